Source: an optimization exercise on an open RTL-to-GDS flow (aim: a short achievable clock period and few clock cycles). Production flows keep margins and buffers that such runs may drop. In this exercise RTL edits were held to simulation tests only and were not proved equivalent to the original. The runs stand in the order in which they began. Some may have run side by side, so a run need not build on the results above it, and the first need not be the original design. Not every run is shown, and edits may drop behaviour that the tests do not exercise. No driver is modelled on the clock port, so clocking that relies on it looks cheaper here than on a real chip. Power is estimated from default activity; no workload was simulated.

$ cat flow/design.v
module microprocessor(clk, rst, imem_addr, imem_data, dmem_addr, dmem_data, dbg_sel, dbg_data, done, data_out);
	input clk;
	input rst;
	output [7:0] imem_addr;
	input [31:0] imem_data;
	output [7:0] dmem_addr;
	input [7:0] dmem_data;
	input [4:0] dbg_sel;
	output [7:0] dbg_data;
	output done;
	output [7:0] data_out;
	reg [7:0] data_out;
	reg [7:0] register_file [31:0];
	reg [7:0] pc;
	reg [31:0] instruction;
	reg [5:0] opcode;
	reg [4:0] rs;
	reg [4:0] rt;
	reg [4:0] rd;
	reg [4:0] shift;
	reg [5:0] function_field;
	reg [7:0] immediate;
	reg [7:0] register_operand_1;
	reg [7:0] register_operand_2;
	reg [7:0] address;
	reg [7:0] lw_read_data;
	reg [2:0] state;
	integer i;
	assign imem_addr = pc;
	assign dmem_addr = address;
	assign dbg_data = register_file[dbg_sel];
	assign done = (state == 3'd7);
	always @(posedge clk) begin
		if (rst) begin
			state <= 0;
			pc <= 8'b00000000;
			address <= 8'b00000000;
			for (i = 0; i < 32; i = i + 1)
				register_file[i] <= 8'b00000000;
		end
		else begin
		case(state) 
			0 :
			begin
				instruction <= imem_data;
				state <= state + 1;
			end
			1 : 
			begin
				opcode <= instruction[31:26];
				case(instruction[31:26])
					0 : 
					begin
						rs <= instruction[25:21];
						rt <= instruction[20:16];
						rd <= instruction[15:11];
						shift <= instruction[10:6];
						function_field <= instruction[5:0];
					end
					default : 
					begin
						rs <= instruction[25:21];
						rt <= instruction[20:16];
						immediate <= instruction[7:0];
					end
				endcase
				state <= state + 1;
			end
			2 : 
			begin
				register_operand_1 <= register_file[rs];
				register_operand_2 <= register_file[rt];
				state <= state + 1;
			end
			3 :
			begin
				case(opcode)
					0 : begin
							case(function_field)
								6'h2a : begin
									register_file[rd] <= $signed(register_operand_1) < $signed(register_operand_2) ? 8'b00000001 : 8'b00000000;
								end
								6'h21 : begin
									register_file[rd] <= register_operand_1 + register_operand_2;
								end
							endcase
							pc <= pc + 1;
						end
					6'h09 : begin
						register_file[rt] <= register_operand_1 + immediate;
						pc <= pc + 1;
					end
					6'h05 : begin
						if(register_operand_1 != register_operand_2) begin
							pc <= pc + immediate;
						end
						else begin
							pc <= pc + 1;
						end
					end
					6'h04 : begin
						if(register_operand_1 == register_operand_2) begin
							pc <= pc + immediate;
						end
						else begin
							pc <= pc + 1;
						end
					end
					6'h23 : begin
						address <= register_operand_1 + immediate;
						pc <= pc + 1;
					end
				endcase
				state <= state + 1;
			end
			4 : 
			begin
				case(opcode) 
					6'h23 : begin
						lw_read_data <= dmem_data;
					end
				endcase
				state <= state + 1;
			end
			5 : 
			begin
				case(opcode)
					6'h23 : begin
						register_file[rt] <= lw_read_data;
					end
				endcase
				if(pc >= 8'h80) begin
					state <= 6;
				end
				else begin
					state <= 0;
				end
			end
			6 :
			begin
				state <= state + 1;
			end
		endcase
		end
	end
	always @(posedge clk)begin
		data_out <= register_file[8'h04];
	end
endmodule
$ cat flow/run.sh
#!/bin/bash
# synth_recipe.tcl (not shown) runs the flow's synth.tcl, then flattens the netlist and writes it again
# the make line also repeats each setting of config.mk as NAME=value (left out here)
make -C /OpenROAD-flow-scripts/flow DESIGN_CONFIG=/design/flow/config.mk WORK_HOME=/design/flow/orfs CLKGATE_MAP_FILE= SYNTH_SCRIPT=/design/flow/synth_recipe.tcl finish
$ cat flow/config.mk
export PLATFORM = sky130hd
export DESIGN_NAME = microprocessor
export DESIGN_NICKNAME = microprocessor
export VERILOG_FILES = /design/flow/design.v
export SDC_FILE = /design/flow/constraint.sdc
export NUM_CORES = 4
export LEC_CHECK = 0
export CAP_MARGIN = 20
export CORE_MARGIN = 2
export CORE_UTILIZATION = 40
export PLACE_DENSITY = 0.6
export SLEW_MARGIN = 20
$ cat flow/constraint.sdc
create_clock -name core_clock -period 10.0 [get_ports {clk}]
set_input_delay 2.0000 -clock core_clock [delete_from_list [all_inputs] [get_ports {clk}]]
set_output_delay 2.0000 -clock core_clock [all_outputs]
set_load 0.01 [all_outputs]
==> results.toml, run 1 <==
[finish]
layout.area.seq_mm2 = 0.01087
stdcell_area_mm2 = 0.02456
regMostFlops = "register_file"
final_cell_mix = "344 x edfxtp_1, 240 x mux4_2, 164 x a21oi_1, 160 x nor2_1, 91 x nand2_1"
largest_register_ffs = 256
layout_commonest_cell = "edfxtp_1"
fill_cells = 4789
drive_above_1_share = 0.2587
multiInputGateArea_mm2 = 0.01016
fin_nets = 1663
reg_top3 = "register_file (256), instruction (29)"
area_growth_pct = 13.88

[global_route]
grt_max_degree = 65
track_usage = 0.2548
grt_pass1_vias = 15030
grt_pass1_wl_um = 102400
antenna_found_initial = 0
grt_overflow = 0

[sta]
max_slew_margin = 0.2175
slew_viol_final = 0
fmax_mhz = 138.6
hold_viol_final = 0
fin_skew_ns = 0.02669
fin_crit_ns = 7.215
period_share = 0.7215
hold_slack_ns = 0.4133
tightestPinTransition_ns = 1.174
rsz0062_at_grt = "false"
fin_ws_ns = 2.785
finalSetupViolations = 0
setup_tns_ns = 0

[worst_setup_path]
setup.worst_path.start_class = "primary input"
crit_buf_inv = 3
crit_chain = "buf_4, buf_4, mux4_2, mux4_2, mux2_2, clkdlybuf4s50_1"
cpPeakStageDelay_ns = 0.65
crit_arrival_ns = 5.22
required_ns = 8.00
slowest_stage = "buf_4"
cp_top_family = "buffers and inverters"
critPathKind = "in2out"
end_kind = "output pin"
crit_fanout = 37

[power]
leakage_nw = 8.024
power_density_mw_per_mm2 = 160.9
peakVddDrop_v = 0.0001144

[clock_tree]
cts_tree = "built"
cts-resized-gates = 0
clockBufferDepth = 3
root_buffer = "clkbuf_16"
holdBufCountCts = 0
numCtsBuffers = 44
htree_levels = 2
clk_latency_ns = 0.60
path_clk_slew_ns = 0.06
cts_setup_buffers = 0
clock-sinks = 371

[synthesis]
synth-simple-area-share = 0.09220
synth_compound_gate_area_share = 0.07799
syn-cell-area_mm2 = 0.02156
yosysWarnings = 1
synthAdderAreaFrac = 0.02425
syn_inst = 1531
synthMuxAreaShare = 0.2686
ys_ff_latch = 371
synth-seq-area-share = 0.5041
ys.flop_type = "edfxtp_1"
async_reset_ff_frac = 0
synth_edf_count = 344
ys_types = 77
avgSynthCellArea_um2 = 14.08
synth_xor_area_frac = 0.006093
synth_top_family_by_area = "multiplexers"

[floorplanning]
design.core.area_mm2 = 0.05360
rows = 85
die_x_um = 236.2
dieArea_mm2 = 0.05578
io_pins = 80
initial_core_util = 0.4023
die_h_um = 236.2

[min_path]
hp-class = "reg2reg"

[detailed_routing]
first_pass_iters = 6
initialDrtViolationCount = 2120
vias = 15260
ant_nets = 0
routed_wirelength_um = 70650
drcViolationCount = 0
routed_via_density = 6.608
wl_per_cell_um = 30.60

[placed_design]
hpwl_um = 48190
placed_cell_area_mm2 = 0.02304
place_ws_ns = 2.669
place_congestion = 0.9502
portBuffers = 76

[status]
status = "timing/DRC/antenna clean"

[run]
cap_violations = 0
==> final cells by class <==
type / count / area share
antenna: 1 / 0.0001019
inverter: 27 / 0.004127
clock inverter: 35 / 0.01610
multi-input combinational: 1018 / 0.4139
tap: 696 / 0.03546
timing repair buffer: 114 / 0.04229
clock buffer: 47 / 0.04530
sequential: 371 / 0.4427
==> worst reg2reg max path: stages, from the launching register on <==
cell and delay (ns):
edfxtp_1 0.32, buf_4 0.61, buf_4 0.80, o31ai_2 0.42, a32oi_1 0.82, nand2_1 0.71
==> cell families after synthesis <==
| group | after synthesis |
|---|---|
| adders and majority gates | 40 |
| and+or+nand+nor | 409 |
| DFF | 371 |
| muxes | 275 |
| AOI/OAI and AO/OA | 279 |
| xor gates and xnor gates | 15 |
| buffers and inverters | 142 |
==> metal layers <==
layer,up-vias,GRT usage,part of all wire
met5,-,0,0
met4,0,0.1166,0.048
met3,171,0.05711,0.11
met2,1033,0.3909,0.46
met1,7805,0.3477,0.38
li1,6248,-,-
==> worst paths after layout <==
kind | depth (start not counted) | end | slack (ns) | startpoint
worst min register to register | 0 | immediate[6] | 0.41 | instruction[6]
worst min-delay path | 0 | immediate[6] | 0.41 | instruction[6]
worst max register to register | 5 | register_file[12][5] | 5.85 | rt[0]
worst max-delay path | 6 | dbg_data[5] | 2.78 | dbg_sel[0]
==> where the power goes <==
| group | leakage, nW | switching (mW) | internal, mW |
|---|---|---|---|
| Sequential | 3.67 | 0.0446 | 1.76 |
| Combinational | 3.62 | 0.243 | 0.213 |
| Clock | 0.727 | 0.693 | 0.996 |
==> synth_stat cells, drive strengths merged, types with 3 or more instances <==
cell type | n | share of area
a211oi | 13 | 0.0048
or2 | 7 | 0.0020
nand2b | 16 | 0.0046
o31ai | 4 | 0.0016
a21oi | 164 | 0.038
and2 | 8 | 0.0023
mux4 | 240 | 0.25
and4 | 4 | 0.0016
mux2i | 6 | 0.0028
mux2 | 29 | 0.015
edfxtp | 344 | 0.48
buf | 45 | 0.0099
nand3 | 15 | 0.0035
a32oi | 6 | 0.0024
nor2 | 164 | 0.029
and3 | 6 | 0.0017
clkbuf | 70 | 0.012
a21boi | 3 | 0.0010
or3 | 5 | 0.0015
fa | 3 | 0.0028
o211ai | 4 | 0.0014
inv | 26 | 0.0045
nor3b | 6 | 0.0021
nor4b | 3 | 0.0012
xor2 | 4 | 0.0016
a2111oi | 3 | 0.0012
nand4 | 8 | 0.0023
a31oi | 10 | 0.0029
nand2 | 96 | 0.018
xnor2 | 11 | 0.0045
o21bai | 4 | 0.0014
dfxtp | 27 | 0.025
nor4 | 7 | 0.0030
o21ai | 31 | 0.0072
a21o | 7 | 0.0024
a22oi | 9 | 0.0031
nor3 | 42 | 0.011
nand3b | 4 | 0.0020
nor2b | 12 | 0.0035
or4 | 3 | 0.0014
ha | 37 | 0.021
==> metrics by stage <==
stage,power (mW),std cells,utilization
2_1_floorplan,2.115,1531,-
3_3_place_gp,2.276,2226,0.4299
3_5_place_dp,2.288,2226,0.4299
4_1_cts,3.955,2308,0.4580
5_1_grt,4.056,2308,0.4581
6_report,3.951,2309,0.4581
Testbench counts, summed over its fixed seeds: cycles 311,328.
==> inputs of run 2 (changes only) <==
==> flow/design.v (replaced) <==
module microprocessor(clk, rst, imem_addr, imem_data, dmem_addr, dmem_data, dbg_sel, dbg_data, done, data_out);
	input clk;
	input rst;
	output [7:0] imem_addr;
	input [31:0] imem_data;
	output [7:0] dmem_addr;
	input [7:0] dmem_data;
	input [4:0] dbg_sel;
	output [7:0] dbg_data;
	output done;
	output [7:0] data_out;
	reg [7:0] register_file [31:0];
	reg [7:0] pc;
	reg [7:0] address;
	reg [31:0] lw_pending;	 
	reg halted;
	reg done_r;
	integer i;
	wire [5:0] opcode = imem_data[31:26];
	wire [4:0] rs = imem_data[25:21];
	wire [4:0] rt = imem_data[20:16];
	wire [4:0] rd = imem_data[15:11];
	wire [5:0] function_field = imem_data[5:0];
	wire [7:0] immediate = imem_data[7:0];
	reg [7:0] operand_file [31:0];
	always @(*)
		for (i = 0; i < 32; i = i + 1)
			operand_file[i] = lw_pending[i] ? dmem_data : register_file[i];
	wire [7:0] register_operand_1 = operand_file[rs];
	wire [7:0] register_operand_2 = operand_file[rt];
	wire is_r = (opcode == 6'h00);
	wire is_addu = is_r && (function_field == 6'h21);
	wire is_slt = is_r && (function_field == 6'h2a);
	wire is_addiu = (opcode == 6'h09);
	wire is_lw = (opcode == 6'h23);
	wire is_beq = (opcode == 6'h04);
	wire is_bne = (opcode == 6'h05);
	wire [7:0] sum_rr = register_operand_1 + register_operand_2;
	wire [7:0] sum_ri = register_operand_1 + immediate;
	wire less = $signed(register_operand_1) < $signed(register_operand_2);
	wire equal = (register_operand_1 == register_operand_2);
	wire taken = (is_beq && equal) || (is_bne && !equal);
	wire [7:0] next_pc = taken ? pc + immediate : pc + 8'd1;
	wire write_en = is_addu || is_slt || is_addiu;
	wire [4:0] write_reg = is_r ? rd : rt;
	wire [7:0] write_data = is_addu ? sum_rr : is_slt ? {7'd0, less} : sum_ri;
	wire run = !halted;
	wire halt_now = run && (next_pc >= 8'h80);
	assign imem_addr = pc;
	assign dmem_addr = address;
	assign dbg_data = register_file[dbg_sel];
	assign data_out = register_file[8'h04];
	assign done = done_r;
	always @(posedge clk) begin
		if (rst) begin
			pc <= 8'd0;
			halted <= 1'b0;
			done_r <= 1'b0;
			lw_pending <= 32'd0;
			for (i = 0; i < 32; i = i + 1)
				register_file[i] <= 8'd0;
		end
		else begin
			for (i = 0; i < 32; i = i + 1) begin
				if (run && write_en && write_reg == i)
					register_file[i] <= write_data;
				else if (lw_pending[i])
					register_file[i] <= dmem_data;
			end
			for (i = 0; i < 32; i = i + 1)
				lw_pending[i] <= run && is_lw && rt == i;
			if (run)
				pc <= next_pc;
			if (halt_now)
				halted <= 1'b1;
			done_r <= halted || (halt_now && !is_lw);
		end
	end
	always @(posedge clk)
		address <= sum_ri;
endmodule
==> run 2 against run 1 <==
Net effect: register-to-register slack got worse by 3.0 ns; combinational power decreased by 38%; clock power decreased by 14%; global-route usage increased by 28 points; sequential share of layout area decreased by 16 points; sequential cell count decreased by 65; final cell count increased by 29%; die area decreased by 12%; critical endpoint is now pc[7]; largest cell class is now multi-input gates.
==> results.toml, run 2 <==
[floorplanning]
io_pins = 80
die_h_um = 221.6
rows = 79
die_x_um = 221.6
dieArea_mm2 = 0.04912
design.core.area_mm2 = 0.04665
initial_core_util = 0.4061

[detailed_routing]
first_pass_iters = 22
routed_wirelength_um = 137300
ant_nets = 0
initialDrtViolationCount = 4856
drcViolationCount = 0
vias = 23070
wl_per_cell_um = 46.05
routed_via_density = 7.735

[clock_tree]
cts-resized-gates = 0
path_clk_slew_ns = 0.06
numCtsBuffers = 38
clk_latency_ns = 0.60
clockBufferDepth = 3
htree_levels = 2
cts_setup_buffers = 0
clock-sinks = 306
holdBufCountCts = 0
root_buffer = "clkbuf_16"
cts_tree = "built"

[worst_setup_path]
crit_arrival_ns = 9.24
end_kind = "flip-flop"
required_ns = 10.49
crit_fanout = 22
setup.worst_path.start_class = "primary input"
critPathKind = "in2reg"
reg2reg_depth = 21

[global_route]
grt_overflow = 0
grt_max_degree = 109
grt_pass1_vias = 20700
antenna_found_initial = 8
track_usage = 0.5369
grt_pass1_wl_um = 179900

[synthesis]
yosys.area.top_type = "dfxtp_1"
synth_common_cells = "383 x nor2_1, 306 x dfxtp_1, 228 x mux2i_1, 222 x a211oi_1, 208 x o22ai_1"
ys_types = 70
avgSynthCellArea_um2 = 8.287
ys_ff_latch = 306
syn-cell-area_mm2 = 0.01894
synth_top_area_frac = 0.3234
synthTopCellsByArea = "dfxtp_1 32%, mux2i_1 12%, a211oi_1 8.8%"
yosysWarnings = 3
syn_inst = 2286
ys.flop_type = "dfxtp_1"
synth_edf_count = 0
async_reset_ff_frac = 0
synth_most_common_cell = "nor2_1"
synth-seq-area-share = 0.3234

[finish]
final_cell_mix = "361 x nor2_1, 304 x dfxtp_1, 228 x mux2i_1, 222 x a211oi_1, 208 x o22ai_1"
area_growth_pct = 16.06
utilization = 0.4713
largest_register_ffs = 256
fill_cells = 4587
fin_nets = 2423
layout_commonest_cell = "nor2_1"
reg_top3 = "register_file (256), lw_pending (32)"
stdcell_area_mm2 = 0.02199
drive_above_1_share = 0.1215
regMostFlops = "register_file"
finalNonFillerCells = 2982

[sta]
hold_slack_ns = 0.4910
setup_tns_ns = 0
fmax_mhz = 114.2
fin_crit_ns = 8.754
hold_viol_final = 0
finalSetupViolations = 0
slew_viol_final = 0
fin_ws_ns = 1.246
max_slew_margin = 0.07414
period_share = 0.8754
rsz0062_at_grt = "false"
tightestPinTransition_ns = 1.387
fin_skew_ns = 0.01457

[min_path]
hp-class = "reg2reg"
holdPathStages = 2

[placed_design]
portBuffers = 76
placedCellCount = 2909
place_congestion = 1.178
hpwl_um = 89300
place_ws_ns = 0.8961
placed_cell_area_mm2 = 0.02069

[run]
cap_violations = 0

[power]
leakage_nw = 6.946
peakVddDrop_v = 0.0001230
power.total_mw = 2.959
power_density_mw_per_mm2 = 134.6

[status]
status = "timing/DRC/antenna clean"
run 2: cell count changes after synthesis, moves of 208 or more:
cell      change
a211oi_1    +210
dfxtp_1     +279
mux2i_1     +222
nor2_1      +222
o22ai_1     +208
mux4_2      -240
edfxtp_1    -344
run 2: worst paths after layout:
path                  startpoint     to  slack [ns]
hold / removal             pc[3]  pc[3]        0.49
hold reg to reg            pc[3]  pc[3]        0.49
setup reg to reg  lw_pending[30]  pc[7]        2.84
setup / recovery    dmem_data[6]  pc[7]        1.25
run 2: cell families after synthesis:
family,share of synthesized area
fa+ha+maj,0.02232
compound gates,0.2750
buf+inv,0.05257
xor+xnor,0.009048
mux,0.1407
simple gates,0.1770
flops,0.3234
run 2: metal layers:
| layer | up-vias | global-route usage | share of wire |
|---|---|---|---|
| met5 | - | 0.07625 | 0.0053 |
| met4 | 29 | 0.4189 | 0.10 |
| met3 | 792 | 0.3452 | 0.18 |
| met2 | 2439 | 0.6901 | 0.36 |
| met1 | 10940 | 0.6148 | 0.35 |
| li1 | 8864 | - | - |
run 2: power by group:
group,internal [mW],switching (mW),total (mW)
registers,1.22,0.00322,1.23
logic,0.0701,0.211,0.281
clock network,0.832,0.619,1.45
run 2: cell type report:
type,count,area [um^2],share of cell area
clock buffers,61,1181,0.05372
flip-flops and latches,306,6128,0.2787
diodes,4,10.01,0.0004552
repair buffers,208,1770,0.08052
well taps,607,759.5,0.03454
clock inverters,6,57.56,0.002618
multi-input cells,1767,11990,0.5455
inverters,23,86.33,0.003926
run 2: critical path, cell delays in order:
cell and delay [ns]:
clkdlybuf4s50_1 0.95, mux2i_1 0.94, o22ai_1 0.14, or4_1 0.50, nor4_1 0.67, a22oi_1 0.31
ha_1 0.45, nor4_1 0.29, nand4_1 0.18, xor2_1 0.19, nor3_1 0.49, nand2_1 0.22
inv_1 0.10, ha_1 0.23, a21o_1 0.18, a21oi_1 0.22, nor2b_1 0.08, o21a_1 0.19
o41ai_1 0.36, xor2_1 0.25, a21oi_1 0.14, o21a_1 0.16
Testbench counts for the RTL of run 2, summed over its fixed seeds: cycles 51,952.
==> inputs of run 3 (changes only) <==
==> flow/design.v (replaced) <==
module microprocessor(clk, rst, imem_addr, imem_data, dmem_addr, dmem_data, dbg_sel, dbg_data, done, data_out);
	input clk;
	input rst;
	output [7:0] imem_addr;
	input [31:0] imem_data;
	output [7:0] dmem_addr;
	input [7:0] dmem_data;
	input [4:0] dbg_sel;
	output [7:0] dbg_data;
	output done;
	output [7:0] data_out;
	function [7:0] prefix_carry;
		input [7:0] a;
		input [7:0] b;
		input cin;
		reg [7:0] g, p, g1, p1, g2, p2, g3;
		begin
			g = a & b;
			p = a ^ b;
			g[0] = g[0] | (p[0] & cin);
			g1 = g | ((p & {g[6:0], 1'b0}));
			p1 = p & {p[6:0], 1'b1};
			g2 = g1 | ((p1 & {g1[5:0], 2'b0}));
			p2 = p1 & {p1[5:0], 2'b11};
			g3 = g2 | ((p2 & {g2[3:0], 4'b0}));
			prefix_carry = g3;
		end
	endfunction
	function [7:0] add8;
		input [7:0] a;
		input [7:0] b;
		reg [7:0] c;
		begin
			c = prefix_carry(a, b, 1'b0);
			add8 = (a ^ b) ^ {c[6:0], 1'b0};
		end
	endfunction
	reg [7:0] register_file [31:0];
	reg [7:0] pc;
	reg [7:0] alu_out;	 
	reg load_pending;	 
	reg [31:0] write_pending;	 
	reg halted;
	reg done_r;
	integer i;
	wire [5:0] opcode = imem_data[31:26];
	wire [4:0] rs = imem_data[25:21];
	wire [4:0] rt = imem_data[20:16];
	wire [4:0] rd = imem_data[15:11];
	wire [5:0] function_field = imem_data[5:0];
	wire [7:0] immediate = imem_data[7:0];
	wire [7:0] write_back = load_pending ? dmem_data : alu_out;
	reg [7:0] operand_file [31:0];
	always @(*)
		for (i = 0; i < 32; i = i + 1)
			operand_file[i] = write_pending[i] ? write_back : register_file[i];
	wire is_r = (opcode == 6'h00);
	wire is_addu = is_r && (function_field == 6'h21);
	wire is_slt = is_r && (function_field == 6'h2a);
	wire is_addiu = (opcode == 6'h09);
	wire is_lw = (opcode == 6'h23);
	wire is_beq = (opcode == 6'h04);
	wire is_bne = (opcode == 6'h05);
	wire use_imm = is_addiu || is_lw;
	wire [7:0] register_operand_1 = operand_file[rs];
	wire [7:0] register_operand_2 = use_imm ? immediate : operand_file[rt];
	wire [7:0] sum = add8(register_operand_1, register_operand_2);
	wire [7:0] cmp_carry = prefix_carry({1'b0, register_operand_1[6:0]}, {1'b0, ~register_operand_2[6:0]}, 1'b1);
	wire low_ge = cmp_carry[6];
	wire less = (register_operand_1[7] != register_operand_2[7]) ? register_operand_1[7] : !low_ge;
	wire equal = (register_operand_1 == register_operand_2);
	wire taken = (is_beq && equal) || (is_bne && !equal);
	wire [7:0] pc_target = add8(pc, immediate);
	wire [7:0] pc_inc = pc + 8'd1;
	wire [7:0] next_pc = ({8{taken}} & pc_target) | ({8{!taken}} & pc_inc);
	wire write_en = is_addu || is_slt || is_addiu || is_lw;
	wire [4:0] write_reg = is_r ? rd : rt;
	wire run = !halted;
	wire halt_now = run && next_pc[7];
	assign imem_addr = pc;
	assign dmem_addr = alu_out;
	assign dbg_data = register_file[dbg_sel];
	assign data_out = register_file[8'h04];
	assign done = done_r;
	always @(posedge clk) begin
		if (rst) begin
			pc <= 8'd0;
			halted <= 1'b0;
			done_r <= 1'b0;
			write_pending <= 32'd0;
			for (i = 0; i < 32; i = i + 1)
				register_file[i] <= 8'd0;
		end
		else begin
			for (i = 0; i < 32; i = i + 1)
				if (write_pending[i])
					register_file[i] <= write_back;
			for (i = 0; i < 32; i = i + 1)
				write_pending[i] <= run && write_en && write_reg == i;
			if (run)
				pc <= next_pc;
			if (halt_now)
				halted <= 1'b1;
			done_r <= halted || (halt_now && !write_en);
		end
	end
	always @(posedge clk) begin
		alu_out <= is_slt ? {7'd0, less} : sum;
		load_pending <= is_lw;
	end
endmodule
--- a/flow/config.mk
+++ b/flow/config.mk
@@ -11,2 +11,3 @@
 export PLACE_DENSITY = 0.6
+export SETUP_SLACK_MARGIN = 5
 export SLEW_MARGIN = 20
==> run 3 against run 2 <==
Net effect: count of clock-buffer cells in the layout decreased by 15; non-clock buffer count increased by 195; clock skew increased by 0.0057 ns; register-to-register slack improved by 2.2 ns; clock power increased by 17%; total power increased by 14%; first-iteration DRC count decreased by 15%; combinational power increased by 48%; synthesized cell count decreased by 1.5%; critical endpoint is now dbg_data[3].
==> results.toml, run 3 <==
[synthesis]
synth_common_cells = "448 x nor2_1, 325 x nand2_1, 307 x dfxtp_1, 254 x o21ai_0, 188 x o22ai_1"
synth_edf_count = 0
async_reset_ff_frac = 0
yosysWarnings = 3
ys.flop_type = "dfxtp_1"
ys_types = 62
synth_top_area_frac = 0.3730
syn_inst = 2252
yosys.area.top_type = "dfxtp_1"
syn-cell-area_mm2 = 0.01648
synth-seq-area-share = 0.3730
synth_most_common_cell = "nor2_1"
synthTopCellsByArea = "dfxtp_1 37%, nor2_1 10%, o21ai_0 7.7%"
avgSynthCellArea_um2 = 7.317
ys_ff_latch = 307

[finish]
utilization = 0.6294
final_cell_mix = "398 x nor2_1, 305 x dfxtp_1, 241 x nand2_1, 202 x buf_4, 164 x o22ai_1"
drive_above_1_share = 0.3435
fill_cells = 3412
layout_commonest_cell = "nor2_1"
reg_top3 = "register_file (256), write_pending (32)"
largest_register_ffs = 256
area_growth_pct = 55.61
stdcell_area_mm2 = 0.02564
regMostFlops = "register_file"
finalNonFillerCells = 3122
fin_nets = 2625

[sta]
period_share = 0.5950
tightestPinTransition_ns = 1.220
finalSetupViolations = 0
max_slew_margin = 0.1859
fin_crit_ns = 5.950
fin_skew_ns = 0.02024
hold_viol_final = 0
slew_viol_final = 0
setup_tns_ns = 0
hold_slack_ns = 0.5307
rsz0062_at_grt = "true"
fmax_mhz = 168.1

[worst_setup_path]
crit_arrival_ns = 3.95
crit_fanout = 8
required_ns = 8.00
critPathKind = "in2out"
setup.worst_path.start_class = "primary input"
end_kind = "output pin"

[detailed_routing]
vias = 23060
wl_per_cell_um = 39.08
routed_wirelength_um = 122000
first_pass_iters = 12
drcViolationCount = 0
ant_nets = 0
initialDrtViolationCount = 4139
routed_via_density = 7.386

[placed_design]
placedCellCount = 2767
place_congestion = 1.059
hpwl_um = 67910
portBuffers = 76
placed_cell_area_mm2 = 0.01795

[global_route]
grt_pass1_wl_um = 159800
antenna_found_initial = 8
track_usage = 0.5442
grt_pass1_vias = 20870
grt_max_degree = 102
grt_overflow = 0

[floorplanning]
die_h_um = 207.0
die_x_um = 207.0
io_pins = 80
initial_core_util = 0.4045
rows = 74
dieArea_mm2 = 0.04283
design.core.area_mm2 = 0.04074

[clock_tree]
clock-sinks = 307
clk_latency_ns = 0.61
holdBufCountCts = 0
cts_tree = "built"
path_clk_slew_ns = 0.06
numCtsBuffers = 38
root_buffer = "clkbuf_16"
clockBufferDepth = 3
htree_levels = 2

[power]
pwr-share-comb = 0.124
seqPwrFrac = 0.370
swShare = 0.2667
power_density_mw_per_mm2 = 131.0
peakVddDrop_v = 0.0001123
p_sw_uw = 896.2
clkPwrFrac = 0.506
power.internal_mw = 2.464
leakage_nw = 9.143

[run]
cap_violations = 0

[min_path]
hp-class = "reg2reg"

[status]
status = "timing/DRC/antenna clean"
==> run 3: changes by cell type after synthesis, moves of 20 or more <==
| cell | change |
|---|---|
| nand3_1 | -41 |
| a211oi_1 | -191 |
| clkbuf_1 | +21 |
| mux2i_1 | -220 |
| nor2_1 | +65 |
| a21oi_1 | -20 |
| a311oi_1 | -32 |
| buf_2 | -60 |
| a2111oi_0 | +46 |
| a22oi_1 | +25 |
| o22ai_1 | -20 |
| nand2_1 | +209 |
| mux2_2 | -33 |
| o21ai_0 | +232 |
==> run 3: layout make-up <==
| class | instances | area, um^2 | share of cell area |
|---|---|---|---|
| clock inverter | 22 | 416.7 | 0.01625 |
| tap | 532 | 665.6 | 0.02596 |
| inverter | 25 | 100.1 | 0.003904 |
| antenna | 8 | 20.02 | 0.0007807 |
| multi-input combinational | 1779 | 12610 | 0.4916 |
| clock buffer | 46 | 1095 | 0.04270 |
| sequential | 307 | 6148 | 0.2398 |
| timing repair buffer | 403 | 4591 | 0.1790 |
==> run 3: metrics by stage <==
| step | total power, mW | setup WS, ns |
|---|---|---|
| 3_5_place_dp | 1.497 | 2.735 |
| 5_1_grt | 3.393 | 4.078 |
| 3_3_place_gp | 1.496 | 2.771 |
| 6_report | 3.360 | 4.050 |
| 2_1_floorplan | 1.397 | 4.786 |
| 4_1_cts | 3.269 | 4.155 |
==> run 3: path summary, 6_finish.rpt <==
| path | end | startpoint | cells past startpoint | slack (ns) |
|---|---|---|---|---|
| worst max-delay path | dbg_data[3] | dbg_sel[4] | 9 | 4.05 |
| worst min-delay path | register_file[26][6] | register_file[26][6] | 2 | 0.53 |
| worst max register to register | pc[0] | load_pending | 18 | 5.03 |
| worst min register to register | register_file[26][6] | register_file[26][6] | 2 | 0.53 |
==> run 3: metal layers <==
metal	GRT usage	vias up	share of wire
li1	-	8958	-
met1	0.6124	10880	0.34
met2	0.7226	2369	0.38
met3	0.3339	842	0.17
met4	0.4230	14	0.099
met5	0.1025	-	0.0033
==> run 3: cells by family (layout without fill, tap and decap cells) <==
family                   Yosys count  after routing  synth area share
other                              0              8                 0
XOR/XNOR                          14             14          0.007441
adder cells (fa/ha/maj)           25             25           0.01974
flip-flops                       307            307            0.3730
multiplexers                      10             10          0.006910
AND/OR/NAND/NOR                  983            987            0.2574
AO/OA/AOI/OAI                    743            743            0.2929
buffers and inverters            170            496           0.04267
==> run 3: timing repair <==
| action | CTS | global route |
|---|---|---|
| resized for setup | 753 | 219 |
| pin swaps | 163 | 112 |
| cloned | 17 | 6 |
| setup buffers | 194 | 62 |
| endpoints found under the setup margin | 26 | 21 |
| endpoints found under the hold margin | 0 | 0 |
==> run 3: worst max-delay path, cell delays in order <==
cell	delay (ns)
buf_12	0.12
nor2_1	0.18
nand2_2	0.19
nor2_4	0.70
a221oi_2	0.14
nand4_1	0.24
nor3_2	0.08
nor2_1	0.13
buf_2	0.15
==> run 3: power by group through the flow <==
stage | Sequential [mW] | Combinational [mW] | Clock (mW)
after CTS | 1.24 | 0.352 | 1.67
after floorplan | 1.27 | 0.131 | 0
final | 1.24 | 0.417 | 1.70
after global placement | 1.27 | 0.226 | 0
after detailed placement | 1.27 | 0.228 | 0
after global routing | 1.24 | 0.418 | 1.73
Testbench counts for the RTL of run 3, summed over its fixed seeds: cycles 51,952.
==> inputs of run 4 (changes only) <==
--- a/flow/design.v
+++ b/flow/design.v
@@ -38,2 +38,3 @@
 	reg [7:0] register_file [31:0];
+	reg [7:0] debug_file [31:0];	 
 	reg [7:0] pc;
@@ -81,4 +82,4 @@
 	assign dmem_addr = alu_out;
-	assign dbg_data = register_file[dbg_sel];
-	assign data_out = register_file[8'h04];
+	assign dbg_data = debug_file[dbg_sel];
+	assign data_out = debug_file[8'h04];
 	assign done = done_r;
@@ -90,4 +91,6 @@
 			write_pending <= 32'd0;
-			for (i = 0; i < 32; i = i + 1)
+			for (i = 0; i < 32; i = i + 1) begin
 				register_file[i] <= 8'd0;
+				debug_file[i] <= 8'd0;
+			end
 		end
@@ -95,8 +98,9 @@
 			for (i = 0; i < 32; i = i + 1)
-				if (write_pending[i])
+				if (write_pending[i]) begin
 					register_file[i] <= write_back;
+					debug_file[i] <= write_back;
+				end
 			for (i = 0; i < 32; i = i + 1)
 				write_pending[i] <= run && write_en && write_reg == i;
-			if (run)
-				pc <= next_pc;
+			pc <= next_pc;
 			if (halt_now)
==> run 4 against run 3 <==
Net effect: total power rose by 48%; routed wire length hardly changed; combinational power fell by 6.2%; register-to-register slack improved by 0.19 ns; clock skew grew 0.0035 ns; count of clock-buffer cells in the layout up 47; die area is 49% higher; area after synthesis increased by 50%; sequential power is 81% higher; clock power up 37%; synthesized cell count increased by 37%; critical endpoint is now dbg_data[0]; largest cell class unchanged.
==> results.toml, run 4 <==
[worst_setup_path]
crit_arrival_ns = 3.92
crit_fanout = 8
critPathKind = "in2out"
required_ns = 8.00
end_kind = "output pin"
setup.worst_path.start_class = "primary input"

[placed_design]
hpwl_um = 69500
placedCellCount = 3758
place_ws_ns = 2.589
portBuffers = 76
place_congestion = 1.021
placed_cell_area_mm2 = 0.02633

[synthesis]
ys.flop_type = "dfxtp_1"
synth-seq-area-share = 0.4564
synthTopCellsByArea = "dfxtp_1 46%, nor2_1 11%, a211oi_1 8.8%"
synth_most_common_cell = "nor2_1"
avgSynthCellArea_um2 = 8.028
synth_common_cells = "700 x nor2_1, 563 x dfxtp_1, 322 x nand2_1, 288 x a211oi_1, 251 x o21ai_0"
async_reset_ff_frac = 0
ys_ff_latch = 563
synth_top_area_frac = 0.4564
ys_types = 56
syn-cell-area_mm2 = 0.02469
yosysWarnings = 4
yosys.area.top_type = "dfxtp_1"
syn_inst = 3076
synth_edf_count = 0

[floorplanning]
io_pins = 80
die_x_um = 252.5
initial_core_util = 0.4024
rows = 91
dieArea_mm2 = 0.06374
die_h_um = 252.5
design.core.area_mm2 = 0.06137

[sta]
fin_ws_ns = 4.085
tightestPinTransition_ns = 1.105
setup_tns_ns = 0
rsz0062_at_grt = "true"
period_share = 0.5915
fin_skew_ns = 0.02374
hold_viol_final = 0
fmax_mhz = 169.1
fin_crit_ns = 5.915
hold_slack_ns = 0.4843
slew_viol_final = 0
max_slew_margin = 0.2631
finalSetupViolations = 0

[finish]
final_cell_mix = "655 x nor2_1, 562 x dfxtp_1, 285 x a211oi_1, 240 x nand2_1, 203 x buf_4"
fill_cells = 5575
multiInputGateArea_mm2 = 0.01512
num_antenna_cells = 0
layout.area.seq_mm2 = 0.01127
finalNonFillerCells = 4097
layout_commonest_cell = "nor2_1"
area_growth_pct = 34.69
stdcell_area_mm2 = 0.03326
reg_top3 = "debug_file (256), register_file (256), write_pending (32)"
fin_nets = 3329
drive_above_1_share = 0.2543

[detailed_routing]
routed_wirelength_um = 122000
routed_via_density = 6.533
wl_per_cell_um = 29.79
vias = 26770
drcViolationCount = 0
first_pass_iters = 7
initialDrtViolationCount = 3449
ant_nets = 0

[clock_tree]
root_buffer = "clkbuf_16"
clock-sinks = 563
path_clk_slew_ns = 0.06
cts_tree = "built"
holdBufCountCts = 0
numCtsBuffers = 60
clk_latency_ns = 0.66
clockBufferDepth = 3
htree_levels = 2

[global_route]
grt_pass1_vias = 25340
antenna_found_initial = 0
track_usage = 0.3736
grt_overflow = 0
grt_pass1_wl_um = 174400
grt_max_degree = 215

[run]
cap_violations = 0

[status]
status = "timing/DRC/antenna clean"

[power]
power.internal_mw = 3.736
seqPwrFrac = 0.453
peakVddDrop_v = 0.0001305
p_sw_mw = 1.239
swShare = 0.2491
leakage_nw = 11.31
pwr-share-comb = 0.079
power_density_mw_per_mm2 = 149.6
clkPwrFrac = 0.468

[min_path]
hp-class = "reg2reg"
-- run 4: cell count changes after synthesis, sizes merged, moves of 7 or more --
| cell | previous run | this run |
|---|---|---|
| a2111oi | 51 | 62 |
| a211oi | 31 | 291 |
| a221oi | 40 | 50 |
| a22o | 40 | 48 |
| a22oi | 41 | 24 |
| a31oi | 17 | 4 |
| buf | 23 | 47 |
| clkbuf | 122 | 192 |
| dfxtp | 307 | 563 |
| nor2 | 448 | 700 |
| nor4 | 46 | 39 |
| or2 | 11 | 4 |
-- run 4: power groups by stage --
stage          Clock, mW  Combinational (mW)  Sequential, mW
4_1_cts             2.34               0.359            2.25
3_3_place_gp           0               0.237            2.30
2_1_floorplan          0               0.147            2.30
5_1_grt             2.43               0.398            2.25
6_report            2.33               0.391            2.25
3_5_place_dp           0               0.238            2.30
-- run 4: area by class of cell --
cell class	count	area share
well taps	790	0.02972
multi-input cells	2258	0.4546
repair buffers	355	0.1125
flip-flops and latches	563	0.3389
clock buffers	93	0.05428
clock inverters	18	0.007335
inverters	20	0.002708
-- run 4: worst max-delay path, cell delays in order --
cell      delay [ns]
buf_12          0.12
or3b_4          0.32
nor2_4          0.12
a22o_1          0.21
a221oi_1        0.31
nand4_1         0.30
o32a_1          0.38
buf_2           0.14
-- run 4: metrics by stage --
stage,power [mW],utilization
floorplan,2.450,-
global placement,2.539,0.4291
detailed placement,2.541,0.4291
CTS,4.949,0.5303
global route,5.082,0.5420
finish,4.975,0.5420
-- run 4: cells by family after synthesis --
| kind of cell | synth area share |
|---|---|
| and+or+nand+nor | 0.2037 |
| buffers and inverters | 0.04129 |
| muxes | 0.004560 |
| adders and majority gates | 0.01317 |
| DFF | 0.4564 |
| xor gates and xnor gates | 0.006739 |
| AOI/OAI and AO/OA | 0.2741 |
-- run 4: repair_timing --
item / CTS / global route
pin swaps: 135 / 95
gates cloned: 21 / 0
gates resized for setup: 765 / 112
endpoints found under the setup margin: 26 / 22
buffers inserted: 170 / 37
-- run 4: path summary, 6_finish.rpt --
check,startpoint,end,cells past startpoint,slack [ns]
worst max-delay path,dbg_sel[0],dbg_data[0],8,4.08
worst min-delay path,debug_file[13][2],debug_file[13][2],2,0.48
worst max register to register,load_pending,pc[0],19,5.22
worst min register to register,debug_file[13][2],debug_file[13][2],2,0.48
-- run 4: per-layer routing --
metal	wire length, um	GRT usage
met1	46040	0.4598
met4	8835	0.2335
met5	0	0
met3	13690	0.09691
met2	53470	0.5830
Testbench counts for the RTL of run 4, summed over its fixed seeds: cycles 51,952.
==> inputs of run 5 (changes only) <==
--- a/flow/config.mk
+++ b/flow/config.mk
@@ -9,4 +9,4 @@
 export CORE_MARGIN = 2
-export CORE_UTILIZATION = 40
-export PLACE_DENSITY = 0.6
+export CORE_UTILIZATION = 60
+export PLACE_DENSITY = 0.75
 export SETUP_SLACK_MARGIN = 5
==> run 5 against run 4 <==
Net effect: still clean on timing, DRC and antenna; combinational power down 5%; first-iteration DRC count rose by 75%; synthesized cell count unchanged; total power down 0.61%; design area is 4.0% lower; hold slack gained 0.0018 ns; via count rose by 8.7%; non-clock buffer count decreased by 47; sequential power is essentially flat; critical endpoint is now dbg_data[3].
==> results.toml, run 5 <==
[worst_setup_path]
crit_fanout = 7
reg2reg_depth = 22
cpPeakStageDelay_ns = 0.56
r2r_end = "alu_out[0]"
crit_buf_inv = 3
slowest_stage = "o32a_1"
critPathKind = "in2out"
crit_arrival_ns = 4.31
cp_top_family = "compound AO/OA/AOI/OAI gates"
end_kind = "output pin"
r2r_start = "load_pending"
crit_chain = "buf_12, nand3b_1, nor2_2, buf_6, a22o_1, a221oi_2, nand4_1, o32a_1, buf_2"
required_ns = 8.00
setup.worst_path.start_class = "primary input"
reg2reg_slack_ns = 4.88

[clock_tree]
cts_tree = "built"
clock-sinks = 563
numCtsBuffers = 57
htree_levels = 2
holdBufCountCts = 0
clk_latency_ns = 0.67
clockBufferDepth = 3
root_buffer = "clkbuf_16"
path_clk_slew_ns = 0.07

[placed_design]
placed_cell_area_mm2 = 0.02600
place_congestion = 1.060
hpwl_um = 65050
placedCellCount = 3499
portBuffers = 76

[synthesis]
synth_common_cells = "700 x nor2_1, 563 x dfxtp_1, 322 x nand2_1, 288 x a211oi_1, 251 x o21ai_0"
synth_xor_area_frac = 0.006739
yosys.area.top_type = "dfxtp_1"
syn-cell-area_mm2 = 0.02469
synthMuxAreaShare = 0.004560
syn_inst = 3076
synthTopCellsByArea = "dfxtp_1 46%, nor2_1 11%, a211oi_1 8.8%"
ys.flop_type = "dfxtp_1"
synth_most_common_cell = "nor2_1"
ys_ff_latch = 563
avgSynthCellArea_um2 = 8.028
yosysWarnings = 4
synth-simple-area-share = 0.2037
ys_types = 56
synth_top_family_by_area = "compound AO/OA/AOI/OAI gates"
synth_top_area_frac = 0.4564
synth_compound_gate_area_share = 0.2741
async_reset_ff_frac = 0
synthAdderAreaFrac = 0.01317
synth-seq-area-share = 0.4564
synth_edf_count = 0

[sta]
fin_crit_ns = 6.305
fin_skew_ns = 0.03071
rsz0062_at_grt = "true"
fmax_mhz = 158.6
setup_tns_ns = 0
max_slew_margin = 0.2346
slew_viol_final = 0
hold_viol_final = 0
tightestPinTransition_ns = 1.148
period_share = 0.6305
finalSetupViolations = 0

[floorplanning]
die_x_um = 206.9
rows = 74
dieArea_mm2 = 0.04280
die_h_um = 206.9
design.core.area_mm2 = 0.04074
initial_core_util = 0.6062
io_pins = 80

[min_path]
holdPathEnd = "debug_file[24][4]"
hp-start = "debug_file[24][4]"
holdPathStages = 2
hp-class = "reg2reg"

[power]
peakVddDrop_v = 0.0001328
leakage_nw = 10.74
power_density_mw_per_mm2 = 154.9

[detailed_routing]
initialDrtViolationCount = 6038
vias = 29110
top_layer = "met5"
met3WireLength_um = 20760
routed_wirelength_um = 125400
drt-met1-wl_um = 40800
first_pass_iters = 14
drcViolationCount = 0
ant_nets = 0
wl_per_cell_um = 33.03
routed_via_density = 7.666
dr_wl_met2_um = 49330

[finish]
fin_nets = 3278
layout.area.seq_mm2 = 0.01128
final_cell_mix = "650 x nor2_1, 558 x dfxtp_1, 282 x a211oi_1, 250 x nand2_1, 179 x o22ai_1"
drive_above_1_share = 0.2299
finalNonFillerCells = 3797
stdcell_area_mm2 = 0.03193
utilization = 0.7838
area_growth_pct = 29.30
reg_top3 = "debug_file (256), register_file (256), write_pending (32)"
fill_cells = 2573
layout_commonest_cell = "nor2_1"
multiInputGateArea_mm2 = 0.01460

[global_route]
track_usage = 0.5575
grt_pass1_vias = 26490
grt_overflow = 0
antenna_found_initial = 12
grt_max_degree = 148
grt_pass1_wl_um = 172800

[status]
status = "timing/DRC/antenna clean"

[run]
cap_violations = 0
run 5: cells by family (layout without fill, tap and decap cells):
| logic type | Yosys count | count (layout) |
|---|---|---|
| other | 0 | 11 |
| flip-flops | 563 | 563 |
| adder cells (fa/ha/maj) | 25 | 25 |
| XOR/XNOR | 19 | 19 |
| buffers and inverters | 259 | 434 |
| AND/OR/NAND/NOR | 1209 | 1209 |
| AO/OA/AOI/OAI | 991 | 992 |
| multiplexers | 10 | 12 |
run 5: worst max path at each step:
stage                 startpoint           to  slack (ns)  cells after the start
floorplan             dbg_sel[3]  dbg_data[0]        4.75                      7
global placement    dmem_data[3]       done_r        2.55                     17
detailed placement  dmem_data[3]       done_r        2.44                     17
CTS                   dbg_sel[1]  dbg_data[3]        4.22                      9
global route          dbg_sel[4]  dbg_data[3]        3.60                      9
finish                dbg_sel[4]  dbg_data[3]        3.69                      9
run 5: worst reg2reg max path, stage by stage (launching register included):
cell and delay (ns):
dfxtp_2 0.87, mux2i_4 0.40, buf_12 0.16, buf_12 0.15
buf_6 0.13, nand2_4 0.05, o21ai_4 0.11, o22ai_1 0.11
or4_4 0.58, nor4_4 0.37, a221oi_2 0.14, a21o_1 0.23
ha_4 0.30, buf_6 0.11, inv_4 0.04, a21oi_2 0.12
nor2_1 0.06, nor2_1 0.16, o21bai_1 0.11, a21oi_1 0.17
o21bai_1 0.12, maj3_2 0.33, mux2i_2 0.21
run 5: repair_timing:
| item | 4_1_cts | 5_1_grt |
|---|---|---|
| setup endpoints to repair | 26 | 23 |
| resized for setup | 596 | 129 |
| endpoints found under the hold margin | 0 | 0 |
| gates cloned | 19 | 1 |
| pin swaps | 136 | 97 |
| buffers inserted | 115 | 46 |
run 5: cell type report:
| cell class | instances | share of cell area |
|---|---|---|
| flip-flops and latches | 563 | 0.3532 |
| multi-input cells | 2257 | 0.4574 |
| inverters | 20 | 0.002508 |
| repair buffers | 308 | 0.1029 |
| clock inverters | 30 | 0.01293 |
| clock buffers | 76 | 0.04941 |
| diodes | 11 | 0.0008621 |
| well taps | 532 | 0.02085 |
run 5: metrics by stage:
step | hold WS (ns) | power, mW | worst slack, ns
floorplan | 0.4593 | 2.450 | 4.746
global placement | 0.4712 | 2.529 | 2.552
detailed placement | 0.4768 | 2.535 | 2.444
CTS | 0.4847 | 4.838 | 4.224
global route | 0.5061 | 5.001 | 3.601
finish | 0.4861 | 4.945 | 3.695
run 5: metal layers:
layer / global-route usage / up-vias
li1: - / 11550
met4: 0.4620 / 20
met3: 0.2812 / 1151
met2: 0.7826 / 3012
met5: 0.04378 / -
met1: 0.6265 / 13370
run 5: report_power, final:
group / internal, mW / leakage [nW] / switching (mW)
combinational: 0.125 / 5.22 / 0.247
clock: 1.33 / 0.982 / 0.993
sequential: 2.25 / 4.54 / 0.00803
==> inputs of run 6 (changes only) <==
--- a/flow/design.v
+++ b/flow/design.v
@@ -39,9 +39,14 @@
 	reg [7:0] debug_file [31:0];	 
-	reg [7:0] pc;
+	reg [7:0] pc_inc;	 
+	reg [7:0] pc_target;	 
+	reg branch_taken;	 
+	reg halted;	 
 	reg [7:0] alu_out;	 
 	reg load_pending;	 
+	reg write_any;	 
 	reg [31:0] write_pending;	 
-	reg halted;
-	reg done_r;
 	integer i;
+	wire [7:0] pc = branch_taken ? pc_target : pc_inc;
+	wire stopped = halted || (pc >= 8'h80);
+	wire run = !stopped;
 	wire [5:0] opcode = imem_data[31:26];
@@ -73,9 +78,4 @@
 	wire taken = (is_beq && equal) || (is_bne && !equal);
-	wire [7:0] pc_target = add8(pc, immediate);
-	wire [7:0] pc_inc = pc + 8'd1;
-	wire [7:0] next_pc = ({8{taken}} & pc_target) | ({8{!taken}} & pc_inc);
 	wire write_en = is_addu || is_slt || is_addiu || is_lw;
 	wire [4:0] write_reg = is_r ? rd : rt;
-	wire run = !halted;
-	wire halt_now = run && next_pc[7];
 	assign imem_addr = pc;
@@ -84,8 +84,10 @@
 	assign data_out = debug_file[8'h04];
-	assign done = done_r;
+	assign done = stopped && !write_any;
 	always @(posedge clk) begin
 		if (rst) begin
-			pc <= 8'd0;
+			pc_inc <= 8'd0;
+			pc_target <= 8'd0;
+			branch_taken <= 1'b0;
 			halted <= 1'b0;
-			done_r <= 1'b0;
+			write_any <= 1'b0;
 			write_pending <= 32'd0;
@@ -104,6 +106,7 @@
 				write_pending[i] <= run && write_en && write_reg == i;
-			pc <= next_pc;
-			if (halt_now)
-				halted <= 1'b1;
-			done_r <= halted || (halt_now && !write_en);
+			write_any <= run && write_en;
+			pc_inc <= pc + 8'd1;
+			pc_target <= add8(pc, immediate);
+			branch_taken <= taken;
+			halted <= stopped;
 		end
--- a/flow/config.mk
+++ b/flow/config.mk
@@ -9,4 +9,4 @@
 export CORE_MARGIN = 2
-export CORE_UTILIZATION = 60
-export PLACE_DENSITY = 0.75
+export CORE_UTILIZATION = 40
+export PLACE_DENSITY = 0.6
 export SETUP_SLACK_MARGIN = 5
==> run 6 against run 5 <==
Net effect: maximum frequency rose by 7.4%; still clean; die area is 51% higher; register-to-register slack improved by 0.77 ns; combinational power decreased by 7.5%; setup slack better by 0.44 ns; first-iteration DRC count decreased by 43%; sequential power up 2%; synthesized cell count increased by 3.2%; sequential cell count grew 9; critical path depth grew 2; routed wire length down 2.7%; critical path type unchanged; via count is 8.8% lower.
==> results.toml, run 6 <==
[placed_design]
portBuffers = 76
hpwl_um = 71790
place_congestion = 1.024

[detailed_routing]
initialDrtViolationCount = 3443
drcViolationCount = 0
routed_via_density = 6.392
first_pass_iters = 8
ant_nets = 0
routed_wirelength_um = 122000
wl_per_cell_um = 29.37
vias = 26550

[power]
p_sw_mw = 1.236
leakage_nw = 10.71
pwr-share-comb = 0.069
swShare = 0.2462
peakVddDrop_v = 0.0001410
clkPwrFrac = 0.475
power.internal_mw = 3.783
power_density_mw_per_mm2 = 156.4
seqPwrFrac = 0.456

[synthesis]
ys_ff_latch = 572
ys_types = 58
syn_inst = 3173
synth-seq-area-share = 0.4569
synth_most_common_cell = "nor2_1"
synthTopCellsByArea = "dfxtp_1 46%, nor2_1 12%, a211oi_1 8.5%"
synth_common_cells = "818 x nor2_1, 572 x dfxtp_1, 321 x nand2_1, 283 x a211oi_1, 253 x o21ai_0"
syn-cell-area_mm2 = 0.02506
synth_edf_count = 0
async_reset_ff_frac = 0
ys.flop_type = "dfxtp_1"
yosys.area.top_type = "dfxtp_1"
avgSynthCellArea_um2 = 7.898
yosysWarnings = 4
synth_top_area_frac = 0.4569

[worst_setup_path]
crit_arrival_ns = 3.87
required_ns = 8.00
slowest_stage = "o32a_1"
crit_top_cell = "buf_12"
crit_fanout = 8
cpPeakStageDelay_ns = 0.33
end_kind = "output pin"
critPathKind = "in2out"
setup.worst_path.start_class = "primary input"
crit_chain = "buf_8, or3b_4, buf_12, nor2_4, buf_12, buf_6, a22o_1, a221oi_2, nand4_1, o32a_1, buf_2"

[finish]
layout_commonest_cell = "nor2_1"
fin_nets = 3337
final_cell_mix = "778 x nor2_1, 570 x dfxtp_1, 283 x a211oi_1, 258 x nand2_1, 148 x o21ai_0"
area_growth_pct = 28.02
utilization = 0.5189
reg_top3 = "debug_file (256), register_file (256), write_pending (32)"
drive_above_1_share = 0.1942

[clock_tree]
clockBufferDepth = 3
path_clk_slew_ns = 0.06
cts_tree = "built"
numCtsBuffers = 61
clk_latency_ns = 0.67
holdBufCountCts = 0
clock-sinks = 572
htree_levels = 2
root_buffer = "clkbuf_16"

[floorplanning]
io_pins = 80
initial_core_util = 0.4053
die_x_um = 254.3
die_h_um = 254.3
rows = 91
design.core.area_mm2 = 0.06183
dieArea_mm2 = 0.06467

[sta]
setup_tns_ns = 0
rsz0062_at_grt = "true"
tightestPinTransition_ns = 1.220
fmax_mhz = 170.4
period_share = 0.5869
fin_crit_ns = 5.869
hold_viol_final = 0
fin_skew_ns = 0.04233
finalSetupViolations = 0
slew_viol_final = 0
max_slew_margin = 0.1853

[status]
status = "timing/DRC/antenna clean"

[global_route]
grt_pass1_vias = 23950
grt_overflow = 0
grt_pass1_wl_um = 168800
track_usage = 0.3605
antenna_found_initial = 3
grt_max_degree = 218

[min_path]
hp-class = "reg2reg"

[run]
cap_violations = 0
run 6: area by class of cell:
| class | instances | area [um^2] |
|---|---|---|
| fill | 5742 | 29740 |
| sequential | 572 | 11450 |
| inverter | 17 | 67.56 |
| timing repair buffer | 270 | 2879 |
| tap | 837 | 1047 |
| clock buffer | 91 | 1780 |
| clock inverter | 22 | 312.8 |
| multi-input combinational | 2344 | 14540 |
| antenna | 1 | 2.502 |
run 6: per-layer routing:
layer	GRT usage	vias up	wire length, um
li1	-	11660	-
met5	0	-	21
met2	0.5415	1719	52130
met3	0.09369	499	13240
met4	0.2247	4	9023
met1	0.4616	12680	47610
run 6: cells by family after synthesis:
logic type / Yosys count / synth area share
simple gates: 1368 / 0.2281
compound gates: 916 / 0.2478
flops: 572 / 0.4569
buf+inv: 260 / 0.04029
fa+ha+maj: 24 / 0.01258
mux: 18 / 0.008537
xor+xnor: 15 / 0.005792
run 6: worst max-delay path, delay by kind of cell:
kind,cells,cell delay (ns)
AO/OA/AOI/OAI,3,0.74
buffers and inverters,5,0.62
AND/OR/NAND/NOR,3,0.50
run 6: what timing repair did:
action / 4_1_cts / 5_1_grt
setup buffers: 76 / 45
pin swaps: 57 / 74
resized for setup: 370 / 249
setup endpoints to repair: 17 / 14
cloned: 9 / 8
run 6: metrics by stage:
stage          setup slack (ns)  total power [mW]  hold slack [ns]  cells  instance area (um^2)
5_1_grt                   4.092             5.128           0.4958   4153                 32080
6_report                  4.131             5.019           0.4857   4154                 32080
2_1_floorplan             4.787             2.476           0.4333   3173                 25360
4_1_cts                   4.192             4.989           0.4842   4100                 30780
3_3_place_gp              2.712             2.577           0.4625   3902                 26710
3_5_place_dp              2.745             2.579           0.4765   3902                 26710
run 6: path summary, 6_finish.rpt:
check                         start               end  slack [ns]  cells past startpoint
setup / recovery         dbg_sel[1]       dbg_data[5]        4.13                     11
setup reg to reg  write_pending[24]        alu_out[7]        5.65                     17
hold / removal     debug_file[5][5]  debug_file[5][5]        0.49                      2
hold reg to reg    debug_file[5][5]  debug_file[5][5]        0.49                      2
run 6: power by group through the flow:
stage | Sequential (mW) | Combinational [mW] | Clock [mW]
2_1_floorplan | 2.34 | 0.137 | 0
3_3_place_gp | 2.34 | 0.237 | 0
3_5_place_dp | 2.34 | 0.238 | 0
4_1_cts | 2.29 | 0.296 | 2.40
5_1_grt | 2.29 | 0.351 | 2.49
6_report | 2.29 | 0.344 | 2.38
Testbench counts for the RTL of run 6, summed over its fixed seeds: cycles 51,952.
==> inputs of run 7 (changes only) <==
--- a/flow/design.v
+++ b/flow/design.v
@@ -82,3 +82,10 @@
 	assign dmem_addr = alu_out;
-	assign dbg_data = debug_file[dbg_sel];
+	wire [255:0] debug_bits;
+	genvar g;
+	generate
+		for (g = 0; g < 32; g = g + 1) begin : debug_flat
+			assign debug_bits[8*g+7:8*g] = debug_file[g];
+		end
+	endgenerate
+	register_select debug_read(.sel(dbg_sel), .regs(debug_bits), .value(dbg_data));
 	assign data_out = debug_file[8'h04];
@@ -118 +125,14 @@
 endmodule
+module register_select(sel, regs, value);
+	input [4:0] sel;
+	input [255:0] regs;
+	output [7:0] value;
+	reg [7:0] acc;
+	integer i;
+	always @(*) begin
+		acc = 8'd0;
+		for (i = 0; i < 32; i = i + 1)
+			acc = acc | (regs[8*i +: 8] & {8{sel == i}});
+	end
+	assign value = acc;
+endmodule
--- a/flow/config.mk
+++ b/flow/config.mk
@@ -13 +13,2 @@
 export SLEW_MARGIN = 20
+export SYNTH_HIERARCHICAL = 1
==> run 7 against run 6 <==
Net effect: still clean; combinational power up 17%; global-route usage is 1.4 points lower; sequential cell count unchanged; hold slack lost 0.0039 ns; area after synthesis up 3.6%; design area grew 2.7%; sequential power is essentially flat; non-clock buffer count rose by 4; critical path depth is 3 lower; synthesized cell count grew 3.9%; via count increased by 1.2%.
==> results.toml, run 7 <==
[clock_tree]
numCtsBuffers = 60
root_buffer = "clkbuf_16"
clockBufferDepth = 3
holdBufCountCts = 0
path_clk_slew_ns = 0.06
clock-sinks = 572
clk_latency_ns = 0.64
cts_tree = "built"
htree_levels = 2

[sta]
fmax_mhz = 177.5
slew_viol_final = 0
rsz0062_at_grt = "true"
max_slew_margin = 0.2206
fin_skew_ns = 0.01608
hold_slack_ns = 0.4818
finalSetupViolations = 0
setup_tns_ns = 0
period_share = 0.5634
hold_viol_final = 0
tightestPinTransition_ns = 1.168
fin_ws_ns = 4.366
fin_crit_ns = 5.634

[worst_setup_path]
setup.worst_path.start_class = "primary input"
slowest_stage = "nor4_4"
r2r_start = "load_pending"
crit_fanout = 5
cpPeakStageDelay_ns = 0.38
end_kind = "output pin"
r2r_end = "alu_out[7]"
reg2reg_depth = 17
path_depth = 8
reg2reg_slack_ns = 5.13
required_ns = 8.00
critPathKind = "in2out"
crit_buf_inv = 3
cp_top_family = "simple AND/OR/NAND/NOR gates"
crit_arrival_ns = 3.63
crit_chain = "buf_16, buf_12, and2_4, nor3b_4, a32o_2, nor4_4, nand4_1, buf_2"

[synthesis]
synth_most_common_cell = "nor2_1"
yosysWarnings = 11
ys.flop_type = "dfxtp_1"
synth_top_area_frac = 0.4410
synth_common_cells = "775 x nor2_1, 572 x dfxtp_1, 330 x nand2_1, 283 x a211oi_1, 263 x o21ai_0"
syn_inst = 3297
yosys.area.top_type = "dfxtp_1"
synth_edf_count = 0
avgSynthCellArea_um2 = 7.875
synthMuxAreaShare = 0.02573
synth_xor_area_frac = 0.004723
ys_ff_latch = 572
synthTopCellsByArea = "dfxtp_1 44%, nor2_1 11%, a211oi_1 8.2%"
synthAdderAreaFrac = 0.01214
synth_compound_gate_area_share = 0.2285
synth-simple-area-share = 0.2367
ys_types = 71
synth_top_family_by_area = "simple AND/OR/NAND/NOR gates"
synth-seq-area-share = 0.4410
async_reset_ff_frac = 0
syn-cell-area_mm2 = 0.02596

[floorplanning]
initial_core_util = 0.4035
die_x_um = 258.8
die_h_um = 258.8
design.core.area_mm2 = 0.06435
dieArea_mm2 = 0.06696
io_pins = 80
rows = 93

[finish]
area_growth_pct = 26.96
num_antenna_cells = 0
fill_cells = 6036
drive_above_1_share = 0.2015
final_cell_mix = "757 x nor2_1, 571 x dfxtp_1, 283 x a211oi_1, 259 x nand2_1, 139 x o22ai_1"
multiInputGateArea_mm2 = 0.01502
reg_top3 = "debug_file (256), register_file (256), write_pending (32)"
layout_commonest_cell = "nor2_1"
fin_nets = 3419
finalNonFillerCells = 4250
stdcell_area_mm2 = 0.03296
layout.area.seq_mm2 = 0.01145
utilization = 0.5123

[global_route]
busiest_layer = "met2"
grt_pass1_wl_um = 171300
grt_pass1_vias = 25000
grt.met1_usage = 0.4342
track_usage = 0.3467
antenna_found_initial = 1
grt_max_degree = 193
use_met3 = 0.07473
gr-usage-met2 = 0.5444
grt_overflow = 0

[detailed_routing]
wl_per_cell_um = 28.35
initialDrtViolationCount = 3416
first_pass_iters = 8
routed_via_density = 6.324
drcViolationCount = 0
ant_nets = 0
routed_wirelength_um = 120500
vias = 26880

[placed_design]
portBuffers = 76
place_ws_ns = 2.533
placed_cell_area_mm2 = 0.02715
hpwl_um = 71180
placedCellCount = 4003
place_congestion = 1.018

[min_path]
holdPathStages = 2
holdPathEnd = "debug_file[1][7]"
hp-class = "reg2reg"
hp-start = "debug_file[1][7]"

[run]
cap_violations = 0

[power]
power.total_mw = 5.088
leakage_nw = 11.18
peakVddDrop_v = 0.0001337
power_density_mw_per_mm2 = 154.3

[status]
status = "timing/DRC/antenna clean"
run 7: changes by cell type after synthesis, moves of 10 or more:
cell,change
nor2_1,-43
a22o_1,-37
a22oi_1,-17
o22ai_1,+31
o21ai_0,+10
buf_4,+12
buf_2,+19
buf_1,+11
mux2_2,+10
nor4_1,-12
mux2i_1,+36
nand3_1,+56
a221oi_1,-31
run 7: timing repair:
| action | in CTS | in global routing |
|---|---|---|
| hold endpoints to repair | 0 | 0 |
| buffers inserted | 70 | 39 |
| gates cloned | 24 | 5 |
| pin swaps | 76 | 62 |
| gates resized for setup | 509 | 230 |
| setup endpoints to repair | 17 | 14 |
run 7: cell families after synthesis:
group / Yosys count
DFF: 572
AOI/OAI and AO/OA: 900
buffers and inverters: 305
xor gates and xnor gates: 14
and+or+nand+nor: 1420
adders and majority gates: 24
muxes: 62
run 7: worst max path at each step:
stage / start / endpoint / slack (ns)
2_1_floorplan: dbg_sel[0] / dbg_data[4] / 4.78
3_3_place_gp: dbg_sel[1] / dbg_data[3] / 2.54
3_5_place_dp: dbg_sel[1] / dbg_data[3] / 2.53
4_1_cts: dbg_sel[0] / dbg_data[5] / 4.37
5_1_grt: dbg_sel[0] / dbg_data[3] / 4.35
6_report: dbg_sel[0] / dbg_data[2] / 4.37
run 7: layout make-up:
| type | instances | area share |
|---|---|---|
| clock buffers | 82 | 0.04988 |
| clock inverters | 27 | 0.01279 |
| multi-input cells | 2422 | 0.4557 |
| flip-flops and latches | 572 | 0.3474 |
| repair buffers | 274 | 0.09960 |
| well taps | 855 | 0.03245 |
| inverters | 18 | 0.002164 |
run 7: where the power goes:
part,internal (mW),switching [mW]
Combinational,0.145,0.258
Sequential,2.29,0.00408
Clock,1.41,0.988
run 7: metal layers:
layer / part of all wire / vias up
li1: - / 11970
met5: 0 / -
met2: 0.44 / 1582
met1: 0.39 / 12890
met3: 0.094 / 436
met4: 0.075 / 0
run 7: worst min-delay path, stage by stage, from the launching register on:
cell      delay, ns
dfxtp_1        0.31
nor2_1         0.08
a211oi_1       0.05
run 7: per-module statistics from Yosys (local to each module, per instance):
| module | cells | cell area (um^2) | flops+latches |
|---|---|---|---|
| microprocessor | 2953 | 23560 | 572 |
| register_select | 344 | 2406 | 0 |
Testbench counts for the RTL of run 7, summed over its fixed seeds: cycles 51,952.
==> inputs of run 8 (changes only) <==
--- a/flow/design.v
+++ b/flow/design.v
@@ -129,8 +129,16 @@
 	output [7:0] value;
+	wire [3:0] lo = 4'b1 << sel[1:0];
+	wire [7:0] hi = 8'b1 << sel[4:2];
+	reg [7:0] grp [7:0];
 	reg [7:0] acc;
-	integer i;
+	integer i, j;
 	always @(*) begin
+		for (j = 0; j < 8; j = j + 1) begin
+			grp[j] = 8'd0;
+			for (i = 0; i < 4; i = i + 1)
+				grp[j] = grp[j] | (regs[8*(4*j+i) +: 8] & {8{lo[i]}});
+		end
 		acc = 8'd0;
-		for (i = 0; i < 32; i = i + 1)
-			acc = acc | (regs[8*i +: 8] & {8{sel == i}});
+		for (j = 0; j < 8; j = j + 1)
+			acc = acc | (grp[j] & {8{hi[j]}});
 	end
==> run 8 against run 7 <==
Net effect: still clean; sequential power is essentially flat; count of clock-buffer cells in the layout up 9; die area is 0.20% lower; first-iteration DRC count decreased by 9.7%; global-route usage is 1.0 points lower; hold slack got worse by 0.0061 ns; synthesized cell count down 1.7%; core utilization hardly changed; final cell count down 1.3%; critical path type unchanged; largest cell class unchanged; largest power group unchanged; highest routed layer is now met5.
==> results.toml, run 8 <==
[status]
status = "timing/DRC/antenna clean"

[finish]
layout.area.seq_mm2 = 0.01146
drive_above_1_share = 0.1887
fill_cells = 6051
final_cell_mix = "794 x nor2_1, 566 x dfxtp_1, 283 x a211oi_1, 259 x nand2_1, 163 x o22ai_1"
area_growth_pct = 27.02
multiInputGateArea_mm2 = 0.01511
layout_commonest_cell = "nor2_1"
fin_nets = 3359
finalNonFillerCells = 4194
reg_top3 = "debug_file (256), register_file (256), write_pending (32)"

[synthesis]
synth_most_common_cell = "nor2_1"
ys_types = 61
synth_common_cells = "803 x nor2_1, 572 x dfxtp_1, 321 x nand2_1, 283 x a211oi_1, 252 x o21ai_0"
ys.flop_type = "dfxtp_1"
syn_inst = 3241
yosysWarnings = 12
synthTopCellsByArea = "dfxtp_1 44%, nor2_1 12%, a211oi_1 8.2%"
avgSynthCellArea_um2 = 7.994
synth_edf_count = 0
ys_ff_latch = 572
synth_top_area_frac = 0.4420
syn-cell-area_mm2 = 0.02591
synth-seq-area-share = 0.4420
async_reset_ff_frac = 0
yosys.area.top_type = "dfxtp_1"

[global_route]
grt_pass1_wl_um = 165900
grt_pass1_vias = 24060
grt_overflow = 0
track_usage = 0.3364
grt_max_degree = 231
antenna_found_initial = 3

[sta]
finalSetupViolations = 0
setup_tns_ns = 0
fin_crit_ns = 5.476
hold_viol_final = 0
tightestPinTransition_ns = 1.340
period_share = 0.5476
slew_viol_final = 0
fmax_mhz = 182.6
max_slew_margin = 0.1066
fin_ws_ns = 4.524
rsz0062_at_grt = "true"
fin_skew_ns = 0.02836
hold_slack_ns = 0.4757

[power]
power_density_mw_per_mm2 = 151.9
leakage_nw = 11.11
power.total_mw = 5.000
peakVddDrop_v = 0.0001484

[min_path]
holdPathStages = 1
hp-class = "reg2reg"
hp-start = "halted"
holdPathEnd = "write_any"

[worst_setup_path]
crit_arrival_ns = 3.48
crit_fanout = 6
r2r_end = "alu_out[7]"
critPathKind = "in2out"
reg2reg_depth = 18
setup.worst_path.start_class = "primary input"
end_kind = "output pin"
reg2reg_slack_ns = 5.78
required_ns = 8.00
r2r_start = "load_pending"

[clock_tree]
clockBufferDepth = 3
root_buffer = "clkbuf_16"
cts_tree = "built"
holdBufCountCts = 0
htree_levels = 2
clock-sinks = 572
path_clk_slew_ns = 0.06
numCtsBuffers = 61
clk_latency_ns = 0.65

[detailed_routing]
initialDrtViolationCount = 3086
first_pass_iters = 8
routed_wirelength_um = 117500
ant_nets = 0
wl_per_cell_um = 28.02
routed_via_density = 6.191
vias = 25970
drcViolationCount = 0

[placed_design]
place_congestion = 0.9839
hpwl_um = 68170
place_ws_ns = 2.945
placedCellCount = 3962
portBuffers = 76

[floorplanning]
rows = 93
design.core.area_mm2 = 0.06423
die_h_um = 258.5
die_x_um = 258.5
io_pins = 80
dieArea_mm2 = 0.06683
initial_core_util = 0.4034

[run]
cap_violations = 0
## run 8: cell types whose count changed in the layout (fill, tap and decap cells not counted), sizes merged, moves of 11 or more
| cell | delta |
|---|---|
| nand3 | -61 |
| a21oi | -11 |
| buf | -23 |
| nand4 | -15 |
| o21ai | -11 |
| o22ai | +40 |
| nor2 | +27 |
| clkbuf | +12 |
| mux2i | +97 |
| a22oi | -25 |
## run 8: repair_timing
| action | in CTS | in global routing |
|---|---|---|
| setup endpoints to repair | 17 | 14 |
| pin swaps | 62 | 42 |
| gates resized for setup | 489 | 193 |
| buffers inserted | 63 | 27 |
| cloned | 21 | 7 |
## run 8: critical path, stage by stage
cell and delay [ns]:
buf_16 0.11, buf_6 0.11, buf_16 0.12, buf_8 0.11, mux2i_4 0.23, o22ai_2 0.14
nor4_4 0.34, nand2_1 0.16, buf_6 0.15
## run 8: metal layers
layer,wire length [um],part of all wire,track usage
met1,47720,0.41,0.4275
met2,52240,0.44,0.5355
met3,11190,0.095,0.08187
met4,6315,0.054,0.1628
met5,40,0.00034,0
## run 8: modules after synthesis, one instance, submodules excluded
module	cell area, um^2	cells
register_select	2242	261
microprocessor	23670	2980
## run 8: power by group
part	leakage, nW	switching [mW]	internal [mW]
logic	5.48	0.237	0.139
clock network	1.02	0.984	1.35
registers	4.61	0.00469	2.29
total	11.1	1.23	3.77
## run 8: worst max-delay path by stage
| stage | slack [ns] | end | depth (start not counted) | start |
|---|---|---|---|---|
| 4_1_cts | 4.54 | dbg_data[5] | 9 | dbg_sel[0] |
| 3_3_place_gp | 2.95 | dbg_data[5] | 7 | dbg_sel[0] |
| 3_5_place_dp | 2.94 | dbg_data[5] | 7 | dbg_sel[0] |
| 2_1_floorplan | 4.93 | dbg_data[0] | 6 | dbg_sel[3] |
| 5_1_grt | 4.51 | dbg_data[1] | 8 | dbg_sel[0] |
| 6_report | 4.52 | dbg_data[5] | 9 | dbg_sel[0] |
## run 8: cells by family after synthesis
logic type	after synthesis	share of synthesized area
xor+xnor	15	0.005602
compound gates	850	0.2133
simple gates	1345	0.2196
fa+ha+maj	24	0.01217
mux	146	0.05785
flops	572	0.4420
buf+inv	289	0.04959
## run 8: final cells by class
type	count	area share
Antenna cell	1	0.00007603
Clock buffer	91	0.05592
Clock inverter	22	0.007451
Inverter	18	0.002243
Multi-Input combinational cell	2382	0.4591
Sequential cell	572	0.3482
Tap cell	855	0.03250
Timing Repair Buffer	253	0.09455
## run 8: metrics by stage
step	cell area [um^2]	utilization
2_1_floorplan	25950	-
3_3_place_gp	27080	0.4216
3_5_place_dp	27080	0.4216
4_1_cts	31940	0.4973
5_1_grt	32910	0.5124
6_report	32910	0.5124
Testbench counts for the RTL of run 8, summed over its fixed seeds: cycles 51,952.
==> inputs of run 9 (changes only) <==
--- a/flow/design.v
+++ b/flow/design.v
@@ -89,3 +89,12 @@
 	endgenerate
-	register_select debug_read(.sel(dbg_sel), .regs(debug_bits), .value(dbg_data));
+	genvar b;
+	generate
+		for (b = 0; b < 8; b = b + 1) begin : debug_read
+			wire [31:0] column;
+			for (g = 0; g < 32; g = g + 1) begin : col
+				assign column[g] = debug_file[g][b];
+			end
+			bit_select sel_bit(.sel(dbg_sel), .bits(column), .value(dbg_data[b]));
+		end
+	endgenerate
 	assign data_out = debug_file[8'h04];
@@ -125,10 +134,10 @@
 endmodule
-module register_select(sel, regs, value);
+module bit_select(sel, bits, value);
 	input [4:0] sel;
-	input [255:0] regs;
-	output [7:0] value;
+	input [31:0] bits;
+	output value;
 	wire [3:0] lo = 4'b1 << sel[1:0];
 	wire [7:0] hi = 8'b1 << sel[4:2];
-	reg [7:0] grp [7:0];
-	reg [7:0] acc;
+	reg [7:0] grp;
+	reg acc;
 	integer i, j;
@@ -136,9 +145,9 @@
 		for (j = 0; j < 8; j = j + 1) begin
-			grp[j] = 8'd0;
+			grp[j] = 1'b0;
 			for (i = 0; i < 4; i = i + 1)
-				grp[j] = grp[j] | (regs[8*(4*j+i) +: 8] & {8{lo[i]}});
+				grp[j] = grp[j] | (bits[4*j+i] & lo[i]);
 		end
-		acc = 8'd0;
+		acc = 1'b0;
 		for (j = 0; j < 8; j = j + 1)
-			acc = acc | (grp[j] & {8{hi[j]}});
+			acc = acc | (grp[j] & hi[j]);
 	end
==> run 9 against run 8 <==
Net effect: area after synthesis increased by 1.3%; design area decreased by 1.8%; core utilization decreased by 1.3 points; die area is 1.3% higher; still clean; largest cell class unchanged; sequential cell count unchanged; sequential power hardly changed; critical path type unchanged; count of clock-buffer cells in the layout decreased by 8.
==> results.toml, run 9 <==
[finish]
final_cell_mix = "782 x nor2_1, 568 x dfxtp_1, 311 x nand2_1, 292 x a211oi_1, 150 x o21ai_0"
stdcell_area_mm2 = 0.03233
area_growth_pct = 23.18
layout_commonest_cell = "nor2_1"
multiInputGateArea_mm2 = 0.01479
drive_above_1_share = 0.1685
fill_cells = 6309
num_antenna_cells = 0
layout.area.seq_mm2 = 0.01146
reg_top3 = "debug_file (256), register_file (256), write_pending (32)"
fin_nets = 3413

[sta]
fin_skew_ns = 0.02093
setup_tns_ns = 0
slew_viol_final = 0
hold_slack_ns = 0.4828
fmax_mhz = 183.5
fin_crit_ns = 5.450
max_slew_margin = 0.2766
period_share = 0.5450
tightestPinTransition_ns = 1.085
rsz0062_at_grt = "true"
finalSetupViolations = 0
hold_viol_final = 0

[power]
peakVddDrop_v = 0.0001516
leakage_nw = 10.93
power.total_mw = 4.975
power_density_mw_per_mm2 = 153.9

[synthesis]
syn_inst = 3302
synthAdderAreaFrac = 0.01201
ys_ff_latch = 572
synth_top_family_by_area = "simple AND/OR/NAND/NOR gates"
ys_types = 60
synth_common_cells = "803 x nor2_1, 572 x dfxtp_1, 372 x nand2_1, 292 x a211oi_1, 254 x o21ai_0"
synth_compound_gate_area_share = 0.2140
synthMuxAreaShare = 0.05725
yosysWarnings = 11
synth-seq-area-share = 0.4363
synth_xor_area_frac = 0.005530
synth_edf_count = 0
synth-simple-area-share = 0.2259
syn-cell-area_mm2 = 0.02625
async_reset_ff_frac = 0
yosys.area.top_type = "dfxtp_1"
synth_most_common_cell = "nor2_1"
avgSynthCellArea_um2 = 7.949
synth_top_area_frac = 0.4363
synthTopCellsByArea = "dfxtp_1 44%, nor2_1 11%, a211oi_1 8.4%"
ys.flop_type = "dfxtp_1"

[detailed_routing]
met3WireLength_um = 9578
vias = 25570
drt-met1-wl_um = 46300
first_pass_iters = 7
initialDrtViolationCount = 3270
top_layer = "met5"
routed_via_density = 6.024
routed_wirelength_um = 109500
drcViolationCount = 0
wl_per_cell_um = 25.80
dr_wl_met2_um = 47180
ant_nets = 0

[worst_setup_path]
setup.worst_path.start_class = "primary input"
critPathKind = "in2out"
crit_arrival_ns = 3.45
end_kind = "output pin"
crit_fanout = 7
required_ns = 8.00

[placed_design]
hpwl_um = 64960
place_congestion = 1.016
placed_cell_area_mm2 = 0.02737
portBuffers = 76

[floorplanning]
initial_core_util = 0.4057
die_x_um = 260.2
rows = 93
design.core.area_mm2 = 0.06470
io_pins = 80
die_h_um = 260.2
dieArea_mm2 = 0.06768

[clock_tree]
holdBufCountCts = 0
htree_levels = 2
clk_latency_ns = 0.65
clock-sinks = 572
numCtsBuffers = 59
path_clk_slew_ns = 0.06
cts_tree = "built"
root_buffer = "clkbuf_16"
clockBufferDepth = 3

[global_route]
grt_max_degree = 134
grt_pass1_wl_um = 154900
grt_overflow = 0
track_usage = 0.3078
grt_pass1_vias = 22640
antenna_found_initial = 1

[status]
status = "timing/DRC/antenna clean"

[min_path]
hp-class = "reg2reg"

[run]
cap_violations = 0
run 9: logic make-up (layout without fill, tap and decap cells):
group	count (synthesis)	after routing
AO/OA/AOI/OAI	855	855
XOR/XNOR	15	15
AND/OR/NAND/NOR	1414	1414
adder cells (fa/ha/maj)	24	24
buffers and inverters	276	363
flip-flops	572	572
multiplexers	146	146
run 9: per-stage QoR:
step | instances | util | worst slack [ns]
floorplan | 3302 | - | 5.003
global placement | 4032 | 0.4232 | 3.055
detailed placement | 4032 | 0.4231 | 3.057
CTS | 4205 | 0.4844 | 4.559
global route | 4244 | 0.4997 | 4.505
finish | 4244 | 0.4997 | 4.550
run 9: layout make-up:
type / instances / share of cell area
multi-input combinational: 2454 / 0.4575
sequential: 572 / 0.3543
timing repair buffer: 238 / 0.09133
clock buffer: 83 / 0.05186
tap: 855 / 0.03309
clock inverter: 25 / 0.009830
inverter: 17 / 0.002090
run 9: modules after synthesis (local to each module, per instance):
module          cells inside  area, um^2
microprocessor          2974       23640
bit_select                41       325.3
run 9: timing repair:
item	4_1_cts	5_1_grt
resized for setup	353	220
pin swaps	45	62
setup buffers	41	30
setup endpoints to repair	17	14
cloned	24	9
run 9: path summary, 6_finish.rpt:
kind                           from                end  slack (ns)  depth (start not counted)
setup / recovery         dbg_sel[4]        dbg_data[6]        4.55                          9
hold / removal    debug_file[24][3]  debug_file[24][3]        0.48                          2
setup reg to reg       load_pending         alu_out[0]        5.33                         19
hold reg to reg   debug_file[24][3]  debug_file[24][3]        0.48                          2
run 9: critical path: stages:
cell	delay (ns)
buf_12	0.08
buf_12	0.11
buf_12	0.12
and2b_2	0.25
a22oi_2	0.21
nand4b_1	0.14
a21oi_2	0.15
a311o_1	0.22
buf_2	0.17
run 9: metal layers:
layer  global-route usage  vias to the layer above
met5                    0                        -
met4               0.1514                        2
met3              0.05604                      357
met2               0.4731                     1339
met1               0.4149                    12010
li1                     -                    11860
run 9: power breakdown:
group	internal [mW]	switching (mW)
registers	2.29	0.00400
logic	0.155	0.250
clock network	1.30	0.978
Testbench counts for the RTL of run 9, summed over its fixed seeds: cycles 51,952.
==> inputs of run 10 (changes only) <==
--- a/flow/design.v
+++ b/flow/design.v
@@ -82,9 +82,5 @@
 	assign dmem_addr = alu_out;
-	wire [255:0] debug_bits;
 	genvar g;
-	generate
-		for (g = 0; g < 32; g = g + 1) begin : debug_flat
-			assign debug_bits[8*g+7:8*g] = debug_file[g];
-		end
-	endgenerate
+	wire [31:0] debug_select;
+	decode5 debug_decode(.sel(dbg_sel), .one_hot(debug_select));
 	genvar b;
@@ -96,3 +92,3 @@
 			end
-			bit_select sel_bit(.sel(dbg_sel), .bits(column), .value(dbg_data[b]));
+			select_or32 sel_bit(.one_hot(debug_select), .bits(column), .value(dbg_data[b]));
 		end
@@ -134,22 +130,74 @@
 endmodule
-module bit_select(sel, bits, value);
+module decode5(sel, one_hot);
 	input [4:0] sel;
+	output [31:0] one_hot;
+	wire [3:0] low_n;	 
+	wire [7:0] high_n;	 
+	genvar i, j;
+	generate
+		for (i = 0; i < 4; i = i + 1) begin : low
+			match2_n #(.VALUE(i)) m(.sel(sel[1:0]), .y_n(low_n[i]));
+		end
+		for (j = 0; j < 8; j = j + 1) begin : high
+			match3_n #(.VALUE(j)) m(.sel(sel[4:2]), .y_n(high_n[j]));
+		end
+		for (j = 0; j < 8; j = j + 1) begin : line_high
+			for (i = 0; i < 4; i = i + 1) begin : line_low
+				gate_nor2 n(.a(low_n[i]), .b(high_n[j]), .y(one_hot[4*j+i]));
+			end
+		end
+	endgenerate
+endmodule
+module match2_n(sel, y_n);
+	parameter VALUE = 0;
+	input [1:0] sel;
+	output y_n;
+	assign y_n = !(sel == VALUE);
+endmodule
+module match3_n(sel, y_n);
+	parameter VALUE = 0;
+	input [2:0] sel;
+	output y_n;
+	assign y_n = !(sel == VALUE);
+endmodule
+module gate_nor2(a, b, y);
+	input a, b;
+	output y;
+	assign y = !(a || b);
+endmodule
+module gate_nand2(a, b, y);
+	input a, b;
+	output y;
+	assign y = !(a && b);
+endmodule
+module gate_nand4(a, b, c, d, y);
+	input a, b, c, d;
+	output y;
+	assign y = !(a && b && c && d);
+endmodule
+module gate_a22oi(a1, a2, b1, b2, y);
+	input a1, a2, b1, b2;
+	output y;
+	assign y = !((a1 && a2) || (b1 && b2));
+endmodule
+module select_or32(one_hot, bits, value);
+	input [31:0] one_hot;
 	input [31:0] bits;
 	output value;
-	wire [3:0] lo = 4'b1 << sel[1:0];
-	wire [7:0] hi = 8'b1 << sel[4:2];
-	reg [7:0] grp;
-	reg acc;
-	integer i, j;
-	always @(*) begin
-		for (j = 0; j < 8; j = j + 1) begin
-			grp[j] = 1'b0;
-			for (i = 0; i < 4; i = i + 1)
-				grp[j] = grp[j] | (bits[4*j+i] & lo[i]);
-		end
-		acc = 1'b0;
-		for (j = 0; j < 8; j = j + 1)
-			acc = acc | (grp[j] & hi[j]);
-	end
-	assign value = acc;
-endmodule
+	wire [15:0] pair_n;	 
+	wire [3:0] oct;	 
+	wire [1:0] half_n;	 
+	genvar k;
+	generate
+		for (k = 0; k < 16; k = k + 1) begin : pair
+			gate_a22oi g(.a1(one_hot[2*k]), .a2(bits[2*k]), .b1(one_hot[2*k+1]), .b2(bits[2*k+1]), .y(pair_n[k]));
+		end
+		for (k = 0; k < 4; k = k + 1) begin : octet
+			gate_nand4 g(.a(pair_n[4*k]), .b(pair_n[4*k+1]), .c(pair_n[4*k+2]), .d(pair_n[4*k+3]), .y(oct[k]));
+		end
+		for (k = 0; k < 2; k = k + 1) begin : half
+			gate_nor2 g(.a(oct[2*k]), .b(oct[2*k+1]), .y(half_n[k]));
+		end
+	endgenerate
+	gate_nand2 top(.a(half_n[0]), .b(half_n[1]), .y(value));
+endmodule
==> run 10 against run 9 <==
Net effect: still clean; sequential share of layout area shrank 1.2 points; die area is 2.2% lower; count of clock-buffer cells in the layout grew 4; final cell count is 0.78% lower; critical path depth stayed put; design area up 3.5%; clock skew down 0.010 ns; sequential cell count did not move; sequential power about the same; setup slack worse by 0.14 ns.
==> results.toml, run 10 <==
[floorplanning]
dieArea_mm2 = 0.06620
design.core.area_mm2 = 0.06331
initial_core_util = 0.4054
rows = 92
die_h_um = 257.3
io_pins = 80
die_x_um = 257.3

[synthesis]
synth-seq-area-share = 0.4462
synth_edf_count = 0
synthTopCellsByArea = "dfxtp_1 45%, nor2_1 12%, a211oi_1 8.2%"
avgSynthCellArea_um2 = 8.078
synth_top_area_frac = 0.4462
async_reset_ff_frac = 0
syn_inst = 3177
ys_ff_latch = 572
yosysWarnings = 10
yosys.area.top_type = "dfxtp_1"
ys_types = 55
ys.flop_type = "dfxtp_1"
syn-cell-area_mm2 = 0.02566
synth_most_common_cell = "nor2_1"
synth_common_cells = "820 x nor2_1, 572 x dfxtp_1, 326 x nand2_1, 281 x a211oi_1, 253 x o21ai_0"

[sta]
hold_viol_final = 0
max_slew_margin = 0.2332
fmax_mhz = 178.8
tightestPinTransition_ns = 1.150
fin_ws_ns = 4.408
period_share = 0.5592
rsz0062_at_grt = "true"
slew_viol_final = 0
fin_crit_ns = 5.592
hold_slack_ns = 0.4924
fin_skew_ns = 0.01092
setup_tns_ns = 0
finalSetupViolations = 0

[worst_setup_path]
crit_fanout = 7
crit_arrival_ns = 3.59
critPathKind = "in2out"
reg2reg_depth = 19
cp-endpoint = "dbg_data[2]"
setup.worst_path.start_class = "primary input"
slowest_stage = "or3b_4"
end_kind = "output pin"
crit_chain = "buf_12, or3b_4, nor2_4, buf_12, a22oi_2, nand4_1, nor2_4, nand2_1, buf_2"
required_ns = 8.00
cp-startpoint = "dbg_sel[2]"
reg2reg_slack_ns = 5.32
cpPeakStageDelay_ns = 0.32
r2r_start = "load_pending"
r2r_end = "alu_out[7]"

[min_path]
hp-class = "reg2reg"

[global_route]
grt_max_degree = 246
grt_overflow = 0
grt_pass1_vias = 24600
track_usage = 0.3482
antenna_found_initial = 1
grt_pass1_wl_um = 169500

[finish]
multiInputGateArea_mm2 = 0.01520
layout.area.seq_mm2 = 0.01146
drive_above_1_share = 0.2536
layout_commonest_cell = "nor2_1"
fin_nets = 3382
stdcell_area_mm2 = 0.03347
final_cell_mix = "770 x nor2_1, 566 x dfxtp_1, 281 x a211oi_1, 255 x nand2_1, 156 x buf_4"
reg_top3 = "debug_file (256), register_file (256), write_pending (32)"
fill_cells = 5899
utilization = 0.5287
area_growth_pct = 30.43

[power]
peakVddDrop_v = 0.0001349
leakage_nw = 11.02
power_density_mw_per_mm2 = 152.2

[clock_tree]
root_buffer = "clkbuf_16"
path_clk_slew_ns = 0.07
clk_latency_ns = 0.66
numCtsBuffers = 61
htree_levels = 2
cts_tree = "built"
clock-sinks = 572
clockBufferDepth = 3

[detailed_routing]
wl_per_cell_um = 28.23
initialDrtViolationCount = 2681
drcViolationCount = 0
routed_wirelength_um = 118900
ant_nets = 0
routed_via_density = 6.186
vias = 26050
first_pass_iters = 6

[status]
status = "timing/DRC/antenna clean"

[placed_design]
placed_cell_area_mm2 = 0.02729
place_congestion = 0.9992
hpwl_um = 72750
portBuffers = 76
place_ws_ns = 2.854

[run]
cap_violations = 0
run 10: worst max-delay path, delay by kind of cell:
kind	cells	cell delay [ns]
buf+inv	3	0.39
compound gates	1	0.15
simple gates	5	1.03
run 10: per-module statistics from Yosys, one instance, submodules excluded, a selection:
module,cells,times used
gate_a22oi,1,128
gate_nor2,1,48
gate_nand2,1,8
microprocessor,2949,1
gate_nand4,1,32
run 10: worst min path at each step:
stage / from / to / cells after the start
2_1_floorplan: halted / write_any / 1
3_3_place_gp: halted / write_any / 1
3_5_place_dp: halted / write_any / 1
4_1_cts: halted / write_any / 1
5_1_grt: debug_file[3][4] / debug_file[3][4] / 2
6_report: register_file[8][2] / register_file[8][2] / 2
run 10: power by group:
| part | switching (mW) | leakage, nW | internal (mW) |
|---|---|---|---|
| Combinational | 0.234 | 5.36 | 0.131 |
| Sequential | 0.00425 | 4.61 | 2.29 |
| Clock | 1.02 | 1.05 | 1.42 |
| Total | 1.26 | 11.0 | 3.84 |
run 10: what timing repair did:
action,in CTS,in global routing
gates cloned,17,3
gates resized for setup,557,167
pin swaps,121,70
hold buffers,0,0
setup buffers,113,48
endpoints found under the hold margin,0,0
setup endpoints to repair,17,14
run 10: per-stage QoR:
| stage | cells | total power [mW] |
|---|---|---|
| floorplan | 3177 | 2.478 |
| global placement | 3913 | 2.577 |
| detailed placement | 3913 | 2.580 |
| CTS | 4159 | 5.089 |
| global route | 4210 | 5.223 |
| finish | 4211 | 5.094 |
run 10: cells by family after synthesis:
family                   synth area share
AO/OA/AOI/OAI                      0.2639
multiplexers                     0.008824
AND/OR/NAND/NOR                    0.2253
XOR/XNOR                         0.005655
adder cells (fa/ha/maj)           0.01229
flip-flops                         0.4462
buffers and inverters             0.03783
run 10: layout make-up:
class,instances,share of cell area
inverter,18,0.002355
sequential,572,0.3423
clock inverter,29,0.01219
timing repair buffer,304,0.1047
tap,846,0.03162
antenna,1,0.00007476
clock buffer,87,0.05270
multi-input combinational,2354,0.4541
run 10: layer usage:
metal  vias to the layer above  wire length, um  GRT usage
li1                      11730                -          -
met1                     12620            47110     0.4338
met2                      1324            53620     0.5603
met3                       383             9763    0.05861
met4                         0             8378     0.2197
met5                         -                0          0
Testbench counts for the RTL of run 10, summed over its fixed seeds: cycles 51,952.
==> inputs of run 11 (changes only) <==
--- a/flow/design.v
+++ b/flow/design.v
@@ -46,2 +46,3 @@
 	reg write_any;	 
+	reg [4:0] last_write_reg;	 
 	reg [31:0] write_pending;	 
@@ -58,6 +59,2 @@
 	wire [7:0] write_back = load_pending ? dmem_data : alu_out;
-	reg [7:0] operand_file [31:0];
-	always @(*)
-		for (i = 0; i < 32; i = i + 1)
-			operand_file[i] = write_pending[i] ? write_back : register_file[i];
 	wire is_r = (opcode == 6'h00);
@@ -70,4 +67,21 @@
 	wire use_imm = is_addiu || is_lw;
-	wire [7:0] register_operand_1 = operand_file[rs];
-	wire [7:0] register_operand_2 = use_imm ? immediate : operand_file[rt];
+	wire forward_1 = write_any && (rs == last_write_reg);
+	wire forward_2 = write_any && (rt == last_write_reg) && !use_imm;
+	wire [31:0] select_1;
+	wire [31:0] select_2;
+	decode5 decode_rs(.sel(rs), .off(1'b0), .one_hot(select_1));
+	decode5 decode_rt(.sel(rt), .off(use_imm), .one_hot(select_2));
+	wire [7:0] register_operand_1;
+	wire [7:0] register_operand_2;
+	genvar g, b;
+	generate
+		for (b = 0; b < 8; b = b + 1) begin : operand_read
+			wire [31:0] column;
+			for (g = 0; g < 32; g = g + 1) begin : col
+				assign column[g] = register_file[g][b] && !write_pending[g];
+			end
+			select_or34 read_1(.one_hot(select_1), .bits(column), .sel_a(forward_1), .a(write_back[b]), .sel_b(1'b0), .b(1'b0), .value(register_operand_1[b]));
+			select_or34 read_2(.one_hot(select_2), .bits(column), .sel_a(forward_2), .a(write_back[b]), .sel_b(use_imm), .b(immediate[b]), .value(register_operand_2[b]));
+		end
+	endgenerate
 	wire [7:0] sum = add8(register_operand_1, register_operand_2);
@@ -82,6 +96,4 @@
 	assign dmem_addr = alu_out;
-	genvar g;
 	wire [31:0] debug_select;
-	decode5 debug_decode(.sel(dbg_sel), .one_hot(debug_select));
-	genvar b;
+	decode5 debug_decode(.sel(dbg_sel), .off(1'b0), .one_hot(debug_select));
 	generate
@@ -104,2 +116,3 @@
 			write_any <= 1'b0;
+			last_write_reg <= 5'd0;
 			write_pending <= 32'd0;
@@ -119,2 +132,3 @@
 			write_any <= run && write_en;
+			last_write_reg <= write_reg;
 			pc_inc <= pc + 8'd1;
@@ -130,4 +144,5 @@
 endmodule
-module decode5(sel, one_hot);
+module decode5(sel, off, one_hot);
 	input [4:0] sel;
+	input off;	 
 	output [31:0] one_hot;
@@ -145,3 +160,3 @@
 			for (i = 0; i < 4; i = i + 1) begin : line_low
-				gate_nor2 n(.a(low_n[i]), .b(high_n[j]), .y(one_hot[4*j+i]));
+				gate_nor3 n(.a(low_n[i]), .b(high_n[j]), .c(off), .y(one_hot[4*j+i]));
 			end
@@ -166,2 +181,12 @@
 	assign y = !(a || b);
+endmodule
+module gate_nor3(a, b, c, y);
+	input a, b, c;
+	output y;
+	assign y = !(a || b || c);
+endmodule
+module gate_and2(a, b, y);
+	input a, b;
+	output y;
+	assign y = a && b;
 endmodule
@@ -203 +228,24 @@
 endmodule
+module select_or34(one_hot, bits, sel_a, a, sel_b, b, value);
+	input [31:0] one_hot;
+	input [31:0] bits;
+	input sel_a, a, sel_b, b;
+	output value;
+	wire [15:0] pair_n;	 
+	wire [3:0] oct;	 
+	wire extra_n;	 
+	wire [1:0] half_n;	 
+	genvar k;
+	generate
+		for (k = 0; k < 16; k = k + 1) begin : pair
+			gate_a22oi g(.a1(one_hot[2*k]), .a2(bits[2*k]), .b1(one_hot[2*k+1]), .b2(bits[2*k+1]), .y(pair_n[k]));
+		end
+		for (k = 0; k < 4; k = k + 1) begin : octet
+			gate_nand4 g(.a(pair_n[4*k]), .b(pair_n[4*k+1]), .c(pair_n[4*k+2]), .d(pair_n[4*k+3]), .y(oct[k]));
+		end
+	endgenerate
+	gate_a22oi extra(.a1(sel_a), .a2(a), .b1(sel_b), .b2(b), .y(extra_n));
+	gate_nor2 half0(.a(oct[0]), .b(oct[1]), .y(half_n[0]));
+	gate_nor3 half1(.a(oct[2]), .b(oct[3]), .c(!extra_n), .y(half_n[1]));
+	gate_nand2 top(.a(half_n[0]), .b(half_n[1]), .y(value));
+endmodule
==> run 11 against run 10 <==
Net effect: combinational power fell by 16%; design area fell by 20%; maximum frequency down 1.1%; area after synthesis down 19%; critical path type unchanged; critical endpoint is now dbg_data[6]; largest cell class unchanged; highest routed layer unchanged.
==> results.toml, run 11 <==
[sta]
max_slew_margin = 0.2648
period_share = 0.5656
fin_skew_ns = 0.02829
setup_tns_ns = 0
rsz0062_at_grt = "true"
finalSetupViolations = 0
slew_viol_final = 0
tightestPinTransition_ns = 1.103
hold_slack_ns = 0.5048
fin_crit_ns = 5.656
fin_ws_ns = 4.344
fmax_mhz = 176.8
hold_viol_final = 0

[synthesis]
avgSynthCellArea_um2 = 9.242
syn_inst = 2255
ys_types = 65
ys.flop_type = "dfxtp_1"
synth_edf_count = 0
synth_common_cells = "400 x a22oi_2, 345 x nor2_1, 321 x dfxtp_1, 267 x nor2b_1, 263 x a211oi_1"
yosys.area.top_type = "dfxtp_1"
yosysWarnings = 9
synth_top_area_frac = 0.3084
synthTopCellsByArea = "dfxtp_1 31%, a22oi_2 24%, a211oi_1 9.5%"
ys_ff_latch = 321
synth-seq-area-share = 0.3084
syn-cell-area_mm2 = 0.02084
async_reset_ff_frac = 0
synth_most_common_cell = "a22oi_2"

[floorplanning]
die_x_um = 232.3
dieArea_mm2 = 0.05394
initial_core_util = 0.4054
io_pins = 80
design.core.area_mm2 = 0.05141
rows = 83
die_h_um = 232.3

[power]
power_density_mw_per_mm2 = 115.1
peakVddDrop_v = 0.00009205
leakage_nw = 8.830

[finish]
finalNonFillerCells = 3207
final_cell_mix = "400 x a22oi_2, 334 x nor2_1, 321 x dfxtp_1, 267 x nor2b_1, 263 x a211oi_1"
layout_commonest_cell = "a22oi_2"
regMostFlops = "register_file"
fin_nets = 2566
largest_register_ffs = 248
area_growth_pct = 27.93
drive_above_1_share = 0.3476
reg_top3 = "register_file (248), write_pending (32)"

[detailed_routing]
ant_nets = 0
initialDrtViolationCount = 1827
routed_via_density = 6.051
drcViolationCount = 0
first_pass_iters = 6
routed_wirelength_um = 79480
vias = 19410
wl_per_cell_um = 24.78

[worst_setup_path]
slowest_stage = "nand3b_1"
cpPeakStageDelay_ns = 0.38
crit_arrival_ns = 3.66
end_kind = "output pin"
crit_buf_inv = 3
critPathKind = "in2out"
required_ns = 8.00
setup.worst_path.start_class = "primary input"
crit_fanout = 8
crit_top_cell = "buf_12"
cp_top_family = "simple AND/OR/NAND/NOR gates"
crit_chain = "buf_12, nand3b_1, nor3_4, buf_12, a22oi_2, nand4_1, nor2_1, nand2_1, buf_2"

[placed_design]
place_ws_ns = 2.793
hpwl_um = 55020
placedCellCount = 2991
portBuffers = 76
place_congestion = 0.9110

[clock_tree]
numCtsBuffers = 39
htree_levels = 2
root_buffer = "clkbuf_16"
clk_latency_ns = 0.59
clockBufferDepth = 3
cts_tree = "built"
path_clk_slew_ns = 0.06
holdBufCountCts = 0
clock-sinks = 321

[global_route]
grt_pass1_vias = 18230
antenna_found_initial = 1
track_usage = 0.2890
grt_pass1_wl_um = 116900
grt_max_degree = 120
grt_overflow = 0

[status]
status = "timing/DRC/antenna clean"

[run]
cap_violations = 0

[min_path]
hp-class = "reg2reg"
run 11: path summary, 6_finish.rpt:
check | from | cells past startpoint | slack, ns | end
max reg2reg | load_pending | 15 | 6.09 | alu_out[6]
min reg2reg | register_file[7][2] | 2 | 0.50 | register_file[7][2]
min | register_file[7][2] | 2 | 0.50 | register_file[7][2]
max | dbg_sel[4] | 9 | 4.34 | dbg_data[6]
run 11: modules after synthesis, one instance, submodules excluded, excerpt:
module / flip-flops and latches / copies in the design
gate_a22oi: 0 / 400
gate_nor3: 0 / 112
select_or34: 0 / 16
microprocessor: 321 / 1
gate_nor2: 0 / 32
gate_nand4: 0 / 96
gate_nand2: 0 / 24
run 11: layout make-up:
type | instances | area [um^2]
Antenna cell | 1 | 2.502
Clock buffer | 49 | 1055
Clock inverter | 23 | 249.0
Fill cell | 4662 | 24750
Inverter | 49 | 183.9
Multi-Input combinational cell | 1833 | 15070
Sequential cell | 321 | 6426
Tap cell | 680 | 850.8
Timing Repair Buffer | 251 | 2823
run 11: cells by family after synthesis:
logic type,Yosys count,share of synthesized area
adder cells (fa/ha/maj),24,0.01513
other,1,0.0001799
multiplexers,23,0.01147
AO/OA/AOI/OAI,719,0.3557
AND/OR/NAND/NOR,966,0.2672
flip-flops,321,0.3084
buffers and inverters,181,0.03362
XOR/XNOR,20,0.008405
run 11: tightest hold or removal path, cell delays in order, from the launching register on:
cell      delay (ns)
dfxtp_1         0.32
nor2_1          0.08
a211oi_1        0.05
run 11: metal layers:
metal  track usage  wire (um)  vias to the layer above
met4        0.1222       3007                        0
met3       0.05317       6004                      124
met2        0.4232      34000                      766
met1        0.4124      36460                     9526
met5             0          0                        -
li1              -          -                     8989
run 11: repair_timing:
item,in CTS,in global routing
setup buffers,93,47
endpoints found under the setup margin,17,13
resized for setup,254,37
gates cloned,3,0
pin swaps,120,87
run 11: through the flow:
step | instance area, um^2 | power (mW) | util
6_report | 26660 | 3.070 | 0.5186
5_1_grt | 26660 | 3.159 | 0.5186
3_5_place_dp | 22930 | 1.571 | 0.4460
4_1_cts | 26080 | 3.079 | 0.5073
2_1_floorplan | 21480 | 1.463 | -
3_3_place_gp | 22930 | 1.568 | 0.4460
run 11: power by group:
part	switching, mW	leakage [nW]	internal, mW
Sequential	0.00650	2.59	1.29
Clock	0.609	0.640	0.858
Combinational	0.210	5.60	0.0974
Testbench counts for the RTL of run 11, summed over its fixed seeds: cycles 51,952.
==> inputs of run 12 (changes only) <==
==> flow/design.v (replaced) <==
module microprocessor(clk, rst, imem_addr, imem_data, dmem_addr, dmem_data, dbg_sel, dbg_data, done, data_out);
	input clk;
	input rst;
	output [7:0] imem_addr;
	input [31:0] imem_data;
	output [7:0] dmem_addr;
	input [7:0] dmem_data;
	input [4:0] dbg_sel;
	output [7:0] dbg_data;
	output done;
	output [7:0] data_out;
	function [7:0] prefix_carry;
		input [7:0] a;
		input [7:0] b;
		input cin;
		reg [7:0] g, p, g1, p1, g2, p2, g3;
		begin
			g = a & b;
			p = a ^ b;
			g[0] = g[0] | (p[0] & cin);
			g1 = g | ((p & {g[6:0], 1'b0}));
			p1 = p & {p[6:0], 1'b1};
			g2 = g1 | ((p1 & {g1[5:0], 2'b0}));
			p2 = p1 & {p1[5:0], 2'b11};
			g3 = g2 | ((p2 & {g2[3:0], 4'b0}));
			prefix_carry = g3;
		end
	endfunction
	function [7:0] add8;
		input [7:0] a;
		input [7:0] b;
		reg [7:0] c;
		begin
			c = prefix_carry(a, b, 1'b0);
			add8 = (a ^ b) ^ {c[6:0], 1'b0};
		end
	endfunction
	reg [7:0] register_file [31:0];
	reg [7:0] debug_file [31:0];	 
	reg [7:0] pc_inc;	 
	reg [7:0] pc_target;	 
	reg branch_taken;	 
	reg halted;	 
	reg [7:0] alu_out;	 
	reg load_pending;	 
	reg write_any;	 
	reg [31:0] debug_pending;	 
	reg [7:0] debug_write_back;	 
	reg debug_any;	 
	reg [31:0] write_pending;	 
	integer i;
	wire [7:0] pc = branch_taken ? pc_target : pc_inc;
	wire stopped = halted || (pc >= 8'h80);
	wire run = !stopped;
	wire [5:0] opcode = imem_data[31:26];
	wire [4:0] rs = imem_data[25:21];
	wire [4:0] rt = imem_data[20:16];
	wire [4:0] rd = imem_data[15:11];
	wire [5:0] function_field = imem_data[5:0];
	wire [7:0] immediate = imem_data[7:0];
	wire [7:0] write_back = load_pending ? dmem_data : alu_out;
	reg [7:0] operand_file [31:0];
	always @(*)
		for (i = 0; i < 32; i = i + 1)
			operand_file[i] = write_pending[i] ? write_back : register_file[i];
	wire is_r = (opcode == 6'h00);
	wire is_addu = is_r && (function_field == 6'h21);
	wire is_slt = is_r && (function_field == 6'h2a);
	wire is_addiu = (opcode == 6'h09);
	wire is_lw = (opcode == 6'h23);
	wire is_beq = (opcode == 6'h04);
	wire is_bne = (opcode == 6'h05);
	wire use_imm = is_addiu || is_lw;
	wire [7:0] register_operand_1 = operand_file[rs];
	wire [7:0] register_operand_2 = use_imm ? immediate : operand_file[rt];
	wire [7:0] sum = add8(register_operand_1, register_operand_2);
	wire [7:0] cmp_carry = prefix_carry({1'b0, register_operand_1[6:0]}, {1'b0, ~register_operand_2[6:0]}, 1'b1);
	wire low_ge = cmp_carry[6];
	wire less = (register_operand_1[7] != register_operand_2[7]) ? register_operand_1[7] : !low_ge;
	wire equal = (register_operand_1 == register_operand_2);
	wire taken = (is_beq && equal) || (is_bne && !equal);
	wire write_en = is_addu || is_slt || is_addiu || is_lw;
	wire [4:0] write_reg = is_r ? rd : rt;
	assign imem_addr = pc;
	assign dmem_addr = alu_out;
	wire [255:0] debug_bits;
	genvar g;
	generate
		for (g = 0; g < 32; g = g + 1) begin : debug_flat
			assign debug_bits[8*g+7:8*g] = debug_file[g];
		end
	endgenerate
	register_select debug_read(.sel(dbg_sel), .regs(debug_bits), .value(dbg_data));
	assign data_out = debug_file[8'h04];
	assign done = stopped && !write_any && !debug_any;
	always @(posedge clk) begin
		if (rst) begin
			pc_inc <= 8'd0;
			pc_target <= 8'd0;
			branch_taken <= 1'b0;
			halted <= 1'b0;
			write_any <= 1'b0;
			debug_pending <= 32'd0;
			debug_any <= 1'b0;
			write_pending <= 32'd0;
			for (i = 0; i < 32; i = i + 1) begin
				register_file[i] <= 8'd0;
				debug_file[i] <= 8'd0;
			end
		end
		else begin
			for (i = 0; i < 32; i = i + 1)
				if (write_pending[i])
					register_file[i] <= write_back;
			for (i = 0; i < 32; i = i + 1)
				if (debug_pending[i])
					debug_file[i] <= debug_write_back;
			debug_pending <= write_pending;
			debug_any <= write_any;
			for (i = 0; i < 32; i = i + 1)
				write_pending[i] <= run && write_en && write_reg == i;
			write_any <= run && write_en;
			pc_inc <= pc + 8'd1;
			pc_target <= add8(pc, immediate);
			branch_taken <= taken;
			halted <= stopped;
		end
	end
	always @(posedge clk) begin
		debug_write_back <= write_back;
		alu_out <= is_slt ? {7'd0, less} : sum;
		load_pending <= is_lw;
	end
endmodule
module register_select(sel, regs, value);
	input [4:0] sel;
	input [255:0] regs;
	output [7:0] value;
	wire [3:0] lo = 4'b1 << sel[1:0];
	wire [7:0] hi = 8'b1 << sel[4:2];
	reg [7:0] grp [7:0];
	reg [7:0] acc;
	integer i, j;
	always @(*) begin
		for (j = 0; j < 8; j = j + 1) begin
			grp[j] = 8'd0;
			for (i = 0; i < 4; i = i + 1)
				grp[j] = grp[j] | (regs[8*(4*j+i) +: 8] & {8{lo[i]}});
		end
		acc = 8'd0;
		for (j = 0; j < 8; j = j + 1)
			acc = acc | (grp[j] & {8{hi[j]}});
	end
	assign value = acc;
endmodule
==> run 12 against run 11 <==
Net effect: still clean on timing, DRC and antenna; final cell count is 34% higher; design area is 31% higher; setup slack better by 0.026 ns; total power is 78% higher; combinational power is 16% higher; count of clock-buffer cells in the layout is 44 higher; via count is 32% higher; critical endpoint is now dbg_data[3].
==> results.toml, run 12 <==
[floorplanning]
design.core.area_mm2 = 0.06835
die_h_um = 266.2
die_x_um = 266.2
io_pins = 80
rows = 96
initial_core_util = 0.4023
dieArea_mm2 = 0.07085

[sta]
period_share = 0.5630
max_slew_margin = 0.1274
setup_tns_ns = 0
hold_viol_final = 0
rsz0062_at_grt = "true"
hold_slack_ns = 0.4716
slew_viol_final = 0
tightestPinTransition_ns = 1.307
fmax_mhz = 177.6
fin_skew_ns = 0.02777
finalSetupViolations = 0
fin_crit_ns = 5.630

[detailed_routing]
vias = 25530
routed_via_density = 5.959
initialDrtViolationCount = 3113
wl_per_cell_um = 26.70
routed_wirelength_um = 114400
drcViolationCount = 0
first_pass_iters = 5
ant_nets = 0

[placed_design]
place_congestion = 1.048
hpwl_um = 70800
portBuffers = 76

[global_route]
grt_pass1_wl_um = 160600
grt_pass1_vias = 23020
grt_overflow = 0
antenna_found_initial = 6
track_usage = 0.3072
grt_max_degree = 219

[clock_tree]
holdBufCountCts = 0
clk_latency_ns = 0.63
htree_levels = 3
clockBufferDepth = 3
clock-sinks = 613
numCtsBuffers = 68
cts_tree = "built"
path_clk_slew_ns = 0.06
root_buffer = "clkbuf_16"

[synthesis]
synth_common_cells = "747 x nor2_1, 613 x dfxtp_1, 397 x mux2i_1, 336 x nand2_1, 257 x o21ai_0"
async_reset_ff_frac = 0
avgSynthCellArea_um2 = 8.370
synth_top_area_frac = 0.4463
ys.flop_type = "dfxtp_1"
synth_edf_count = 0
synthTopCellsByArea = "dfxtp_1 45%, mux2i_1 14%, nor2_1 10%"
ys_types = 64
synth-seq-area-share = 0.4463
syn_inst = 3285
ys_ff_latch = 613
yosys.area.top_type = "dfxtp_1"
yosysWarnings = 12
synth_most_common_cell = "nor2_1"
syn-cell-area_mm2 = 0.02750

[worst_setup_path]
crit_fanout = 8
critPathKind = "in2out"
required_ns = 8.00
setup.worst_path.start_class = "primary input"
crit_arrival_ns = 3.63
end_kind = "output pin"

[min_path]
hp-class = "reg2reg"

[finish]
num_antenna_cells = 0
layout.area.seq_mm2 = 0.01227
multiInputGateArea_mm2 = 0.01615
fin_nets = 3424
fill_cells = 6419
layout_commonest_cell = "nor2_1"
final_cell_mix = "725 x nor2_1, 611 x dfxtp_1, 384 x mux2i_1, 261 x nand2_1, 166 x o22ai_1"
drive_above_1_share = 0.2105
area_growth_pct = 26.86
reg_top3 = "debug_file (256), register_file (256)"

[power]
power_density_mw_per_mm2 = 156.8
peakVddDrop_v = 0.0001301
leakage_nw = 12.22

[run]
cap_violations = 0

[status]
status = "timing/DRC/antenna clean"
[run 12: path summary, 6_finish.rpt]
path,from,endpoint,slack (ns),depth (start not counted)
max,dbg_sel[1],dbg_data[3],4.37,8
min,write_any,debug_any,0.47,1
max reg2reg,load_pending,alu_out[7],5.53,22
min reg2reg,write_any,debug_any,0.47,1
[run 12: modules after synthesis, one instance, submodules excluded]
module,copies in the design,flip-flops and latches,cell area (um^2),cells
microprocessor,1,613,25250,3024
register_select,1,0,2242,261
[run 12: layout make-up]
cell class	count	area share
flip-flops and latches	613	0.3519
multi-input cells	2377	0.4629
clock buffers	93	0.05610
inverters	24	0.002583
clock inverters	26	0.01159
repair buffers	269	0.08326
well taps	882	0.03164
[run 12: through the flow]
stage | setup WS (ns) | std cells | area, um^2 | total power, mW | util
final | 4.370 | 4284 | 34880 | 5.469 | 0.5104
after detailed placement | 2.799 | 4033 | 28700 | 2.759 | 0.4199
after global routing | 4.373 | 4284 | 34880 | 5.610 | 0.5104
after floorplan | 4.931 | 3285 | 27530 | 2.664 | -
after global placement | 2.740 | 4033 | 28700 | 2.761 | 0.4199
after CTS | 4.359 | 4225 | 33340 | 5.463 | 0.4878
[run 12: cell families (layout without fill, tap and decap cells)]
family	after synthesis	after routing	share of synthesized area
AO/OA/AOI/OAI	617	617	0.1361
buffers and inverters	295	412	0.04837
multiplexers	403	403	0.1474
XOR/XNOR	15	15	0.005279
adder cells (fa/ha/maj)	24	24	0.01147
AND/OR/NAND/NOR	1318	1318	0.2051
flip-flops	613	613	0.4463
[run 12: critical path, cell delays in order]
cell and delay (ns):
buf_12 0.12, buf_8 0.13, or4b_4 0.65, buf_6 0.17
o22ai_4 0.18, nor4_4 0.08, nand2_1 0.14, buf_2 0.15
[run 12: layer usage]
layer / share of wire / track usage
met1: 0.43 / 0.4205
met2: 0.43 / 0.4739
met3: 0.091 / 0.05989
met4: 0.050 / 0.1244
met5: 0.00040 / 0
[run 12: power by group]
part           total (mW)  switching (mW)  internal, mW
clock                2.66            1.09          1.57
combinational       0.356           0.230         0.126
sequential           2.46         0.00593          2.45
total                5.47            1.32          4.14
[run 12: timing repair]
| action | CTS | global route |
|---|---|---|
| pin swaps | 70 | 92 |
| cloned | 11 | 8 |
| setup buffers | 62 | 51 |
| setup endpoints to repair | 17 | 13 |
| gates resized for setup | 490 | 321 |
Testbench counts for the RTL of run 12, summed over its fixed seeds: cycles 52,014.
==> inputs of run 13 (changes only) <==
--- a/flow/design.v
+++ b/flow/design.v
@@ -46,5 +46,2 @@
 	reg write_any;	 
-	reg [31:0] debug_pending;	 
-	reg [7:0] debug_write_back;	 
-	reg debug_any;	 
 	reg [31:0] write_pending;	 
@@ -94,3 +91,3 @@
 	assign data_out = debug_file[8'h04];
-	assign done = stopped && !write_any && !debug_any;
+	assign done = stopped && !write_any;
 	always @(posedge clk) begin
@@ -102,4 +99,2 @@
 			write_any <= 1'b0;
-			debug_pending <= 32'd0;
-			debug_any <= 1'b0;
 			write_pending <= 32'd0;
@@ -112,9 +107,6 @@
 			for (i = 0; i < 32; i = i + 1)
-				if (write_pending[i])
+				if (write_pending[i]) begin
 					register_file[i] <= write_back;
-			for (i = 0; i < 32; i = i + 1)
-				if (debug_pending[i])
-					debug_file[i] <= debug_write_back;
-			debug_pending <= write_pending;
-			debug_any <= write_any;
+					debug_file[i] <= write_back;
+				end
 			for (i = 0; i < 32; i = i + 1)
@@ -129,3 +121,2 @@
 	always @(posedge clk) begin
-		debug_write_back <= write_back;
 		alu_out <= is_slt ? {7'd0, less} : sum;
==> flow/flow/run.sh (new file) <==
#!/bin/bash
# The standard layout (standard.sh) with one addition: after clock tree
# synthesis and after global routing, the cells on the worst setup paths are
# resized greedily (sizing.tcl); placement is legalized and global routing
# updated afterwards. Synthesis, floorplan, power grid, placement, clock tree,
# routing and finishing are the standard flow's.
set -euo pipefail
cd "$(dirname "$0")/.."
W=$(pwd)
export POST_CTS_TCL=$W/flow/post_cts.tcl
export POST_GLOBAL_ROUTE_TCL=$W/flow/post_grt.tcl
export GREEDY_SIZING_TCL=$W/flow/sizing.tcl
bash standard.sh finish > "$W/standard_flow.log" 2>&1
==> flow/flow/post_cts.tcl (new file) <==
# After clock tree synthesis: greedy sizing with placement parasitics, then legalize.
source $::env(GREEDY_SIZING_TCL)
estimate_parasitics -placement
greedy_sizing 6 40
detailed_placement
check_placement -verbose
estimate_parasitics -placement
report_worst_slack
==> flow/flow/post_grt.tcl (new file) <==
# After global routing: greedy sizing with global-route parasitics, then fix
# slew and capacitance, legalize, update the global routes and the guides.
source $::env(GREEDY_SIZING_TCL)
global_route -start_incremental
estimate_parasitics -global_routing
greedy_sizing 6 40
repair_design_helper
detailed_placement
global_route -end_incremental -congestion_report_file $::env(REPORTS_DIR)/congestion_post_greedy.rpt
check_placement -verbose
estimate_parasitics -global_routing
report_worst_slack
write_guides $::env(RESULTS_DIR)/route.guide
==> flow/flow/sizing.tcl (new file) <==
# Greedy gate sizing: for each cell on the worst setup paths, try every
# equivalent cell (same function, other drive strength) and keep the one that
# gives the best worst setup slack, without making hold or the worst hold
# slack negative. Registers and clock cells are left alone.
proc gs_wslack {} { return [sta::worst_slack_cmd max] }
proc gs_hslack {} { return [sta::worst_slack_cmd min] }

set gs_dont_use {}
if { [info exists ::env(DONT_USE_CELLS)] } { set gs_dont_use $::env(DONT_USE_CELLS) }
proc gs_allowed { name } {
  foreach pat $::gs_dont_use {
    if { [string match $pat $name] } { return 0 }
  }
  return 1
}

proc gs_path_insts { n } {
  set res {}
  foreach pe [find_timing_paths -path_delay max -group_path_count $n -endpoint_path_count 1 -sort_by_slack] {
    foreach pt [get_property $pe points] {
      set pin [get_property $pt pin]
      if { [get_property $pin is_port] } { continue }
      set pn [get_full_name $pin]
      set name [string range $pn 0 [expr { [string last "/" $pn] - 1 }]]
      if { [lsearch -exact $res $name] < 0 } { lappend res $name }
    }
  }
  return $res
}

proc gs_pass { n } {
  set changed 0
  foreach name [gs_path_insts $n] {
    set inst [get_cells $name]
    set cur [get_property $inst ref_name]
    if { [string match "*df*" $cur] || [string match "*clk*" $cur] } { continue }
    set lc [lindex [get_lib_cells */$cur] 0]
    set eqs [sta::find_equiv_cells $lc]
    if { [llength $eqs] < 2 } { continue }
    set best [gs_wslack]
    set bestc $cur
    foreach e $eqs {
      set en [get_name $e]
      if { $en eq $cur || ![gs_allowed $en] } { continue }
      replace_cell $inst $en
      set s [gs_wslack]
      if { $s > $best + 1e-12 && [gs_hslack] > 0.05e-9 } {
        set best $s
        set bestc $en
      }
    }
    replace_cell $inst $bestc
    if { $bestc ne $cur } { incr changed }
  }
  return $changed
}

proc greedy_sizing { passes n } {
  sta::make_equiv_cells [get_libs *]
  puts "greedy sizing: worst setup slack [gs_wslack] before"
  for { set k 0 } { $k < $passes } { incr k } {
    set c [gs_pass $n]
    puts "greedy sizing: pass $k resized $c, worst setup slack [gs_wslack]"
    if { $c == 0 } { break }
  }
}
==> flow/standard.sh (new file) <==
#!/bin/bash
# synth_recipe.tcl (not shown) runs the flow's synth.tcl, then flattens the netlist and writes it again
# the make line also repeats each setting of config.mk as NAME=value (left out here)
make -C /OpenROAD-flow-scripts/flow DESIGN_CONFIG=/design/flow/config.mk WORK_HOME=/design/flow/orfs CLKGATE_MAP_FILE= SYNTH_SCRIPT=/design/flow/synth_recipe.tcl "${@:-finish}"
removed: flow/run.sh
==> run 13 against run 12 <==
Net effect: the run now fails in clock tree synthesis (4_1_cts); area after synthesis shrank 5.8%; synthesized cell count shrank 1.3%.
==> results.toml, run 13 <==
[floorplanning]
io_pins = 80
initial_core_util = 0.4034
die_h_um = 258.5
die_x_um = 258.5
rows = 93

[synthesis]
synth_top_area_frac = 0.4420
synthTopCellsByArea = "dfxtp_1 44%, nor2_1 12%, a211oi_1 8.2%"
synth_common_cells = "803 x nor2_1, 572 x dfxtp_1, 321 x nand2_1, 283 x a211oi_1, 252 x o21ai_0"
syn_inst = 3241
synth_most_common_cell = "nor2_1"
yosys.area.top_type = "dfxtp_1"
yosysWarnings = 12
synth_edf_count = 0
avgSynthCellArea_um2 = 7.994
synth-seq-area-share = 0.4420
syn-cell-area_mm2 = 0.02591
ys_ff_latch = 572
ys.flop_type = "dfxtp_1"
async_reset_ff_frac = 0
ys_types = 61

[status]
stop_error = "Error: cts.tcl, 90 can't read \"::gs_dont_use\": no such variable"
lastStage = "clock tree synthesis (4_1_cts)"
status = "stopped before the end"

[placed_design]
hpwl_um = 68170
place_congestion = 0.9839
portBuffers = 76

[clock_tree]
clock-sinks = 572
run 13: changes by cell type after synthesis, moves of 7 or more:
cell / change
a211oi_1: +261
buf_1: +13
a2111oi_0: +7
nand2_1: -15
nor2b_1: -36
nor3_1: +9
clkbuf_1: -8
mux2i_1: -262
dfxtp_1: -41
nor2_1: +56
nand4_1: +8
o22ai_1: -18
run 13: cells by family after synthesis:
kind of cell | share of synthesized area
adder cells (fa/ha/maj) | 0.01217
XOR/XNOR | 0.005602
flip-flops | 0.4420
multiplexers | 0.05785
buffers and inverters | 0.04959
AO/OA/AOI/OAI | 0.2133
AND/OR/NAND/NOR | 0.2196
run 13: per-stage QoR:
step	utilization	hold WS [ns]	area (um^2)	setup WS [ns]	instances
global placement	0.4216	0.4509	27080	2.947	3962
detailed placement	0.4216	0.4465	27080	2.945	3962
floorplan	-	0.4219	25950	4.931	3241
run 13: power groups by stage:
stage / registers (mW) / clock network (mW) / logic [mW]
after floorplan: 2.34 / 0 / 0.155
after global placement: 2.34 / 0 / 0.244
after detailed placement: 2.34 / 0 / 0.245
run 13: Yosys stat by module (local to each module, per instance):
module | cells | cell area [um^2]
register_select | 261 | 2242
microprocessor | 2980 | 23670
run 13: worst max-delay path by stage:
stage	startpoint	to	slack, ns	cells after the start
after floorplan	dbg_sel[3]	dbg_data[0]	4.93	6
after detailed placement	dbg_sel[0]	dbg_data[5]	2.94	7
after global placement	dbg_sel[0]	dbg_data[5]	2.95	7
Testbench counts for the RTL of run 13, summed over its fixed seeds: cycles 51,952.
==> inputs of run 14 (changes only) <==
--- a/flow/flow/sizing.tcl
+++ b/flow/flow/sizing.tcl
@@ -7,4 +7,4 @@
 
-set gs_dont_use {}
-if { [info exists ::env(DONT_USE_CELLS)] } { set gs_dont_use $::env(DONT_USE_CELLS) }
+set ::gs_dont_use {}
+if { [info exists ::env(DONT_USE_CELLS)] } { set ::gs_dont_use $::env(DONT_USE_CELLS) }
 proc gs_allowed { name } {
==> run 14 against run 13 <==
Net effect: synthesized cell count unchanged; the run fails in global routing (5_1_grt); area after synthesis unchanged.
==> results.toml, run 14 <==
[status]
status = "stopped before the end"
lastStage = "global routing (5_1_grt)"
stop_error = "[ERROR EST-0104] inconsistent parasitics state"

[synthesis]
yosysWarnings = 12
ys_ff_latch = 572
synthTopCellsByArea = "dfxtp_1 44%, nor2_1 12%, a211oi_1 8.2%"
syn_inst = 3241
synth-seq-area-share = 0.4420
synth_common_cells = "803 x nor2_1, 572 x dfxtp_1, 321 x nand2_1, 283 x a211oi_1, 252 x o21ai_0"
ys.flop_type = "dfxtp_1"
synth_most_common_cell = "nor2_1"
avgSynthCellArea_um2 = 7.994
ys_types = 61
synth_top_area_frac = 0.4420
synth_edf_count = 0
async_reset_ff_frac = 0
syn-cell-area_mm2 = 0.02591
yosys.area.top_type = "dfxtp_1"

[floorplanning]
io_pins = 80
die_h_um = 258.5
rows = 93
initial_core_util = 0.4034
die_x_um = 258.5

[clock_tree]
clock-sinks = 572

[placed_design]
placedCellCount = 3962
place_congestion = 0.9839
portBuffers = 76
placed_cell_area_mm2 = 0.02708
hpwl_um = 68170

[sta]
worst-ep-kind = "primary output"
worst_endpoint = "dbg_data[0]"

[global_route]
grt_max_degree = 231
antenna_found_initial = 3
run 14: cell counts after synthesis:
Identical to the previous run, type by type.
run 14: kinds of logic after synthesis:
group | count (synthesis) | synth area share
AOI/OAI and AO/OA | 850 | 0.2133
muxes | 146 | 0.05785
DFF | 572 | 0.4420
and+or+nand+nor | 1345 | 0.2196
xor gates and xnor gates | 15 | 0.005602
adders and majority gates | 24 | 0.01217
buffers and inverters | 289 | 0.04959
run 14: power by group through the flow:
stage          clock (mW)  combinational, mW  sequential [mW]
3_3_place_gp            0              0.244             2.34
2_1_floorplan           0              0.155             2.34
3_5_place_dp            0              0.245             2.34
run 14: worst min-delay path by stage:
stage | from | endpoint | cells after the start
2_1_floorplan | halted | write_any | 1
3_3_place_gp | halted | write_any | 1
3_5_place_dp | halted | write_any | 1
run 14: Yosys stat by module (local to each module, per instance):
| module | cells inside | area [um^2] |
|---|---|---|
| register_select | 261 | 2242 |
| microprocessor | 2980 | 23670 |
run 14: metrics by stage:
step | util | total power, mW | hold WS, ns | setup slack (ns)
2_1_floorplan | - | 2.494 | 0.4219 | 4.931
3_5_place_dp | 0.4216 | 2.586 | 0.4465 | 2.945
3_3_place_gp | 0.4216 | 2.584 | 0.4509 | 2.947
==> inputs of run 15 (changes only) <==
==> flow/flow/post_grt.tcl (replaced) <==
# After global routing: greedy sizing with global-route parasitics, fix slew
# and capacitance, then legalize, update the global routes and the guides, as
# global_route.tcl does after its own repairs.
source $::env(GREEDY_SIZING_TCL)
estimate_parasitics -global_routing
greedy_sizing 6 40
repair_design_helper
global_route -start_incremental
detailed_placement
global_route -end_incremental -congestion_report_file $::env(REPORTS_DIR)/congestion_post_greedy.rpt
check_placement -verbose
estimate_parasitics -global_routing
report_worst_slack
write_guides $::env(RESULTS_DIR)/route.guide
==> run 15 against run 14 <==
Net effect: synthesized cell count is the same; area after synthesis unchanged; the run again fails in global routing (5_1_grt).
==> results.toml, run 15 <==
[synthesis]
synthTopCellsByArea = "dfxtp_1 44%, nor2_1 12%, a211oi_1 8.2%"
synth_edf_count = 0
yosys.area.top_type = "dfxtp_1"
ys.flop_type = "dfxtp_1"
synth-seq-area-share = 0.4420
syn_inst = 3241
synth_most_common_cell = "nor2_1"
yosysWarnings = 12
ys_types = 61
synth_common_cells = "803 x nor2_1, 572 x dfxtp_1, 321 x nand2_1, 283 x a211oi_1, 252 x o21ai_0"
syn-cell-area_mm2 = 0.02591
ys_ff_latch = 572
async_reset_ff_frac = 0
synth_top_area_frac = 0.4420
avgSynthCellArea_um2 = 7.994

[status]
status = "stopped before the end"
stop_error = "[ERROR EST-0104] inconsistent parasitics state"
lastStage = "global routing (5_1_grt)"

[placed_design]
portBuffers = 76
hpwl_um = 68170
placed_cell_area_mm2 = 0.02708
place_ws_ns = 2.945
place_congestion = 0.9839
placedCellCount = 3962

[sta]
worst_endpoint = "dbg_data[0]"
worst-ep-kind = "primary output"

[global_route]
grt_max_degree = 231
antenna_found_initial = 3

[floorplanning]
die_x_um = 258.5
io_pins = 80
initial_core_util = 0.4034
rows = 93
die_h_um = 258.5

[clock_tree]
clock-sinks = 572
==> run 15: metrics by stage <==
| step | hold WS [ns] | utilization | power [mW] |
|---|---|---|---|
| 2_1_floorplan | 0.4219 | - | 2.494 |
| 3_3_place_gp | 0.4509 | 0.4216 | 2.584 |
| 3_5_place_dp | 0.4465 | 0.4216 | 2.586 |
==> run 15: kinds of logic after synthesis <==
| logic type | share of synthesized area |
|---|---|
| AO/OA/AOI/OAI | 0.2133 |
| buffers and inverters | 0.04959 |
| AND/OR/NAND/NOR | 0.2196 |
| flip-flops | 0.4420 |
| adder cells (fa/ha/maj) | 0.01217 |
| multiplexers | 0.05785 |
| XOR/XNOR | 0.005602 |
==> run 15: worst min-delay path by stage <==
stage	cells after the start	start	to	slack [ns]
3_5_place_dp	1	halted	write_any	0.45
3_3_place_gp	1	halted	write_any	0.45
2_1_floorplan	1	halted	write_any	0.42
==> run 15: power groups by stage <==
stage          sequential, mW  clock [mW]  combinational [mW]
2_1_floorplan            2.34           0               0.155
3_3_place_gp             2.34           0               0.244
3_5_place_dp             2.34           0               0.245
==> run 15: Yosys stat by module, one instance, submodules excluded <==
| module | area, um^2 | times used | cells inside | flip-flops and latches |
|---|---|---|---|---|
| register_select | 2242 | 1 | 261 | 0 |
| microprocessor | 23670 | 1 | 2980 | 572 |
==> inputs of run 16 (changes only) <==
--- a/flow/flow/post_grt.tcl
+++ b/flow/flow/post_grt.tcl
@@ -6,2 +6,3 @@
 greedy_sizing 6 40
+estimate_parasitics -global_routing
 repair_design_helper
==> run 16 against run 15 <==
Net effect: the flow again stops in global routing (5_1_grt); synthesized cell count unchanged; area after synthesis unchanged.
==> results.toml, run 16 <==
[synthesis]
avgSynthCellArea_um2 = 7.994
synth_top_area_frac = 0.4420
synth-seq-area-share = 0.4420
synth_common_cells = "803 x nor2_1, 572 x dfxtp_1, 321 x nand2_1, 283 x a211oi_1, 252 x o21ai_0"
syn_inst = 3241
ys_ff_latch = 572
synth_edf_count = 0
yosys.area.top_type = "dfxtp_1"
synth_most_common_cell = "nor2_1"
ys.flop_type = "dfxtp_1"
synthTopCellsByArea = "dfxtp_1 44%, nor2_1 12%, a211oi_1 8.2%"
yosysWarnings = 12
async_reset_ff_frac = 0
syn-cell-area_mm2 = 0.02591
ys_types = 61

[floorplanning]
initial_core_util = 0.4034
rows = 93
io_pins = 80
die_h_um = 258.5
die_x_um = 258.5

[sta]
worst-ep-kind = "primary output"
worst_endpoint = "dbg_data[0]"

[global_route]
antenna_found_initial = 3
grt_max_degree = 231

[clock_tree]
clock-sinks = 572

[placed_design]
place_congestion = 0.9839
hpwl_um = 68170
portBuffers = 76

[status]
status = "stopped before the end"
lastStage = "global routing (5_1_grt)"
stop_error = "[ERROR EST-0104] inconsistent parasitics state"
-- run 16: how the worst min path moves through the flow --
stage                       from         to  slack, ns  cells after the start
after global placement    halted  write_any       0.45                      1
after floorplan           halted  write_any       0.42                      1
after detailed placement  halted  write_any       0.45                      1
-- run 16: power groups by stage --
| stage | logic (mW) | registers (mW) | clock network, mW |
|---|---|---|---|
| floorplan | 0.155 | 2.34 | 0 |
| global placement | 0.244 | 2.34 | 0 |
| detailed placement | 0.245 | 2.34 | 0 |
-- run 16: logic make-up after synthesis --
family | after synthesis | synth area share
simple gates | 1345 | 0.2196
xor+xnor | 15 | 0.005602
compound gates | 850 | 0.2133
mux | 146 | 0.05785
fa+ha+maj | 24 | 0.01217
buf+inv | 289 | 0.04959
flops | 572 | 0.4420
-- run 16: metrics by stage --
stage | power, mW | worst slack (ns) | cell area (um^2) | hold WS (ns) | cells
after detailed placement | 2.586 | 2.945 | 27080 | 0.4465 | 3962
after global placement | 2.584 | 2.947 | 27080 | 0.4509 | 3962
after floorplan | 2.494 | 4.931 | 25950 | 0.4219 | 3241
-- run 16: modules after synthesis, one instance, submodules excluded --
| module | cells | copies in the design | area [um^2] |
|---|---|---|---|
| microprocessor | 2980 | 1 | 23670 |
| register_select | 261 | 1 | 2242 |
==> inputs of run 17 (changes only) <==
==> flow/flow/post_grt.tcl (replaced) <==
# After global routing: greedy sizing with global-route parasitics, then
# legalize, update the global routes and the guides, as global_route.tcl does
# after its own repairs.
source $::env(GREEDY_SIZING_TCL)
estimate_parasitics -global_routing
greedy_sizing 6 40
global_route -start_incremental
detailed_placement
global_route -end_incremental -congestion_report_file $::env(REPORTS_DIR)/congestion_post_greedy.rpt
check_placement -verbose
estimate_parasitics -global_routing
report_worst_slack
write_guides $::env(RESULTS_DIR)/route.guide
--- a/flow/flow/sizing.tcl
+++ b/flow/flow/sizing.tcl
@@ -3,5 +3,7 @@
 # gives the best worst setup slack, without making hold or the worst hold
-# slack negative. Registers and clock cells are left alone.
+# slack negative, and without adding max-slew or max-capacitance violations.
+# Registers and clock cells are left alone.
 proc gs_wslack {} { return [sta::worst_slack_cmd max] }
 proc gs_hslack {} { return [sta::worst_slack_cmd min] }
+proc gs_drv {} { return [expr { [sta::max_slew_violation_count] + [sta::max_capacitance_violation_count] }] }
 
@@ -41,2 +43,3 @@
     set bestc $cur
+    set drv [gs_drv]
     foreach e $eqs {
@@ -46,3 +49,3 @@
       set s [gs_wslack]
-      if { $s > $best + 1e-12 && [gs_hslack] > 0.05e-9 } {
+      if { $s > $best + 1e-12 && [gs_hslack] > 0.05e-9 && [gs_drv] <= $drv } {
         set best $s
==> run 17 against run 16 <==
Net effect: now clean on timing, DRC and antenna; synthesized cell count stayed put; area after synthesis is the same.
==> results.toml, run 17 <==
[status]
status = "timing/DRC/antenna clean"

[floorplanning]
dieArea_mm2 = 0.06683
initial_core_util = 0.4034
io_pins = 80
die_x_um = 258.5
rows = 93
design.core.area_mm2 = 0.06423
die_h_um = 258.5

[detailed_routing]
drcViolationCount = 0
vias = 26080
ant_nets = 0
routed_wirelength_um = 117900
initialDrtViolationCount = 3312
wl_per_cell_um = 28.08
first_pass_iters = 6
routed_via_density = 6.211

[worst_setup_path]
cp-startpoint = "dbg_sel[0]"
end_kind = "output pin"
required_ns = 8.00
crit_arrival_ns = 3.89
reg2reg_depth = 18
setup.worst_path.start_class = "primary input"
reg2reg_slack_ns = 5.79
r2r_end = "alu_out[7]"
critPathKind = "in2out"
crit_fanout = 6
r2r_start = "load_pending"

[finish]
finalNonFillerCells = 4199
utilization = 0.5129
fin_nets = 3365
final_cell_mix = "794 x nor2_1, 566 x dfxtp_1, 283 x a211oi_1, 255 x nand2_1, 161 x o22ai_1"
layout.area.seq_mm2 = 0.01146
reg_top3 = "debug_file (256), register_file (256), write_pending (32)"
fill_cells = 6059
layout_commonest_cell = "nor2_1"
num_antenna_cells = 0
drive_above_1_share = 0.1920
stdcell_area_mm2 = 0.03295
area_growth_pct = 27.16
multiInputGateArea_mm2 = 0.01511

[global_route]
antenna_found_initial = 3
track_usage = 0.3364
grt_pass1_vias = 24080
grt_overflow = 0
grt_max_degree = 231
grt_pass1_wl_um = 166000

[min_path]
hp-class = "reg2reg"
holdPathEnd = "write_any"
hp-start = "halted"
holdPathStages = 1

[synthesis]
synth_most_common_cell = "nor2_1"
syn-cell-area_mm2 = 0.02591
ys_ff_latch = 572
yosys.area.top_type = "dfxtp_1"
ys.flop_type = "dfxtp_1"
synth_edf_count = 0
synth_top_area_frac = 0.4420
synthTopCellsByArea = "dfxtp_1 44%, nor2_1 12%, a211oi_1 8.2%"
syn_inst = 3241
avgSynthCellArea_um2 = 7.994
ys_types = 61
async_reset_ff_frac = 0
yosysWarnings = 12
synth-seq-area-share = 0.4420
synth_common_cells = "803 x nor2_1, 572 x dfxtp_1, 321 x nand2_1, 283 x a211oi_1, 252 x o21ai_0"

[clock_tree]
clock-sinks = 572
path_clk_slew_ns = 0.06
cts_tree = "built"
clk_latency_ns = 0.65

[sta]
finalSetupViolations = 0
fmax_mhz = 169.6
max_slew_margin = 0.1371
hold_viol_final = 0
period_share = 0.5895
setup_tns_ns = 0
fin_skew_ns = 0.02333
hold_slack_ns = 0.4738
tightestPinTransition_ns = 1.294
slew_viol_final = 0
fin_ws_ns = 4.105
fin_crit_ns = 5.895

[placed_design]
place_congestion = 0.9839
place_ws_ns = 2.945
hpwl_um = 68170
placed_cell_area_mm2 = 0.02708
placedCellCount = 3962
portBuffers = 76

[power]
leakage_nw = 11.07
peakVddDrop_v = 0.0001479
power_density_mw_per_mm2 = 152.0
power.total_mw = 5.008

[run]
cap_violations = 0
run 17: worst max-delay path, stage by stage:
cell	delay, ns
buf_12	0.12
buf_8	0.12
buf_16	0.13
mux2i_2	0.18
o22ai_2	0.11
nor4_1	0.82
nand2_1	0.20
buf_2	0.20
run 17: worst max-delay path by stage:
stage	end	slack (ns)	cells after the start
3_3_place_gp	dbg_data[5]	2.95	7
2_1_floorplan	dbg_data[0]	4.93	6
3_5_place_dp	dbg_data[5]	2.94	7
6_report	dbg_data[0]	4.11	8
run 17: cell families (layout without fill, tap and decap cells):
group | count (synthesis) | after routing | share of synthesized area
adder cells (fa/ha/maj) | 24 | 24 | 0.01217
buffers and inverters | 289 | 390 | 0.04959
XOR/XNOR | 15 | 15 | 0.005602
flip-flops | 572 | 572 | 0.4420
multiplexers | 146 | 148 | 0.05785
AND/OR/NAND/NOR | 1345 | 1345 | 0.2196
AO/OA/AOI/OAI | 850 | 850 | 0.2133
run 17: per-layer routing:
layer | wire length, um | vias to the layer above | track usage
li1 | - | 11690 | -
met1 | 47530 | 12700 | 0.4270
met2 | 52300 | 1318 | 0.5362
met3 | 11440 | 375 | 0.08187
met4 | 6586 | 6 | 0.1627
met5 | 40 | - | 0
run 17: power by group:
| part | leakage [nW] | internal (mW) | switching [mW] |
|---|---|---|---|
| Clock | 1.02 | 1.35 | 0.989 |
| Combinational | 5.44 | 0.140 | 0.238 |
| Sequential | 4.61 | 2.29 | 0.00469 |
run 17: per-module statistics from Yosys, one instance, submodules excluded:
module	cells	times used	cell area, um^2	flip-flops and latches
microprocessor	2980	1	23670	572
register_select	261	1	2242	0
run 17: area by class of cell:
| class | instances | share of cell area |
|---|---|---|
| Multi-Input combinational cell | 2382 | 0.4588 |
| Timing Repair Buffer | 259 | 0.09544 |
| Clock inverter | 22 | 0.007443 |
| Tap cell | 855 | 0.03247 |
| Sequential cell | 572 | 0.3478 |
| Clock buffer | 91 | 0.05586 |
| Inverter | 18 | 0.002241 |
==> inputs of run 18 (changes only) <==
==> flow/flow/post_grt.tcl (replaced) <==
# After global routing: rounds of greedy sizing with global-route parasitics,
# each followed by legalization and an update of the global routes, as
# global_route.tcl does after its own repairs; then the guides are rewritten.
source $::env(GREEDY_SIZING_TCL)
for { set round 0 } { $round < 3 } { incr round } {
  estimate_parasitics -global_routing
  greedy_sizing 4 40
  global_route -start_incremental
  detailed_placement
  global_route -end_incremental -congestion_report_file $::env(REPORTS_DIR)/congestion_post_greedy.rpt
  estimate_parasitics -global_routing
  puts "greedy sizing: round $round after legalization, worst setup slack [gs_wslack]"
}
check_placement -verbose
report_worst_slack
write_guides $::env(RESULTS_DIR)/route.guide
--- a/flow/flow/sizing.tcl
+++ b/flow/flow/sizing.tcl
@@ -1,3 +1,3 @@
 # Greedy gate sizing: for each cell on the worst setup paths, try every
-# equivalent cell (same function, other drive strength) and keep the one that
+# equivalent cell (same function, same or larger drive strength) and keep the one that
 # gives the best worst setup slack, without making hold or the worst hold
@@ -16,2 +16,7 @@
   return 1
+}
+
+proc gs_drive { name } {
+  if { [regexp {_([0-9]+)$} $name m d] } { return $d }
+  return 0
 }
@@ -47,2 +52,3 @@
       if { $en eq $cur || ![gs_allowed $en] } { continue }
+      if { [gs_drive $en] < [gs_drive $cur] } { continue }
       replace_cell $inst $en
==> run 18 against run 17 <==
Net effect: maximum frequency grew 6.4%; first-iteration DRC count shrank 6.3%; global-route usage is essentially flat; sequential power is essentially flat; largest cell class unchanged.
==> results.toml, run 18 <==
[detailed_routing]
initialDrtViolationCount = 3104
wl_per_cell_um = 28.13
drcViolationCount = 0
vias = 26120
routed_via_density = 6.217
dr_wl_met2_um = 52280
met3WireLength_um = 11460
top_layer = "met5"
ant_nets = 0
drt-met1-wl_um = 47700
first_pass_iters = 7
routed_wirelength_um = 118200

[worst_setup_path]
crit_fanout = 7
crit_arrival_ns = 3.54
critPathKind = "in2out"
setup.worst_path.start_class = "primary input"
required_ns = 8.00
end_kind = "output pin"

[sta]
period_share = 0.5538
max_slew_margin = 0.1562
hold_slack_ns = 0.4740
setup_tns_ns = 0
tightestPinTransition_ns = 1.266
fin_crit_ns = 5.538
finalSetupViolations = 0
fin_skew_ns = 0.02034
hold_viol_final = 0
slew_viol_final = 0
fmax_mhz = 180.6

[synthesis]
yosys.area.top_type = "dfxtp_1"
synth_top_area_frac = 0.4420
synth_common_cells = "803 x nor2_1, 572 x dfxtp_1, 321 x nand2_1, 283 x a211oi_1, 252 x o21ai_0"
synthTopCellsByArea = "dfxtp_1 44%, nor2_1 12%, a211oi_1 8.2%"
avgSynthCellArea_um2 = 7.994
synth_most_common_cell = "nor2_1"
synth_edf_count = 0
ys_types = 61
async_reset_ff_frac = 0
synth-seq-area-share = 0.4420
ys.flop_type = "dfxtp_1"
syn-cell-area_mm2 = 0.02591
yosysWarnings = 12
ys_ff_latch = 572
syn_inst = 3241

[power]
power_density_mw_per_mm2 = 150.6
seqPwrFrac = 0.457
pwr-share-comb = 0.076
power.internal_mw = 3.778
swShare = 0.2458
p_sw_mw = 1.231
leakage_nw = 11.20
clkPwrFrac = 0.466
peakVddDrop_v = 0.0001453
power.total_mw = 5.009

[floorplanning]
die_x_um = 258.5
io_pins = 80
die_h_um = 258.5
initial_core_util = 0.4034
design.core.area_mm2 = 0.06423
dieArea_mm2 = 0.06683
rows = 93

[finish]
fill_cells = 5989
layout.area.seq_mm2 = 0.01146
stdcell_area_mm2 = 0.03326
fin_nets = 3368
area_growth_pct = 28.38
num_antenna_cells = 0
final_cell_mix = "794 x nor2_1, 566 x dfxtp_1, 283 x a211oi_1, 252 x nand2_1, 160 x o22ai_1"
drive_above_1_share = 0.1960
reg_top3 = "debug_file (256), register_file (256), write_pending (32)"
multiInputGateArea_mm2 = 0.01531
layout_commonest_cell = "nor2_1"

[clock_tree]
clock-sinks = 572
clk_latency_ns = 0.65
path_clk_slew_ns = 0.06
cts_tree = "built"

[global_route]
grt_max_degree = 231
grt_overflow = 0
track_usage = 0.3365
grt_pass1_wl_um = 166000
grt_pass1_vias = 24070
antenna_found_initial = 4

[placed_design]
hpwl_um = 68170
placed_cell_area_mm2 = 0.02708
portBuffers = 76
place_congestion = 0.9839

[status]
status = "timing/DRC/antenna clean"

[run]
cap_violations = 0

[min_path]
hp-class = "reg2reg"
run 18: changes by cell type in the layout (fill, tap and decap cells not counted), sizes merged:
cell and delta:
clkbuf +7, buf -4
run 18: path summary, 6_finish.rpt:
kind / start / end / slack, ns / depth (start not counted)
setup / recovery: dbg_sel[0] / dbg_data[1] / 4.46 / 9
hold reg to reg: halted / write_any / 0.47 / 1
setup reg to reg: load_pending / alu_out[7] / 5.78 / 18
hold / removal: halted / write_any / 0.47 / 1
run 18: kinds of logic after synthesis:
logic type / share of synthesized area
buf+inv: 0.04959
compound gates: 0.2133
simple gates: 0.2196
mux: 0.05785
fa+ha+maj: 0.01217
xor+xnor: 0.005602
flops: 0.4420
run 18: layout make-up:
type,count,area share
clock buffer,91,0.05533
clock inverter,22,0.007373
inverter,18,0.002219
multi-input combinational,2382,0.4603
sequential,572,0.3445
tap,855,0.03216
timing repair buffer,262,0.09818
run 18: per-module statistics from Yosys, one instance, submodules excluded:
module | cell area, um^2 | cells inside
microprocessor | 23670 | 2980
register_select | 2242 | 261
run 18: through the flow:
| step | setup WS, ns | util | instances |
|---|---|---|---|
| finish | 4.462 | 0.5179 | 4202 |
| detailed placement | 2.945 | 0.4216 | 3962 |
| global placement | 2.947 | 0.4216 | 3962 |
| floorplan | 4.931 | - | 3241 |
run 18: metal layers:
metal / GRT usage / vias up
li1: - / 11700
met1: 0.4269 / 12580
met2: 0.5370 / 1443
met3: 0.08196 / 396
met4: 0.1612 / 6
met5: 0 / -
run 18: critical path, cell delays in order:
cell       delay (ns)
buf_16           0.11
clkbuf_16        0.16
clkbuf_16        0.16
buf_16           0.11
mux2i_4          0.23
o22ai_4          0.09
nor4_4           0.36
nand2_1          0.14
buf_2            0.17
run 18: power groups by stage:
| stage | Sequential (mW) | Combinational [mW] | Clock (mW) |
|---|---|---|---|
| 2_1_floorplan | 2.34 | 0.155 | 0 |
| 3_3_place_gp | 2.34 | 0.244 | 0 |
| 3_5_place_dp | 2.34 | 0.245 | 0 |
| 6_report | 2.29 | 0.382 | 2.34 |
==> inputs of run 19 (changes only) <==
==> flow/run.sh (new file) <==
#!/bin/bash
# synth_recipe.tcl (not shown) runs the flow's synth.tcl, then flattens the netlist and writes it again
# the make line also repeats each setting of config.mk as NAME=value (left out here)
make -C /OpenROAD-flow-scripts/flow DESIGN_CONFIG=/design/flow/config.mk WORK_HOME=/design/flow/orfs CLKGATE_MAP_FILE= SYNTH_SCRIPT=/design/flow/synth_recipe.tcl finish
--- a/flow/config.mk
+++ b/flow/config.mk
@@ -9,4 +9,4 @@
 export CORE_MARGIN = 2
-export CORE_UTILIZATION = 40
-export PLACE_DENSITY = 0.6
+export CORE_UTILIZATION = 60
+export PLACE_DENSITY = 0.75
 export SETUP_SLACK_MARGIN = 5
removed: flow/flow/run.sh
removed: flow/flow/post_cts.tcl
removed: flow/flow/post_grt.tcl
removed: flow/flow/sizing.tcl
removed: flow/standard.sh
==> run 19 against run 18 <==
Net effect: first-iteration DRC count rose by 110%; still clean; combinational power rose by 5.5%; largest power group is now registers; sequential power barely moved; via count rose by 15%; global-route usage rose by 18 points; sequential cell count did not move; maximum frequency fell by 15%; die area fell by 33%; final cell count fell by 5.5%; register-to-register slack got worse by 0.32 ns; clock skew rose by 0.017 ns; sequential share of layout area rose by 0.40 points.
==> results.toml, run 19 <==
[status]
status = "timing/DRC/antenna clean"

[sta]
setup_tns_ns = 0
fmax_mhz = 153.7
fin_crit_ns = 6.504
fin_skew_ns = 0.03693
tightestPinTransition_ns = 1.450
hold_viol_final = 0
hold_slack_ns = 0.4674
period_share = 0.6504
slew_viol_final = 0
max_slew_margin = 0.03358
finalSetupViolations = 0
rsz0062_at_grt = "true"

[worst_setup_path]
reg2reg_slack_ns = 5.46
cp_top_family = "multiplexers"
crit_arrival_ns = 4.50
crit_buf_inv = 2
crit_fanout = 31
r2r_end = "alu_out[6]"
critPathKind = "in2out"
slowest_stage = "mux2i_1"
r2r_start = "load_pending"
cpPeakStageDelay_ns = 1.10
end_kind = "output pin"
cp-startpoint = "dbg_sel[0]"
crit_chain = "buf_16, mux2i_1, o22ai_4, nor4_4, nand2_1, buf_2"
required_ns = 8.00
setup.worst_path.start_class = "primary input"
reg2reg_depth = 19

[global_route]
track_usage = 0.5185
grt.met1_usage = 0.5995
grt_overflow = 0
use_met3 = 0.2069
gr-usage-met2 = 0.7642
busiest_layer = "met2"
grt_pass1_vias = 26500
grt_pass1_wl_um = 170300
grt_max_degree = 235
antenna_found_initial = 13

[power]
leakage_nw = 11.27
power_density_mw_per_mm2 = 151.1
peakVddDrop_v = 0.0001831
power.total_mw = 4.969

[min_path]
holdPathStages = 1
hp-start = "halted"
hp-class = "reg2reg"
holdPathEnd = "write_any"

[floorplanning]
dieArea_mm2 = 0.04486
die_h_um = 211.8
initial_core_util = 0.6042
die_x_um = 211.8
rows = 76
design.core.area_mm2 = 0.04289
io_pins = 80

[finish]
reg_top3 = "debug_file (256), register_file (256), write_pending (32)"
layout_commonest_cell = "nor2_1"
layout.area.seq_mm2 = 0.01146
drive_above_1_share = 0.2084
utilization = 0.7670
multiInputGateArea_mm2 = 0.01530
fin_nets = 3392
final_cell_mix = "783 x nor2_1, 563 x dfxtp_1, 282 x a211oi_1, 252 x nand2_1, 160 x o22ai_1"
fill_cells = 2681
area_growth_pct = 26.96

[clock_tree]
root_buffer = "clkbuf_16"
clockBufferDepth = 3
numCtsBuffers = 58
clk_latency_ns = 0.68
htree_levels = 2
cts_tree = "built"
holdBufCountCts = 0
clock-sinks = 572
path_clk_slew_ns = 0.06

[synthesis]
syn-cell-area_mm2 = 0.02591
ys_ff_latch = 572
synth-seq-area-share = 0.4420
synth_edf_count = 0
ys_types = 61
synth_top_area_frac = 0.4420
avgSynthCellArea_um2 = 7.994
synth_common_cells = "803 x nor2_1, 572 x dfxtp_1, 321 x nand2_1, 283 x a211oi_1, 252 x o21ai_0"
yosysWarnings = 12
yosys.area.top_type = "dfxtp_1"
ys.flop_type = "dfxtp_1"
syn_inst = 3241
synthTopCellsByArea = "dfxtp_1 44%, nor2_1 12%, a211oi_1 8.2%"
synth_most_common_cell = "nor2_1"
async_reset_ff_frac = 0

[detailed_routing]
drcViolationCount = 0
ant_nets = 0
initialDrtViolationCount = 6417
routed_via_density = 7.541
wl_per_cell_um = 33.46
first_pass_iters = 20
vias = 29940
routed_wirelength_um = 132800

[placed_design]
hpwl_um = 62090
portBuffers = 76
place_congestion = 1.061

[run]
cap_violations = 0
## run 19: metal layers
metal	up-vias	part of all wire
met4	24	0.11
met3	1196	0.16
li1	11770	-
met1	13860	0.33
met5	-	0.0045
met2	3098	0.40
## run 19: cell type report
| cell class | count | share of cell area |
|---|---|---|
| Multi-Input combinational cell | 2381 | 0.4650 |
| Clock buffer | 89 | 0.05283 |
| Timing Repair Buffer | 290 | 0.1010 |
| Tap cell | 585 | 0.02225 |
| Clock inverter | 19 | 0.006733 |
| Inverter | 18 | 0.002510 |
| Antenna cell | 16 | 0.001217 |
| Sequential cell | 572 | 0.3485 |
## run 19: cell families (layout without fill, tap and decap cells)
logic type                 count (synthesis)  in the layout  share of synthesized area
AOI/OAI and AO/OA                        850            850                     0.2133
buffers and inverters                    289            416                    0.04959
muxes                                    146            147                    0.05785
adders and majority gates                 24             24                    0.01217
xor gates and xnor gates                  15             15                   0.005602
DFF                                      572            572                     0.4420
and+or+nand+nor                         1345           1345                     0.2196
other                                      0             16                          0
## run 19: timing repair
item | in CTS | in global routing
gates resized for setup | 482 | 302
setup endpoints to repair | 17 | 13
pin swaps | 60 | 79
setup buffers | 67 | 79
cloned | 16 | 6
## run 19: how the worst max path moves through the flow
stage                        endpoint  slack (ns)  cells after the start
after floorplan           dbg_data[0]        4.93                      6
after global routing      dbg_data[6]        3.22                      6
after CTS                 dbg_data[3]        4.57                      7
after detailed placement  dbg_data[6]        2.97                      7
after global placement    dbg_data[5]        3.02                      7
final                     dbg_data[6]        3.50                      6
## run 19: modules after synthesis (local to each module, per instance)
module           cells inside  flops+latches  cell area (um^2)
register_select           261              0              2242
microprocessor           2980            572             23670
## run 19: where the power goes
group | leakage [nW] | internal [mW] | switching [mW]
Sequential | 4.61 | 2.29 | 0.00519
Combinational | 5.70 | 0.146 | 0.257
Clock | 0.961 | 1.28 | 0.997
Total | 11.3 | 3.71 | 1.26
## run 19: stage by stage
step,std cells,cell area (um^2),setup slack [ns]
after CTS,3869,31220,4.574
after global placement,3678,26640,3.016
final,3970,32890,3.496
after detailed placement,3678,26640,2.968
after global routing,3959,32870,3.218
after floorplan,3241,25950,4.931
==> inputs of run 20 (changes only) <==
--- a/flow/config.mk
+++ b/flow/config.mk
@@ -9,4 +9,4 @@
 export CORE_MARGIN = 2
-export CORE_UTILIZATION = 60
-export PLACE_DENSITY = 0.75
+export CORE_UTILIZATION = 50
+export PLACE_DENSITY = 0.68
 export SETUP_SLACK_MARGIN = 5
==> run 20 against run 19 <==
Net effect: still clean on timing, DRC and antenna; first-iteration DRC count down 48%; clock power is 3% higher; via count decreased by 14%; count of clock-buffer cells in the layout fell by 3; area after synthesis is the same; final cell count grew 0.78%; largest power group is now clock.
==> results.toml, run 20 <==
[synthesis]
syn_inst = 3241
syn-cell-area_mm2 = 0.02591
synth_top_area_frac = 0.4420
synth_common_cells = "803 x nor2_1, 572 x dfxtp_1, 321 x nand2_1, 283 x a211oi_1, 252 x o21ai_0"
async_reset_ff_frac = 0
ys.flop_type = "dfxtp_1"
ys_types = 61
ys_ff_latch = 572
yosys.area.top_type = "dfxtp_1"
synth-seq-area-share = 0.4420
avgSynthCellArea_um2 = 7.994
synthTopCellsByArea = "dfxtp_1 44%, nor2_1 12%, a211oi_1 8.2%"
yosysWarnings = 12
synth_most_common_cell = "nor2_1"
synth_edf_count = 0

[power]
seqPwrFrac = 0.459
power.internal_mw = 3.783
clkPwrFrac = 0.470
p_sw_mw = 1.207
power_density_mw_per_mm2 = 155.4
swShare = 0.2419
power.total_mw = 4.990
peakVddDrop_v = 0.0001461
pwr-share-comb = 0.071
leakage_nw = 10.89

[sta]
period_share = 0.5457
slew_viol_final = 0
finalSetupViolations = 0
setup_tns_ns = 0
fmax_mhz = 183.2
fin_skew_ns = 0.04195
tightestPinTransition_ns = 1.168
hold_viol_final = 0
rsz0062_at_grt = "true"
max_slew_margin = 0.2213
fin_crit_ns = 5.457

[finish]
num_antenna_cells = 0
drive_above_1_share = 0.1765
final_cell_mix = "795 x nor2_1, 564 x dfxtp_1, 283 x a211oi_1, 260 x nand2_1, 162 x o22ai_1"
utilization = 0.6258
fin_nets = 3344
area_growth_pct = 23.91
finalNonFillerCells = 4001
reg_top3 = "debug_file (256), register_file (256), write_pending (32)"
layout_commonest_cell = "nor2_1"

[worst_setup_path]
r2r_start = "load_pending"
end_kind = "output pin"
reg2reg_slack_ns = 5.35
r2r_end = "alu_out[7]"
slowest_stage = "or4_4"
crit_top_cell = "buf_12"
crit_fanout = 7
crit_arrival_ns = 3.46
setup.worst_path.start_class = "primary input"
required_ns = 8.00
reg2reg_depth = 19
crit_chain = "buf_12, or4_4, buf_12, buf_6, o22ai_4, nor4_4, nand2_1, buf_2"
critPathKind = "in2out"
cpPeakStageDelay_ns = 0.56

[run]
cap_violations = 0

[status]
status = "timing/DRC/antenna clean"

[detailed_routing]
routed_via_density = 6.472
wl_per_cell_um = 27.87
drcViolationCount = 0
routed_wirelength_um = 111500
first_pass_iters = 8
vias = 25890
ant_nets = 0
initialDrtViolationCount = 3328

[placed_design]
portBuffers = 76
place_congestion = 1.018
hpwl_um = 64720
placedCellCount = 3780

[clock_tree]
cts_tree = "built"
clockBufferDepth = 3
clk_latency_ns = 0.66
numCtsBuffers = 60
root_buffer = "clkbuf_16"
htree_levels = 2
holdBufCountCts = 0
path_clk_slew_ns = 0.06
clock-sinks = 572

[global_route]
grt_pass1_vias = 23920
grt_max_degree = 158
grt_pass1_wl_um = 158000
antenna_found_initial = 1
track_usage = 0.4001
grt_overflow = 0

[floorplanning]
dieArea_mm2 = 0.05366
rows = 83
die_x_um = 231.6
io_pins = 80
initial_core_util = 0.5050
die_h_um = 231.6
design.core.area_mm2 = 0.05130

[min_path]
holdPathEnd = "write_any"
hp-class = "reg2reg"
holdPathStages = 1
hp-start = "halted"
run 20: worst max-delay path, delay by kind of cell:
| kind | cells | cell delay [ns] |
|---|---|---|
| simple gates | 3 | 0.73 |
| buf+inv | 4 | 0.53 |
| compound gates | 1 | 0.18 |
run 20: timing repair:
| item | in CTS | in global routing |
|---|---|---|
| pin swaps | 55 | 47 |
| setup buffers | 57 | 34 |
| endpoints found under the setup margin | 17 | 14 |
| cloned | 15 | 5 |
| resized for setup | 449 | 184 |
run 20: logic make-up (layout without fill, tap and decap cells):
| logic type | Yosys count | in the layout | synth area share |
|---|---|---|---|
| compound gates | 850 | 850 | 0.2133 |
| xor+xnor | 15 | 15 | 0.005602 |
| fa+ha+maj | 24 | 24 | 0.01217 |
| buf+inv | 289 | 369 | 0.04959 |
| flops | 572 | 572 | 0.4420 |
| mux | 146 | 146 | 0.05785 |
| simple gates | 1345 | 1345 | 0.2196 |
run 20: stage by stage:
stage | cell area [um^2] | hold slack, ns | setup slack (ns)
global route | 32100 | 0.4925 | 4.511
finish | 32100 | 0.4654 | 4.543
detailed placement | 26800 | 0.4437 | 2.951
floorplan | 25950 | 0.4219 | 4.931
CTS | 31210 | 0.4680 | 4.560
global placement | 26800 | 0.4463 | 2.972
run 20: worst max path at each step:
stage               start  cells past startpoint     endpoint
6_report       dbg_sel[2]                      8  dbg_data[0]
5_1_grt        dbg_sel[4]                      7  dbg_data[1]
4_1_cts        dbg_sel[2]                      8  dbg_data[0]
3_5_place_dp   dbg_sel[0]                      7  dbg_data[6]
3_3_place_gp   dbg_sel[0]                      7  dbg_data[3]
2_1_floorplan  dbg_sel[3]                      6  dbg_data[0]
run 20: modules after synthesis, one instance, submodules excluded:
module           times used  cell area (um^2)  cells
microprocessor            1             23670   2980
register_select           1              2242    261
run 20: layout make-up:
cell class | count | area (um^2)
inverters | 18 | 73.82
repair buffers | 241 | 2759
multi-input cells | 2380 | 14890
well taps | 680 | 850.8
clock buffers | 86 | 1750
fillers | 4358 | 19200
flip-flops and latches | 572 | 11460
clock inverters | 24 | 317.8
run 20: routing by layer:
| metal | vias up | wire length, um | global-route usage |
|---|---|---|---|
| met1 | 12410 | 43620 | 0.4946 |
| li1 | 11640 | - | - |
| met5 | - | 69 | 0.007353 |
| met3 | 417 | 10490 | 0.08526 |
| met4 | 4 | 7761 | 0.2448 |
| met2 | 1418 | 49560 | 0.6382 |
run 20: power by group through the flow:
| stage | Combinational, mW | Clock (mW) | Sequential (mW) |
|---|---|---|---|
| floorplan | 0.155 | 0 | 2.34 |
| global placement | 0.240 | 0 | 2.34 |
| detailed placement | 0.243 | 0 | 2.34 |
| CTS | 0.317 | 2.36 | 2.29 |
| global route | 0.362 | 2.44 | 2.29 |
| finish | 0.354 | 2.35 | 2.29 |
==> inputs of run 21 (changes only) <==
==> flow/flow/run.sh (new file) <==
#!/bin/bash
# The standard layout (standard.sh) with stronger timing-driven net weights in
# global placement, so that the cells of the most critical paths are pulled
# closer together. Everything else is the standard flow.
set -euo pipefail
cd "$(dirname "$0")/.."
W=$(pwd)
export GLOBAL_PLACEMENT_ARGS="-timing_driven_net_weight_max 6 -timing_driven_nets_percentage 4"
bash standard.sh finish > "$W/standard_flow.log" 2>&1
==> flow/standard.sh (new file) <==
#!/bin/bash
# synth_recipe.tcl (not shown) runs the flow's synth.tcl, then flattens the netlist and writes it again
# the make line also repeats each setting of config.mk as NAME=value (left out here)
make -C /OpenROAD-flow-scripts/flow DESIGN_CONFIG=/design/flow/config.mk WORK_HOME=/design/flow/orfs CLKGATE_MAP_FILE= SYNTH_SCRIPT=/design/flow/synth_recipe.tcl "${@:-finish}"
--- a/flow/config.mk
+++ b/flow/config.mk
@@ -9,4 +9,4 @@
 export CORE_MARGIN = 2
-export CORE_UTILIZATION = 50
-export PLACE_DENSITY = 0.68
+export CORE_UTILIZATION = 40
+export PLACE_DENSITY = 0.6
 export SETUP_SLACK_MARGIN = 5
removed: flow/run.sh
==> run 21 against run 20 <==
Net effect: sequential power barely moved; first-iteration DRC count down 14%; register-to-register slack better by 0.05 ns; total power rose by 3.7%; critical endpoint unchanged; critical path depth is 1 lower; largest power group unchanged; clock power increased by 6%; clock skew fell by 0.024 ns; design area increased by 4.2%; critical path type unchanged.
==> results.toml, run 21 <==
[synthesis]
synth_compound_gate_area_share = 0.2133
synth_common_cells = "803 x nor2_1, 572 x dfxtp_1, 321 x nand2_1, 283 x a211oi_1, 252 x o21ai_0"
synth_xor_area_frac = 0.005602
synthAdderAreaFrac = 0.01217
synth_edf_count = 0
syn-cell-area_mm2 = 0.02591
synth-simple-area-share = 0.2196
synth-seq-area-share = 0.4420
yosysWarnings = 12
async_reset_ff_frac = 0
avgSynthCellArea_um2 = 7.994
synth_most_common_cell = "nor2_1"
ys.flop_type = "dfxtp_1"
syn_inst = 3241
yosys.area.top_type = "dfxtp_1"
synthMuxAreaShare = 0.05785
synth_top_family_by_area = "simple AND/OR/NAND/NOR gates"
ys_types = 61
synth_top_area_frac = 0.4420
ys_ff_latch = 572
synthTopCellsByArea = "dfxtp_1 44%, nor2_1 12%, a211oi_1 8.2%"

[sta]
setup_tns_ns = 0
hold_viol_final = 0
fin_crit_ns = 5.446
hold_slack_ns = 0.4622
tightestPinTransition_ns = 1.221
rsz0062_at_grt = "true"
fin_skew_ns = 0.01825
max_slew_margin = 0.1862
fmax_mhz = 183.6
slew_viol_final = 0
finalSetupViolations = 0
period_share = 0.5446

[detailed_routing]
ant_nets = 0
routed_via_density = 6.096
routed_wirelength_um = 114900
initialDrtViolationCount = 2849
drcViolationCount = 0
met3WireLength_um = 10380
vias = 25670
wl_per_cell_um = 27.29
first_pass_iters = 6
dr_wl_met2_um = 51020
top_layer = "met5"
drt-met1-wl_um = 46670

[floorplanning]
initial_core_util = 0.4034
die_x_um = 258.5
io_pins = 80
die_h_um = 258.5
design.core.area_mm2 = 0.06423
rows = 93
dieArea_mm2 = 0.06683

[power]
leakage_nw = 11.38
power.total_mw = 5.175
peakVddDrop_v = 0.0001273
power_density_mw_per_mm2 = 154.7

[finish]
drive_above_1_share = 0.2042
fill_cells = 6045
utilization = 0.5209
layout_commonest_cell = "nor2_1"
num_antenna_cells = 0
reg_top3 = "debug_file (256), register_file (256), write_pending (32)"
fin_nets = 3379
multiInputGateArea_mm2 = 0.01534
layout.area.seq_mm2 = 0.01146
final_cell_mix = "784 x nor2_1, 567 x dfxtp_1, 283 x a211oi_1, 250 x nand2_1, 161 x o22ai_1"
area_growth_pct = 29.13

[global_route]
grt_max_degree = 217
grt_pass1_vias = 24250
grt_pass1_wl_um = 164100
grt_overflow = 0
antenna_found_initial = 2
track_usage = 0.3328

[placed_design]
hpwl_um = 67010
place_congestion = 0.9915
portBuffers = 76

[clock_tree]
root_buffer = "clkbuf_16"
clk_latency_ns = 0.62
htree_levels = 3
cts_tree = "built"
clockBufferDepth = 3
numCtsBuffers = 66
clock-sinks = 572
path_clk_slew_ns = 0.06

[min_path]
hp-start = "halted"
hp-class = "reg2reg"

[worst_setup_path]
cp-startpoint = "dbg_sel[0]"
required_ns = 8.00
critPathKind = "in2out"
crit_fanout = 7
crit_arrival_ns = 3.45
end_kind = "output pin"
setup.worst_path.start_class = "primary input"
r2r_start = "load_pending"

[run]
cap_violations = 0

[status]
status = "timing/DRC/antenna clean"
==> run 21: per-stage QoR <==
step                      cell area [um^2]  cells  worst slack [ns]
after CTS                            32160   4157             4.579
after global routing                 33460   4210             4.517
after global placement               27020   3954             3.012
final                                33460   4210             4.554
after floorplan                      25950   3241             4.931
after detailed placement             27020   3954             2.958
==> run 21: cell families after synthesis <==
kind of cell               Yosys count
buffers and inverters              289
DFF                                572
and+or+nand+nor                   1345
xor gates and xnor gates            15
adders and majority gates           24
muxes                              146
AOI/OAI and AO/OA                  850
==> run 21: routing by layer <==
| metal | global-route usage | vias to the layer above |
|---|---|---|
| met3 | 0.06886 | 374 |
| met5 | 0 | - |
| met1 | 0.4251 | 12310 |
| met4 | 0.1805 | 4 |
| li1 | - | 11730 |
| met2 | 0.5274 | 1248 |
==> run 21: power by group <==
group          internal, mW  total [mW]  switching [mW]  leakage, nW
clock                  1.48        2.50            1.02         1.09
sequential             2.29        2.29         0.00429         4.61
combinational         0.146       0.386           0.240         5.68
total                  3.91        5.17            1.26         11.4
==> run 21: path summary, 6_finish.rpt <==
path,to,slack (ns),depth (start not counted)
max reg2reg,alu_out[7],5.40,20
max,dbg_data[0],4.55,7
min,write_any,0.46,1
min reg2reg,write_any,0.46,1
==> run 21: timing repair <==
action	CTS	global route
cloned	17	9
hold buffers	0	0
hold endpoints to repair	0	0
endpoints found under the setup margin	17	14
resized for setup	510	269
buffers inserted	71	44
pin swaps	60	79
==> run 21: per-module statistics from Yosys, one instance, submodules excluded <==
module,flip-flops and latches,area [um^2],copies in the design,cells inside
microprocessor,572,23670,1,2980
register_select,0,2242,1,261
==> run 21: area by class of cell <==
| cell class | count | share of cell area |
|---|---|---|
| clock buffer | 92 | 0.05744 |
| clock inverter | 23 | 0.009386 |
| inverter | 18 | 0.002356 |
| multi-input combinational | 2380 | 0.4585 |
| sequential | 572 | 0.3424 |
| tap | 855 | 0.03197 |
| timing repair buffer | 270 | 0.09786 |
==> run 21: critical path: stages <==
cell	delay (ns)
buf_16	0.16
buf_16	0.16
mux2i_1	0.24
o22ai_2	0.12
nor4_4	0.41
nand2_1	0.16
buf_2	0.17
==> inputs of run 22 (changes only) <==
--- a/flow/design.v
+++ b/flow/design.v
@@ -89,4 +89,4 @@
 	endgenerate
-	register_select debug_read(.sel(dbg_sel), .regs(debug_bits), .value(dbg_data));
-	assign data_out = debug_file[8'h04];
+	register_select debug_read(.sel(dbg_sel), .regs_n(debug_bits), .value(dbg_data));
+	assign data_out = ~debug_file[8'h04];
 	assign done = stopped && !write_any;
@@ -102,3 +102,3 @@
 				register_file[i] <= 8'd0;
-				debug_file[i] <= 8'd0;
+				debug_file[i] <= 8'hff;
 			end
@@ -109,3 +109,3 @@
 					register_file[i] <= write_back;
-					debug_file[i] <= write_back;
+					debug_file[i] <= ~write_back;
 				end
@@ -125,22 +125,33 @@
 endmodule
-module register_select(sel, regs, value);
+module register_select(sel, regs_n, value);
 	input [4:0] sel;
-	input [255:0] regs;
+	input [255:0] regs_n;	 
 	output [7:0] value;
-	wire [3:0] lo = 4'b1 << sel[1:0];
-	wire [7:0] hi = 8'b1 << sel[4:2];
-	reg [7:0] grp [7:0];
-	reg [7:0] acc;
-	integer i, j;
-	always @(*) begin
-		for (j = 0; j < 8; j = j + 1) begin
-			grp[j] = 8'd0;
-			for (i = 0; i < 4; i = i + 1)
-				grp[j] = grp[j] | (regs[8*(4*j+i) +: 8] & {8{lo[i]}});
+	wire [127:0] level1;
+	wire [63:0] level2;
+	wire [31:0] level3;
+	wire [15:0] level4;
+	genvar b, k;
+	generate
+		for (b = 0; b < 8; b = b + 1) begin : bits
+			for (k = 0; k < 16; k = k + 1) begin : l1
+				mux2_n m(.s(sel[0]), .a(regs_n[8*(2*k)+b]), .b(regs_n[8*(2*k+1)+b]), .y_n(level1[16*b+k]));
+			end
+			for (k = 0; k < 8; k = k + 1) begin : l2
+				mux2_n m(.s(sel[1]), .a(level1[16*b+2*k]), .b(level1[16*b+2*k+1]), .y_n(level2[8*b+k]));
+			end
+			for (k = 0; k < 4; k = k + 1) begin : l3
+				mux2_n m(.s(sel[2]), .a(level2[8*b+2*k]), .b(level2[8*b+2*k+1]), .y_n(level3[4*b+k]));
+			end
+			for (k = 0; k < 2; k = k + 1) begin : l4
+				mux2_n m(.s(sel[3]), .a(level3[4*b+2*k]), .b(level3[4*b+2*k+1]), .y_n(level4[2*b+k]));
+			end
+			mux2_n l5(.s(sel[4]), .a(level4[2*b]), .b(level4[2*b+1]), .y_n(value[b]));
 		end
-		acc = 8'd0;
-		for (j = 0; j < 8; j = j + 1)
-			acc = acc | (grp[j] & {8{hi[j]}});
-	end
-	assign value = acc;
+	endgenerate
 endmodule
+module mux2_n(s, a, b, y_n);
+	input s, a, b;
+	output y_n;
+	assign y_n = !(s ? b : a);
+endmodule
==> flow/run.sh (new file) <==
#!/bin/bash
# synth_recipe.tcl (not shown) runs the flow's synth.tcl, then flattens the netlist and writes it again
# the make line also repeats each setting of config.mk as NAME=value (left out here)
make -C /OpenROAD-flow-scripts/flow DESIGN_CONFIG=/design/flow/config.mk WORK_HOME=/design/flow/orfs CLKGATE_MAP_FILE= SYNTH_SCRIPT=/design/flow/synth_recipe.tcl finish
removed: flow/flow/run.sh
removed: flow/standard.sh
==> run 22 against run 21 <==
Net effect: sequential share of layout area down 0.29 points; die area down 2.4%; clock power shrank 6%; largest cell class unchanged; critical path depth increased by 2; non-clock buffer count increased by 61; count of clock-buffer cells in the layout down 7; clock skew is 0.011 ns higher; first-iteration DRC count up 16%; design area increased by 0.83%.
==> results.toml, run 22 <==
[placed_design]
place_congestion = 1.087
hpwl_um = 90160
portBuffers = 76

[floorplanning]
die_h_um = 255.3
dieArea_mm2 = 0.06520
design.core.area_mm2 = 0.06274
die_x_um = 255.3
io_pins = 80
initial_core_util = 0.4028
rows = 92

[detailed_routing]
first_pass_iters = 6
wl_per_cell_um = 32.57
vias = 26810
ant_nets = 0
routed_via_density = 6.294
drcViolationCount = 0
routed_wirelength_um = 138700
initialDrtViolationCount = 3317

[clock_tree]
root_buffer = "clkbuf_16"
path_clk_slew_ns = 0.06
numCtsBuffers = 61
htree_levels = 2
cts_tree = "built"
clock-sinks = 572
clk_latency_ns = 0.66
holdBufCountCts = 0
clockBufferDepth = 3

[sta]
fin_crit_ns = 5.727
period_share = 0.5727
tightestPinTransition_ns = 1.300
fmax_mhz = 174.6
finalSetupViolations = 0
rsz0062_at_grt = "true"
fin_skew_ns = 0.02897
hold_viol_final = 0
slew_viol_final = 0
setup_tns_ns = 0
max_slew_margin = 0.1319

[synthesis]
async_reset_ff_frac = 0
syn-cell-area_mm2 = 0.02527
synth-seq-area-share = 0.4532
avgSynthCellArea_um2 = 8.045
ys_types = 55
synthTopCellsByArea = "dfxtp_1 45%, mux2i_1 10%, nand2_1 9.1%"
synth_most_common_cell = "nand2_1"
yosysWarnings = 10
ys.flop_type = "dfxtp_1"
synth_edf_count = 0
yosys.area.top_type = "dfxtp_1"
synth_top_area_frac = 0.4532
synth_common_cells = "615 x nand2_1, 572 x dfxtp_1, 403 x nor2_1, 279 x a21oi_1, 258 x mux2i_1"
ys_ff_latch = 572
syn_inst = 3141

[min_path]
hp-start = "debug_file[12][1]"
hp-class = "reg2reg"

[worst_setup_path]
critPathKind = "in2out"
reg2reg_slack_ns = 5.34
crit_chain = "buf_16, buf_16, buf_12, mux2i_1, mux2i_1, mux2i_2, mux2i_1, mux2i_1, buf_2"
cpPeakStageDelay_ns = 0.38
r2r_start = "load_pending"
crit_fanout = 6
cp-startpoint = "dbg_sel[0]"
crit_arrival_ns = 3.73
required_ns = 8.00
slowest_stage = "mux2i_2"
end_kind = "output pin"
crit_top_cell = "mux2i_1"
setup.worst_path.start_class = "primary input"

[global_route]
grt_pass1_vias = 24620
track_usage = 0.4031
antenna_found_initial = 3
grt_overflow = 0
grt_max_degree = 160
grt_pass1_wl_um = 187600

[status]
status = "timing/DRC/antenna clean"

[power]
leakage_nw = 12.07
power.total_mw = 5.040
peakVddDrop_v = 0.0001230
power_density_mw_per_mm2 = 149.4

[run]
cap_violations = 0

[finish]
layout_commonest_cell = "dfxtp_1"
reg_top3 = "debug_file (256), register_file (256), write_pending (32)"
final_cell_mix = "569 x dfxtp_1, 513 x nand2_1, 389 x nor2_1, 275 x a21oi_1, 202 x mux2i_1"
fin_nets = 3431
drive_above_1_share = 0.2302
area_growth_pct = 33.52
run 22: cell types whose count changed in the layout (fill, tap and decap cells not counted), sizes merged, moves of 46 or more:
| cell | delta |
|---|---|
| nor2 | -400 |
| mux2i | +120 |
| a21oi | +254 |
| nor4 | -46 |
| a211oi | -256 |
| nand2 | +294 |
| buf | +66 |
run 22: report_power, final:
| group | switching (mW) | leakage (nW) | internal [mW] |
|---|---|---|---|
| sequential | 0.00468 | 4.62 | 2.29 |
| combinational | 0.247 | 6.44 | 0.145 |
| clock | 0.986 | 1.01 | 1.37 |
run 22: kinds of logic (layout without fill, tap and decap cells):
logic type	Yosys count	count (layout)	synth area share
AO/OA/AOI/OAI	864	864	0.1966
XOR/XNOR	14	14	0.004853
buffers and inverters	233	501	0.03669
other	0	3	0
multiplexers	266	267	0.1068
flip-flops	572	572	0.4532
adder cells (fa/ha/maj)	24	24	0.01248
AND/OR/NAND/NOR	1168	1168	0.1894
run 22: final timing paths:
path | to | cells past startpoint
setup reg to reg | alu_out[6] | 21
hold / removal | debug_file[12][1] | 2
hold reg to reg | debug_file[12][1] | 2
setup / recovery | dbg_data[0] | 9
run 22: modules after synthesis, one instance, submodules excluded, a selection:
module	times used	cells
microprocessor	1	2893
mux2_n	248	1
run 22: metrics by stage:
stage	hold WS, ns	setup slack, ns	std cells	cell area (um^2)	util
final	0.4688	4.273	4259	33740	0.5378
after global placement	0.4477	2.820	3986	27280	0.4348
after floorplan	0.4304	4.997	3141	25350	-
after CTS	0.4677	4.348	4204	32390	0.5164
after detailed placement	0.4542	2.858	3987	27280	0.4349
after global routing	0.4840	4.314	4256	33730	0.5377
run 22: routing by layer:
metal	global-route usage	vias to the layer above	wire length (um)
met5	0	-	12
met1	0.5240	13010	54130
li1	-	11570	-
met3	0.08938	455	14850
met4	0.2497	2	10870
met2	0.6082	1770	58840
run 22: area by class of cell:
| cell class | instances | area, um^2 |
|---|---|---|
| diodes | 3 | 7.507 |
| well taps | 846 | 1059 |
| flip-flops and latches | 572 | 11450 |
| repair buffers | 331 | 3682 |
| fillers | 5690 | 29000 |
| clock buffers | 85 | 1747 |
| clock inverters | 28 | 324.1 |
| inverters | 57 | 217.7 |
| multi-input cells | 2337 | 15250 |
run 22: repair_timing:
| item | 4_1_cts | 5_1_grt |
|---|---|---|
| setup buffers | 82 | 48 |
| resized for setup | 586 | 240 |
| cloned | 22 | 4 |
| pin swaps | 52 | 72 |
| endpoints found under the hold margin | 0 | 0 |
| setup endpoints to repair | 17 | 14 |
run 22: worst max-delay path: cells and delay by family:
kind,cells,cell delay (ns)
buf+inv,4,0.64
mux,5,1.09
Testbench counts for the RTL of run 22, summed over its fixed seeds: cycles 51,952.
==> inputs of run 23 (changes only) <==
--- a/flow/design.v
+++ b/flow/design.v
@@ -89,4 +89,4 @@
 	endgenerate
-	register_select debug_read(.sel(dbg_sel), .regs_n(debug_bits), .value(dbg_data));
-	assign data_out = ~debug_file[8'h04];
+	register_select debug_read(.sel(dbg_sel), .regs(debug_bits), .value(dbg_data));
+	assign data_out = debug_file[8'h04];
 	assign done = stopped && !write_any;
@@ -102,3 +102,3 @@
 				register_file[i] <= 8'd0;
-				debug_file[i] <= 8'hff;
+				debug_file[i] <= 8'd0;
 			end
@@ -109,3 +109,3 @@
 					register_file[i] <= write_back;
-					debug_file[i] <= ~write_back;
+					debug_file[i] <= write_back;
 				end
@@ -125,26 +125,26 @@
 endmodule
-module register_select(sel, regs_n, value);
+module register_select(sel, regs, value);
 	input [4:0] sel;
-	input [255:0] regs_n;	 
+	input [255:0] regs;
 	output [7:0] value;
-	wire [127:0] level1;
-	wire [63:0] level2;
-	wire [31:0] level3;
-	wire [15:0] level4;
+	wire [7:0] group_select;
 	genvar b, k;
 	generate
+		for (k = 0; k < 8; k = k + 1) begin : decode
+			match3 #(.VALUE(k)) m(.sel(sel[4:2]), .y(group_select[k]));
+		end
 		for (b = 0; b < 8; b = b + 1) begin : bits
+			wire [15:0] pair_n;
+			wire [7:0] group;
+			wire [3:0] two_n;
 			for (k = 0; k < 16; k = k + 1) begin : l1
-				mux2_n m(.s(sel[0]), .a(regs_n[8*(2*k)+b]), .b(regs_n[8*(2*k+1)+b]), .y_n(level1[16*b+k]));
+				mux2_n m(.s(sel[0]), .a(regs[8*(2*k)+b]), .b(regs[8*(2*k+1)+b]), .y_n(pair_n[k]));
 			end
 			for (k = 0; k < 8; k = k + 1) begin : l2
-				mux2_n m(.s(sel[1]), .a(level1[16*b+2*k]), .b(level1[16*b+2*k+1]), .y_n(level2[8*b+k]));
+				mux2_n m(.s(sel[1]), .a(pair_n[2*k]), .b(pair_n[2*k+1]), .y_n(group[k]));
 			end
 			for (k = 0; k < 4; k = k + 1) begin : l3
-				mux2_n m(.s(sel[2]), .a(level2[8*b+2*k]), .b(level2[8*b+2*k+1]), .y_n(level3[4*b+k]));
+				gate_a22oi g(.a1(group_select[2*k]), .a2(group[2*k]), .b1(group_select[2*k+1]), .b2(group[2*k+1]), .y(two_n[k]));
 			end
-			for (k = 0; k < 2; k = k + 1) begin : l4
-				mux2_n m(.s(sel[3]), .a(level3[4*b+2*k]), .b(level3[4*b+2*k+1]), .y_n(level4[2*b+k]));
-			end
-			mux2_n l5(.s(sel[4]), .a(level4[2*b]), .b(level4[2*b+1]), .y_n(value[b]));
+			gate_nand4 l4(.a(two_n[0]), .b(two_n[1]), .c(two_n[2]), .d(two_n[3]), .y(value[b]));
 		end
@@ -157 +157,17 @@
 endmodule
+module match3(sel, y);
+	parameter VALUE = 0;
+	input [2:0] sel;
+	output y;
+	assign y = (sel == VALUE);
+endmodule
+module gate_a22oi(a1, a2, b1, b2, y);
+	input a1, a2, b1, b2;
+	output y;
+	assign y = !((a1 && a2) || (b1 && b2));
+endmodule
+module gate_nand4(a, b, c, d, y);
+	input a, b, c, d;
+	output y;
+	assign y = !(a && b && c && d);
+endmodule
==> run 23 against run 22 <==
Net effect: sequential power hardly changed; largest power group unchanged; synthesized cell count is 1.8% higher; count of clock-buffer cells in the layout is 6 lower; clock power is 3% higher; critical path type unchanged; via count is 3.9% lower; total power is 0.80% higher.
==> results.toml, run 23 <==
[status]
status = "timing/DRC/antenna clean"

[floorplanning]
design.core.area_mm2 = 0.06446
io_pins = 80
rows = 93
dieArea_mm2 = 0.06727
die_x_um = 259.4
die_h_um = 259.4
initial_core_util = 0.4046

[finish]
reg_top3 = "debug_file (256), register_file (256), write_pending (32)"
drive_above_1_share = 0.1794
area_growth_pct = 24.76
stdcell_area_mm2 = 0.03254
layout_commonest_cell = "nor2_1"
utilization = 0.5048
final_cell_mix = "763 x nor2_1, 563 x dfxtp_1, 281 x a211oi_1, 254 x nand2_1, 189 x mux2i_1"
fin_nets = 3323
fill_cells = 6064

[worst_setup_path]
reg2reg_slack_ns = 5.67
crit_top_cell = "mux2i_1"
crit_fanout = 8
slowest_stage = "a22oi_2"
crit_chain = "buf_16, buf_4, mux2i_1, mux2i_1, a22oi_2, nand4_1, buf_2"
cpPeakStageDelay_ns = 0.36
critPathKind = "in2out"
end_kind = "output pin"
crit_buf_inv = 3
crit_arrival_ns = 3.40
setup.worst_path.start_class = "primary input"
required_ns = 8.00
cp_top_family = "buffers and inverters"

[power]
peakVddDrop_v = 0.0001230
leakage_nw = 11.34
clkPwrFrac = 0.476
p_sw_mw = 1.230
power_density_mw_per_mm2 = 156.1
power.internal_mw = 3.851
seqPwrFrac = 0.451
pwr-share-comb = 0.073
swShare = 0.2421

[placed_design]
place_congestion = 0.9970
placed_cell_area_mm2 = 0.02747
place_ws_ns = 2.874
hpwl_um = 68290
portBuffers = 76

[synthesis]
avgSynthCellArea_um2 = 8.158
synthAdderAreaFrac = 0.01209
yosysWarnings = 10
synth-seq-area-share = 0.4390
syn-cell-area_mm2 = 0.02608
synth_top_family_by_area = "compound AO/OA/AOI/OAI gates"
ys.flop_type = "dfxtp_1"
synthMuxAreaShare = 0.08237
ys_types = 54
ys_ff_latch = 572
synth-simple-area-share = 0.2078
synth_xor_area_frac = 0.005565
yosys.area.top_type = "dfxtp_1"
synth_edf_count = 0
syn_inst = 3197
synth_top_area_frac = 0.4390
synth_most_common_cell = "nor2_1"
synthTopCellsByArea = "dfxtp_1 44%, nor2_1 11%, a211oi_1 8.1%"
async_reset_ff_frac = 0
synth_common_cells = "772 x nor2_1, 572 x dfxtp_1, 317 x nand2_1, 281 x a211oi_1, 253 x o21ai_0"
synth_compound_gate_area_share = 0.2137

[global_route]
grt_max_degree = 228
antenna_found_initial = 2
track_usage = 0.3274
grt_overflow = 0
grt_pass1_wl_um = 162100
grt_pass1_vias = 24060

[sta]
max_slew_margin = 0.2188
fin_skew_ns = 0.01902
fin_ws_ns = 4.598
hold_viol_final = 0
setup_tns_ns = 0
fin_crit_ns = 5.402
hold_slack_ns = 0.4830
period_share = 0.5402
rsz0062_at_grt = "true"
finalSetupViolations = 0
tightestPinTransition_ns = 1.172
slew_viol_final = 0
fmax_mhz = 185.1

[clock_tree]
root_buffer = "clkbuf_16"
holdBufCountCts = 0
cts_tree = "built"
path_clk_slew_ns = 0.06
htree_levels = 2
numCtsBuffers = 60
clockBufferDepth = 3
clk_latency_ns = 0.65
clock-sinks = 572

[detailed_routing]
dr_wl_met2_um = 51090
first_pass_iters = 8
initialDrtViolationCount = 2739
drcViolationCount = 0
drt-met1-wl_um = 46180
met3WireLength_um = 10610
routed_wirelength_um = 115200
top_layer = "met5"
ant_nets = 0
wl_per_cell_um = 27.72
vias = 25750
routed_via_density = 6.197

[min_path]
hp-class = "reg2reg"

[run]
cap_violations = 0
-- run 23: modules after synthesis (local to each module, per instance), excerpt --
| module | flip-flops and latches | area (um^2) | cells | times used |
|---|---|---|---|---|
| microprocessor | 572 | 23630 | 2957 | 1 |
| gate_a22oi | 0 | 12.51 | 1 | 32 |
| mux2_n | 0 | 10.01 | 1 | 192 |
| gate_nand4 | 0 | 6.256 | 1 | 8 |
-- run 23: per-layer routing --
metal	up-vias	GRT usage
li1	11550	-
met1	12440	0.4045
met2	1351	0.5210
met3	413	0.08192
met4	2	0.1823
met5	-	0.004986
-- run 23: what timing repair did --
action,CTS,global route
resized for setup,355,246
endpoints found under the setup margin,17,13
endpoints found under the hold margin,0,0
gates cloned,19,7
pin swaps,34,61
setup buffers,44,31
-- run 23: kinds of logic after synthesis --
group	after synthesis
simple gates	1295
xor+xnor	15
flops	572
mux	210
buf+inv	259
fa+ha+maj	24
compound gates	822
-- run 23: cell type report --
type	count	area (um^2)	share of cell area
Multi-Input combinational cell	2367	15000	0.4611
Sequential cell	572	11460	0.3522
Timing Repair Buffer	233	2811	0.08640
Clock buffer	79	1663	0.05110
Tap cell	855	1070	0.03288
Clock inverter	31	460.4	0.01415
Inverter	18	67.56	0.002076
Antenna cell	1	2.502	0.00007690
-- run 23: worst register-to-register path, stage by stage, from the launching register on --
cell      delay (ns)
dfxtp_1         0.96
buf_4           0.42
nand2_1         0.09
o21ai_1         0.19
o22ai_2         0.13
nor4_2          0.33
nand2_1         0.15
o21ai_4         0.28
o21ai_1         0.12
ha_1            0.34
a21o_1          0.18
a21oi_2         0.15
o21bai_1        0.13
a21oi_2         0.19
o21bai_1        0.11
a21oi_2         0.15
xnor3_1         0.22
nor2_1          0.12
-- run 23: power groups by stage --
stage	clock [mW]	sequential [mW]	combinational, mW
global route	2.54	2.29	0.379
global placement	0	2.34	0.253
CTS	2.45	2.29	0.333
detailed placement	0	2.34	0.255
finish	2.42	2.29	0.370
floorplan	0	2.34	0.140
-- run 23: final timing paths --
| check | depth (start not counted) | start | endpoint |
|---|---|---|---|
| setup reg to reg | 17 | write_pending[3] | alu_out[7] |
| hold / removal | 2 | debug_file[18][2] | debug_file[18][2] |
| setup / recovery | 7 | dbg_sel[0] | dbg_data[6] |
| hold reg to reg | 2 | debug_file[18][2] | debug_file[18][2] |
-- run 23: per-stage QoR --
stage | std cells | total power, mW
final | 4156 | 5.081
after global routing | 4155 | 5.208
after CTS | 4117 | 5.071
after detailed placement | 3944 | 2.595
after global placement | 3944 | 2.593
after floorplan | 3197 | 2.479
Testbench counts for the RTL of run 23, summed over its fixed seeds: cycles 51,952.
==> inputs of run 24 (changes only) <==
--- a/flow/design.v
+++ b/flow/design.v
@@ -89,4 +89,4 @@
 	endgenerate
-	register_select debug_read(.sel(dbg_sel), .regs(debug_bits), .value(dbg_data));
-	assign data_out = debug_file[8'h04];
+	register_select debug_read(.sel(dbg_sel), .regs_n(debug_bits), .value(dbg_data));
+	assign data_out = ~debug_file[8'h04];
 	assign done = stopped && !write_any;
@@ -102,3 +102,3 @@
 				register_file[i] <= 8'd0;
-				debug_file[i] <= 8'd0;
+				debug_file[i] <= 8'hff;
 			end
@@ -109,3 +109,3 @@
 					register_file[i] <= write_back;
-					debug_file[i] <= write_back;
+					debug_file[i] <= ~write_back;
 				end
@@ -125,26 +125,30 @@
 endmodule
-module register_select(sel, regs, value);
+module register_select(sel, regs_n, value);
 	input [4:0] sel;
-	input [255:0] regs;
+	input [255:0] regs_n;	 
 	output [7:0] value;
-	wire [7:0] group_select;
+	wire [3:0] quarter_select;
 	genvar b, k;
 	generate
-		for (k = 0; k < 8; k = k + 1) begin : decode
-			match3 #(.VALUE(k)) m(.sel(sel[4:2]), .y(group_select[k]));
+		for (k = 0; k < 4; k = k + 1) begin : decode
+			match2 #(.VALUE(k)) m(.sel(sel[4:3]), .y(quarter_select[k]));
 		end
 		for (b = 0; b < 8; b = b + 1) begin : bits
-			wire [15:0] pair_n;
-			wire [7:0] group;
-			wire [3:0] two_n;
+			wire [15:0] pair;
+			wire [7:0] four_n;
+			wire [3:0] eight;
+			wire [1:0] two_n;
 			for (k = 0; k < 16; k = k + 1) begin : l1
-				mux2_n m(.s(sel[0]), .a(regs[8*(2*k)+b]), .b(regs[8*(2*k+1)+b]), .y_n(pair_n[k]));
+				mux2_n m(.s(sel[0]), .a(regs_n[8*(2*k)+b]), .b(regs_n[8*(2*k+1)+b]), .y_n(pair[k]));
 			end
 			for (k = 0; k < 8; k = k + 1) begin : l2
-				mux2_n m(.s(sel[1]), .a(pair_n[2*k]), .b(pair_n[2*k+1]), .y_n(group[k]));
+				mux2_n m(.s(sel[1]), .a(pair[2*k]), .b(pair[2*k+1]), .y_n(four_n[k]));
 			end
 			for (k = 0; k < 4; k = k + 1) begin : l3
-				gate_a22oi g(.a1(group_select[2*k]), .a2(group[2*k]), .b1(group_select[2*k+1]), .b2(group[2*k+1]), .y(two_n[k]));
+				mux2_n m(.s(sel[2]), .a(four_n[2*k]), .b(four_n[2*k+1]), .y_n(eight[k]));
 			end
-			gate_nand4 l4(.a(two_n[0]), .b(two_n[1]), .c(two_n[2]), .d(two_n[3]), .y(value[b]));
+			for (k = 0; k < 2; k = k + 1) begin : l4
+				gate_a22oi g(.a1(quarter_select[2*k]), .a2(eight[2*k]), .b1(quarter_select[2*k+1]), .b2(eight[2*k+1]), .y(two_n[k]));
+			end
+			gate_nand2 l5(.a(two_n[0]), .b(two_n[1]), .y(value[b]));
 		end
@@ -157,5 +161,5 @@
 endmodule
-module match3(sel, y);
+module match2(sel, y);
 	parameter VALUE = 0;
-	input [2:0] sel;
+	input [1:0] sel;
 	output y;
@@ -168,6 +172,6 @@
 endmodule
-module gate_nand4(a, b, c, d, y);
-	input a, b, c, d;
+module gate_nand2(a, b, y);
+	input a, b;
 	output y;
-	assign y = !(a && b && c && d);
+	assign y = !(a && b);
 endmodule
==> run 24 against run 23 <==
Net effect: still clean; non-clock buffer count increased by 87; register-to-register slack lost 0.74 ns; total power is 4.1% lower; clock skew is 0.022 ns higher; final cell count rose by 2.1%; sequential share of layout area down 0.73 points; clock power shrank 9.1%; critical endpoint is now dbg_data[1]; largest power group is now registers.
==> results.toml, run 24 <==
[clock_tree]
htree_levels = 2
root_buffer = "clkbuf_16"
numCtsBuffers = 59
cts_tree = "built"
clockBufferDepth = 3
clk_latency_ns = 0.65
clock-sinks = 572
path_clk_slew_ns = 0.06

[placed_design]
hpwl_um = 93240
place_congestion = 1.048
placed_cell_area_mm2 = 0.02741
place_ws_ns = 2.826
portBuffers = 76

[detailed_routing]
initialDrtViolationCount = 2972
routed_via_density = 6.204
ant_nets = 0
drcViolationCount = 0
routed_wirelength_um = 139500
wl_per_cell_um = 32.86
first_pass_iters = 6
vias = 26330

[synthesis]
ys.flop_type = "dfxtp_1"
synthTopCellsByArea = "dfxtp_1 45%, mux2i_1 9.3%, nand2_1 9.2%"
synth-seq-area-share = 0.4527
synth_most_common_cell = "nand2_1"
synth_common_cells = "623 x nand2_1, 572 x dfxtp_1, 404 x nor2_1, 279 x a21oi_1, 256 x o21ai_0"
syn_inst = 3145
synth_top_area_frac = 0.4527
syn-cell-area_mm2 = 0.02530
ys_types = 57
yosys.area.top_type = "dfxtp_1"
synth_edf_count = 0
async_reset_ff_frac = 0
ys_ff_latch = 572
avgSynthCellArea_um2 = 8.043
yosysWarnings = 10

[min_path]
holdPathStages = 2
hp-start = "debug_file[17][2]"
hp-class = "reg2reg"
holdPathEnd = "debug_file[17][2]"

[worst_setup_path]
crit_arrival_ns = 3.54
crit_buf_inv = 4
cpPeakStageDelay_ns = 0.36
required_ns = 8.00
r2r_end = "alu_out[6]"
critPathKind = "in2out"
setup.worst_path.start_class = "primary input"
cp_top_family = "multiplexers"
end_kind = "output pin"
reg2reg_depth = 22
crit_fanout = 8
r2r_start = "load_pending"
reg2reg_slack_ns = 4.93
crit_chain = "buf_16, buf_16, buf_8, mux2i_1, mux2i_1, mux2i_2, a22oi_2, nand2_1, buf_2"
slowest_stage = "mux2i_2"

[global_route]
grt_pass1_vias = 24410
grt_max_degree = 229
grt_pass1_wl_um = 189100
grt_overflow = 0
antenna_found_initial = 4
track_usage = 0.4088

[sta]
setup_tns_ns = 0
finalSetupViolations = 0
fin_skew_ns = 0.04093
tightestPinTransition_ns = 1.305
max_slew_margin = 0.1287
hold_viol_final = 0
rsz0062_at_grt = "true"
slew_viol_final = 0
fmax_mhz = 180.5
period_share = 0.5539
fin_crit_ns = 5.539
fin_ws_ns = 4.461

[finish]
fill_cells = 5745
stdcell_area_mm2 = 0.03322
utilization = 0.5285
drive_above_1_share = 0.2184
fin_nets = 3421
layout_commonest_cell = "dfxtp_1"
final_cell_mix = "567 x dfxtp_1, 539 x nand2_1, 392 x nor2_1, 272 x a21oi_1, 187 x o22ai_1"
reg_top3 = "debug_file (256), register_file (256), write_pending (32)"
area_growth_pct = 31.31

[floorplanning]
dieArea_mm2 = 0.06527
rows = 92
die_h_um = 255.5
initial_core_util = 0.4025
design.core.area_mm2 = 0.06285
die_x_um = 255.5
io_pins = 80

[run]
cap_violations = 0

[power]
power.total_mw = 4.872
peakVddDrop_v = 0.0001359
power_density_mw_per_mm2 = 146.7
leakage_nw = 11.89

[status]
status = "timing/DRC/antenna clean"
-- run 24: how the worst max path moves through the flow --
stage	endpoint	slack (ns)	cells past startpoint	startpoint
final	dbg_data[1]	4.46	9	dbg_sel[0]
after global routing	dbg_data[3]	4.45	9	dbg_sel[0]
after CTS	dbg_data[7]	4.44	9	dbg_sel[0]
after detailed placement	alu_out[7]	2.83	19	dmem_data[1]
after global placement	alu_out[7]	2.93	19	dmem_data[1]
after floorplan	alu_out[7]	5.00	17	imem_data[24]
-- run 24: per-stage QoR --
step           cells  hold slack [ns]
2_1_floorplan   3145           0.4304
3_3_place_gp    4002           0.4500
3_5_place_dp    4002           0.4534
4_1_cts         4213           0.4682
5_1_grt         4243           0.4857
6_report        4244           0.4672
-- run 24: Yosys stat by module (local to each module, per instance), a selection --
module / cell area (um^2) / cells
gate_a22oi: 12.51 / 1
gate_nand2: 3.754 / 1
microprocessor: 22790 / 2893
mux2_n: 10.01 / 1
-- run 24: timing repair --
| action | 4_1_cts | 5_1_grt |
|---|---|---|
| hold endpoints to repair | 0 | 0 |
| hold buffers | 0 | 0 |
| buffers inserted | 84 | 25 |
| endpoints found under the setup margin | 17 | 14 |
| pin swaps | 75 | 51 |
| gates cloned | 19 | 5 |
| resized for setup | 606 | 115 |
-- run 24: cells by family (layout without fill, tap and decap cells) --
| family | Yosys count | after routing | share of synthesized area |
|---|---|---|---|
| muxes | 242 | 242 | 0.09720 |
| adders and majority gates | 24 | 24 | 0.01246 |
| AOI/OAI and AO/OA | 880 | 880 | 0.2043 |
| xor gates and xnor gates | 14 | 14 | 0.004848 |
| other | 0 | 1 | 0 |
| DFF | 572 | 572 | 0.4527 |
| buffers and inverters | 233 | 485 | 0.03665 |
| and+or+nand+nor | 1180 | 1180 | 0.1918 |
-- run 24: routing by layer --
| layer | vias up | part of all wire | track usage |
|---|---|---|---|
| met5 | - | 0.000093 | 0 |
| met4 | 2 | 0.074 | 0.2471 |
| met3 | 346 | 0.089 | 0.06478 |
| met2 | 1515 | 0.44 | 0.6355 |
| met1 | 12910 | 0.40 | 0.5347 |
| li1 | 11560 | - | - |
-- run 24: final cells by class --
type                       count  area, um^2  area share
clock buffer                  91        1808     0.05443
sequential                   572       11460      0.3449
antenna                        1       2.502  0.00007534
tap                          846        1059     0.03187
multi-input combinational   2340       14930      0.4495
timing repair buffer         320        3606      0.1086
inverter                      57       220.2    0.006630
clock inverter                17       132.6    0.003993
-- run 24: worst min-delay path, cell delays in order (launching register included) --
cell and delay (ns):
dfxtp_1 0.32, a21oi_1 0.06, nand2_1 0.05
-- run 24: report_power, final --
group / total (mW) / leakage (nW) / switching, mW / internal (mW)
clock: 2.20 / 0.956 / 0.956 / 1.24
sequential: 2.29 / 4.62 / 0.00447 / 2.29
combinational: 0.384 / 6.31 / 0.240 / 0.144
Testbench counts for the RTL of run 24, summed over its fixed seeds: cycles 51,952.
==> inputs of run 25 (changes only) <==
==> flow/design.v: back to that of run 23 <==
==> flow/flow/run.sh (new file) <==
#!/bin/bash
# The standard layout (standard.sh) with stronger timing-driven net weights in
# global placement, so that the cells of the most critical paths are pulled
# closer together. Everything else is the standard flow.
set -euo pipefail
cd "$(dirname "$0")/.."
W=$(pwd)
export GLOBAL_PLACEMENT_ARGS="-timing_driven_net_weight_max 6 -timing_driven_nets_percentage 4"
bash standard.sh finish > "$W/standard_flow.log" 2>&1
==> flow/standard.sh (new file) <==
#!/bin/bash
# synth_recipe.tcl (not shown) runs the flow's synth.tcl, then flattens the netlist and writes it again
# the make line also repeats each setting of config.mk as NAME=value (left out here)
make -C /OpenROAD-flow-scripts/flow DESIGN_CONFIG=/design/flow/config.mk WORK_HOME=/design/flow/orfs CLKGATE_MAP_FILE= SYNTH_SCRIPT=/design/flow/synth_recipe.tcl "${@:-finish}"
removed: flow/run.sh
==> run 25 against run 24 <==
Net effect: final cell count fell by 1.9%; core utilization fell by 1.8 points; first-iteration DRC count fell by 2.2%; setup slack improved by 0.16 ns; sequential share of layout area rose by 0.33 points; global-route usage fell by 7.3 points; clock skew fell by 0.016 ns; clock power rose by 16%; area after synthesis rose by 3.1%; critical path depth fell by 2; total power rose by 7.4%; count of clock-buffer cells in the layout rose by 4.
==> results.toml, run 25 <==
[status]
status = "timing/DRC/antenna clean"

[global_route]
grt_overflow = 0
grt_max_degree = 230
grt_pass1_wl_um = 165300
grt_pass1_vias = 23870
antenna_found_initial = 4
track_usage = 0.3362

[sta]
slew_viol_final = 0
tightestPinTransition_ns = 1.195
setup_tns_ns = 0
fin_skew_ns = 0.02526
period_share = 0.5374
finalSetupViolations = 0
hold_viol_final = 0
rsz0062_at_grt = "true"
fmax_mhz = 186.1
max_slew_margin = 0.2032
fin_crit_ns = 5.374

[clock_tree]
clk_latency_ns = 0.63
clock-sinks = 572
clockBufferDepth = 3
cts_tree = "built"
root_buffer = "clkbuf_16"
numCtsBuffers = 66
htree_levels = 3
path_clk_slew_ns = 0.06

[detailed_routing]
met3WireLength_um = 10010
drcViolationCount = 0
ant_nets = 0
vias = 25870
drt-met1-wl_um = 46840
first_pass_iters = 6
dr_wl_met2_um = 52200
routed_via_density = 6.211
wl_per_cell_um = 28.01
top_layer = "met5"
initialDrtViolationCount = 2906
routed_wirelength_um = 116600

[synthesis]
synth_compound_gate_area_share = 0.2137
async_reset_ff_frac = 0
synth_top_family_by_area = "compound AO/OA/AOI/OAI gates"
syn_inst = 3197
synth_top_area_frac = 0.4390
synth-seq-area-share = 0.4390
synthAdderAreaFrac = 0.01209
yosys.area.top_type = "dfxtp_1"
avgSynthCellArea_um2 = 8.158
yosysWarnings = 10
synth_edf_count = 0
synth_common_cells = "772 x nor2_1, 572 x dfxtp_1, 317 x nand2_1, 281 x a211oi_1, 253 x o21ai_0"
synth_xor_area_frac = 0.005565
synth_most_common_cell = "nor2_1"
ys_ff_latch = 572
syn-cell-area_mm2 = 0.02608
ys_types = 54
synthMuxAreaShare = 0.08237
ys.flop_type = "dfxtp_1"
synthTopCellsByArea = "dfxtp_1 44%, nor2_1 11%, a211oi_1 8.1%"
synth-simple-area-share = 0.2078

[placed_design]
placedCellCount = 3941
hpwl_um = 69620
portBuffers = 76
place_congestion = 1.000

[floorplanning]
rows = 93
die_x_um = 259.4
dieArea_mm2 = 0.06727
design.core.area_mm2 = 0.06446
initial_core_util = 0.4046
die_h_um = 259.4
io_pins = 80

[worst_setup_path]
crit_chain = "buf_16, buf_12, mux2i_1, mux2i_1, a22oi_2, nand4_1, buf_2"
required_ns = 8.00
reg2reg_slack_ns = 5.74
r2r_end = "alu_out[7]"
crit_top_cell = "mux2i_1"
reg2reg_depth = 15
crit_fanout = 7
cp-endpoint = "dbg_data[5]"
cpPeakStageDelay_ns = 0.41
cp-startpoint = "dbg_sel[0]"
crit_arrival_ns = 3.37
r2r_start = "write_pending[30]"
slowest_stage = "a22oi_2"
end_kind = "output pin"
setup.worst_path.start_class = "primary input"
critPathKind = "in2out"

[finish]
drive_above_1_share = 0.1889
final_cell_mix = "764 x nor2_1, 564 x dfxtp_1, 281 x a211oi_1, 253 x nand2_1, 183 x mux2i_1"
layout.area.seq_mm2 = 0.01146
reg_top3 = "debug_file (256), register_file (256), write_pending (32)"
layout_commonest_cell = "nor2_1"
fin_nets = 3324
fill_cells = 6059
finalNonFillerCells = 4165
multiInputGateArea_mm2 = 0.01505
area_growth_pct = 26.18

[power]
peakVddDrop_v = 0.0001407
leakage_nw = 11.38
power_density_mw_per_mm2 = 159.0
power.total_mw = 5.232

[min_path]
hp-class = "reg2reg"

[run]
cap_violations = 0
-- run 25: changes by cell type after synthesis, sizes merged, moves of 39 or more --
cell    before  now
a211oi      27  281
a21oi      280   24
buf         25   68
inv         57   18
nand2      623  317
nor2       404  772
o22ai      202  122
-- run 25: how the worst min path moves through the flow --
stage	start	endpoint	cells after the start
floorplan	halted	write_any	1
global placement	halted	write_any	1
detailed placement	halted	halted	2
CTS	debug_file[26][6]	debug_file[26][6]	2
global route	debug_file[19][0]	debug_file[19][0]	2
finish	debug_file[19][2]	debug_file[19][2]	2
-- run 25: cells by family (layout without fill, tap and decap cells) --
logic type,Yosys count,after routing
flip-flops,572,572
other,0,6
AO/OA/AOI/OAI,822,822
adder cells (fa/ha/maj),24,24
AND/OR/NAND/NOR,1295,1295
XOR/XNOR,15,15
buffers and inverters,259,365
multiplexers,210,211
-- run 25: layout make-up --
type,count,area share
clock inverter,24,0.01045
tap,855,0.03250
antenna,6,0.0004562
inverter,18,0.002281
multi-input combinational,2367,0.4573
clock buffer,95,0.05961
timing repair buffer,228,0.08911
sequential,572,0.3482
-- run 25: per-module statistics from Yosys, one instance, submodules excluded, a selection --
| module | times used | area, um^2 |
|---|---|---|
| mux2_n | 192 | 10.01 |
| gate_nand4 | 8 | 6.256 |
| gate_a22oi | 32 | 12.51 |
| microprocessor | 1 | 23630 |
-- run 25: report_power, final --
| part | switching [mW] | leakage, nW | total (mW) | internal, mW |
|---|---|---|---|---|
| Sequential | 0.00422 | 4.61 | 2.29 | 2.29 |
| Combinational | 0.241 | 5.62 | 0.381 | 0.140 |
| Clock | 1.01 | 1.14 | 2.56 | 1.55 |
-- run 25: worst max-delay path, delay by kind of cell --
kind	cells	cell delay, ns
compound gates	1	0.41
mux	2	0.31
buf+inv	3	0.46
simple gates	1	0.18
-- run 25: repair_timing --
| item | 4_1_cts | 5_1_grt |
|---|---|---|
| gates resized for setup | 420 | 213 |
| buffers inserted | 39 | 29 |
| endpoints found under the setup margin | 17 | 14 |
| pin swaps | 52 | 39 |
| hold buffers | 0 | 0 |
| cloned | 25 | 6 |
-- run 25: per-layer routing --
metal | global-route usage | vias to the layer above
met5 | 0 | -
li1 | - | 11610
met1 | 0.4236 | 12530
met4 | 0.1871 | 4
met3 | 0.07596 | 384
met2 | 0.5317 | 1346
-- run 25: metrics by stage --
| step | hold WS (ns) | utilization | setup slack, ns | cell area, um^2 |
|---|---|---|---|---|
| after floorplan | 0.4304 | - | 5.024 | 26090 |
| after detailed placement | 0.4737 | 0.4258 | 2.553 | 27450 |
| after global routing | 0.5006 | 0.5103 | 4.602 | 32900 |
| after global placement | 0.4610 | 0.4258 | 2.625 | 27450 |
| final | 0.4808 | 0.5105 | 4.626 | 32910 |
| after CTS | 0.4839 | 0.4947 | 4.679 | 31890 |
Testbench counts for the RTL of run 25, summed over its fixed seeds: cycles 51,952.
==> inputs of run 26 (changes only) <==
==> flow/flow/run.sh (replaced) <==
#!/bin/bash
# The standard layout (standard.sh) with one addition: before the pins are
# placed, the dbg_sel and dbg_data pins are constrained to sit next to each
# other (io.tcl), so that the register read they connect through is placed
# compactly. Everything else is the standard flow.
set -euo pipefail
cd "$(dirname "$0")/.."
W=$(pwd)
export PRE_IO_PLACEMENT_TCL=$W/flow/io.tcl
bash standard.sh finish > "$W/standard_flow.log" 2>&1
==> flow/flow/io.tcl (new file) <==
# Keep the debug port pins together, in this order, on one stretch of the die's edge.
set_io_pin_constraint -group -order -pin_names {dbg_data[0] dbg_data[1] dbg_data[2] dbg_data[3] dbg_sel[0] dbg_sel[1] dbg_sel[2] dbg_sel[3] dbg_sel[4] dbg_data[4] dbg_data[5] dbg_data[6] dbg_data[7]}
==> run 26 against run 25 <==
Net effect: area after synthesis stayed put; critical path depth unchanged; largest power group unchanged; sequential power about the same; die area did not move; still clean on timing, DRC and antenna; global-route usage fell by 0.51 points; hold slack got worse by 0.0070 ns; via count shrank 1.3%; first-iteration DRC count rose by 3.1%; routed wire length shrank 1.5%; sequential cell count stayed put; highest routed layer unchanged.
==> results.toml, run 26 <==
[detailed_routing]
drcViolationCount = 0
routed_via_density = 6.161
drt-met1-wl_um = 47170
met3WireLength_um = 10020
wl_per_cell_um = 27.72
initialDrtViolationCount = 2996
top_layer = "met5"
first_pass_iters = 7
vias = 25540
routed_wirelength_um = 114900
dr_wl_met2_um = 50740
ant_nets = 0

[finish]
fill_cells = 6030
area_growth_pct = 24.61
fin_nets = 3308
drive_above_1_share = 0.1803
layout_commonest_cell = "nor2_1"
final_cell_mix = "762 x nor2_1, 563 x dfxtp_1, 281 x a211oi_1, 252 x nand2_1, 196 x mux2i_1"
reg_top3 = "debug_file (256), register_file (256), write_pending (32)"
finalNonFillerCells = 4145

[min_path]
hp-class = "reg2reg"
holdPathStages = 1
hp-start = "halted"

[placed_design]
hpwl_um = 67790
portBuffers = 76
placedCellCount = 3935
place_congestion = 0.9735

[clock_tree]
path_clk_slew_ns = 0.06
clockBufferDepth = 3
numCtsBuffers = 61
clk_latency_ns = 0.67
root_buffer = "clkbuf_16"
clock-sinks = 572
htree_levels = 2
holdBufCountCts = 0
cts_tree = "built"

[sta]
finalSetupViolations = 0
max_slew_margin = 0.2365
hold_slack_ns = 0.4738
fin_skew_ns = 0.02229
fin_crit_ns = 5.391
setup_tns_ns = 0
slew_viol_final = 0
hold_viol_final = 0
rsz0062_at_grt = "true"
tightestPinTransition_ns = 1.145
period_share = 0.5391
fmax_mhz = 185.5

[synthesis]
syn_inst = 3197
synth_edf_count = 0
ys_types = 54
ys.flop_type = "dfxtp_1"
async_reset_ff_frac = 0
yosysWarnings = 10
avgSynthCellArea_um2 = 8.158
synth_common_cells = "772 x nor2_1, 572 x dfxtp_1, 317 x nand2_1, 281 x a211oi_1, 253 x o21ai_0"
yosys.area.top_type = "dfxtp_1"
synth-seq-area-share = 0.4390
synth_top_area_frac = 0.4390
syn-cell-area_mm2 = 0.02608
synthTopCellsByArea = "dfxtp_1 44%, nor2_1 11%, a211oi_1 8.1%"
synth_most_common_cell = "nor2_1"
ys_ff_latch = 572

[run]
cap_violations = 0

[global_route]
grt_max_degree = 205
grt_pass1_wl_um = 163300
antenna_found_initial = 3
track_usage = 0.3310
grt_overflow = 0
grt_pass1_vias = 23410

[worst_setup_path]
end_kind = "output pin"
critPathKind = "in2out"
cp-endpoint = "dbg_data[2]"
required_ns = 8.00
crit_arrival_ns = 3.39
setup.worst_path.start_class = "primary input"
reg2reg_slack_ns = 5.82
crit_chain = "buf_16, buf_16, mux2i_2, mux2i_1, a22oi_2, nand4_1, buf_2"
r2r_end = "alu_out[0]"
crit_top_cell = "buf_16"
cpPeakStageDelay_ns = 0.34
slowest_stage = "a22oi_2"
crit_fanout = 7
reg2reg_depth = 17
cp-startpoint = "dbg_sel[0]"
r2r_start = "load_pending"

[floorplanning]
die_x_um = 259.4
rows = 93
dieArea_mm2 = 0.06727
initial_core_util = 0.4046
design.core.area_mm2 = 0.06446
io_pins = 80
die_h_um = 259.4

[status]
status = "timing/DRC/antenna clean"

[power]
power_density_mw_per_mm2 = 157.5
peakVddDrop_v = 0.0001411
leakage_nw = 11.29
==> run 26: cell count changes in the layout (fill, tap and decap cells not counted), moves of 6 or more <==
| cell | change |
|---|---|
| mux2i_1 | +13 |
| o21ai_1 | +10 |
| clkinvlp_4 | +7 |
| clkbuf_16 | -7 |
| mux2i_2 | -13 |
| buf_16 | -9 |
| o21ai_2 | -6 |
==> run 26: area by class of cell <==
class	count	area, um^2	area share
sequential	572	11460	0.3527
multi-input combinational	2367	14970	0.4606
timing repair buffer	217	2718	0.08361
clock inverter	32	449.2	0.01382
tap	855	1070	0.03291
clock buffer	83	1759	0.05412
inverter	18	71.32	0.002194
antenna	1	2.502	0.00007699
==> run 26: what timing repair did <==
item,CTS,global route
resized for setup,408,199
cloned,19,5
pin swaps,46,51
buffers inserted,41,29
endpoints found under the setup margin,17,14
==> run 26: Yosys stat by module (local to each module, per instance), excerpt <==
| module | times used | cells inside | cell area [um^2] |
|---|---|---|---|
| gate_nand4 | 8 | 1 | 6.256 |
| gate_a22oi | 32 | 1 | 12.51 |
| microprocessor | 1 | 2957 | 23630 |
| mux2_n | 192 | 1 | 10.01 |
==> run 26: logic make-up after synthesis <==
| logic type | share of synthesized area |
|---|---|
| compound gates | 0.2137 |
| flops | 0.4390 |
| buf+inv | 0.03953 |
| simple gates | 0.2078 |
| mux | 0.08237 |
| xor+xnor | 0.005565 |
| fa+ha+maj | 0.01209 |
==> run 26: worst min-delay path by stage <==
stage	to
floorplan	write_any
global placement	write_any
detailed placement	write_any
CTS	write_any
global route	debug_file[2][1]
finish	write_any
==> run 26: metrics by stage <==
step | total power [mW] | worst slack (ns) | cell area [um^2] | utilization
after floorplan | 2.479 | 5.024 | 26090 | -
after global placement | 2.594 | 2.909 | 27420 | 0.4254
after detailed placement | 2.597 | 2.907 | 27440 | 0.4256
after CTS | 5.110 | 4.593 | 31670 | 0.4912
after global routing | 5.253 | 4.565 | 32500 | 0.5042
final | 5.120 | 4.609 | 32500 | 0.5042
==> run 26: where the power goes <==
| group | switching, mW | internal [mW] | leakage, nW | total (mW) |
|---|---|---|---|---|
| registers | 0.00440 | 2.29 | 4.61 | 2.29 |
| logic | 0.233 | 0.131 | 5.62 | 0.364 |
| clock network | 1.02 | 1.45 | 1.06 | 2.47 |
| total | 1.26 | 3.86 | 11.3 | 5.12 |
==> run 26: worst max-delay path, delay by kind of cell <==
kind,cells,cell delay (ns)
buf+inv,3,0.48
simple gates,1,0.20
mux,2,0.35
compound gates,1,0.34
==> run 26: layer usage <==
| layer | GRT usage | vias up |
|---|---|---|
| met4 | 0.1847 | 2 |
| met5 | 0 | - |
| met1 | 0.4293 | 12280 |
| met2 | 0.5165 | 1355 |
| li1 | - | 11560 |
| met3 | 0.06434 | 342 |
==> inputs of run 27 (changes only) <==
--- a/flow/design.v
+++ b/flow/design.v
@@ -38,3 +38,2 @@
 	reg [7:0] register_file [31:0];
-	reg [7:0] debug_file [31:0];	 
 	reg [7:0] pc_inc;	 
@@ -86,3 +85,3 @@
 		for (g = 0; g < 32; g = g + 1) begin : debug_flat
-			assign debug_bits[8*g+7:8*g] = debug_file[g];
+			assign debug_bits[8*g+7:8*g] = register_file[g];
 		end
@@ -90,3 +89,3 @@
 	register_select debug_read(.sel(dbg_sel), .regs(debug_bits), .value(dbg_data));
-	assign data_out = debug_file[8'h04];
+	assign data_out = register_file[8'h04];
 	assign done = stopped && !write_any;
@@ -100,6 +99,4 @@
 			write_pending <= 32'd0;
-			for (i = 0; i < 32; i = i + 1) begin
+			for (i = 0; i < 32; i = i + 1)
 				register_file[i] <= 8'd0;
-				debug_file[i] <= 8'd0;
-			end
 		end
@@ -107,6 +104,4 @@
 			for (i = 0; i < 32; i = i + 1)
-				if (write_pending[i]) begin
+				if (write_pending[i])
 					register_file[i] <= write_back;
-					debug_file[i] <= write_back;
-				end
 			for (i = 0; i < 32; i = i + 1)
==> flow/run.sh (new file) <==
#!/bin/bash
# synth_recipe.tcl (not shown) runs the flow's synth.tcl, then flattens the netlist and writes it again
# the make line also repeats each setting of config.mk as NAME=value (left out here)
make -C /OpenROAD-flow-scripts/flow DESIGN_CONFIG=/design/flow/config.mk WORK_HOME=/design/flow/orfs CLKGATE_MAP_FILE= SYNTH_SCRIPT=/design/flow/synth_recipe.tcl finish
removed: flow/flow/run.sh
removed: flow/flow/io.tcl
removed: flow/standard.sh
==> run 27 against run 26 <==
Net effect: setup slack worse by 0.044 ns; still clean; design area down 25%; final cell count down 24%; clock power down 38%; global-route usage up 7.8 points; maximum frequency down 0.81%; synthesized cell count down 26%; critical path type unchanged; first-iteration DRC count down 1.4%; clock skew down 0.0075 ns.
==> results.toml, run 27 <==
[status]
status = "timing/DRC/antenna clean"

[power]
power_density_mw_per_mm2 = 129.6
power.total_mw = 3.150
leakage_nw = 8.918
peakVddDrop_v = 0.0001331

[synthesis]
synth-seq-area-share = 0.3555
yosys.area.top_type = "dfxtp_1"
async_reset_ff_frac = 0
synth_common_cells = "537 x nor2_1, 316 x dfxtp_1, 312 x nand2_1, 251 x o21ai_0, 205 x mux2i_1"
avgSynthCellArea_um2 = 7.569
syn_inst = 2351
yosysWarnings = 9
ys_types = 58
ys.flop_type = "dfxtp_1"
synth_most_common_cell = "nor2_1"
synthTopCellsByArea = "dfxtp_1 36%, mux2i_1 12%, nor2_1 11%"
ys_ff_latch = 316
syn-cell-area_mm2 = 0.01780
synth_edf_count = 0
synth_top_area_frac = 0.3555

[detailed_routing]
drcViolationCount = 0
routed_wirelength_um = 100800
vias = 20870
first_pass_iters = 8
routed_via_density = 6.660
wl_per_cell_um = 32.17
initialDrtViolationCount = 2953
ant_nets = 0

[sta]
hold_viol_final = 0
rsz0062_at_grt = "true"
fmax_mhz = 184.0
setup_tns_ns = 0
fin_ws_ns = 4.565
fin_skew_ns = 0.01478
max_slew_margin = 0.1527
tightestPinTransition_ns = 1.269
period_share = 0.5435
slew_viol_final = 0
finalSetupViolations = 0
fin_crit_ns = 5.435

[finish]
area_growth_pct = 36.62
drive_above_1_share = 0.2625
fin_nets = 2584
reg_top3 = "register_file (256), write_pending (32)"
stdcell_area_mm2 = 0.02431
num_antenna_cells = 0
final_cell_mix = "526 x nor2_1, 308 x dfxtp_1, 241 x nand2_1, 186 x mux2i_1, 129 x o21ai_2"
regMostFlops = "register_file"
finalNonFillerCells = 3133
largest_register_ffs = 256
layout_commonest_cell = "nor2_1"

[clock_tree]
htree_levels = 2
clock-sinks = 316
clk_latency_ns = 0.59
root_buffer = "clkbuf_16"
numCtsBuffers = 39
path_clk_slew_ns = 0.06
cts_tree = "built"
clockBufferDepth = 3

[placed_design]
placedCellCount = 2922
place_congestion = 1.070
place_ws_ns = 3.197
placed_cell_area_mm2 = 0.01911
portBuffers = 76
hpwl_um = 60450

[floorplanning]
io_pins = 80
dieArea_mm2 = 0.04619
design.core.area_mm2 = 0.04403
die_x_um = 214.9
initial_core_util = 0.4042
die_h_um = 214.9
rows = 77

[global_route]
grt_overflow = 0
track_usage = 0.4091
grt_max_degree = 104
antenna_found_initial = 1
grt_pass1_vias = 18960
grt_pass1_wl_um = 135300

[min_path]
hp-class = "reg2reg"

[worst_setup_path]
critPathKind = "in2out"
reg2reg_slack_ns = 5.22
crit_fanout = 6
setup.worst_path.start_class = "primary input"
required_ns = 8.00
end_kind = "output pin"
crit_arrival_ns = 3.43

[run]
cap_violations = 0
[run 27: changes by cell type in the layout (fill, tap and decap cells not counted), moves of 19 or more]
cell	previous run	this run
a211oi_1	281	26
buf_4	86	119
clkbuf_16	66	47
dfxtp_1	563	308
nor2_1	762	526
o21ai_0	123	77
o21ai_2	93	129
[run 27: cell type report]
cell class / instances / area [um^2]
fillers: 4090 / 19720
clock buffers: 56 / 1120
repair buffers: 267 / 3236
multi-input cells: 1870 / 12580
inverters: 18 / 77.57
clock inverters: 14 / 217.7
flip-flops and latches: 316 / 6336
well taps: 592 / 740.7
[run 27: Yosys stat by module, one instance, submodules excluded, excerpt]
module / times used / flip-flops and latches / cells inside
microprocessor: 1 / 316 / 2111
gate_nand4: 8 / 0 / 1
gate_a22oi: 32 / 0 / 1
mux2_n: 192 / 0 / 1
[run 27: final timing paths]
kind,from,to,cells after the start
worst min register to register,halted,write_any,1
worst max-delay path,dbg_sel[0],dbg_data[3],7
worst min-delay path,halted,write_any,1
worst max register to register,load_pending,alu_out[0],21
[run 27: cells by family (layout without fill, tap and decap cells)]
logic type	after synthesis	in the layout	share of synthesized area
AND/OR/NAND/NOR	1061	1061	0.2560
AO/OA/AOI/OAI	558	558	0.2026
flip-flops	316	316	0.3555
multiplexers	210	210	0.1186
XOR/XNOR	15	15	0.008156
adder cells (fa/ha/maj)	26	26	0.01905
buffers and inverters	165	355	0.04015
[run 27: routing by layer]
layer | wire [um] | share of wire | vias up | track usage
met2 | 40760 | 0.40 | 1665 | 0.5759
met3 | 13670 | 0.14 | 446 | 0.1488
li1 | - | - | 8767 | -
met5 | 13 | 0.00013 | - | 0
met4 | 8612 | 0.085 | 2 | 0.2718
met1 | 37750 | 0.37 | 9986 | 0.5216
[run 27: power by group]
group	total (mW)	leakage (nW)	switching (mW)	internal (mW)
clock	1.52	0.658	0.611	0.912
combinational	0.357	5.71	0.216	0.141
sequential	1.27	2.55	0.00380	1.27
total	3.15	8.92	0.831	2.32
[run 27: worst max-delay path, stage by stage]
cell     delay (ns)
buf_16         0.14
buf_12         0.15
mux2i_4        0.29
mux2i_1        0.13
a22oi_2        0.33
nand4_1        0.20
buf_2          0.19
[run 27: per-stage QoR]
| step | hold slack (ns) | utilization |
|---|---|---|
| finish | 0.4623 | 0.5522 |
| global route | 0.5004 | 0.5522 |
| CTS | 0.4634 | 0.5142 |
| detailed placement | 0.4528 | 0.4339 |
| global placement | 0.4633 | 0.4339 |
| floorplan | 0.4276 | - |
[run 27: repair_timing]
item	4_1_cts	5_1_grt
hold buffers	0	0
buffers inserted	48	61
gates resized for setup	464	328
gates cloned	22	10
setup endpoints to repair	17	13
pin swaps	54	89
Testbench counts for the RTL of run 27, summed over its fixed seeds: cycles 51,952.
==> inputs of run 28 (changes only) <==
--- a/flow/design.v
+++ b/flow/design.v
@@ -38,2 +38,3 @@
 	reg [7:0] register_file [31:0];
+	reg [7:0] debug_file [31:0];	 
 	reg [7:0] pc_inc;	 
@@ -85,3 +86,3 @@
 		for (g = 0; g < 32; g = g + 1) begin : debug_flat
-			assign debug_bits[8*g+7:8*g] = register_file[g];
+			assign debug_bits[8*g+7:8*g] = debug_file[g];
 		end
@@ -89,3 +90,3 @@
 	register_select debug_read(.sel(dbg_sel), .regs(debug_bits), .value(dbg_data));
-	assign data_out = register_file[8'h04];
+	assign data_out = debug_file[8'h04];
 	assign done = stopped && !write_any;
@@ -99,4 +100,6 @@
 			write_pending <= 32'd0;
-			for (i = 0; i < 32; i = i + 1)
+			for (i = 0; i < 32; i = i + 1) begin
 				register_file[i] <= 8'd0;
+				debug_file[i] <= 8'd0;
+			end
 		end
@@ -104,4 +107,6 @@
 			for (i = 0; i < 32; i = i + 1)
-				if (write_pending[i])
+				if (write_pending[i]) begin
 					register_file[i] <= write_back;
+					debug_file[i] <= write_back;
+				end
 			for (i = 0; i < 32; i = i + 1)
--- a/flow/config.mk
+++ b/flow/config.mk
@@ -10,3 +10,3 @@
 export CORE_UTILIZATION = 40
-export PLACE_DENSITY = 0.6
+export PLACE_DENSITY = 0.8
 export SETUP_SLACK_MARGIN = 5
==> run 28 against run 27 <==
Net effect: core utilization down 5.4 points; hold slack better by 0.019 ns; critical path type unchanged; area after synthesis up 47%; final cell count up 32%; non-clock buffer count down 43; critical path depth up 1; clock power up 49%; count of clock-buffer cells in the layout up 17; routed wire length up 7.8%; setup slack better by 0.11 ns; highest routed layer unchanged; still clean; register-to-register slack better by 0.47 ns.
==> results.toml, run 28 <==
[synthesis]
yosysWarnings = 10
synthTopCellsByArea = "dfxtp_1 44%, nor2_1 11%, a211oi_1 8.1%"
avgSynthCellArea_um2 = 8.158
synthMuxAreaShare = 0.08237
ys_ff_latch = 572
async_reset_ff_frac = 0
syn-cell-area_mm2 = 0.02608
synth_edf_count = 0
synthAdderAreaFrac = 0.01209
synth_top_area_frac = 0.4390
synth-simple-area-share = 0.2078
synth_most_common_cell = "nor2_1"
synth_compound_gate_area_share = 0.2137
ys.flop_type = "dfxtp_1"
syn_inst = 3197
synth_top_family_by_area = "compound AO/OA/AOI/OAI gates"
synth_common_cells = "772 x nor2_1, 572 x dfxtp_1, 317 x nand2_1, 281 x a211oi_1, 253 x o21ai_0"
synth-seq-area-share = 0.4390
ys_types = 54
synth_xor_area_frac = 0.005565
yosys.area.top_type = "dfxtp_1"

[min_path]
hp-class = "reg2reg"
holdPathEnd = "write_any"
hp-start = "halted"
holdPathStages = 1

[global_route]
antenna_found_initial = 6
grt_pass1_vias = 24360
track_usage = 0.3077
grt_pass1_wl_um = 156000
grt_max_degree = 206
grt_overflow = 0

[floorplanning]
dieArea_mm2 = 0.06727
die_h_um = 259.4
die_x_um = 259.4
design.core.area_mm2 = 0.06446
initial_core_util = 0.4046
io_pins = 80
rows = 93

[sta]
setup_tns_ns = 0
slew_viol_final = 0
tightestPinTransition_ns = 1.057
max_slew_margin = 0.2953
rsz0062_at_grt = "true"
hold_viol_final = 0
period_share = 0.5322
finalSetupViolations = 0
fmax_mhz = 187.9
fin_skew_ns = 0.03508
fin_crit_ns = 5.322
fin_ws_ns = 4.678

[detailed_routing]
routed_wirelength_um = 108700
drcViolationCount = 0
routed_via_density = 6.416
ant_nets = 0
wl_per_cell_um = 26.25
initialDrtViolationCount = 4132
first_pass_iters = 10
vias = 26570

[finish]
layout_commonest_cell = "nor2_1"
reg_top3 = "debug_file (256), register_file (256), write_pending (32)"
drive_above_1_share = 0.1657
stdcell_area_mm2 = 0.03212
area_growth_pct = 23.15
fin_nets = 3309
final_cell_mix = "765 x nor2_1, 567 x dfxtp_1, 281 x a211oi_1, 254 x nand2_1, 192 x mux2i_1"
utilization = 0.4983

[worst_setup_path]
slowest_stage = "mux2i_1"
r2r_start = "load_pending"
r2r_end = "alu_out[7]"
crit_arrival_ns = 3.32
crit_fanout = 8
end_kind = "output pin"
critPathKind = "in2out"
reg2reg_depth = 19
crit_chain = "buf_16, buf_16, buf_4, mux2i_1, mux2i_1, a22oi_2, nand4_1, buf_2"
cpPeakStageDelay_ns = 0.23
required_ns = 8.00
setup.worst_path.start_class = "primary input"
reg2reg_slack_ns = 5.69

[power]
power_density_mw_per_mm2 = 152.9
peakVddDrop_v = 0.0001323
leakage_nw = 11.07

[clock_tree]
cts_tree = "built"
htree_levels = 2
clock-sinks = 572
root_buffer = "clkbuf_16"
clk_latency_ns = 0.65
holdBufCountCts = 0
path_clk_slew_ns = 0.06
numCtsBuffers = 54
clockBufferDepth = 3

[status]
status = "timing/DRC/antenna clean"

[placed_design]
place_congestion = 1.069
placed_cell_area_mm2 = 0.02742
hpwl_um = 60820
portBuffers = 76
place_ws_ns = 3.028

[run]
cap_violations = 0
[run 28: cell count changes after synthesis, sizes merged, moves of 9 or more]
cell    delta
a211oi   +254
buf       +34
clkbuf    +60
dfxtp    +256
nor2     +235
nor4      -10
or4        +9
[run 28: kinds of logic (layout without fill, tap and decap cells)]
logic type	Yosys count	after routing
fa+ha+maj	24	24
compound gates	822	822
flops	572	572
buf+inv	259	343
other cells	0	3
xor+xnor	15	15
mux	210	212
simple gates	1295	1295
[run 28: worst max-delay path by stage]
stage                              from  slack (ns)     endpoint
final                        dbg_sel[0]        4.68  dbg_data[2]
after global routing         dbg_sel[0]        4.66  dbg_data[7]
after CTS                    dbg_sel[0]        4.76  dbg_data[5]
after detailed placement   dmem_data[2]        3.03   alu_out[7]
after global placement     dmem_data[2]        3.06   alu_out[7]
after floorplan           imem_data[17]        5.02   alu_out[6]
[run 28: timing repair]
action	in CTS	in global routing
cloned	29	2
endpoints found under the setup margin	17	14
hold endpoints to repair	0	0
pin swaps	41	31
buffers inserted	37	31
gates resized for setup	379	130
[run 28: per-layer routing]
| layer | routed length [um] | track usage | vias to the layer above | part of all wire |
|---|---|---|---|---|
| met2 | 45440 | 0.4621 | 1993 | 0.42 |
| met5 | 172 | 0.008547 | - | 0.0016 |
| met1 | 40240 | 0.3781 | 12440 | 0.37 |
| li1 | - | - | 11540 | - |
| met4 | 8434 | 0.1879 | 10 | 0.078 |
| met3 | 14400 | 0.1054 | 587 | 0.13 |
[run 28: power by group]
group	switching (mW)	internal, mW
registers	0.00460	2.28
logic	0.230	0.135
clock network	0.963	1.29
total	1.20	3.71
[run 28: Yosys stat by module, one instance, submodules excluded, a selection]
module	flops+latches	copies in the design	area, um^2	cells
gate_a22oi	0	32	12.51	1
gate_nand4	0	8	6.256	1
microprocessor	572	1	23630	2957
mux2_n	0	192	10.01	1
[run 28: critical path, delay by kind of cell]
kind            cells  cell delay [ns]
buf+inv             4             0.60
mux                 2             0.35
simple gates        1             0.18
compound gates      1             0.17
[run 28: final cells by class]
cell class / count / area (um^2)
Clock buffer: 73 / 1533
Clock inverter: 28 / 400.4
Tap cell: 855 / 1070
Sequential cell: 572 / 11460
Timing Repair Buffer: 224 / 2819
Fill cell: 5867 / 32340
Inverter: 18 / 67.56
Antenna cell: 3 / 7.507
Multi-Input combinational cell: 2368 / 14770
[run 28: stage by stage]
stage          hold WS, ns  total power, mW  std cells
2_1_floorplan       0.4304            2.479       3197
6_report            0.4812            4.911       4141
3_5_place_dp        0.4655            2.586       3938
3_3_place_gp        0.4564            2.586       3938
4_1_cts             0.4746            4.870       4105
5_1_grt             0.4954            5.017       4138
Testbench counts for the RTL of run 28, summed over its fixed seeds: cycles 51,952.
==> inputs of run 29 (changes only) <==
--- a/flow/design.v
+++ b/flow/design.v
@@ -38,3 +38,2 @@
 	reg [7:0] register_file [31:0];
-	reg [7:0] debug_file [31:0];	 
 	reg [7:0] pc_inc;	 
@@ -86,3 +85,3 @@
 		for (g = 0; g < 32; g = g + 1) begin : debug_flat
-			assign debug_bits[8*g+7:8*g] = debug_file[g];
+			assign debug_bits[8*g+7:8*g] = register_file[g];
 		end
@@ -90,3 +89,3 @@
 	register_select debug_read(.sel(dbg_sel), .regs(debug_bits), .value(dbg_data));
-	assign data_out = debug_file[8'h04];
+	assign data_out = register_file[8'h04];
 	assign done = stopped && !write_any;
@@ -100,6 +99,4 @@
 			write_pending <= 32'd0;
-			for (i = 0; i < 32; i = i + 1) begin
+			for (i = 0; i < 32; i = i + 1)
 				register_file[i] <= 8'd0;
-				debug_file[i] <= 8'd0;
-			end
 		end
@@ -107,6 +104,4 @@
 			for (i = 0; i < 32; i = i + 1)
-				if (write_pending[i]) begin
+				if (write_pending[i])
 					register_file[i] <= write_back;
-					debug_file[i] <= write_back;
-				end
 			for (i = 0; i < 32; i = i + 1)
==> run 29 against run 28 <==
Net effect: sequential cell count decreased by 256; maximum frequency shrank 3.0%; core utilization grew 5.7 points; clock skew rose by 0.0028 ns; largest power group is now clock; first-iteration DRC count increased by 15%; clock power is 37% lower; critical path depth shrank 1; via count down 17%; die area down 31%; routed wire length down 8.8%; total power shrank 38%; register-to-register slack worse by 0.52 ns.
==> results.toml, run 29 <==
[synthesis]
yosys.area.top_type = "dfxtp_1"
ys_types = 58
synth-simple-area-share = 0.2560
synthAdderAreaFrac = 0.01905
synthMuxAreaShare = 0.1186
synth_most_common_cell = "nor2_1"
synthTopCellsByArea = "dfxtp_1 36%, mux2i_1 12%, nor2_1 11%"
async_reset_ff_frac = 0
synth_xor_area_frac = 0.008156
synth_edf_count = 0
syn-cell-area_mm2 = 0.01780
synth_top_family_by_area = "simple AND/OR/NAND/NOR gates"
syn_inst = 2351
avgSynthCellArea_um2 = 7.569
ys_ff_latch = 316
synth_top_area_frac = 0.3555
ys.flop_type = "dfxtp_1"
synth_common_cells = "537 x nor2_1, 316 x dfxtp_1, 312 x nand2_1, 251 x o21ai_0, 205 x mux2i_1"
yosysWarnings = 9
synth_compound_gate_area_share = 0.2026
synth-seq-area-share = 0.3555

[worst_setup_path]
cp-endpoint = "dbg_data[0]"
end_kind = "output pin"
r2r_start = "load_pending"
path_depth = 7
slowest_stage = "nand4_1"
crit_chain = "buf_16, buf_16, mux2i_2, mux2i_1, a22oi_2, nand4_1, buf_2"
crit_arrival_ns = 3.49
reg2reg_depth = 19
crit_top_cell = "buf_16"
reg2reg_slack_ns = 5.17
r2r_end = "alu_out[7]"
crit_buf_inv = 3
cp-startpoint = "dbg_sel[0]"
required_ns = 8.00
cpPeakStageDelay_ns = 0.33
crit_fanout = 6
setup.worst_path.start_class = "primary input"
cp_top_family = "buffers and inverters"
critPathKind = "in2out"

[clock_tree]
numCtsBuffers = 36
clockBufferDepth = 3
holdBufCountCts = 0
htree_levels = 2
path_clk_slew_ns = 0.06
root_buffer = "clkbuf_16"
cts_tree = "built"
clock-sinks = 316
clk_latency_ns = 0.57

[sta]
slew_viol_final = 0
setup_tns_ns = 0
tightestPinTransition_ns = 1.441
period_share = 0.5486
finalSetupViolations = 0
fmax_mhz = 182.3
max_slew_margin = 0.03804
hold_viol_final = 0
fin_crit_ns = 5.486
rsz0062_at_grt = "true"
fin_skew_ns = 0.03784
fin_ws_ns = 4.514

[global_route]
grt_pass1_vias = 19690
grt_max_degree = 170
grt_pass1_wl_um = 130900
grt_overflow = 0
track_usage = 0.3868
antenna_found_initial = 1

[finish]
final_cell_mix = "514 x nor2_1, 314 x dfxtp_1, 237 x nand2_1, 186 x mux2i_1, 130 x o21ai_2"
layout_commonest_cell = "nor2_1"
reg_top3 = "register_file (256), write_pending (32)"
largest_register_ffs = 256
drive_above_1_share = 0.2687
area_growth_pct = 37.35
fin_nets = 2596
utilization = 0.5551
regMostFlops = "register_file"
fill_cells = 3827
finalNonFillerCells = 3144

[power]
clkPwrFrac = 0.464
seqPwrFrac = 0.414
power_density_mw_per_mm2 = 125.3
p_sw_uw = 812.3
peakVddDrop_v = 0.00009246
power.internal_mw = 2.251
leakage_nw = 8.942
pwr-share-comb = 0.122
swShare = 0.2652

[floorplanning]
die_h_um = 214.9
design.core.area_mm2 = 0.04403
rows = 77
die_x_um = 214.9
dieArea_mm2 = 0.04619
io_pins = 80
initial_core_util = 0.4042

[detailed_routing]
wl_per_cell_um = 31.52
first_pass_iters = 19
ant_nets = 0
routed_via_density = 7.044
initialDrtViolationCount = 4764
vias = 22150
drcViolationCount = 0
routed_wirelength_um = 99100

[placed_design]
place_ws_ns = 3.197
placedCellCount = 2921
place_congestion = 1.161
portBuffers = 76
hpwl_um = 58280

[run]
cap_violations = 0

[min_path]
hp-class = "reg2reg"

[status]
status = "timing/DRC/antenna clean"
==> run 29: power groups by stage <==
stage / registers, mW / logic [mW] / clock network, mW
2_1_floorplan: 1.30 / 0.113 / 0
3_3_place_gp: 1.30 / 0.213 / 0
3_5_place_dp: 1.30 / 0.216 / 0
4_1_cts: 1.27 / 0.298 / 1.40
5_1_grt: 1.27 / 0.371 / 1.45
6_report: 1.27 / 0.373 / 1.42
==> run 29: worst min-delay path by stage <==
stage,endpoint,cells after the start,slack [ns],start
final,write_any,1,0.47,halted
after global routing,write_any,1,0.50,halted
after CTS,write_any,1,0.47,halted
after detailed placement,write_any,1,0.46,halted
after global placement,write_any,1,0.45,halted
after floorplan,write_any,1,0.43,halted
==> run 29: layout make-up <==
| type | count | area (um^2) | share of cell area |
|---|---|---|---|
| diodes | 3 | 7.507 | 0.0003071 |
| clock buffers | 51 | 1049 | 0.04290 |
| clock inverters | 12 | 177.7 | 0.007269 |
| inverters | 18 | 81.33 | 0.003327 |
| multi-input cells | 1870 | 12610 | 0.5159 |
| flip-flops and latches | 316 | 6329 | 0.2589 |
| well taps | 592 | 740.7 | 0.03030 |
| repair buffers | 282 | 3448 | 0.1411 |
==> run 29: per-stage QoR <==
| step | power (mW) | cell area (um^2) | hold WS (ns) |
|---|---|---|---|
| 2_1_floorplan | 1.409 | 17800 | 0.4276 |
| 3_3_place_gp | 1.510 | 19090 | 0.4504 |
| 4_1_cts | 2.971 | 22570 | 0.4660 |
| 3_5_place_dp | 1.513 | 19090 | 0.4585 |
| 5_1_grt | 3.094 | 24430 | 0.4951 |
| 6_report | 3.063 | 24440 | 0.4690 |
==> run 29: cell families after synthesis <==
group                    after synthesis
AND/OR/NAND/NOR                     1061
AO/OA/AOI/OAI                        558
flip-flops                           316
multiplexers                         210
buffers and inverters                165
adder cells (fa/ha/maj)               26
XOR/XNOR                              15
==> run 29: worst reg2reg max path, delay by kind of cell, from the launching register on <==
family / cells / cell delay [ns]
flops: 1 / 1.05
buf+inv: 3 / 0.39
xor+xnor: 1 / 0.25
simple gates: 4 / 0.79
mux: 1 / 0.41
compound gates: 9 / 1.64
fa+ha+maj: 1 / 0.24
==> run 29: metal layers <==
layer | vias to the layer above | GRT usage | part of all wire
met2 | 2201 | 0.5374 | 0.38
met5 | - | 0.02813 | 0.0041
li1 | 8803 | - | -
met1 | 10360 | 0.4596 | 0.34
met3 | 766 | 0.1993 | 0.18
met4 | 12 | 0.2583 | 0.099
==> run 29: timing repair <==
action                                  4_1_cts  5_1_grt
resized for setup                           473      331
pin swaps                                    63      105
setup buffers                                50       75
endpoints found under the setup margin       17       14
gates cloned                                 23        8
==> run 29: modules after synthesis (local to each module, per instance), a selection <==
module / cells inside / flops+latches / copies in the design
gate_nand4: 1 / 0 / 8
mux2_n: 1 / 0 / 192
gate_a22oi: 1 / 0 / 32
microprocessor: 2111 / 316 / 1
Testbench counts for the RTL of run 29, summed over its fixed seeds: cycles 51,952.
==> inputs of run 30 (changes only) <==
--- a/flow/design.v
+++ b/flow/design.v
@@ -38,2 +38,3 @@
 	reg [7:0] register_file [31:0];
+	reg [7:0] debug_file [31:0];	 
 	reg [7:0] pc_inc;	 
@@ -85,3 +86,3 @@
 		for (g = 0; g < 32; g = g + 1) begin : debug_flat
-			assign debug_bits[8*g+7:8*g] = register_file[g];
+			assign debug_bits[8*g+7:8*g] = debug_file[g];
 		end
@@ -89,3 +90,3 @@
 	register_select debug_read(.sel(dbg_sel), .regs(debug_bits), .value(dbg_data));
-	assign data_out = register_file[8'h04];
+	assign data_out = debug_file[8'h04];
 	assign done = stopped && !write_any;
@@ -99,4 +100,6 @@
 			write_pending <= 32'd0;
-			for (i = 0; i < 32; i = i + 1)
+			for (i = 0; i < 32; i = i + 1) begin
 				register_file[i] <= 8'd0;
+				debug_file[i] <= 8'd0;
+			end
 		end
@@ -104,4 +107,6 @@
 			for (i = 0; i < 32; i = i + 1)
-				if (write_pending[i])
+				if (write_pending[i]) begin
 					register_file[i] <= write_back;
+					debug_file[i] <= write_back;
+				end
 			for (i = 0; i < 32; i = i + 1)
--- a/flow/config.mk
+++ b/flow/config.mk
@@ -10,3 +10,3 @@
 export CORE_UTILIZATION = 40
-export PLACE_DENSITY = 0.8
+export PLACE_DENSITY = 0.9
 export SETUP_SLACK_MARGIN = 5
==> run 30 against run 29 <==
Net effect: hold slack improved by 0.015 ns; critical endpoint is now dbg_data[4]; sequential share of layout area increased by 9.1 points; area after synthesis increased by 47%; combinational power increased by 5.9%; final cell count increased by 33%; largest power group is now registers; count of clock-buffer cells in the layout increased by 21; setup slack improved by 0.019 ns.
==> results.toml, run 30 <==
[worst_setup_path]
reg2reg_depth = 19
crit_arrival_ns = 3.47
setup.worst_path.start_class = "primary input"
reg2reg_slack_ns = 5.38
r2r_end = "alu_out[6]"
end_kind = "output pin"
required_ns = 8.00
crit_fanout = 12
critPathKind = "in2out"
cp-endpoint = "dbg_data[4]"
cp-startpoint = "dbg_sel[0]"
r2r_start = "load_pending"

[power]
power.total_mw = 4.846
leakage_nw = 11.46
power_density_mw_per_mm2 = 148.1
peakVddDrop_v = 0.0001017

[status]
status = "timing/DRC/antenna clean"

[placed_design]
placed_cell_area_mm2 = 0.02749
hpwl_um = 60650
portBuffers = 76
placedCellCount = 3944
place_congestion = 1.121

[global_route]
track_usage = 0.3142
grt_overflow = 0
antenna_found_initial = 8
grt_max_degree = 227
grt_pass1_wl_um = 160200
grt_pass1_vias = 25670

[synthesis]
synthTopCellsByArea = "dfxtp_1 44%, nor2_1 11%, a211oi_1 8.1%"
synth-seq-area-share = 0.4390
ys.flop_type = "dfxtp_1"
ys_types = 54
synth_most_common_cell = "nor2_1"
syn_inst = 3197
syn-cell-area_mm2 = 0.02608
synth_top_area_frac = 0.4390
yosysWarnings = 10
synth_common_cells = "772 x nor2_1, 572 x dfxtp_1, 317 x nand2_1, 281 x a211oi_1, 253 x o21ai_0"
yosys.area.top_type = "dfxtp_1"
ys_ff_latch = 572
synth_edf_count = 0
avgSynthCellArea_um2 = 8.158
async_reset_ff_frac = 0

[floorplanning]
initial_core_util = 0.4046
design.core.area_mm2 = 0.06446
dieArea_mm2 = 0.06727
die_h_um = 259.4
die_x_um = 259.4
io_pins = 80
rows = 93

[finish]
fill_cells = 5436
area_growth_pct = 25.43
finalNonFillerCells = 4172
layout_commonest_cell = "nor2_1"
reg_top3 = "debug_file (256), register_file (256), write_pending (32)"
fin_nets = 3343
utilization = 0.5075
drive_above_1_share = 0.1884
layout.area.seq_mm2 = 0.01146
stdcell_area_mm2 = 0.03272
final_cell_mix = "763 x nor2_1, 563 x dfxtp_1, 281 x a211oi_1, 248 x nand2_1, 189 x mux2i_1"
multiInputGateArea_mm2 = 0.01515

[clock_tree]
clock-sinks = 572
clockBufferDepth = 3
clk_latency_ns = 0.64
path_clk_slew_ns = 0.06
root_buffer = "clkbuf_16"
htree_levels = 2
cts_tree = "built"
numCtsBuffers = 53

[sta]
slew_viol_final = 0
setup_tns_ns = 0
hold_viol_final = 0
period_share = 0.5466
fmax_mhz = 182.9
fin_crit_ns = 5.466
max_slew_margin = 0.2429
tightestPinTransition_ns = 1.136
fin_skew_ns = 0.02461
finalSetupViolations = 0
rsz0062_at_grt = "true"

[run]
cap_violations = 0

[min_path]
hp-class = "reg2reg"

[detailed_routing]
routed_wirelength_um = 116600
drcViolationCount = 0
initialDrtViolationCount = 5398
vias = 28280
routed_via_density = 6.779
ant_nets = 0
wl_per_cell_um = 27.94
first_pass_iters = 14
[run 30: changes by cell type after synthesis, moves of 4 or more]
cell      previous run  this run
dfxtp_1            316       572
a211oi_1            27       281
nor2_1             537       772
clkbuf_1           113       173
buf_1                5        44
or4_1                0         9
nor4_1              59        51
mux2i_1            205       199
a21oi_2              5         0
nand2_1            312       317
o221ai_1             2         7
o22ai_1            126       121
buf_6                5         1
[run 30: kinds of logic (layout without fill, tap and decap cells)]
family / Yosys count / count (layout) / share of synthesized area
multiplexers: 210 / 212 / 0.08237
AND/OR/NAND/NOR: 1295 / 1295 / 0.2078
buffers and inverters: 259 / 372 / 0.03953
AO/OA/AOI/OAI: 822 / 822 / 0.2137
flip-flops: 572 / 572 / 0.4390
XOR/XNOR: 15 / 15 / 0.005565
adder cells (fa/ha/maj): 24 / 24 / 0.01209
other: 0 / 5 / 0
[run 30: timing repair]
action	4_1_cts	5_1_grt
pin swaps	44	66
gates cloned	21	8
setup endpoints to repair	17	14
buffers inserted	57	42
hold buffers	0	0
gates resized for setup	411	232
[run 30: worst min-delay path by stage]
stage,from,to,slack [ns],cells after the start
after CTS,halted,write_any,0.48,1
after detailed placement,halted,write_any,0.48,1
after global placement,halted,write_any,0.45,1
after global routing,debug_file[31][3],debug_file[31][3],0.50,2
final,debug_file[7][3],debug_file[7][3],0.48,2
after floorplan,halted,write_any,0.43,1
[run 30: layer usage]
| metal | routed length, um | up-vias | track usage |
|---|---|---|---|
| met5 | 305 | - | 0.02279 |
| li1 | - | 11600 | - |
| met2 | 47170 | 2571 | 0.4536 |
| met3 | 18070 | 934 | 0.1322 |
| met4 | 10740 | 14 | 0.2197 |
| met1 | 40270 | 13160 | 0.3738 |
[run 30: modules after synthesis, one instance, submodules excluded, excerpt]
| module | copies in the design | cell area (um^2) |
|---|---|---|
| gate_a22oi | 32 | 12.51 |
| gate_nand4 | 8 | 6.256 |
| microprocessor | 1 | 23630 |
| mux2_n | 192 | 10.01 |
[run 30: worst max-delay path, cell delays in order]
cell	delay, ns
buf_16	0.13
mux2i_1	0.26
mux2i_1	0.17
a22oi_2	0.55
nand4_1	0.16
buf_2	0.18
[run 30: final cells by class]
| class | count | share of cell area |
|---|---|---|
| tap | 855 | 0.03270 |
| multi-input combinational | 2368 | 0.4631 |
| sequential | 572 | 0.3504 |
| inverter | 18 | 0.002371 |
| timing repair buffer | 259 | 0.09542 |
| antenna | 5 | 0.0003825 |
| clock buffer | 72 | 0.04639 |
| clock inverter | 23 | 0.009255 |
[run 30: power by group]
part           switching, mW  leakage [nW]  internal (mW)
Clock                  0.962         0.891           1.20
Sequential           0.00558          4.61           2.28
Combinational          0.250          5.95          0.145
[run 30: metrics by stage]
step / setup WS [ns] / hold WS, ns
after floorplan: 5.024 / 0.4304
after global routing: 4.540 / 0.4986
after CTS: 4.666 / 0.4786
after global placement: 3.006 / 0.4494
after detailed placement: 2.959 / 0.4763
final: 4.534 / 0.4843
Testbench counts for the RTL of run 30, summed over its fixed seeds: cycles 51,952.

static timing again, ports no longer ideal:
In the flow no input, the clock included, has a driving cell. The finished layouts below were timed again as built, in two steps.
Step 1 assumes that a clkbuf_16 drives the clock port and a buf_2 every other input.
Step 2 adds t to the input delays and takes it off the output delays; t is the mean of the earliest and latest rising clock arrival at the registers after step 1. Input paths then give back, and output paths get back, about the clock's delay inside the block.
Slacks: ideal / step 1 / step 2; pairs: ideal / step 1.
run	t, ns	slack for setup (ns)	latest minus earliest clock arrival (ns)	slew at the worst register clock pin (ns)
run 1	0.645	2.785 / 2.760 / 2.760	0.026 / 0.027	0.07 / 0.07
run 2	0.651	1.246 / 1.273 / 0.621	0.014 / 0.015	0.07 / 0.07
run 3	0.662	4.050 / 3.975 / 3.975	0.020 / 0.020	0.07 / 0.07
run 4	0.709	4.085 / 4.034 / 4.034	0.026 / 0.026	0.07 / 0.07
run 5	0.720	3.695 / 3.627 / 3.627	0.038 / 0.038	0.07 / 0.07
run 6	0.717	4.131 / 4.090 / 4.090	0.044 / 0.044	0.07 / 0.07
run 7	0.705	4.366 / 4.235 / 4.235	0.022 / 0.022	0.07 / 0.07
run 8	0.708	4.524 / 4.269 / 4.269	0.032 / 0.031	0.07 / 0.07
run 9	0.718	4.550 / 4.206 / 4.206	0.033 / 0.032	0.07 / 0.07
run 10	0.718	4.408 / 4.357 / 4.285	0.017 / 0.017	0.07 / 0.07
run 11	0.641	4.344 / 4.278 / 4.262	0.028 / 0.029	0.07 / 0.07
run 12	0.685	4.370 / 4.116 / 4.116	0.038 / 0.037	0.07 / 0.07
run 17	0.712	4.105 / 3.823 / 3.823	0.027 / 0.027	0.07 / 0.07
run 18	0.706	4.462 / 4.165 / 4.165	0.027 / 0.027	0.07 / 0.07
run 19	0.719	3.496 / 3.243 / 3.243	0.046 / 0.046	0.08 / 0.08
run 20	0.708	4.543 / 4.287 / 4.287	0.042 / 0.042	0.07 / 0.07
run 21	0.674	4.554 / 4.285 / 4.285	0.022 / 0.022	0.07 / 0.07
run 22	0.713	4.273 / 3.898 / 3.898	0.030 / 0.030	0.07 / 0.07
run 23	0.708	4.598 / 4.372 / 4.335	0.025 / 0.025	0.07 / 0.07
run 24	0.696	4.461 / 4.069 / 4.069	0.042 / 0.042	0.07 / 0.07
run 25	0.678	4.626 / 4.403 / 4.275	0.031 / 0.031	0.06 / 0.06
run 26	0.721	4.609 / 4.422 / 4.360	0.028 / 0.028	0.07 / 0.07
run 27	0.639	4.565 / 4.114 / 4.114	0.016 / 0.017	0.07 / 0.07
run 28	0.705	4.678 / 4.237 / 4.002	0.035 / 0.036	0.07 / 0.07
run 29	0.609	4.514 / 4.168 / 4.168	0.038 / 0.038	0.07 / 0.07
run 30	0.690	4.534 / 4.274 / 4.128	0.024 / 0.025	0.08 / 0.08
After both steps every run listed still meets setup and hold. For run 28, which loses most, drivers alone change the setup slack by -0.441 ns; drivers and shift together by -0.676 ns.
